This design comes from an exercise in tuning for small area on the open sky130 flow, not from production work.
RTL that was checked went through simulation tests only; none was proved equivalent to the original.
The runs stand in the order in which they began. Some may have run side by side, so a run need not build on the results above it, and the first need not be the original design.
Some runs may be left out. An edit can pass the tests and still lose a function that they never use.
No functional check of the RTL was part of runs 1 to 10.

<file path="flow/config.mk">
export PLATFORM = sky130hd
export DESIGN_NAME = MemChecker
export DESIGN_NICKNAME = MemChecker
export VERILOG_FILES = /design/flow/design.v
export SDC_FILE = /design/flow/constraint.sdc
export NUM_CORES = 8
export LEC_CHECK = 0
export CAP_MARGIN = 30
export CORE_MARGIN = 2
export CORE_UTILIZATION = 40
export SLEW_MARGIN = 30
</file>
<file path="flow/constraint.sdc">
create_clock -name core_clock -period 10.0 [get_ports {clock}]
set_input_delay 2.0000 -clock core_clock [delete_from_list [all_inputs] [get_ports {clock}]]
set_output_delay 2.0000 -clock core_clock [all_outputs]
set_load 0.01 [all_outputs]
</file>
<file path="flow/design.v">
module MemCheckerAxiSlave(
  input         clock,
  input         reset,
  output        io_ctrl_AW_ready,
  input         io_ctrl_AW_valid,
  input  [7:0]  io_ctrl_AW_bits_addr,
  output        io_ctrl_W_ready,
  input         io_ctrl_W_valid,
  input  [31:0] io_ctrl_W_bits_wdata,
  input         io_ctrl_B_ready,
  output        io_ctrl_B_valid,
  output        io_ctrl_AR_ready,
  input         io_ctrl_AR_valid,
  input  [7:0]  io_ctrl_AR_bits_addr,
  input         io_ctrl_R_ready,
  output        io_ctrl_R_valid,
  output [31:0] io_ctrl_R_bits_rdata,
  output        io_ctrl_dir,
  output [2:0]  io_ctrl_mode,
  output [63:0] io_read_addr,
  output [31:0] io_read_len,
  output        io_read_start,
  input  [31:0] io_rd_stats_resp_cntr,
  input         io_rd_stats_done,
  input  [31:0] io_rd_stats_duration,
  output [63:0] io_write_addr,
  output [31:0] io_write_len,
  output        io_write_start,
  input  [31:0] io_wr_stats_resp_cntr,
  input         io_wr_stats_done,
  input  [31:0] io_wr_stats_duration,
  input  [31:0] io_check_tot,
  input  [31:0] io_check_ok
);
  reg  reg_ctrl_dir;  
  reg [2:0] reg_ctrl_mode;  
  reg [31:0] reg_read_status;  
  reg  reg_read_start;  
  reg [63:0] reg_read_addr;  
  reg [31:0] reg_read_len;  
  reg [31:0] reg_read_resp_cntr;  
  reg [31:0] reg_read_duration;  
  reg [31:0] reg_write_status;  
  reg  reg_write_start;  
  reg [63:0] reg_write_addr;  
  reg [31:0] reg_write_len;  
  reg [31:0] reg_write_resp_cntr;  
  reg [31:0] reg_write_duration;  
  reg [31:0] reg_check_tot;  
  reg [31:0] reg_check_ok;  
  reg  wr_en;  
  reg [5:0] wr_addr;  
  wire  _T_20 = 6'h4 == wr_addr;  
  wire  _T_23 = 6'h8 == wr_addr;  
  reg [31:0] wr_data;  
  wire [31:0] _GEN_79 = _T_23 ? wr_data : 32'h0;  
  wire [31:0] _GEN_89 = _T_20 ? 32'h0 : _GEN_79;  
  wire [31:0] reg_read_status_clear = wr_en ? _GEN_89 : 32'h0;  
  wire [31:0] _T = ~reg_read_status_clear;  
  wire [31:0] _T_1 = reg_read_status & _T;  
  wire [31:0] _T_2 = {31'h0,io_rd_stats_done};  
  wire [31:0] _T_3 = _T_1 | _T_2;  
  wire  _T_24 = 6'h9 == wr_addr;  
  wire  _T_26 = 6'ha == wr_addr;  
  wire  _T_28 = 6'hb == wr_addr;  
  wire  _T_30 = 6'hc == wr_addr;  
  wire  _T_31 = 6'h18 == wr_addr;  
  wire [31:0] _GEN_51 = _T_31 ? wr_data : 32'h0;  
  wire [31:0] _GEN_56 = _T_30 ? 32'h0 : _GEN_51;  
  wire [31:0] _GEN_62 = _T_28 ? 32'h0 : _GEN_56;  
  wire [31:0] _GEN_68 = _T_26 ? 32'h0 : _GEN_62;  
  wire [31:0] _GEN_75 = _T_24 ? 32'h0 : _GEN_68;  
  wire [31:0] _GEN_83 = _T_23 ? 32'h0 : _GEN_75;  
  wire [31:0] _GEN_93 = _T_20 ? 32'h0 : _GEN_83;  
  wire [31:0] reg_write_status_clear = wr_en ? _GEN_93 : 32'h0;  
  wire [31:0] _T_4 = ~reg_write_status_clear;  
  wire [31:0] _T_5 = reg_write_status & _T_4;  
  wire [31:0] _T_6 = {31'h0,io_wr_stats_done};  
  wire [31:0] _T_7 = _T_5 | _T_6;  
  reg [1:0] state_wr;  
  wire  _T_8 = 2'h0 == state_wr;  
  wire  _T_9 = io_ctrl_AW_valid & io_ctrl_W_valid;  
  wire [31:0] _GEN_0 = io_ctrl_W_valid ? io_ctrl_W_bits_wdata : wr_data;  
  wire [1:0] _GEN_2 = io_ctrl_W_valid ? 2'h2 : state_wr;  
  wire [5:0] _GEN_3 = io_ctrl_AW_valid ? io_ctrl_AW_bits_addr[7:2] : wr_addr;  
  wire  _T_12 = 2'h1 == state_wr;  
  wire  _T_13 = 2'h2 == state_wr;  
  wire [1:0] _GEN_16 = io_ctrl_AW_valid ? 2'h3 : state_wr;  
  wire  _T_15 = 2'h3 == state_wr;  
  wire [1:0] _GEN_17 = io_ctrl_B_ready ? 2'h0 : state_wr;  
  wire [1:0] _GEN_18 = _T_15 ? _GEN_17 : state_wr;  
  wire  _GEN_19 = _T_13 & io_ctrl_AW_valid;  
  wire  _GEN_36 = _T_12 ? 1'h0 : _T_15;  
  wire  _GEN_38 = _T_13 ? 1'h0 : _T_12;  
  wire  _GEN_39 = _T_13 ? 1'h0 : _GEN_36;  
  wire [31:0] hi = reg_read_addr[63:32];  
  wire [63:0] _T_27 = {hi,wr_data};  
  wire [31:0] lo = reg_read_addr[31:0];  
  wire [63:0] _T_29 = {wr_data,lo};  
  wire  _T_32 = 6'h19 == wr_addr;  
  wire  _T_34 = 6'h1a == wr_addr;  
  wire [31:0] hi_1 = reg_write_addr[63:32];  
  wire [63:0] _T_35 = {hi_1,wr_data};  
  wire  _T_36 = 6'h1b == wr_addr;  
  wire [31:0] lo_1 = reg_write_addr[31:0];  
  wire [63:0] _T_37 = {wr_data,lo_1};  
  wire  _T_38 = 6'h1c == wr_addr;  
  wire [31:0] _GEN_43 = _T_38 ? wr_data : reg_write_len;  
  wire [63:0] _GEN_44 = _T_36 ? _T_37 : reg_write_addr;  
  wire [31:0] _GEN_45 = _T_36 ? reg_write_len : _GEN_43;  
  wire [63:0] _GEN_46 = _T_34 ? _T_35 : _GEN_44;  
  wire [31:0] _GEN_47 = _T_34 ? reg_write_len : _GEN_45;  
  wire  _GEN_48 = _T_32 & wr_data[0];  
  wire [63:0] _GEN_49 = _T_32 ? reg_write_addr : _GEN_46;  
  wire [31:0] _GEN_50 = _T_32 ? reg_write_len : _GEN_47;  
  wire  _GEN_52 = _T_31 ? 1'h0 : _GEN_48;  
  wire [63:0] _GEN_53 = _T_31 ? reg_write_addr : _GEN_49;  
  wire [31:0] _GEN_54 = _T_31 ? reg_write_len : _GEN_50;  
  wire [31:0] _GEN_55 = _T_30 ? wr_data : reg_read_len;  
  wire  _GEN_57 = _T_30 ? 1'h0 : _GEN_52;  
  wire [63:0] _GEN_58 = _T_30 ? reg_write_addr : _GEN_53;  
  wire [31:0] _GEN_59 = _T_30 ? reg_write_len : _GEN_54;  
  wire [63:0] _GEN_60 = _T_28 ? _T_29 : reg_read_addr;  
  wire [31:0] _GEN_61 = _T_28 ? reg_read_len : _GEN_55;  
  wire  _GEN_63 = _T_28 ? 1'h0 : _GEN_57;  
  wire [63:0] _GEN_64 = _T_28 ? reg_write_addr : _GEN_58;  
  wire [31:0] _GEN_65 = _T_28 ? reg_write_len : _GEN_59;  
  wire [63:0] _GEN_66 = _T_26 ? _T_27 : _GEN_60;  
  wire [31:0] _GEN_67 = _T_26 ? reg_read_len : _GEN_61;  
  wire  _GEN_69 = _T_26 ? 1'h0 : _GEN_63;  
  wire [63:0] _GEN_70 = _T_26 ? reg_write_addr : _GEN_64;  
  wire [31:0] _GEN_71 = _T_26 ? reg_write_len : _GEN_65;  
  wire  _GEN_72 = _T_24 & wr_data[0];  
  wire [63:0] _GEN_73 = _T_24 ? reg_read_addr : _GEN_66;  
  wire [31:0] _GEN_74 = _T_24 ? reg_read_len : _GEN_67;  
  wire  _GEN_76 = _T_24 ? 1'h0 : _GEN_69;  
  wire [63:0] _GEN_77 = _T_24 ? reg_write_addr : _GEN_70;  
  wire [31:0] _GEN_78 = _T_24 ? reg_write_len : _GEN_71;  
  wire  _GEN_80 = _T_23 ? 1'h0 : _GEN_72;  
  wire  _GEN_84 = _T_23 ? 1'h0 : _GEN_76;  
  wire  _GEN_90 = _T_20 ? 1'h0 : _GEN_80;  
  wire  _GEN_94 = _T_20 ? 1'h0 : _GEN_84;  
  wire  _GEN_100 = wr_en & _GEN_90;  
  wire  _GEN_104 = wr_en & _GEN_94;  
  reg [1:0] state_rd;  
  reg  rd_en;  
  reg [5:0] rd_addr;  
  reg [33:0] rd_data;  
  wire  _T_39 = 2'h0 == state_rd;  
  wire  _T_41 = 2'h1 == state_rd;  
  wire  _T_42 = 2'h2 == state_rd;  
  wire [1:0] _GEN_110 = io_ctrl_R_ready ? 2'h0 : state_rd;  
  wire [33:0] _GEN_118 = _T_42 ? rd_data : 34'h0;  
  wire  _GEN_120 = _T_41 ? 1'h0 : _T_42;  
  wire [33:0] _GEN_121 = _T_41 ? 34'h0 : _GEN_118;  
  wire [33:0] _GEN_124 = _T_39 ? 34'h0 : _GEN_121;  
  wire  _T_46 = 6'h0 == rd_addr;  
  wire  _T_47 = 6'h1 == rd_addr;  
  wire  _T_48 = 6'h2 == rd_addr;  
  wire  _T_50 = 6'h4 == rd_addr;  
  wire [10:0] _T_51 = {reg_ctrl_mode,7'h0,reg_ctrl_dir};  
  wire  _T_52 = 6'h8 == rd_addr;  
  wire  _T_53 = 6'h9 == rd_addr;  
  wire  _T_54 = 6'ha == rd_addr;  
  wire  _T_56 = 6'hb == rd_addr;  
  wire  _T_58 = 6'hc == rd_addr;  
  wire  _T_59 = 6'hd == rd_addr;  
  wire  _T_60 = 6'he == rd_addr;  
  wire  _T_61 = 6'h18 == rd_addr;  
  wire  _T_62 = 6'h19 == rd_addr;  
  wire  _T_63 = 6'h1a == rd_addr;  
  wire  _T_65 = 6'h1b == rd_addr;  
  wire  _T_67 = 6'h1c == rd_addr;  
  wire  _T_68 = 6'h1d == rd_addr;  
  wire  _T_69 = 6'h1e == rd_addr;  
  wire  _T_70 = 6'h28 == rd_addr;  
  wire  _T_71 = 6'h29 == rd_addr;  
  wire [33:0] _GEN_125 = _T_71 ? {{2'd0}, reg_check_ok} : rd_data;  
  wire [33:0] _GEN_126 = _T_70 ? {{2'd0}, reg_check_tot} : _GEN_125;  
  wire [33:0] _GEN_127 = _T_69 ? {{2'd0}, reg_write_duration} : _GEN_126;  
  wire [33:0] _GEN_128 = _T_68 ? {{2'd0}, reg_write_resp_cntr} : _GEN_127;  
  wire [33:0] _GEN_129 = _T_67 ? {{2'd0}, reg_write_len} : _GEN_128;  
  wire [33:0] _GEN_130 = _T_65 ? {{2'd0}, hi_1} : _GEN_129;  
  wire [33:0] _GEN_131 = _T_63 ? {{2'd0}, lo_1} : _GEN_130;  
  wire [33:0] _GEN_132 = _T_62 ? 34'h0 : _GEN_131;  
  wire [33:0] _GEN_133 = _T_61 ? {{2'd0}, reg_write_status} : _GEN_132;  
  wire [33:0] _GEN_134 = _T_60 ? {{2'd0}, reg_read_duration} : _GEN_133;  
  wire [33:0] _GEN_135 = _T_59 ? {{2'd0}, reg_read_resp_cntr} : _GEN_134;  
  wire [33:0] _GEN_136 = _T_58 ? {{2'd0}, reg_read_len} : _GEN_135;  
  wire [33:0] _GEN_137 = _T_56 ? {{2'd0}, hi} : _GEN_136;  
  wire [33:0] _GEN_138 = _T_54 ? {{2'd0}, lo} : _GEN_137;  
  wire [33:0] _GEN_139 = _T_53 ? 34'h0 : _GEN_138;  
  wire [33:0] _GEN_140 = _T_52 ? {{2'd0}, reg_read_status} : _GEN_139;  
  wire [33:0] _GEN_141 = _T_50 ? {{23'd0}, _T_51} : _GEN_140;  
  assign io_ctrl_AW_ready = _T_8 | _T_13;  
  assign io_ctrl_W_ready = _T_8 | _GEN_38;  
  assign io_ctrl_B_valid = _T_8 ? 1'h0 : _GEN_39;  
  assign io_ctrl_AR_ready = 2'h0 == state_rd;  
  assign io_ctrl_R_valid = _T_39 ? 1'h0 : _GEN_120;  
  assign io_ctrl_R_bits_rdata = _GEN_124[31:0];
  assign io_ctrl_dir = reg_ctrl_dir;  
  assign io_ctrl_mode = reg_ctrl_mode;  
  assign io_read_addr = reg_read_addr;  
  assign io_read_len = reg_read_len;  
  assign io_read_start = reg_read_start;  
  assign io_write_addr = reg_write_addr;  
  assign io_write_len = reg_write_len;  
  assign io_write_start = reg_write_start;  
  always @(posedge clock) begin
    if (reset) begin  
      reg_ctrl_dir <= 1'h0;  
    end else if (wr_en) begin  
      if (_T_20) begin  
        reg_ctrl_dir <= wr_data[0];  
      end
    end
    if (reset) begin  
      reg_ctrl_mode <= 3'h0;  
    end else if (wr_en) begin  
      if (_T_20) begin  
        reg_ctrl_mode <= wr_data[10:8];  
      end
    end
    if (reset) begin  
      reg_read_status <= 32'h0;  
    end else begin
      reg_read_status <= _T_3;  
    end
    if (reset) begin  
      reg_read_start <= 1'h0;  
    end else begin
      reg_read_start <= _GEN_100;
    end
    if (reset) begin  
      reg_read_addr <= 64'h0;  
    end else if (wr_en) begin  
      if (!(_T_20)) begin  
        if (!(_T_23)) begin  
          reg_read_addr <= _GEN_73;
        end
      end
    end
    if (reset) begin  
      reg_read_len <= 32'h0;  
    end else if (wr_en) begin  
      if (!(_T_20)) begin  
        if (!(_T_23)) begin  
          reg_read_len <= _GEN_74;
        end
      end
    end
    reg_read_resp_cntr <= io_rd_stats_resp_cntr;  
    reg_read_duration <= io_rd_stats_duration;  
    if (reset) begin  
      reg_write_status <= 32'h0;  
    end else begin
      reg_write_status <= _T_7;  
    end
    if (reset) begin  
      reg_write_start <= 1'h0;  
    end else begin
      reg_write_start <= _GEN_104;
    end
    if (reset) begin  
      reg_write_addr <= 64'h0;  
    end else if (wr_en) begin  
      if (!(_T_20)) begin  
        if (!(_T_23)) begin  
          reg_write_addr <= _GEN_77;
        end
      end
    end
    if (reset) begin  
      reg_write_len <= 32'h0;  
    end else if (wr_en) begin  
      if (!(_T_20)) begin  
        if (!(_T_23)) begin  
          reg_write_len <= _GEN_78;
        end
      end
    end
    reg_write_resp_cntr <= io_wr_stats_resp_cntr;  
    reg_write_duration <= io_wr_stats_duration;  
    reg_check_tot <= io_check_tot;  
    reg_check_ok <= io_check_ok;  
    if (_T_8) begin  
      wr_en <= _T_9;
    end else if (_T_12) begin  
      wr_en <= io_ctrl_W_valid;
    end else begin
      wr_en <= _GEN_19;
    end
    if (_T_8) begin  
      if (io_ctrl_AW_valid & io_ctrl_W_valid) begin  
        wr_addr <= io_ctrl_AW_bits_addr[7:2];  
      end else begin
        wr_addr <= _GEN_3;
      end
    end else if (!(_T_12)) begin  
      if (_T_13) begin  
        wr_addr <= _GEN_3;
      end
    end
    if (_T_8) begin  
      if (io_ctrl_AW_valid & io_ctrl_W_valid) begin  
        wr_data <= io_ctrl_W_bits_wdata;  
      end else if (!(io_ctrl_AW_valid)) begin  
        wr_data <= _GEN_0;
      end
    end else if (_T_12) begin  
      wr_data <= _GEN_0;
    end
    if (reset) begin  
      state_wr <= 2'h0;  
    end else if (_T_8) begin  
      if (io_ctrl_AW_valid & io_ctrl_W_valid) begin  
        state_wr <= 2'h3;  
      end else if (io_ctrl_AW_valid) begin  
        state_wr <= 2'h1;  
      end else begin
        state_wr <= _GEN_2;
      end
    end else if (_T_12) begin  
      if (io_ctrl_W_valid) begin  
        state_wr <= 2'h3;  
      end
    end else if (_T_13) begin  
      state_wr <= _GEN_16;
    end else begin
      state_wr <= _GEN_18;
    end
    if (reset) begin  
      state_rd <= 2'h0;  
    end else if (_T_39) begin  
      if (io_ctrl_AR_valid) begin  
        state_rd <= 2'h1;  
      end
    end else if (_T_41) begin  
      state_rd <= 2'h2;  
    end else if (_T_42) begin  
      state_rd <= _GEN_110;
    end
    rd_en <= _T_39 & io_ctrl_AR_valid;  
    if (_T_39) begin  
      if (io_ctrl_AR_valid) begin  
        rd_addr <= io_ctrl_AR_bits_addr[7:2];  
      end
    end
    if (rd_en) begin  
      if (_T_46) begin  
        rd_data <= 34'h3e3c8ec8;  
      end else if (_T_47) begin  
        rd_data <= 34'h10003;  
      end else if (_T_48) begin  
        rd_data <= 34'h4040;  
      end else begin
        rd_data <= _GEN_141;
      end
    end
  end
endmodule
module AvalonMMWriter(
  input          clock,
  input          reset,
  output [31:0]  io_address,
  input  [1:0]   io_response,
  output         io_write,
  output [511:0] io_writedata,
  input          io_waitrequest,
  input          io_writeresponsevalid,
  output [7:0]   io_burstcount,
  input  [31:0]  io_ctrl_addr,
  input  [31:0]  io_ctrl_len_bytes,
  input          io_ctrl_start,
  output         io_data_init,
  output         io_data_inc,
  input  [511:0] io_data_data,
  output [31:0]  io_stats_resp_cntr,
  output         io_stats_done,
  output [31:0]  io_stats_duration
);
  reg [31:0] cur_addr;  
  reg [31:0] rem_tot_len_bytes;  
  reg [7:0] rem_cyc_len_words;  
  reg [1:0] state;  
  wire  _T = 2'h0 == state;  
  wire [31:0] _T_2 = io_ctrl_len_bytes - 32'h40;  
  wire [31:0] _T_4 = io_ctrl_len_bytes / 32'h40;  
  wire [31:0] _T_6 = _T_4 - 32'h1;  
  wire [31:0] _GEN_0 = io_ctrl_len_bytes > 32'h1000 ? 32'h3f : _T_6;  
  wire [31:0] _GEN_3 = io_ctrl_start ? _GEN_0 : {{24'd0}, rem_cyc_len_words};  
  wire  _T_7 = 2'h1 == state;  
  wire  _T_8 = ~io_waitrequest;  
  wire [7:0] _T_10 = rem_cyc_len_words - 8'h1;  
  wire [31:0] _T_12 = rem_tot_len_bytes - 32'h40;  
  wire  _T_13 = rem_cyc_len_words == 8'h0;  
  wire [1:0] _GEN_5 = rem_cyc_len_words == 8'h0 ? 2'h0 : 2'h2;  
  wire [7:0] _GEN_6 = ~io_waitrequest ? _T_10 : rem_cyc_len_words;  
  wire [31:0] _GEN_7 = ~io_waitrequest ? _T_12 : rem_tot_len_bytes;  
  wire  _T_14 = 2'h2 == state;  
  wire [31:0] _T_23 = cur_addr + 32'h1000;  
  wire [31:0] _T_25 = rem_tot_len_bytes / 32'h40;  
  wire [31:0] _T_27 = _T_25 - 32'h1;  
  wire [31:0] _GEN_9 = rem_tot_len_bytes >= 32'h1000 ? 32'h3f : _T_27;  
  wire [1:0] _GEN_10 = rem_tot_len_bytes == 32'h0 ? 2'h0 : 2'h1;  
  wire [31:0] _GEN_11 = rem_tot_len_bytes == 32'h0 ? cur_addr : _T_23;  
  wire [31:0] _GEN_12 = rem_tot_len_bytes == 32'h0 ? {{24'd0}, _T_10} : _GEN_9;  
  wire [1:0] _GEN_13 = _T_13 ? _GEN_10 : state;  
  wire [31:0] _GEN_14 = _T_13 ? _GEN_11 : cur_addr;  
  wire [31:0] _GEN_15 = _T_13 ? _GEN_12 : {{24'd0}, _T_10};  
  wire [31:0] _GEN_16 = _T_8 ? _GEN_15 : {{24'd0}, rem_cyc_len_words};  
  wire [1:0] _GEN_18 = _T_8 ? _GEN_13 : state;  
  wire [31:0] _GEN_20 = _T_14 ? _GEN_16 : {{24'd0}, rem_cyc_len_words};  
  wire [31:0] _GEN_24 = _T_7 ? {{24'd0}, _GEN_6} : _GEN_20;  
  wire [31:0] _GEN_30 = _T ? _GEN_3 : _GEN_24;  
  wire  _T_29 = state == 2'h1;  
  wire [7:0] _T_31 = rem_cyc_len_words + 8'h1;  
  wire  _T_33 = state != 2'h0;  
  wire  _T_34 = state == 2'h0;  
  wire  _T_35 = state == 2'h0 & io_ctrl_start;  
  reg [31:0] resp_cntr_reg;  
  wire [31:0] _T_45 = resp_cntr_reg + 32'h1;  
  reg [1:0] state_prev;  
  reg [31:0] wr_duration;  
  reg  wr_duration_en;  
  wire  _GEN_37 = io_stats_done ? 1'h0 : wr_duration_en;  
  wire  _GEN_38 = _T_35 | _GEN_37;  
  wire [31:0] _T_52 = wr_duration + 32'h1;  
  assign io_address = _T_29 ? cur_addr : 32'h0;  
  assign io_write = state != 2'h0;  
  assign io_writedata = io_data_data;  
  assign io_burstcount = state == 2'h1 ? _T_31 : 8'h0;  
  assign io_data_init = state == 2'h0 & io_ctrl_start;  
  assign io_data_inc = _T_33 & _T_8;  
  assign io_stats_resp_cntr = resp_cntr_reg;  
  assign io_stats_done = state_prev != 2'h0 & _T_34;  
  assign io_stats_duration = wr_duration;  
  always @(posedge clock) begin
    if (_T) begin  
      if (io_ctrl_start) begin  
        cur_addr <= io_ctrl_addr;  
      end
    end else if (!(_T_7)) begin  
      if (_T_14) begin  
        if (_T_8) begin  
          cur_addr <= _GEN_14;
        end
      end
    end
    if (_T) begin  
      if (io_ctrl_start) begin  
        rem_tot_len_bytes <= _T_2;  
      end
    end else if (_T_7) begin  
      rem_tot_len_bytes <= _GEN_7;
    end else if (_T_14) begin  
      rem_tot_len_bytes <= _GEN_7;
    end
    rem_cyc_len_words <= _GEN_30[7:0];
    if (reset) begin  
      state <= 2'h0;  
    end else if (_T) begin  
      if (io_ctrl_start) begin  
        state <= 2'h1;  
      end
    end else if (_T_7) begin  
      if (~io_waitrequest) begin  
        state <= _GEN_5;
      end
    end else if (_T_14) begin  
      state <= _GEN_18;
    end
    if (reset | _T_35) begin  
      resp_cntr_reg <= 32'h0;  
    end else if (_T_33) begin  
      if (io_writeresponsevalid & io_response == 2'h0) begin  
        resp_cntr_reg <= _T_45;  
      end
    end
    state_prev <= state;  
    if (reset) begin  
      wr_duration <= 32'h0;  
    end else if (wr_duration_en) begin  
      wr_duration <= _T_52;  
    end else if (_T_35) begin  
      wr_duration <= 32'h0;  
    end
    if (reset) begin  
      wr_duration_en <= 1'h0;  
    end else begin
      wr_duration_en <= _GEN_38;
    end
  end
endmodule
module AvalonMMReader(
  input          clock,
  input          reset,
  output [31:0]  io_address,
  output         io_read,
  input  [511:0] io_readdata,
  input  [1:0]   io_response,
  input          io_waitrequest,
  input          io_readdatavalid,
  output [7:0]   io_burstcount,
  input  [31:0]  io_ctrl_addr,
  input  [31:0]  io_ctrl_len_bytes,
  input          io_ctrl_start,
  output         io_data_init,
  output         io_data_inc,
  output [511:0] io_data_data,
  output [31:0]  io_stats_resp_cntr,
  output         io_stats_done,
  output [31:0]  io_stats_duration
);
  reg [31:0] cur_addr;  
  reg [31:0] rem_tot_len_bytes;  
  reg [7:0] rem_cyc_len_words;  
  reg [1:0] state;  
  wire  _T = 2'h0 == state;  
  wire [31:0] _T_2 = io_ctrl_len_bytes - 32'h40;  
  wire [31:0] _T_4 = io_ctrl_len_bytes / 32'h40;  
  wire [31:0] _T_6 = _T_4 - 32'h1;  
  wire [31:0] _GEN_0 = io_ctrl_len_bytes > 32'h1000 ? 32'h3f : _T_6;  
  wire [31:0] _GEN_3 = io_ctrl_start ? _GEN_0 : {{24'd0}, rem_cyc_len_words};  
  wire  _T_7 = 2'h1 == state;  
  wire  _T_9 = rem_cyc_len_words == 8'h0;  
  wire [1:0] _GEN_5 = rem_cyc_len_words == 8'h0 ? 2'h0 : 2'h2;  
  wire  _T_10 = 2'h2 == state;  
  wire [7:0] _T_12 = rem_cyc_len_words - 8'h1;  
  wire [31:0] _T_14 = rem_tot_len_bytes - 32'h40;  
  wire [31:0] _T_18 = cur_addr + 32'h1000;  
  wire [31:0] _T_20 = rem_tot_len_bytes / 32'h40;  
  wire [31:0] _T_22 = _T_20 - 32'h1;  
  wire [31:0] _GEN_7 = rem_tot_len_bytes >= 32'h1000 ? 32'h3f : _T_22;  
  wire [1:0] _GEN_8 = rem_tot_len_bytes == 32'h0 ? 2'h0 : 2'h1;  
  wire [31:0] _GEN_9 = rem_tot_len_bytes == 32'h0 ? cur_addr : _T_18;  
  wire [31:0] _GEN_10 = rem_tot_len_bytes == 32'h0 ? {{24'd0}, _T_12} : _GEN_7;  
  wire [1:0] _GEN_11 = _T_9 ? _GEN_8 : state;  
  wire [31:0] _GEN_12 = _T_9 ? _GEN_9 : cur_addr;  
  wire [31:0] _GEN_13 = _T_9 ? _GEN_10 : {{24'd0}, _T_12};  
  wire [31:0] _GEN_14 = io_readdatavalid ? _GEN_13 : {{24'd0}, rem_cyc_len_words};  
  wire [1:0] _GEN_16 = io_readdatavalid ? _GEN_11 : state;  
  wire [31:0] _GEN_18 = _T_10 ? _GEN_14 : {{24'd0}, rem_cyc_len_words};  
  wire [31:0] _GEN_23 = _T_7 ? {{24'd0}, rem_cyc_len_words} : _GEN_18;  
  wire [31:0] _GEN_28 = _T ? _GEN_3 : _GEN_23;  
  wire  _T_23 = state == 2'h1;  
  wire [7:0] _T_25 = rem_cyc_len_words + 8'h1;  
  wire  _T_28 = state == 2'h0;  
  wire  _T_29 = state == 2'h0 & io_ctrl_start;  
  wire  _T_30 = state != 2'h0;  
  reg [31:0] resp_cntr_reg;  
  wire [31:0] _T_38 = resp_cntr_reg + 32'h1;  
  reg [1:0] state_prev;  
  reg [31:0] rd_duration;  
  reg  rd_duration_en;  
  wire  _GEN_35 = io_stats_done ? 1'h0 : rd_duration_en;  
  wire  _GEN_36 = _T_29 | _GEN_35;  
  wire [31:0] _T_45 = rd_duration + 32'h1;  
  assign io_address = _T_23 ? cur_addr : 32'h0;  
  assign io_read = state == 2'h1;  
  assign io_burstcount = state == 2'h1 ? _T_25 : 8'h0;  
  assign io_data_init = state == 2'h0 & io_ctrl_start;  
  assign io_data_inc = state != 2'h0 & io_readdatavalid;  
  assign io_data_data = io_readdata;  
  assign io_stats_resp_cntr = resp_cntr_reg;  
  assign io_stats_done = state_prev != 2'h0 & _T_28;  
  assign io_stats_duration = rd_duration;  
  always @(posedge clock) begin
    if (_T) begin  
      if (io_ctrl_start) begin  
        cur_addr <= io_ctrl_addr;  
      end
    end else if (!(_T_7)) begin  
      if (_T_10) begin  
        if (io_readdatavalid) begin  
          cur_addr <= _GEN_12;
        end
      end
    end
    if (_T) begin  
      if (io_ctrl_start) begin  
        rem_tot_len_bytes <= _T_2;  
      end
    end else if (!(_T_7)) begin  
      if (_T_10) begin  
        if (io_readdatavalid) begin  
          rem_tot_len_bytes <= _T_14;  
        end
      end
    end
    rem_cyc_len_words <= _GEN_28[7:0];
    if (reset) begin  
      state <= 2'h0;  
    end else if (_T) begin  
      if (io_ctrl_start) begin  
        state <= 2'h1;  
      end
    end else if (_T_7) begin  
      if (~io_waitrequest) begin  
        state <= _GEN_5;
      end
    end else if (_T_10) begin  
      state <= _GEN_16;
    end
    if (reset | _T_29) begin  
      resp_cntr_reg <= 32'h0;  
    end else if (_T_30) begin  
      if (io_readdatavalid & io_response == 2'h0) begin  
        resp_cntr_reg <= _T_38;  
      end
    end
    state_prev <= state;  
    if (reset) begin  
      rd_duration <= 32'h0;  
    end else if (rd_duration_en) begin  
      rd_duration <= _T_45;  
    end else if (_T_29) begin  
      rd_duration <= 32'h0;  
    end
    if (reset) begin  
      rd_duration_en <= 1'h0;  
    end else begin
      rd_duration_en <= _GEN_36;
    end
  end
endmodule
module PatternGen(
  input          clock,
  input          reset,
  input          io_data_init,
  input          io_data_inc,
  output [511:0] io_out_walk1,
  output [511:0] io_out_walk0,
  output [511:0] io_out_alt,
  output [511:0] io_out_8bit_cntr,
  output [511:0] io_out_32bit_cntr,
  output [511:0] io_out_128bit_cntr
);
  reg [511:0] data_reg_walk1;  
  reg [511:0] data_reg_walk0;  
  reg [511:0] data_reg_alt;  
  reg [7:0] data_reg_8bit_cntr_vec_0;  
  reg [7:0] data_reg_8bit_cntr_vec_1;  
  reg [7:0] data_reg_8bit_cntr_vec_2;  
  reg [7:0] data_reg_8bit_cntr_vec_3;  
  reg [7:0] data_reg_8bit_cntr_vec_4;  
  reg [7:0] data_reg_8bit_cntr_vec_5;  
  reg [7:0] data_reg_8bit_cntr_vec_6;  
  reg [7:0] data_reg_8bit_cntr_vec_7;  
  reg [7:0] data_reg_8bit_cntr_vec_8;  
  reg [7:0] data_reg_8bit_cntr_vec_9;  
  reg [7:0] data_reg_8bit_cntr_vec_10;  
  reg [7:0] data_reg_8bit_cntr_vec_11;  
  reg [7:0] data_reg_8bit_cntr_vec_12;  
  reg [7:0] data_reg_8bit_cntr_vec_13;  
  reg [7:0] data_reg_8bit_cntr_vec_14;  
  reg [7:0] data_reg_8bit_cntr_vec_15;  
  reg [7:0] data_reg_8bit_cntr_vec_16;  
  reg [7:0] data_reg_8bit_cntr_vec_17;  
  reg [7:0] data_reg_8bit_cntr_vec_18;  
  reg [7:0] data_reg_8bit_cntr_vec_19;  
  reg [7:0] data_reg_8bit_cntr_vec_20;  
  reg [7:0] data_reg_8bit_cntr_vec_21;  
  reg [7:0] data_reg_8bit_cntr_vec_22;  
  reg [7:0] data_reg_8bit_cntr_vec_23;  
  reg [7:0] data_reg_8bit_cntr_vec_24;  
  reg [7:0] data_reg_8bit_cntr_vec_25;  
  reg [7:0] data_reg_8bit_cntr_vec_26;  
  reg [7:0] data_reg_8bit_cntr_vec_27;  
  reg [7:0] data_reg_8bit_cntr_vec_28;  
  reg [7:0] data_reg_8bit_cntr_vec_29;  
  reg [7:0] data_reg_8bit_cntr_vec_30;  
  reg [7:0] data_reg_8bit_cntr_vec_31;  
  reg [7:0] data_reg_8bit_cntr_vec_32;  
  reg [7:0] data_reg_8bit_cntr_vec_33;  
  reg [7:0] data_reg_8bit_cntr_vec_34;  
  reg [7:0] data_reg_8bit_cntr_vec_35;  
  reg [7:0] data_reg_8bit_cntr_vec_36;  
  reg [7:0] data_reg_8bit_cntr_vec_37;  
  reg [7:0] data_reg_8bit_cntr_vec_38;  
  reg [7:0] data_reg_8bit_cntr_vec_39;  
  reg [7:0] data_reg_8bit_cntr_vec_40;  
  reg [7:0] data_reg_8bit_cntr_vec_41;  
  reg [7:0] data_reg_8bit_cntr_vec_42;  
  reg [7:0] data_reg_8bit_cntr_vec_43;  
  reg [7:0] data_reg_8bit_cntr_vec_44;  
  reg [7:0] data_reg_8bit_cntr_vec_45;  
  reg [7:0] data_reg_8bit_cntr_vec_46;  
  reg [7:0] data_reg_8bit_cntr_vec_47;  
  reg [7:0] data_reg_8bit_cntr_vec_48;  
  reg [7:0] data_reg_8bit_cntr_vec_49;  
  reg [7:0] data_reg_8bit_cntr_vec_50;  
  reg [7:0] data_reg_8bit_cntr_vec_51;  
  reg [7:0] data_reg_8bit_cntr_vec_52;  
  reg [7:0] data_reg_8bit_cntr_vec_53;  
  reg [7:0] data_reg_8bit_cntr_vec_54;  
  reg [7:0] data_reg_8bit_cntr_vec_55;  
  reg [7:0] data_reg_8bit_cntr_vec_56;  
  reg [7:0] data_reg_8bit_cntr_vec_57;  
  reg [7:0] data_reg_8bit_cntr_vec_58;  
  reg [7:0] data_reg_8bit_cntr_vec_59;  
  reg [7:0] data_reg_8bit_cntr_vec_60;  
  reg [7:0] data_reg_8bit_cntr_vec_61;  
  reg [7:0] data_reg_8bit_cntr_vec_62;  
  reg [7:0] data_reg_8bit_cntr_vec_63;  
  reg [31:0] data_reg_32bit_cntr_vec_0;  
  reg [31:0] data_reg_32bit_cntr_vec_1;  
  reg [31:0] data_reg_32bit_cntr_vec_2;  
  reg [31:0] data_reg_32bit_cntr_vec_3;  
  reg [31:0] data_reg_32bit_cntr_vec_4;  
  reg [31:0] data_reg_32bit_cntr_vec_5;  
  reg [31:0] data_reg_32bit_cntr_vec_6;  
  reg [31:0] data_reg_32bit_cntr_vec_7;  
  reg [31:0] data_reg_32bit_cntr_vec_8;  
  reg [31:0] data_reg_32bit_cntr_vec_9;  
  reg [31:0] data_reg_32bit_cntr_vec_10;  
  reg [31:0] data_reg_32bit_cntr_vec_11;  
  reg [31:0] data_reg_32bit_cntr_vec_12;  
  reg [31:0] data_reg_32bit_cntr_vec_13;  
  reg [31:0] data_reg_32bit_cntr_vec_14;  
  reg [31:0] data_reg_32bit_cntr_vec_15;  
  reg [127:0] data_reg_128bit_cntr_vec_0;  
  reg [127:0] data_reg_128bit_cntr_vec_1;  
  reg [127:0] data_reg_128bit_cntr_vec_2;  
  reg [127:0] data_reg_128bit_cntr_vec_3;  
  wire [510:0] hi = data_reg_walk1[510:0];  
  wire  lo = data_reg_walk1[511];  
  wire [511:0] _T_3 = {hi,lo};  
  wire [510:0] hi_1 = data_reg_walk0[510:0];  
  wire  lo_1 = data_reg_walk0[511];  
  wire [511:0] _T_4 = {hi_1,lo_1};  
  wire [511:0] _T_6 = data_reg_alt ^ 512'hffffffffffffffffffffffffffffffffffffffffffffffffffffffffffffffffffffffffffffffffffffffffffffffffffffffffffffffffffffffffffffffff
    ;  
  wire [7:0] _T_8 = data_reg_8bit_cntr_vec_0 + 8'h40;  
  wire [7:0] _T_10 = data_reg_8bit_cntr_vec_1 + 8'h40;  
  wire [7:0] _T_12 = data_reg_8bit_cntr_vec_2 + 8'h40;  
  wire [7:0] _T_14 = data_reg_8bit_cntr_vec_3 + 8'h40;  
  wire [7:0] _T_16 = data_reg_8bit_cntr_vec_4 + 8'h40;  
  wire [7:0] _T_18 = data_reg_8bit_cntr_vec_5 + 8'h40;  
  wire [7:0] _T_20 = data_reg_8bit_cntr_vec_6 + 8'h40;  
  wire [7:0] _T_22 = data_reg_8bit_cntr_vec_7 + 8'h40;  
  wire [7:0] _T_24 = data_reg_8bit_cntr_vec_8 + 8'h40;  
  wire [7:0] _T_26 = data_reg_8bit_cntr_vec_9 + 8'h40;  
  wire [7:0] _T_28 = data_reg_8bit_cntr_vec_10 + 8'h40;  
  wire [7:0] _T_30 = data_reg_8bit_cntr_vec_11 + 8'h40;  
  wire [7:0] _T_32 = data_reg_8bit_cntr_vec_12 + 8'h40;  
  wire [7:0] _T_34 = data_reg_8bit_cntr_vec_13 + 8'h40;  
  wire [7:0] _T_36 = data_reg_8bit_cntr_vec_14 + 8'h40;  
  wire [7:0] _T_38 = data_reg_8bit_cntr_vec_15 + 8'h40;  
  wire [7:0] _T_40 = data_reg_8bit_cntr_vec_16 + 8'h40;  
  wire [7:0] _T_42 = data_reg_8bit_cntr_vec_17 + 8'h40;  
  wire [7:0] _T_44 = data_reg_8bit_cntr_vec_18 + 8'h40;  
  wire [7:0] _T_46 = data_reg_8bit_cntr_vec_19 + 8'h40;  
  wire [7:0] _T_48 = data_reg_8bit_cntr_vec_20 + 8'h40;  
  wire [7:0] _T_50 = data_reg_8bit_cntr_vec_21 + 8'h40;  
  wire [7:0] _T_52 = data_reg_8bit_cntr_vec_22 + 8'h40;  
  wire [7:0] _T_54 = data_reg_8bit_cntr_vec_23 + 8'h40;  
  wire [7:0] _T_56 = data_reg_8bit_cntr_vec_24 + 8'h40;  
  wire [7:0] _T_58 = data_reg_8bit_cntr_vec_25 + 8'h40;  
  wire [7:0] _T_60 = data_reg_8bit_cntr_vec_26 + 8'h40;  
  wire [7:0] _T_62 = data_reg_8bit_cntr_vec_27 + 8'h40;  
  wire [7:0] _T_64 = data_reg_8bit_cntr_vec_28 + 8'h40;  
  wire [7:0] _T_66 = data_reg_8bit_cntr_vec_29 + 8'h40;  
  wire [7:0] _T_68 = data_reg_8bit_cntr_vec_30 + 8'h40;  
  wire [7:0] _T_70 = data_reg_8bit_cntr_vec_31 + 8'h40;  
  wire [7:0] _T_72 = data_reg_8bit_cntr_vec_32 + 8'h40;  
  wire [7:0] _T_74 = data_reg_8bit_cntr_vec_33 + 8'h40;  
  wire [7:0] _T_76 = data_reg_8bit_cntr_vec_34 + 8'h40;  
  wire [7:0] _T_78 = data_reg_8bit_cntr_vec_35 + 8'h40;  
  wire [7:0] _T_80 = data_reg_8bit_cntr_vec_36 + 8'h40;  
  wire [7:0] _T_82 = data_reg_8bit_cntr_vec_37 + 8'h40;  
  wire [7:0] _T_84 = data_reg_8bit_cntr_vec_38 + 8'h40;  
  wire [7:0] _T_86 = data_reg_8bit_cntr_vec_39 + 8'h40;  
  wire [7:0] _T_88 = data_reg_8bit_cntr_vec_40 + 8'h40;  
  wire [7:0] _T_90 = data_reg_8bit_cntr_vec_41 + 8'h40;  
  wire [7:0] _T_92 = data_reg_8bit_cntr_vec_42 + 8'h40;  
  wire [7:0] _T_94 = data_reg_8bit_cntr_vec_43 + 8'h40;  
  wire [7:0] _T_96 = data_reg_8bit_cntr_vec_44 + 8'h40;  
  wire [7:0] _T_98 = data_reg_8bit_cntr_vec_45 + 8'h40;  
  wire [7:0] _T_100 = data_reg_8bit_cntr_vec_46 + 8'h40;  
  wire [7:0] _T_102 = data_reg_8bit_cntr_vec_47 + 8'h40;  
  wire [7:0] _T_104 = data_reg_8bit_cntr_vec_48 + 8'h40;  
  wire [7:0] _T_106 = data_reg_8bit_cntr_vec_49 + 8'h40;  
  wire [7:0] _T_108 = data_reg_8bit_cntr_vec_50 + 8'h40;  
  wire [7:0] _T_110 = data_reg_8bit_cntr_vec_51 + 8'h40;  
  wire [7:0] _T_112 = data_reg_8bit_cntr_vec_52 + 8'h40;  
  wire [7:0] _T_114 = data_reg_8bit_cntr_vec_53 + 8'h40;  
  wire [7:0] _T_116 = data_reg_8bit_cntr_vec_54 + 8'h40;  
  wire [7:0] _T_118 = data_reg_8bit_cntr_vec_55 + 8'h40;  
  wire [7:0] _T_120 = data_reg_8bit_cntr_vec_56 + 8'h40;  
  wire [7:0] _T_122 = data_reg_8bit_cntr_vec_57 + 8'h40;  
  wire [7:0] _T_124 = data_reg_8bit_cntr_vec_58 + 8'h40;  
  wire [7:0] _T_126 = data_reg_8bit_cntr_vec_59 + 8'h40;  
  wire [7:0] _T_128 = data_reg_8bit_cntr_vec_60 + 8'h40;  
  wire [7:0] _T_130 = data_reg_8bit_cntr_vec_61 + 8'h40;  
  wire [7:0] _T_132 = data_reg_8bit_cntr_vec_62 + 8'h40;  
  wire [7:0] _T_134 = data_reg_8bit_cntr_vec_63 + 8'h40;  
  wire [31:0] _T_136 = data_reg_32bit_cntr_vec_0 + 32'h10;  
  wire [31:0] _T_138 = data_reg_32bit_cntr_vec_1 + 32'h10;  
  wire [31:0] _T_140 = data_reg_32bit_cntr_vec_2 + 32'h10;  
  wire [31:0] _T_142 = data_reg_32bit_cntr_vec_3 + 32'h10;  
  wire [31:0] _T_144 = data_reg_32bit_cntr_vec_4 + 32'h10;  
  wire [31:0] _T_146 = data_reg_32bit_cntr_vec_5 + 32'h10;  
  wire [31:0] _T_148 = data_reg_32bit_cntr_vec_6 + 32'h10;  
  wire [31:0] _T_150 = data_reg_32bit_cntr_vec_7 + 32'h10;  
  wire [31:0] _T_152 = data_reg_32bit_cntr_vec_8 + 32'h10;  
  wire [31:0] _T_154 = data_reg_32bit_cntr_vec_9 + 32'h10;  
  wire [31:0] _T_156 = data_reg_32bit_cntr_vec_10 + 32'h10;  
  wire [31:0] _T_158 = data_reg_32bit_cntr_vec_11 + 32'h10;  
  wire [31:0] _T_160 = data_reg_32bit_cntr_vec_12 + 32'h10;  
  wire [31:0] _T_162 = data_reg_32bit_cntr_vec_13 + 32'h10;  
  wire [31:0] _T_164 = data_reg_32bit_cntr_vec_14 + 32'h10;  
  wire [31:0] _T_166 = data_reg_32bit_cntr_vec_15 + 32'h10;  
  wire [127:0] _T_168 = data_reg_128bit_cntr_vec_0 + 128'h4;  
  wire [127:0] _T_170 = data_reg_128bit_cntr_vec_1 + 128'h4;  
  wire [127:0] _T_172 = data_reg_128bit_cntr_vec_2 + 128'h4;  
  wire [127:0] _T_174 = data_reg_128bit_cntr_vec_3 + 128'h4;  
  wire [63:0] lo_lo_lo = {data_reg_8bit_cntr_vec_7,data_reg_8bit_cntr_vec_6,data_reg_8bit_cntr_vec_5,
    data_reg_8bit_cntr_vec_4,data_reg_8bit_cntr_vec_3,data_reg_8bit_cntr_vec_2,data_reg_8bit_cntr_vec_1,
    data_reg_8bit_cntr_vec_0};  
  wire [127:0] lo_lo = {data_reg_8bit_cntr_vec_15,data_reg_8bit_cntr_vec_14,data_reg_8bit_cntr_vec_13,
    data_reg_8bit_cntr_vec_12,data_reg_8bit_cntr_vec_11,data_reg_8bit_cntr_vec_10,data_reg_8bit_cntr_vec_9,
    data_reg_8bit_cntr_vec_8,lo_lo_lo};  
  wire [63:0] lo_hi_lo = {data_reg_8bit_cntr_vec_23,data_reg_8bit_cntr_vec_22,data_reg_8bit_cntr_vec_21,
    data_reg_8bit_cntr_vec_20,data_reg_8bit_cntr_vec_19,data_reg_8bit_cntr_vec_18,data_reg_8bit_cntr_vec_17,
    data_reg_8bit_cntr_vec_16};  
  wire [255:0] lo_2 = {data_reg_8bit_cntr_vec_31,data_reg_8bit_cntr_vec_30,data_reg_8bit_cntr_vec_29,
    data_reg_8bit_cntr_vec_28,data_reg_8bit_cntr_vec_27,data_reg_8bit_cntr_vec_26,data_reg_8bit_cntr_vec_25,
    data_reg_8bit_cntr_vec_24,lo_hi_lo,lo_lo};  
  wire [63:0] hi_lo_lo = {data_reg_8bit_cntr_vec_39,data_reg_8bit_cntr_vec_38,data_reg_8bit_cntr_vec_37,
    data_reg_8bit_cntr_vec_36,data_reg_8bit_cntr_vec_35,data_reg_8bit_cntr_vec_34,data_reg_8bit_cntr_vec_33,
    data_reg_8bit_cntr_vec_32};  
  wire [127:0] hi_lo = {data_reg_8bit_cntr_vec_47,data_reg_8bit_cntr_vec_46,data_reg_8bit_cntr_vec_45,
    data_reg_8bit_cntr_vec_44,data_reg_8bit_cntr_vec_43,data_reg_8bit_cntr_vec_42,data_reg_8bit_cntr_vec_41,
    data_reg_8bit_cntr_vec_40,hi_lo_lo};  
  wire [63:0] hi_hi_lo = {data_reg_8bit_cntr_vec_55,data_reg_8bit_cntr_vec_54,data_reg_8bit_cntr_vec_53,
    data_reg_8bit_cntr_vec_52,data_reg_8bit_cntr_vec_51,data_reg_8bit_cntr_vec_50,data_reg_8bit_cntr_vec_49,
    data_reg_8bit_cntr_vec_48};  
  wire [255:0] hi_2 = {data_reg_8bit_cntr_vec_63,data_reg_8bit_cntr_vec_62,data_reg_8bit_cntr_vec_61,
    data_reg_8bit_cntr_vec_60,data_reg_8bit_cntr_vec_59,data_reg_8bit_cntr_vec_58,data_reg_8bit_cntr_vec_57,
    data_reg_8bit_cntr_vec_56,hi_hi_lo,hi_lo};  
  wire [255:0] lo_3 = {data_reg_32bit_cntr_vec_7,data_reg_32bit_cntr_vec_6,data_reg_32bit_cntr_vec_5,
    data_reg_32bit_cntr_vec_4,data_reg_32bit_cntr_vec_3,data_reg_32bit_cntr_vec_2,data_reg_32bit_cntr_vec_1,
    data_reg_32bit_cntr_vec_0};  
  wire [255:0] hi_3 = {data_reg_32bit_cntr_vec_15,data_reg_32bit_cntr_vec_14,data_reg_32bit_cntr_vec_13,
    data_reg_32bit_cntr_vec_12,data_reg_32bit_cntr_vec_11,data_reg_32bit_cntr_vec_10,data_reg_32bit_cntr_vec_9,
    data_reg_32bit_cntr_vec_8};  
  wire [255:0] lo_4 = {data_reg_128bit_cntr_vec_1,data_reg_128bit_cntr_vec_0};  
  wire [255:0] hi_4 = {data_reg_128bit_cntr_vec_3,data_reg_128bit_cntr_vec_2};  
  assign io_out_walk1 = data_reg_walk1;  
  assign io_out_walk0 = data_reg_walk0;  
  assign io_out_alt = data_reg_alt;  
  assign io_out_8bit_cntr = {hi_2,lo_2};  
  assign io_out_32bit_cntr = {hi_3,lo_3};  
  assign io_out_128bit_cntr = {hi_4,lo_4};  
  always @(posedge clock) begin
    if (io_data_init) begin  
      data_reg_walk1 <= 512'h1;  
    end else if (io_data_inc) begin  
      data_reg_walk1 <= _T_3;  
    end
    if (io_data_init) begin  
      data_reg_walk0 <= 512'hfffffffffffffffffffffffffffffffffffffffffffffffffffffffffffffffffffffffffffffffffffffffffffffffffffffffffffffffffffffffffffffffe
        ;  
    end else if (io_data_inc) begin  
      data_reg_walk0 <= _T_4;  
    end
    if (io_data_init) begin  
      data_reg_alt <= 512'hffffffffffffffffffffffffffffffffffffffffffffffffffffffffffffffffffffffffffffffffffffffffffffffffffffffffffffffffffffffffffffffff
        ;  
    end else if (io_data_inc) begin  
      data_reg_alt <= _T_6;  
    end
    if (reset) begin  
      data_reg_8bit_cntr_vec_0 <= 8'h0;  
    end else if (io_data_init) begin  
      data_reg_8bit_cntr_vec_0 <= 8'h0;  
    end else if (io_data_inc) begin  
      data_reg_8bit_cntr_vec_0 <= _T_8;  
    end
    if (reset) begin  
      data_reg_8bit_cntr_vec_1 <= 8'h1;  
    end else if (io_data_init) begin  
      data_reg_8bit_cntr_vec_1 <= 8'h1;  
    end else if (io_data_inc) begin  
      data_reg_8bit_cntr_vec_1 <= _T_10;  
    end
    if (reset) begin  
      data_reg_8bit_cntr_vec_2 <= 8'h2;  
    end else if (io_data_init) begin  
      data_reg_8bit_cntr_vec_2 <= 8'h2;  
    end else if (io_data_inc) begin  
      data_reg_8bit_cntr_vec_2 <= _T_12;  
    end
    if (reset) begin  
      data_reg_8bit_cntr_vec_3 <= 8'h3;  
    end else if (io_data_init) begin  
      data_reg_8bit_cntr_vec_3 <= 8'h3;  
    end else if (io_data_inc) begin  
      data_reg_8bit_cntr_vec_3 <= _T_14;  
    end
    if (reset) begin  
      data_reg_8bit_cntr_vec_4 <= 8'h4;  
    end else if (io_data_init) begin  
      data_reg_8bit_cntr_vec_4 <= 8'h4;  
    end else if (io_data_inc) begin  
      data_reg_8bit_cntr_vec_4 <= _T_16;  
    end
    if (reset) begin  
      data_reg_8bit_cntr_vec_5 <= 8'h5;  
    end else if (io_data_init) begin  
      data_reg_8bit_cntr_vec_5 <= 8'h5;  
    end else if (io_data_inc) begin  
      data_reg_8bit_cntr_vec_5 <= _T_18;  
    end
    if (reset) begin  
      data_reg_8bit_cntr_vec_6 <= 8'h6;  
    end else if (io_data_init) begin  
      data_reg_8bit_cntr_vec_6 <= 8'h6;  
    end else if (io_data_inc) begin  
      data_reg_8bit_cntr_vec_6 <= _T_20;  
    end
    if (reset) begin  
      data_reg_8bit_cntr_vec_7 <= 8'h7;  
    end else if (io_data_init) begin  
      data_reg_8bit_cntr_vec_7 <= 8'h7;  
    end else if (io_data_inc) begin  
      data_reg_8bit_cntr_vec_7 <= _T_22;  
    end
    if (reset) begin  
      data_reg_8bit_cntr_vec_8 <= 8'h8;  
    end else if (io_data_init) begin  
      data_reg_8bit_cntr_vec_8 <= 8'h8;  
    end else if (io_data_inc) begin  
      data_reg_8bit_cntr_vec_8 <= _T_24;  
    end
    if (reset) begin  
      data_reg_8bit_cntr_vec_9 <= 8'h9;  
    end else if (io_data_init) begin  
      data_reg_8bit_cntr_vec_9 <= 8'h9;  
    end else if (io_data_inc) begin  
      data_reg_8bit_cntr_vec_9 <= _T_26;  
    end
    if (reset) begin  
      data_reg_8bit_cntr_vec_10 <= 8'ha;  
    end else if (io_data_init) begin  
      data_reg_8bit_cntr_vec_10 <= 8'ha;  
    end else if (io_data_inc) begin  
      data_reg_8bit_cntr_vec_10 <= _T_28;  
    end
    if (reset) begin  
      data_reg_8bit_cntr_vec_11 <= 8'hb;  
    end else if (io_data_init) begin  
      data_reg_8bit_cntr_vec_11 <= 8'hb;  
    end else if (io_data_inc) begin  
      data_reg_8bit_cntr_vec_11 <= _T_30;  
    end
    if (reset) begin  
      data_reg_8bit_cntr_vec_12 <= 8'hc;  
    end else if (io_data_init) begin  
      data_reg_8bit_cntr_vec_12 <= 8'hc;  
    end else if (io_data_inc) begin  
      data_reg_8bit_cntr_vec_12 <= _T_32;  
    end
    if (reset) begin  
      data_reg_8bit_cntr_vec_13 <= 8'hd;  
    end else if (io_data_init) begin  
      data_reg_8bit_cntr_vec_13 <= 8'hd;  
    end else if (io_data_inc) begin  
      data_reg_8bit_cntr_vec_13 <= _T_34;  
    end
    if (reset) begin  
      data_reg_8bit_cntr_vec_14 <= 8'he;  
    end else if (io_data_init) begin  
      data_reg_8bit_cntr_vec_14 <= 8'he;  
    end else if (io_data_inc) begin  
      data_reg_8bit_cntr_vec_14 <= _T_36;  
    end
    if (reset) begin  
      data_reg_8bit_cntr_vec_15 <= 8'hf;  
    end else if (io_data_init) begin  
      data_reg_8bit_cntr_vec_15 <= 8'hf;  
    end else if (io_data_inc) begin  
      data_reg_8bit_cntr_vec_15 <= _T_38;  
    end
    if (reset) begin  
      data_reg_8bit_cntr_vec_16 <= 8'h10;  
    end else if (io_data_init) begin  
      data_reg_8bit_cntr_vec_16 <= 8'h10;  
    end else if (io_data_inc) begin  
      data_reg_8bit_cntr_vec_16 <= _T_40;  
    end
    if (reset) begin  
      data_reg_8bit_cntr_vec_17 <= 8'h11;  
    end else if (io_data_init) begin  
      data_reg_8bit_cntr_vec_17 <= 8'h11;  
    end else if (io_data_inc) begin  
      data_reg_8bit_cntr_vec_17 <= _T_42;  
    end
    if (reset) begin  
      data_reg_8bit_cntr_vec_18 <= 8'h12;  
    end else if (io_data_init) begin  
      data_reg_8bit_cntr_vec_18 <= 8'h12;  
    end else if (io_data_inc) begin  
      data_reg_8bit_cntr_vec_18 <= _T_44;  
    end
    if (reset) begin  
      data_reg_8bit_cntr_vec_19 <= 8'h13;  
    end else if (io_data_init) begin  
      data_reg_8bit_cntr_vec_19 <= 8'h13;  
    end else if (io_data_inc) begin  
      data_reg_8bit_cntr_vec_19 <= _T_46;  
    end
    if (reset) begin  
      data_reg_8bit_cntr_vec_20 <= 8'h14;  
    end else if (io_data_init) begin  
      data_reg_8bit_cntr_vec_20 <= 8'h14;  
    end else if (io_data_inc) begin  
      data_reg_8bit_cntr_vec_20 <= _T_48;  
    end
    if (reset) begin  
      data_reg_8bit_cntr_vec_21 <= 8'h15;  
    end else if (io_data_init) begin  
      data_reg_8bit_cntr_vec_21 <= 8'h15;  
    end else if (io_data_inc) begin  
      data_reg_8bit_cntr_vec_21 <= _T_50;  
    end
    if (reset) begin  
      data_reg_8bit_cntr_vec_22 <= 8'h16;  
    end else if (io_data_init) begin  
      data_reg_8bit_cntr_vec_22 <= 8'h16;  
    end else if (io_data_inc) begin  
      data_reg_8bit_cntr_vec_22 <= _T_52;  
    end
    if (reset) begin  
      data_reg_8bit_cntr_vec_23 <= 8'h17;  
    end else if (io_data_init) begin  
      data_reg_8bit_cntr_vec_23 <= 8'h17;  
    end else if (io_data_inc) begin  
      data_reg_8bit_cntr_vec_23 <= _T_54;  
    end
    if (reset) begin  
      data_reg_8bit_cntr_vec_24 <= 8'h18;  
    end else if (io_data_init) begin  
      data_reg_8bit_cntr_vec_24 <= 8'h18;  
    end else if (io_data_inc) begin  
      data_reg_8bit_cntr_vec_24 <= _T_56;  
    end
    if (reset) begin  
      data_reg_8bit_cntr_vec_25 <= 8'h19;  
    end else if (io_data_init) begin  
      data_reg_8bit_cntr_vec_25 <= 8'h19;  
    end else if (io_data_inc) begin  
      data_reg_8bit_cntr_vec_25 <= _T_58;  
    end
    if (reset) begin  
      data_reg_8bit_cntr_vec_26 <= 8'h1a;  
    end else if (io_data_init) begin  
      data_reg_8bit_cntr_vec_26 <= 8'h1a;  
    end else if (io_data_inc) begin  
      data_reg_8bit_cntr_vec_26 <= _T_60;  
    end
    if (reset) begin  
      data_reg_8bit_cntr_vec_27 <= 8'h1b;  
    end else if (io_data_init) begin  
      data_reg_8bit_cntr_vec_27 <= 8'h1b;  
    end else if (io_data_inc) begin  
      data_reg_8bit_cntr_vec_27 <= _T_62;  
    end
    if (reset) begin  
      data_reg_8bit_cntr_vec_28 <= 8'h1c;  
    end else if (io_data_init) begin  
      data_reg_8bit_cntr_vec_28 <= 8'h1c;  
    end else if (io_data_inc) begin  
      data_reg_8bit_cntr_vec_28 <= _T_64;  
    end
    if (reset) begin  
      data_reg_8bit_cntr_vec_29 <= 8'h1d;  
    end else if (io_data_init) begin  
      data_reg_8bit_cntr_vec_29 <= 8'h1d;  
    end else if (io_data_inc) begin  
      data_reg_8bit_cntr_vec_29 <= _T_66;  
    end
    if (reset) begin  
      data_reg_8bit_cntr_vec_30 <= 8'h1e;  
    end else if (io_data_init) begin  
      data_reg_8bit_cntr_vec_30 <= 8'h1e;  
    end else if (io_data_inc) begin  
      data_reg_8bit_cntr_vec_30 <= _T_68;  
    end
    if (reset) begin  
      data_reg_8bit_cntr_vec_31 <= 8'h1f;  
    end else if (io_data_init) begin  
      data_reg_8bit_cntr_vec_31 <= 8'h1f;  
    end else if (io_data_inc) begin  
      data_reg_8bit_cntr_vec_31 <= _T_70;  
    end
    if (reset) begin  
      data_reg_8bit_cntr_vec_32 <= 8'h20;  
    end else if (io_data_init) begin  
      data_reg_8bit_cntr_vec_32 <= 8'h20;  
    end else if (io_data_inc) begin  
      data_reg_8bit_cntr_vec_32 <= _T_72;  
    end
    if (reset) begin  
      data_reg_8bit_cntr_vec_33 <= 8'h21;  
    end else if (io_data_init) begin  
      data_reg_8bit_cntr_vec_33 <= 8'h21;  
    end else if (io_data_inc) begin  
      data_reg_8bit_cntr_vec_33 <= _T_74;  
    end
    if (reset) begin  
      data_reg_8bit_cntr_vec_34 <= 8'h22;  
    end else if (io_data_init) begin  
      data_reg_8bit_cntr_vec_34 <= 8'h22;  
    end else if (io_data_inc) begin  
      data_reg_8bit_cntr_vec_34 <= _T_76;  
    end
    if (reset) begin  
      data_reg_8bit_cntr_vec_35 <= 8'h23;  
    end else if (io_data_init) begin  
      data_reg_8bit_cntr_vec_35 <= 8'h23;  
    end else if (io_data_inc) begin  
      data_reg_8bit_cntr_vec_35 <= _T_78;  
    end
    if (reset) begin  
      data_reg_8bit_cntr_vec_36 <= 8'h24;  
    end else if (io_data_init) begin  
      data_reg_8bit_cntr_vec_36 <= 8'h24;  
    end else if (io_data_inc) begin  
      data_reg_8bit_cntr_vec_36 <= _T_80;  
    end
    if (reset) begin  
      data_reg_8bit_cntr_vec_37 <= 8'h25;  
    end else if (io_data_init) begin  
      data_reg_8bit_cntr_vec_37 <= 8'h25;  
    end else if (io_data_inc) begin  
      data_reg_8bit_cntr_vec_37 <= _T_82;  
    end
    if (reset) begin  
      data_reg_8bit_cntr_vec_38 <= 8'h26;  
    end else if (io_data_init) begin  
      data_reg_8bit_cntr_vec_38 <= 8'h26;  
    end else if (io_data_inc) begin  
      data_reg_8bit_cntr_vec_38 <= _T_84;  
    end
    if (reset) begin  
      data_reg_8bit_cntr_vec_39 <= 8'h27;  
    end else if (io_data_init) begin  
      data_reg_8bit_cntr_vec_39 <= 8'h27;  
    end else if (io_data_inc) begin  
      data_reg_8bit_cntr_vec_39 <= _T_86;  
    end
    if (reset) begin  
      data_reg_8bit_cntr_vec_40 <= 8'h28;  
    end else if (io_data_init) begin  
      data_reg_8bit_cntr_vec_40 <= 8'h28;  
    end else if (io_data_inc) begin  
      data_reg_8bit_cntr_vec_40 <= _T_88;  
    end
    if (reset) begin  
      data_reg_8bit_cntr_vec_41 <= 8'h29;  
    end else if (io_data_init) begin  
      data_reg_8bit_cntr_vec_41 <= 8'h29;  
    end else if (io_data_inc) begin  
      data_reg_8bit_cntr_vec_41 <= _T_90;  
    end
    if (reset) begin  
      data_reg_8bit_cntr_vec_42 <= 8'h2a;  
    end else if (io_data_init) begin  
      data_reg_8bit_cntr_vec_42 <= 8'h2a;  
    end else if (io_data_inc) begin  
      data_reg_8bit_cntr_vec_42 <= _T_92;  
    end
    if (reset) begin  
      data_reg_8bit_cntr_vec_43 <= 8'h2b;  
    end else if (io_data_init) begin  
      data_reg_8bit_cntr_vec_43 <= 8'h2b;  
    end else if (io_data_inc) begin  
      data_reg_8bit_cntr_vec_43 <= _T_94;  
    end
    if (reset) begin  
      data_reg_8bit_cntr_vec_44 <= 8'h2c;  
    end else if (io_data_init) begin  
      data_reg_8bit_cntr_vec_44 <= 8'h2c;  
    end else if (io_data_inc) begin  
      data_reg_8bit_cntr_vec_44 <= _T_96;  
    end
    if (reset) begin  
      data_reg_8bit_cntr_vec_45 <= 8'h2d;  
    end else if (io_data_init) begin  
      data_reg_8bit_cntr_vec_45 <= 8'h2d;  
    end else if (io_data_inc) begin  
      data_reg_8bit_cntr_vec_45 <= _T_98;  
    end
    if (reset) begin  
      data_reg_8bit_cntr_vec_46 <= 8'h2e;  
    end else if (io_data_init) begin  
      data_reg_8bit_cntr_vec_46 <= 8'h2e;  
    end else if (io_data_inc) begin  
      data_reg_8bit_cntr_vec_46 <= _T_100;  
    end
    if (reset) begin  
      data_reg_8bit_cntr_vec_47 <= 8'h2f;  
    end else if (io_data_init) begin  
      data_reg_8bit_cntr_vec_47 <= 8'h2f;  
    end else if (io_data_inc) begin  
      data_reg_8bit_cntr_vec_47 <= _T_102;  
    end
    if (reset) begin  
      data_reg_8bit_cntr_vec_48 <= 8'h30;  
    end else if (io_data_init) begin  
      data_reg_8bit_cntr_vec_48 <= 8'h30;  
    end else if (io_data_inc) begin  
      data_reg_8bit_cntr_vec_48 <= _T_104;  
    end
    if (reset) begin  
      data_reg_8bit_cntr_vec_49 <= 8'h31;  
    end else if (io_data_init) begin  
      data_reg_8bit_cntr_vec_49 <= 8'h31;  
    end else if (io_data_inc) begin  
      data_reg_8bit_cntr_vec_49 <= _T_106;  
    end
    if (reset) begin  
      data_reg_8bit_cntr_vec_50 <= 8'h32;  
    end else if (io_data_init) begin  
      data_reg_8bit_cntr_vec_50 <= 8'h32;  
    end else if (io_data_inc) begin  
      data_reg_8bit_cntr_vec_50 <= _T_108;  
    end
    if (reset) begin  
      data_reg_8bit_cntr_vec_51 <= 8'h33;  
    end else if (io_data_init) begin  
      data_reg_8bit_cntr_vec_51 <= 8'h33;  
    end else if (io_data_inc) begin  
      data_reg_8bit_cntr_vec_51 <= _T_110;  
    end
    if (reset) begin  
      data_reg_8bit_cntr_vec_52 <= 8'h34;  
    end else if (io_data_init) begin  
      data_reg_8bit_cntr_vec_52 <= 8'h34;  
    end else if (io_data_inc) begin  
      data_reg_8bit_cntr_vec_52 <= _T_112;  
    end
    if (reset) begin  
      data_reg_8bit_cntr_vec_53 <= 8'h35;  
    end else if (io_data_init) begin  
      data_reg_8bit_cntr_vec_53 <= 8'h35;  
    end else if (io_data_inc) begin  
      data_reg_8bit_cntr_vec_53 <= _T_114;  
    end
    if (reset) begin  
      data_reg_8bit_cntr_vec_54 <= 8'h36;  
    end else if (io_data_init) begin  
      data_reg_8bit_cntr_vec_54 <= 8'h36;  
    end else if (io_data_inc) begin  
      data_reg_8bit_cntr_vec_54 <= _T_116;  
    end
    if (reset) begin  
      data_reg_8bit_cntr_vec_55 <= 8'h37;  
    end else if (io_data_init) begin  
      data_reg_8bit_cntr_vec_55 <= 8'h37;  
    end else if (io_data_inc) begin  
      data_reg_8bit_cntr_vec_55 <= _T_118;  
    end
    if (reset) begin  
      data_reg_8bit_cntr_vec_56 <= 8'h38;  
    end else if (io_data_init) begin  
      data_reg_8bit_cntr_vec_56 <= 8'h38;  
    end else if (io_data_inc) begin  
      data_reg_8bit_cntr_vec_56 <= _T_120;  
    end
    if (reset) begin  
      data_reg_8bit_cntr_vec_57 <= 8'h39;  
    end else if (io_data_init) begin  
      data_reg_8bit_cntr_vec_57 <= 8'h39;  
    end else if (io_data_inc) begin  
      data_reg_8bit_cntr_vec_57 <= _T_122;  
    end
    if (reset) begin  
      data_reg_8bit_cntr_vec_58 <= 8'h3a;  
    end else if (io_data_init) begin  
      data_reg_8bit_cntr_vec_58 <= 8'h3a;  
    end else if (io_data_inc) begin  
      data_reg_8bit_cntr_vec_58 <= _T_124;  
    end
    if (reset) begin  
      data_reg_8bit_cntr_vec_59 <= 8'h3b;  
    end else if (io_data_init) begin  
      data_reg_8bit_cntr_vec_59 <= 8'h3b;  
    end else if (io_data_inc) begin  
      data_reg_8bit_cntr_vec_59 <= _T_126;  
    end
    if (reset) begin  
      data_reg_8bit_cntr_vec_60 <= 8'h3c;  
    end else if (io_data_init) begin  
      data_reg_8bit_cntr_vec_60 <= 8'h3c;  
    end else if (io_data_inc) begin  
      data_reg_8bit_cntr_vec_60 <= _T_128;  
    end
    if (reset) begin  
      data_reg_8bit_cntr_vec_61 <= 8'h3d;  
    end else if (io_data_init) begin  
      data_reg_8bit_cntr_vec_61 <= 8'h3d;  
    end else if (io_data_inc) begin  
      data_reg_8bit_cntr_vec_61 <= _T_130;  
    end
    if (reset) begin  
      data_reg_8bit_cntr_vec_62 <= 8'h3e;  
    end else if (io_data_init) begin  
      data_reg_8bit_cntr_vec_62 <= 8'h3e;  
    end else if (io_data_inc) begin  
      data_reg_8bit_cntr_vec_62 <= _T_132;  
    end
    if (reset) begin  
      data_reg_8bit_cntr_vec_63 <= 8'h3f;  
    end else if (io_data_init) begin  
      data_reg_8bit_cntr_vec_63 <= 8'h3f;  
    end else if (io_data_inc) begin  
      data_reg_8bit_cntr_vec_63 <= _T_134;  
    end
    if (reset) begin  
      data_reg_32bit_cntr_vec_0 <= 32'h0;  
    end else if (io_data_init) begin  
      data_reg_32bit_cntr_vec_0 <= 32'h0;  
    end else if (io_data_inc) begin  
      data_reg_32bit_cntr_vec_0 <= _T_136;  
    end
    if (reset) begin  
      data_reg_32bit_cntr_vec_1 <= 32'h1;  
    end else if (io_data_init) begin  
      data_reg_32bit_cntr_vec_1 <= 32'h1;  
    end else if (io_data_inc) begin  
      data_reg_32bit_cntr_vec_1 <= _T_138;  
    end
    if (reset) begin  
      data_reg_32bit_cntr_vec_2 <= 32'h2;  
    end else if (io_data_init) begin  
      data_reg_32bit_cntr_vec_2 <= 32'h2;  
    end else if (io_data_inc) begin  
      data_reg_32bit_cntr_vec_2 <= _T_140;  
    end
    if (reset) begin  
      data_reg_32bit_cntr_vec_3 <= 32'h3;  
    end else if (io_data_init) begin  
      data_reg_32bit_cntr_vec_3 <= 32'h3;  
    end else if (io_data_inc) begin  
      data_reg_32bit_cntr_vec_3 <= _T_142;  
    end
    if (reset) begin  
      data_reg_32bit_cntr_vec_4 <= 32'h4;  
    end else if (io_data_init) begin  
      data_reg_32bit_cntr_vec_4 <= 32'h4;  
    end else if (io_data_inc) begin  
      data_reg_32bit_cntr_vec_4 <= _T_144;  
    end
    if (reset) begin  
      data_reg_32bit_cntr_vec_5 <= 32'h5;  
    end else if (io_data_init) begin  
      data_reg_32bit_cntr_vec_5 <= 32'h5;  
    end else if (io_data_inc) begin  
      data_reg_32bit_cntr_vec_5 <= _T_146;  
    end
    if (reset) begin  
      data_reg_32bit_cntr_vec_6 <= 32'h6;  
    end else if (io_data_init) begin  
      data_reg_32bit_cntr_vec_6 <= 32'h6;  
    end else if (io_data_inc) begin  
      data_reg_32bit_cntr_vec_6 <= _T_148;  
    end
    if (reset) begin  
      data_reg_32bit_cntr_vec_7 <= 32'h7;  
    end else if (io_data_init) begin  
      data_reg_32bit_cntr_vec_7 <= 32'h7;  
    end else if (io_data_inc) begin  
      data_reg_32bit_cntr_vec_7 <= _T_150;  
    end
    if (reset) begin  
      data_reg_32bit_cntr_vec_8 <= 32'h8;  
    end else if (io_data_init) begin  
      data_reg_32bit_cntr_vec_8 <= 32'h8;  
    end else if (io_data_inc) begin  
      data_reg_32bit_cntr_vec_8 <= _T_152;  
    end
    if (reset) begin  
      data_reg_32bit_cntr_vec_9 <= 32'h9;  
    end else if (io_data_init) begin  
      data_reg_32bit_cntr_vec_9 <= 32'h9;  
    end else if (io_data_inc) begin  
      data_reg_32bit_cntr_vec_9 <= _T_154;  
    end
    if (reset) begin  
      data_reg_32bit_cntr_vec_10 <= 32'ha;  
    end else if (io_data_init) begin  
      data_reg_32bit_cntr_vec_10 <= 32'ha;  
    end else if (io_data_inc) begin  
      data_reg_32bit_cntr_vec_10 <= _T_156;  
    end
    if (reset) begin  
      data_reg_32bit_cntr_vec_11 <= 32'hb;  
    end else if (io_data_init) begin  
      data_reg_32bit_cntr_vec_11 <= 32'hb;  
    end else if (io_data_inc) begin  
      data_reg_32bit_cntr_vec_11 <= _T_158;  
    end
    if (reset) begin  
      data_reg_32bit_cntr_vec_12 <= 32'hc;  
    end else if (io_data_init) begin  
      data_reg_32bit_cntr_vec_12 <= 32'hc;  
    end else if (io_data_inc) begin  
      data_reg_32bit_cntr_vec_12 <= _T_160;  
    end
    if (reset) begin  
      data_reg_32bit_cntr_vec_13 <= 32'hd;  
    end else if (io_data_init) begin  
      data_reg_32bit_cntr_vec_13 <= 32'hd;  
    end else if (io_data_inc) begin  
      data_reg_32bit_cntr_vec_13 <= _T_162;  
    end
    if (reset) begin  
      data_reg_32bit_cntr_vec_14 <= 32'he;  
    end else if (io_data_init) begin  
      data_reg_32bit_cntr_vec_14 <= 32'he;  
    end else if (io_data_inc) begin  
      data_reg_32bit_cntr_vec_14 <= _T_164;  
    end
    if (reset) begin  
      data_reg_32bit_cntr_vec_15 <= 32'hf;  
    end else if (io_data_init) begin  
      data_reg_32bit_cntr_vec_15 <= 32'hf;  
    end else if (io_data_inc) begin  
      data_reg_32bit_cntr_vec_15 <= _T_166;  
    end
    if (reset) begin  
      data_reg_128bit_cntr_vec_0 <= 128'h0;  
    end else if (io_data_init) begin  
      data_reg_128bit_cntr_vec_0 <= 128'h0;  
    end else if (io_data_inc) begin  
      data_reg_128bit_cntr_vec_0 <= _T_168;  
    end
    if (reset) begin  
      data_reg_128bit_cntr_vec_1 <= 128'h1;  
    end else if (io_data_init) begin  
      data_reg_128bit_cntr_vec_1 <= 128'h1;  
    end else if (io_data_inc) begin  
      data_reg_128bit_cntr_vec_1 <= _T_170;  
    end
    if (reset) begin  
      data_reg_128bit_cntr_vec_2 <= 128'h2;  
    end else if (io_data_init) begin  
      data_reg_128bit_cntr_vec_2 <= 128'h2;  
    end else if (io_data_inc) begin  
      data_reg_128bit_cntr_vec_2 <= _T_172;  
    end
    if (reset) begin  
      data_reg_128bit_cntr_vec_3 <= 128'h3;  
    end else if (io_data_init) begin  
      data_reg_128bit_cntr_vec_3 <= 128'h3;  
    end else if (io_data_inc) begin  
      data_reg_128bit_cntr_vec_3 <= _T_174;  
    end
  end
endmodule
module DataDriver(
  input          clock,
  input          reset,
  input  [3:0]   io_ctrl_mode,
  input          io_data_init,
  input          io_data_inc,
  output [511:0] io_data_data
);
  wire  mod_pattern_gen_clock;  
  wire  mod_pattern_gen_reset;  
  wire  mod_pattern_gen_io_data_init;  
  wire  mod_pattern_gen_io_data_inc;  
  wire [511:0] mod_pattern_gen_io_out_walk1;  
  wire [511:0] mod_pattern_gen_io_out_walk0;  
  wire [511:0] mod_pattern_gen_io_out_alt;  
  wire [511:0] mod_pattern_gen_io_out_8bit_cntr;  
  wire [511:0] mod_pattern_gen_io_out_32bit_cntr;  
  wire [511:0] mod_pattern_gen_io_out_128bit_cntr;  
  reg [3:0] mode_reg;  
  wire  _T = 4'h0 == mode_reg;  
  wire  _T_1 = 4'h1 == mode_reg;  
  wire  _T_3 = 4'h2 == mode_reg;  
  wire  _T_4 = 4'h3 == mode_reg;  
  wire  _T_5 = 4'h4 == mode_reg;  
  wire  _T_6 = 4'h5 == mode_reg;  
  wire  _T_7 = 4'h6 == mode_reg;  
  wire  _T_8 = 4'h7 == mode_reg;  
  wire [511:0] _GEN_0 = _T_8 ? mod_pattern_gen_io_out_128bit_cntr : 512'h0;  
  wire [511:0] _GEN_1 = _T_7 ? mod_pattern_gen_io_out_32bit_cntr : _GEN_0;  
  wire [511:0] _GEN_2 = _T_6 ? mod_pattern_gen_io_out_8bit_cntr : _GEN_1;  
  wire [511:0] _GEN_3 = _T_5 ? mod_pattern_gen_io_out_alt : _GEN_2;  
  wire [511:0] _GEN_4 = _T_4 ? mod_pattern_gen_io_out_walk0 : _GEN_3;  
  wire [511:0] _GEN_5 = _T_3 ? mod_pattern_gen_io_out_walk1 : _GEN_4;  
  wire [511:0] _GEN_6 = _T_1 ? 512'hffffffffffffffffffffffffffffffffffffffffffffffffffffffffffffffffffffffffffffffffffffffffffffffffffffffffffffffffffffffffffffffff
     : _GEN_5;  
  PatternGen mod_pattern_gen (  
    .clock(mod_pattern_gen_clock),
    .reset(mod_pattern_gen_reset),
    .io_data_init(mod_pattern_gen_io_data_init),
    .io_data_inc(mod_pattern_gen_io_data_inc),
    .io_out_walk1(mod_pattern_gen_io_out_walk1),
    .io_out_walk0(mod_pattern_gen_io_out_walk0),
    .io_out_alt(mod_pattern_gen_io_out_alt),
    .io_out_8bit_cntr(mod_pattern_gen_io_out_8bit_cntr),
    .io_out_32bit_cntr(mod_pattern_gen_io_out_32bit_cntr),
    .io_out_128bit_cntr(mod_pattern_gen_io_out_128bit_cntr)
  );
  assign io_data_data = _T ? 512'h0 : _GEN_6;  
  assign mod_pattern_gen_clock = clock;
  assign mod_pattern_gen_reset = reset;
  assign mod_pattern_gen_io_data_init = io_data_init;  
  assign mod_pattern_gen_io_data_inc = io_data_inc;  
  always @(posedge clock) begin
    mode_reg <= io_ctrl_mode;  
  end
endmodule
module DataChecker(
  input          clock,
  input          reset,
  input  [3:0]   io_ctrl_mode,
  input          io_data_init,
  input          io_data_inc,
  input  [511:0] io_data_data,
  output [31:0]  io_check_tot,
  output [31:0]  io_check_ok
);
  wire  mod_pattern_gen_clock;  
  wire  mod_pattern_gen_reset;  
  wire  mod_pattern_gen_io_data_init;  
  wire  mod_pattern_gen_io_data_inc;  
  wire [511:0] mod_pattern_gen_io_out_walk1;  
  wire [511:0] mod_pattern_gen_io_out_walk0;  
  wire [511:0] mod_pattern_gen_io_out_alt;  
  wire [511:0] mod_pattern_gen_io_out_8bit_cntr;  
  wire [511:0] mod_pattern_gen_io_out_32bit_cntr;  
  wire [511:0] mod_pattern_gen_io_out_128bit_cntr;  
  reg [3:0] mode_reg;  
  wire  _T = 4'h0 == mode_reg;  
  wire  _T_1 = 4'h1 == mode_reg;  
  wire  _T_3 = 4'h2 == mode_reg;  
  wire  _T_4 = 4'h3 == mode_reg;  
  wire  _T_5 = 4'h4 == mode_reg;  
  wire  _T_6 = 4'h5 == mode_reg;  
  wire  _T_7 = 4'h6 == mode_reg;  
  wire  _T_8 = 4'h7 == mode_reg;  
  wire [511:0] _GEN_0 = _T_8 ? mod_pattern_gen_io_out_128bit_cntr : 512'h0;  
  wire [511:0] _GEN_1 = _T_7 ? mod_pattern_gen_io_out_32bit_cntr : _GEN_0;  
  wire [511:0] _GEN_2 = _T_6 ? mod_pattern_gen_io_out_8bit_cntr : _GEN_1;  
  wire [511:0] _GEN_3 = _T_5 ? mod_pattern_gen_io_out_alt : _GEN_2;  
  wire [511:0] _GEN_4 = _T_4 ? mod_pattern_gen_io_out_walk0 : _GEN_3;  
  wire [511:0] _GEN_5 = _T_3 ? mod_pattern_gen_io_out_walk1 : _GEN_4;  
  wire [511:0] _GEN_6 = _T_1 ? 512'hffffffffffffffffffffffffffffffffffffffffffffffffffffffffffffffffffffffffffffffffffffffffffffffffffffffffffffffffffffffffffffffff
     : _GEN_5;  
  wire [511:0] data_to_cmp = _T ? 512'h0 : _GEN_6;  
  reg [31:0] check_tot_reg;  
  reg [31:0] check_ok_reg;  
  reg  REG;  
  reg  REG_1;  
  wire [31:0] _T_10 = check_tot_reg + 32'h1;  
  reg  REG_2;  
  wire [31:0] _T_13 = check_ok_reg + 32'h1;  
  PatternGen mod_pattern_gen (  
    .clock(mod_pattern_gen_clock),
    .reset(mod_pattern_gen_reset),
    .io_data_init(mod_pattern_gen_io_data_init),
    .io_data_inc(mod_pattern_gen_io_data_inc),
    .io_out_walk1(mod_pattern_gen_io_out_walk1),
    .io_out_walk0(mod_pattern_gen_io_out_walk0),
    .io_out_alt(mod_pattern_gen_io_out_alt),
    .io_out_8bit_cntr(mod_pattern_gen_io_out_8bit_cntr),
    .io_out_32bit_cntr(mod_pattern_gen_io_out_32bit_cntr),
    .io_out_128bit_cntr(mod_pattern_gen_io_out_128bit_cntr)
  );
  assign io_check_tot = check_tot_reg;  
  assign io_check_ok = check_ok_reg;  
  assign mod_pattern_gen_clock = clock;
  assign mod_pattern_gen_reset = reset;
  assign mod_pattern_gen_io_data_init = io_data_init;  
  assign mod_pattern_gen_io_data_inc = io_data_inc;  
  always @(posedge clock) begin
    mode_reg <= io_ctrl_mode;  
    if (reset | REG) begin  
      check_tot_reg <= 32'h0;  
    end else if (REG_1) begin  
      check_tot_reg <= _T_10;  
    end
    if (reset | REG) begin  
      check_ok_reg <= 32'h0;  
    end else if (REG_1) begin  
      if (REG_2) begin  
        check_ok_reg <= _T_13;  
      end
    end
    REG <= io_data_init;  
    REG_1 <= io_data_inc;  
    REG_2 <= data_to_cmp == io_data_data;  
  end
endmodule
module MemChecker(
  input          clock,
  input          reset,
  output [31:0]  io_mem_address,
  output [63:0]  io_mem_byteenable,
  output         io_mem_read,
  input  [511:0] io_mem_readdata,
  input  [1:0]   io_mem_response,
  output         io_mem_write,
  output [511:0] io_mem_writedata,
  input          io_mem_waitrequest,
  input          io_mem_readdatavalid,
  input          io_mem_writeresponsevalid,
  output [7:0]   io_mem_burstcount,
  output         io_ctrl_AW_ready,
  input          io_ctrl_AW_valid,
  input  [7:0]   io_ctrl_AW_bits_addr,
  input  [2:0]   io_ctrl_AW_bits_prot,
  output         io_ctrl_W_ready,
  input          io_ctrl_W_valid,
  input  [31:0]  io_ctrl_W_bits_wdata,
  input  [3:0]   io_ctrl_W_bits_wstrb,
  input          io_ctrl_B_ready,
  output         io_ctrl_B_valid,
  output [1:0]   io_ctrl_B_bits,
  output         io_ctrl_AR_ready,
  input          io_ctrl_AR_valid,
  input  [7:0]   io_ctrl_AR_bits_addr,
  input  [2:0]   io_ctrl_AR_bits_prot,
  input          io_ctrl_R_ready,
  output         io_ctrl_R_valid,
  output [31:0]  io_ctrl_R_bits_rdata,
  output [1:0]   io_ctrl_R_bits_rresp
);
  wire  mod_axi_slave_clock;  
  wire  mod_axi_slave_reset;  
  wire  mod_axi_slave_io_ctrl_AW_ready;  
  wire  mod_axi_slave_io_ctrl_AW_valid;  
  wire [7:0] mod_axi_slave_io_ctrl_AW_bits_addr;  
  wire  mod_axi_slave_io_ctrl_W_ready;  
  wire  mod_axi_slave_io_ctrl_W_valid;  
  wire [31:0] mod_axi_slave_io_ctrl_W_bits_wdata;  
  wire  mod_axi_slave_io_ctrl_B_ready;  
  wire  mod_axi_slave_io_ctrl_B_valid;  
  wire  mod_axi_slave_io_ctrl_AR_ready;  
  wire  mod_axi_slave_io_ctrl_AR_valid;  
  wire [7:0] mod_axi_slave_io_ctrl_AR_bits_addr;  
  wire  mod_axi_slave_io_ctrl_R_ready;  
  wire  mod_axi_slave_io_ctrl_R_valid;  
  wire [31:0] mod_axi_slave_io_ctrl_R_bits_rdata;  
  wire  mod_axi_slave_io_ctrl_dir;  
  wire [2:0] mod_axi_slave_io_ctrl_mode;  
  wire [63:0] mod_axi_slave_io_read_addr;  
  wire [31:0] mod_axi_slave_io_read_len;  
  wire  mod_axi_slave_io_read_start;  
  wire [31:0] mod_axi_slave_io_rd_stats_resp_cntr;  
  wire  mod_axi_slave_io_rd_stats_done;  
  wire [31:0] mod_axi_slave_io_rd_stats_duration;  
  wire [63:0] mod_axi_slave_io_write_addr;  
  wire [31:0] mod_axi_slave_io_write_len;  
  wire  mod_axi_slave_io_write_start;  
  wire [31:0] mod_axi_slave_io_wr_stats_resp_cntr;  
  wire  mod_axi_slave_io_wr_stats_done;  
  wire [31:0] mod_axi_slave_io_wr_stats_duration;  
  wire [31:0] mod_axi_slave_io_check_tot;  
  wire [31:0] mod_axi_slave_io_check_ok;  
  wire  mod_avalon_wr_clock;  
  wire  mod_avalon_wr_reset;  
  wire [31:0] mod_avalon_wr_io_address;  
  wire [1:0] mod_avalon_wr_io_response;  
  wire  mod_avalon_wr_io_write;  
  wire [511:0] mod_avalon_wr_io_writedata;  
  wire  mod_avalon_wr_io_waitrequest;  
  wire  mod_avalon_wr_io_writeresponsevalid;  
  wire [7:0] mod_avalon_wr_io_burstcount;  
  wire [31:0] mod_avalon_wr_io_ctrl_addr;  
  wire [31:0] mod_avalon_wr_io_ctrl_len_bytes;  
  wire  mod_avalon_wr_io_ctrl_start;  
  wire  mod_avalon_wr_io_data_init;  
  wire  mod_avalon_wr_io_data_inc;  
  wire [511:0] mod_avalon_wr_io_data_data;  
  wire [31:0] mod_avalon_wr_io_stats_resp_cntr;  
  wire  mod_avalon_wr_io_stats_done;  
  wire [31:0] mod_avalon_wr_io_stats_duration;  
  wire  mod_avalon_rd_clock;  
  wire  mod_avalon_rd_reset;  
  wire [31:0] mod_avalon_rd_io_address;  
  wire  mod_avalon_rd_io_read;  
  wire [511:0] mod_avalon_rd_io_readdata;  
  wire [1:0] mod_avalon_rd_io_response;  
  wire  mod_avalon_rd_io_waitrequest;  
  wire  mod_avalon_rd_io_readdatavalid;  
  wire [7:0] mod_avalon_rd_io_burstcount;  
  wire [31:0] mod_avalon_rd_io_ctrl_addr;  
  wire [31:0] mod_avalon_rd_io_ctrl_len_bytes;  
  wire  mod_avalon_rd_io_ctrl_start;  
  wire  mod_avalon_rd_io_data_init;  
  wire  mod_avalon_rd_io_data_inc;  
  wire [511:0] mod_avalon_rd_io_data_data;  
  wire [31:0] mod_avalon_rd_io_stats_resp_cntr;  
  wire  mod_avalon_rd_io_stats_done;  
  wire [31:0] mod_avalon_rd_io_stats_duration;  
  wire  mod_data_drv_clock;  
  wire  mod_data_drv_reset;  
  wire [3:0] mod_data_drv_io_ctrl_mode;  
  wire  mod_data_drv_io_data_init;  
  wire  mod_data_drv_io_data_inc;  
  wire [511:0] mod_data_drv_io_data_data;  
  wire  mod_data_chk_clock;  
  wire  mod_data_chk_reset;  
  wire [3:0] mod_data_chk_io_ctrl_mode;  
  wire  mod_data_chk_io_data_init;  
  wire  mod_data_chk_io_data_inc;  
  wire [511:0] mod_data_chk_io_data_data;  
  wire [31:0] mod_data_chk_io_check_tot;  
  wire [31:0] mod_data_chk_io_check_ok;  
  MemCheckerAxiSlave mod_axi_slave (  
    .clock(mod_axi_slave_clock),
    .reset(mod_axi_slave_reset),
    .io_ctrl_AW_ready(mod_axi_slave_io_ctrl_AW_ready),
    .io_ctrl_AW_valid(mod_axi_slave_io_ctrl_AW_valid),
    .io_ctrl_AW_bits_addr(mod_axi_slave_io_ctrl_AW_bits_addr),
    .io_ctrl_W_ready(mod_axi_slave_io_ctrl_W_ready),
    .io_ctrl_W_valid(mod_axi_slave_io_ctrl_W_valid),
    .io_ctrl_W_bits_wdata(mod_axi_slave_io_ctrl_W_bits_wdata),
    .io_ctrl_B_ready(mod_axi_slave_io_ctrl_B_ready),
    .io_ctrl_B_valid(mod_axi_slave_io_ctrl_B_valid),
    .io_ctrl_AR_ready(mod_axi_slave_io_ctrl_AR_ready),
    .io_ctrl_AR_valid(mod_axi_slave_io_ctrl_AR_valid),
    .io_ctrl_AR_bits_addr(mod_axi_slave_io_ctrl_AR_bits_addr),
    .io_ctrl_R_ready(mod_axi_slave_io_ctrl_R_ready),
    .io_ctrl_R_valid(mod_axi_slave_io_ctrl_R_valid),
    .io_ctrl_R_bits_rdata(mod_axi_slave_io_ctrl_R_bits_rdata),
    .io_ctrl_dir(mod_axi_slave_io_ctrl_dir),
    .io_ctrl_mode(mod_axi_slave_io_ctrl_mode),
    .io_read_addr(mod_axi_slave_io_read_addr),
    .io_read_len(mod_axi_slave_io_read_len),
    .io_read_start(mod_axi_slave_io_read_start),
    .io_rd_stats_resp_cntr(mod_axi_slave_io_rd_stats_resp_cntr),
    .io_rd_stats_done(mod_axi_slave_io_rd_stats_done),
    .io_rd_stats_duration(mod_axi_slave_io_rd_stats_duration),
    .io_write_addr(mod_axi_slave_io_write_addr),
    .io_write_len(mod_axi_slave_io_write_len),
    .io_write_start(mod_axi_slave_io_write_start),
    .io_wr_stats_resp_cntr(mod_axi_slave_io_wr_stats_resp_cntr),
    .io_wr_stats_done(mod_axi_slave_io_wr_stats_done),
    .io_wr_stats_duration(mod_axi_slave_io_wr_stats_duration),
    .io_check_tot(mod_axi_slave_io_check_tot),
    .io_check_ok(mod_axi_slave_io_check_ok)
  );
  AvalonMMWriter mod_avalon_wr (  
    .clock(mod_avalon_wr_clock),
    .reset(mod_avalon_wr_reset),
    .io_address(mod_avalon_wr_io_address),
    .io_response(mod_avalon_wr_io_response),
    .io_write(mod_avalon_wr_io_write),
    .io_writedata(mod_avalon_wr_io_writedata),
    .io_waitrequest(mod_avalon_wr_io_waitrequest),
    .io_writeresponsevalid(mod_avalon_wr_io_writeresponsevalid),
    .io_burstcount(mod_avalon_wr_io_burstcount),
    .io_ctrl_addr(mod_avalon_wr_io_ctrl_addr),
    .io_ctrl_len_bytes(mod_avalon_wr_io_ctrl_len_bytes),
    .io_ctrl_start(mod_avalon_wr_io_ctrl_start),
    .io_data_init(mod_avalon_wr_io_data_init),
    .io_data_inc(mod_avalon_wr_io_data_inc),
    .io_data_data(mod_avalon_wr_io_data_data),
    .io_stats_resp_cntr(mod_avalon_wr_io_stats_resp_cntr),
    .io_stats_done(mod_avalon_wr_io_stats_done),
    .io_stats_duration(mod_avalon_wr_io_stats_duration)
  );
  AvalonMMReader mod_avalon_rd (  
    .clock(mod_avalon_rd_clock),
    .reset(mod_avalon_rd_reset),
    .io_address(mod_avalon_rd_io_address),
    .io_read(mod_avalon_rd_io_read),
    .io_readdata(mod_avalon_rd_io_readdata),
    .io_response(mod_avalon_rd_io_response),
    .io_waitrequest(mod_avalon_rd_io_waitrequest),
    .io_readdatavalid(mod_avalon_rd_io_readdatavalid),
    .io_burstcount(mod_avalon_rd_io_burstcount),
    .io_ctrl_addr(mod_avalon_rd_io_ctrl_addr),
    .io_ctrl_len_bytes(mod_avalon_rd_io_ctrl_len_bytes),
    .io_ctrl_start(mod_avalon_rd_io_ctrl_start),
    .io_data_init(mod_avalon_rd_io_data_init),
    .io_data_inc(mod_avalon_rd_io_data_inc),
    .io_data_data(mod_avalon_rd_io_data_data),
    .io_stats_resp_cntr(mod_avalon_rd_io_stats_resp_cntr),
    .io_stats_done(mod_avalon_rd_io_stats_done),
    .io_stats_duration(mod_avalon_rd_io_stats_duration)
  );
  DataDriver mod_data_drv (  
    .clock(mod_data_drv_clock),
    .reset(mod_data_drv_reset),
    .io_ctrl_mode(mod_data_drv_io_ctrl_mode),
    .io_data_init(mod_data_drv_io_data_init),
    .io_data_inc(mod_data_drv_io_data_inc),
    .io_data_data(mod_data_drv_io_data_data)
  );
  DataChecker mod_data_chk (  
    .clock(mod_data_chk_clock),
    .reset(mod_data_chk_reset),
    .io_ctrl_mode(mod_data_chk_io_ctrl_mode),
    .io_data_init(mod_data_chk_io_data_init),
    .io_data_inc(mod_data_chk_io_data_inc),
    .io_data_data(mod_data_chk_io_data_data),
    .io_check_tot(mod_data_chk_io_check_tot),
    .io_check_ok(mod_data_chk_io_check_ok)
  );
  assign io_mem_address = mod_axi_slave_io_ctrl_dir ? mod_avalon_wr_io_address : mod_avalon_rd_io_address;  
  assign io_mem_byteenable = 64'hffffffffffffffff;  
  assign io_mem_read = mod_avalon_rd_io_read;  
  assign io_mem_write = mod_avalon_wr_io_write;  
  assign io_mem_writedata = mod_avalon_wr_io_writedata;  
  assign io_mem_burstcount = mod_axi_slave_io_ctrl_dir ? mod_avalon_wr_io_burstcount : mod_avalon_rd_io_burstcount;  
  assign io_ctrl_AW_ready = mod_axi_slave_io_ctrl_AW_ready;  
  assign io_ctrl_W_ready = mod_axi_slave_io_ctrl_W_ready;  
  assign io_ctrl_B_valid = mod_axi_slave_io_ctrl_B_valid;  
  assign io_ctrl_B_bits = 2'h0;  
  assign io_ctrl_AR_ready = mod_axi_slave_io_ctrl_AR_ready;  
  assign io_ctrl_R_valid = mod_axi_slave_io_ctrl_R_valid;  
  assign io_ctrl_R_bits_rdata = mod_axi_slave_io_ctrl_R_bits_rdata;  
  assign io_ctrl_R_bits_rresp = 2'h0;  
  assign mod_axi_slave_clock = clock;
  assign mod_axi_slave_reset = reset;
  assign mod_axi_slave_io_ctrl_AW_valid = io_ctrl_AW_valid;  
  assign mod_axi_slave_io_ctrl_AW_bits_addr = io_ctrl_AW_bits_addr;  
  assign mod_axi_slave_io_ctrl_W_valid = io_ctrl_W_valid;  
  assign mod_axi_slave_io_ctrl_W_bits_wdata = io_ctrl_W_bits_wdata;  
  assign mod_axi_slave_io_ctrl_B_ready = io_ctrl_B_ready;  
  assign mod_axi_slave_io_ctrl_AR_valid = io_ctrl_AR_valid;  
  assign mod_axi_slave_io_ctrl_AR_bits_addr = io_ctrl_AR_bits_addr;  
  assign mod_axi_slave_io_ctrl_R_ready = io_ctrl_R_ready;  
  assign mod_axi_slave_io_rd_stats_resp_cntr = mod_avalon_rd_io_stats_resp_cntr;  
  assign mod_axi_slave_io_rd_stats_done = mod_avalon_rd_io_stats_done;  
  assign mod_axi_slave_io_rd_stats_duration = mod_avalon_rd_io_stats_duration;  
  assign mod_axi_slave_io_wr_stats_resp_cntr = mod_avalon_wr_io_stats_resp_cntr;  
  assign mod_axi_slave_io_wr_stats_done = mod_avalon_wr_io_stats_done;  
  assign mod_axi_slave_io_wr_stats_duration = mod_avalon_wr_io_stats_duration;  
  assign mod_axi_slave_io_check_tot = mod_data_chk_io_check_tot;  
  assign mod_axi_slave_io_check_ok = mod_data_chk_io_check_ok;  
  assign mod_avalon_wr_clock = clock;
  assign mod_avalon_wr_reset = reset;
  assign mod_avalon_wr_io_response = io_mem_response;  
  assign mod_avalon_wr_io_waitrequest = io_mem_waitrequest;  
  assign mod_avalon_wr_io_writeresponsevalid = io_mem_writeresponsevalid;  
  assign mod_avalon_wr_io_ctrl_addr = mod_axi_slave_io_write_addr[31:0];  
  assign mod_avalon_wr_io_ctrl_len_bytes = mod_axi_slave_io_write_len;  
  assign mod_avalon_wr_io_ctrl_start = mod_axi_slave_io_write_start;  
  assign mod_avalon_wr_io_data_data = mod_data_drv_io_data_data;  
  assign mod_avalon_rd_clock = clock;
  assign mod_avalon_rd_reset = reset;
  assign mod_avalon_rd_io_readdata = io_mem_readdata;  
  assign mod_avalon_rd_io_response = io_mem_response;  
  assign mod_avalon_rd_io_waitrequest = io_mem_waitrequest;  
  assign mod_avalon_rd_io_readdatavalid = io_mem_readdatavalid;  
  assign mod_avalon_rd_io_ctrl_addr = mod_axi_slave_io_read_addr[31:0];  
  assign mod_avalon_rd_io_ctrl_len_bytes = mod_axi_slave_io_read_len;  
  assign mod_avalon_rd_io_ctrl_start = mod_axi_slave_io_read_start;  
  assign mod_data_drv_clock = clock;
  assign mod_data_drv_reset = reset;
  assign mod_data_drv_io_ctrl_mode = {{1'd0}, mod_axi_slave_io_ctrl_mode};  
  assign mod_data_drv_io_data_init = mod_avalon_wr_io_data_init;  
  assign mod_data_drv_io_data_inc = mod_avalon_wr_io_data_inc;  
  assign mod_data_chk_clock = clock;
  assign mod_data_chk_reset = reset;
  assign mod_data_chk_io_ctrl_mode = {{1'd0}, mod_axi_slave_io_ctrl_mode};  
  assign mod_data_chk_io_data_init = mod_avalon_rd_io_data_init;  
  assign mod_data_chk_io_data_inc = mod_avalon_rd_io_data_inc;  
  assign mod_data_chk_io_data_data = mod_avalon_rd_io_data_data;  
endmodule
</file>
<file path="flow/run.sh">
#!/bin/bash
# synth_recipe.tcl (not shown) runs the flow's synth.tcl, then flattens the netlist and writes it again
# the make line also repeats each setting of config.mk as NAME=value (left out here)
make -C /OpenROAD-flow-scripts/flow DESIGN_CONFIG=/design/flow/config.mk WORK_HOME=/design/flow/orfs CLKGATE_MAP_FILE= SYNTH_SCRIPT=/design/flow/synth_recipe.tcl finish
</file>
==> qor.csv, run 1 <==
stage;metric;value;unit
detailed_routing;avgRoutedWirePerCell;28.9;um
cts;h-tree-depth;6;
cts;cts_buffers;673;
critical_path;path_buf_inv;4;
detailed_routing;avgViaCountPerCell;6.00;
detailed_routing;drt_iter0_markers;29100;
cts;cts_buffer_depth;4;
floorplanning;num_rows;302;
critical_path;crit_family;buffers and inverters;
worst_hold_path;holdPathStages;0;
critical_path;path_max_fanout;42;
critical_path;endpoint_kind;primary output;
floorplanning;fp.dieArea;687000;um2
critical_path;reg2reg_from;mod_data_chk.mode_reg[0]$_DFF_P_;
global_routing;grtUsageTotal;32.3;%
final_layout;syn_to_final_growth;15.9;%
floorplanning;io_pins;1241;
synth;yosysTopAreaCell;dfxtp_1;
floorplanning;initial_core_util;40.2;%
sta;fin_crit_sh;75.9;%
critical_path;r2r_cells;14;
synth;synth_edf_count;220;
critical_path;cp.depth;8;
final_layout;fin_nets;31600;
critical_path;cp-start-kind;register;
placed_design;gp_congestion;1.07;
final_layout;layout-drive-gt1-share;8.37;%
critical_path;worst-r2r-setup-slack;3560;ps
sta;worstMarginPinSlew;1340;ps
critical_path;cp_slowest_stage_delay;770;ps
critical_path;critPathKind;register to primary output;
sta;grt_setup_unrepaired;false;
synth;yosysSeqAreaShare;45.8;%
synth;synth_cell_type_count;91;
cts;clock-sinks;6120;
detailed_routing;dr.pass1.iters;9;
synth;synth_cells;30900;
sta;setup_violations;0;
critical_path;cpMostUsedCell;buf_4;
detailed_routing;ant_nets;0;
global_routing;overflow;0;
placed_design;dp_hpwl;840000;um
critical_path;crit_chain;buf_4, and2_4, buf_4, buf_4, o21ai_0, o21a_1, o22ai_1, clkdlybuf4s50_1;
global_routing;grt_pass1_wl;1640000;um
sta;fmax;132;MHz
final_layout;n_fill_cell;64700;
global_routing;antenna_found_initial;134;
global_routing;grt_pass1_vias;220000;
synth;synth.area.top_cells;dfxtp_1 (43%), a21oi_1 (6.1%), nor2_1 (5.8%);
run_status;status;timing/DRC/antenna clean;
cts;ctsResizeCount;0;
synth;synthFlopType;dfxtp_1;
sta;final_hold_viol_count;0;
cts;root_buffer;clkbuf_16;
worst_hold_path;hp-class;register to register;
cts;post-cts-setup-buffers;0;
critical_path;arrival;5590;ps
critical_path;cp_data_required_time;8000;ps
global_routing;grt_max_degree;200;
critical_path;crit_slowest_cell;buf_4;
worst_hold_path;min_to;mod_axi_slave.reg_read_duration[15]$_DFF_P_;
sta;drv_slew;0;
floorplanning;die_width;829;um
run;maxCapViolations;0;
detailed_routing;vias;243000;
synth;ys.warnings.count;6;
sta;tns;0;ps
synth;synth.most_common_cell;dfxtp_1;
placed_design;port_buffers;1158;
critical_path;reg2reg_to;mod_data_chk.REG_2$_DFF_P_;
detailed_routing;drt-total-wl;1170000;um
synth;async_flop_share;0;%
floorplanning;design.core.area;677000;um2
synth;synth_area;272000;um2
synth;synthTopCellsByCount;dfxtp_1 (5900), nor2_1 (4196), a21oi_1 (3315);
sta;slew_headroom;10.6;%
sta;worst_clock_skew;84.6;ps
worst_hold_path;worstHoldStart;mod_avalon_rd.rd_duration[15]$_SDFFE_PP0P_;
detailed_routing;drcViolationCount;0;
cts;holdBufCountCts;0;
synth;syn_avg_cell_area;8.82;um2
cts;cts_tree;done;
cts;clk_latency;1160;ps
synth;synth_top_cell_area_share;43.4;%
floorplanning;die_h;829;um
sta;fin_crit;7590;ps
synth;yosys_register_bits;6120;
cts;clk_pin_slew;60;ps
==> placed cells by master (no fill, tap or decap), drive strengths merged, types with 196 or more instances in the layout <==
cell type and count:
dfxtp 5900, nor2 4196, a21oi 3315, nand2 2608, xor2 1544, clkdlybuf4s50 1157, xnor2 989, clkbuf 985
o22a 971, o21ai 875, nand3 857, a22o 849, nand4 555, buf 525, mux2 476, mux2i 429
and3 416, o31ai 399, inv 397, nor3 345, or3 326, o22ai 323, o221ai 242, edfxtp 220
a22oi 205, mux4 198, nor4 196
==> worst register-to-register path, cell delays in order (launching register included) <==
cell	delay, ps
dfxtp_4	720
buf_4	670
buf_4	410
and2_4	650
buf_12	350
buf_4	630
a22oi_1	230
o221a_2	370
xnor2_1	270
a2111oi_0	520
buf_4	240
nand4_1	350
nor4_1	440
nand4_1	300
nor4_2	280
==> through the flow <==
step	area, um2	cells	hold WS (ps)	utilization, %	worst slack (ps)
after floorplan	272000	30900	326	-	4480
after detailed placement	292000	39300	352	43.1	2810
after global routing	315000	40500	367	46.5	2300
final	315000	40600	346	46.6	2410
after global placement	291000	39200	335	43.0	2820
after CTS	315000	40500	361	46.5	2210
==> cells by family (layout without fill, tap and decap cells) <==
kind of cell	after synthesis	count (layout)	share of synthesized area, %
AND/OR/NAND/NOR	10300	10300	17.2
AO/OA/AOI/OAI	8050	8050	19.5
flip-flops	6120	6120	45.8
buffers and inverters	2678	3281	3.87
XOR/XNOR	2533	2533	8.15
multiplexers	1103	1103	5.19
adder cells (fa/ha/maj)	68	68	0.313
other	2	144	0.00276
==> worst max path at each step <==
stage / endpoint / startpoint
2_1_floorplan: mod_avalon_wr.rem_tot_len_bytes[10]$_DFFE_PP_ / io_mem_waitrequest
3_3_place_gp: register / io_mem_waitrequest
3_5_place_dp: register / io_mem_waitrequest
4_1_cts: io_mem_writedata[36] / mod_data_chk.mode_reg[2]$_DFF_P_
5_1_grt: io_mem_writedata[466] / mod_data_chk.mode_reg[2]$_DFF_P_
6_report: io_mem_writedata[474] / mod_data_chk.mode_reg[0]$_DFF_P_
==> routing by layer <==
| layer | track usage (%) | part of all wire (%) | vias to the layer above |
|---|---|---|---|
| met1 | 44.2 | 42 | 120000 |
| met3 | 7.21 | 9.7 | 2198 |
| met5 | 0 | 0.021 | - |
| met2 | 46.7 | 42 | 11400 |
| li1 | - | - | 110000 |
| met4 | 18.2 | 6.7 | 36 |
==> area by class of cell <==
type,instances,area (um2),share of cell area [%]
Antenna cell,76,190,0.0603
Clock buffer,984,19700,6.24
Clock inverter,242,3260,1.03
Inverter,372,1430,0.452
Multi-Input combinational cell,22100,138000,43.8
Sequential cell,6120,125000,39.6
Tap cell,8968,11200,3.56
Timing Repair Buffer,1683,16600,5.28
Power of run 1 is not shown: the default activity estimate is doubtful for this run.
==> run 2, diff against run 1 <==
==> flow/design.v (replaced) <==
module MemCheckerInc #(parameter W = 32) (
  input  [W-1:0] a,
  input          ci,
  output [W-1:0] s
);
  wire [W:0] c;
  assign c[0] = ci;
  genvar i;
  generate
    for (i = 0; i < W; i = i + 1) begin : g
      assign s[i] = a[i] ^ c[i];
      assign c[i+1] = c[i] & a[i];
    end
  endgenerate
endmodule
module MemCheckerDec #(parameter W = 26) (
  input  [W-1:0] a,
  output [W-1:0] s
);
  wire [W:0] b;
  assign b[0] = 1'b1;
  genvar i;
  generate
    for (i = 0; i < W; i = i + 1) begin : g
      assign s[i] = a[i] ^ b[i];
      assign b[i+1] = b[i] & ~a[i];
    end
  endgenerate
endmodule
module MemCheckerWrPat #(parameter W = 26) (
  input  [2:0]   mode,
  input  [W-1:0] n,
  output [511:0] pat
);
  wire m1 = mode == 3'd1;
  wire m2 = mode == 3'd2;
  wire m3 = mode == 3'd3;
  wire m4 = mode == 3'd4;
  wire m5 = mode == 3'd5;
  wire m6 = mode == 3'd6;
  wire m7 = mode == 3'd7;
  wire walk = m2 | m3;
  wire G = m1 | m3 | (m4 & ~n[0]);
  wire [7:0] phi;
  wire [15:0] plo;
  wire [3:0] dl;
  genvar i, c, l;
  generate
    for (i = 0; i < 8; i = i + 1) begin : g_phi
      assign phi[i] = ~walk | (n[6:4] == i);
    end
    for (i = 0; i < 16; i = i + 1) begin : g_plo
      assign plo[i] = ~walk | (n[3:0] == i);
    end
    for (i = 0; i < 4; i = i + 1) begin : g_dl
      assign dl[i] = n[8:7] == i;
    end
  endgenerate
  wire [3:0] bU  = ({4{m2}} & ~dl) | ({4{m3}} & dl);
  wire [3:0] bA5 = bU | ({4{m5}} & 4'b0101);
  wire [3:0] bB5 = bU | ({4{m5}} & 4'b0011);
  wire [3:0] bA6 = bU | ({4{m6}} & 4'b0101);
  wire [3:0] bB6 = bU | ({4{m6}} & 4'b0011);
  wire [3:0] bA7 = bU | ({4{m7}} & 4'b0101);
  wire [3:0] bB7 = bU | ({4{m7}} & 4'b0011);
  generate
    for (c = 0; c < 128; c = c + 1) begin : g_col
      localparam integer B5 = c % 8;
      localparam integer B6 = c % 32;
      wire v5, v6, v7;
      if (B5 < 4) begin : g5c
        assign v5 = ((c >> (3 + B5)) & 1) ? m5 : 1'b0;
      end else if (B5 < 6) begin : g5m
        assign v5 = m5;
      end else begin : g5n
        assign v5 = m5 & n[B5 - 6];
      end
      if (B6 < 2) begin : g6c
        assign v6 = ((c >> (5 + B6)) & 1) ? m6 : 1'b0;
      end else if (B6 < 4) begin : g6m
        assign v6 = m6;
      end else if (B6 - 4 < W) begin : g6n
        assign v6 = m6 & n[B6 - 4];
      end else begin : g6z
        assign v6 = 1'b0;
      end
      if (c < 2) begin : g7m
        assign v7 = m7;
      end else if (c - 2 < W) begin : g7n
        assign v7 = m7 & n[c - 2];
      end else begin : g7z
        assign v7 = 1'b0;
      end
      wire a = phi[c / 16] & plo[c % 16];
      wire g = ~((m2 & a) | G | v5 | v6 | v7);
      wire [3:0] b = (B5 == 4) ? bA5 : (B5 == 5) ? bB5 : (B6 == 2) ? bA6 : (B6 == 3) ? bB6 :
                     (c == 0) ? bA7 : (c == 1) ? bB7 : bU;
      for (l = 0; l < 4; l = l + 1) begin : g_lane
        assign pat[128 * l + c] = ~((a & b[l]) | g);
      end
    end
  endgenerate
endmodule
module MemCheckerRdChk #(parameter W = 32) (
  input  [2:0]   mode,
  input  [W-1:0] n,
  input  [511:0] rd,
  output         match
);
  wire [127:0] A1, A0, MA, MB;    
  wire [3:0] R1, R0;              
  genvar c, i, l;
  generate
    for (c = 0; c < 128; c = c + 1) begin : g_col
      assign A1[c] = rd[c] & rd[128 + c] & rd[256 + c] & rd[384 + c];
      assign A0[c] = ~(rd[c] | rd[128 + c] | rd[256 + c] | rd[384 + c]);
      assign MA[c] = ~rd[c] & rd[128 + c] & ~rd[256 + c] & rd[384 + c];
      assign MB[c] = ~rd[c] & ~rd[128 + c] & rd[256 + c] & rd[384 + c];
    end
    for (l = 0; l < 4; l = l + 1) begin : g_row
      assign R1[l] = &rd[128 * l +: 128];
      assign R0[l] = ~|rd[128 * l +: 128];
    end
  endgenerate
  wire [7:0] T1, T0;
  wire [15:0] S1, S0;
  generate
    for (i = 0; i < 8; i = i + 1) begin : g_blk
      assign T1[i] = &A1[16 * i +: 16];
      assign T0[i] = &A0[16 * i +: 16];
    end
    for (i = 0; i < 16; i = i + 1) begin : g_str
      assign S1[i] = A1[i] & A1[16 + i] & A1[32 + i] & A1[48 + i] & A1[64 + i] & A1[80 + i] & A1[96 + i] & A1[112 + i];
      assign S0[i] = A0[i] & A0[16 + i] & A0[32 + i] & A0[48 + i] & A0[64 + i] & A0[80 + i] & A0[96 + i] & A0[112 + i];
    end
  endgenerate
  wire [7:0] dhi;
  wire [15:0] dlo;
  wire [3:0] dl;
  generate
    for (i = 0; i < 8; i = i + 1) begin : g_dhi
      assign dhi[i] = n[6:4] == i;
    end
    for (i = 0; i < 16; i = i + 1) begin : g_dlo
      assign dlo[i] = n[3:0] == i;
    end
    for (i = 0; i < 4; i = i + 1) begin : g_dl
      assign dl[i] = n[8:7] == i;
    end
  endgenerate
  wire match0 = &T0;
  wire match1 = &T1;
  wire match2 = (&(T0 | dhi)) & (&(S0 | dlo)) & (&(R0 ^ dl));
  wire match3 = (&(T1 | dhi)) & (&(S1 | dlo)) & (&(R1 ^ dl));
  wire match4 = n[0] ? match0 : match1;
  wire [127:0] leaf5;
  wire [1:0] grp5;
  generate
    for (c = 0; c < 128; c = c + 1) begin : g_l5
      localparam integer B5 = c % 8;
      if (B5 < 4) begin : gc
        assign leaf5[c] = ((c >> (3 + B5)) & 1) ? A1[c] : A0[c];
      end else if (B5 == 4) begin : ga
        assign leaf5[c] = MA[c];
      end else if (B5 == 5) begin : gb
        assign leaf5[c] = MB[c];
      end else begin : gn
        assign leaf5[c] = 1'b1;
      end
    end
    for (i = 0; i < 2; i = i + 1) begin : g_g5
      wire all1 = A1[6 + i] & A1[14 + i] & A1[22 + i] & A1[30 + i] & A1[38 + i] & A1[46 + i] & A1[54 + i] & A1[62 + i] &
                  A1[70 + i] & A1[78 + i] & A1[86 + i] & A1[94 + i] & A1[102 + i] & A1[110 + i] & A1[118 + i] & A1[126 + i];
      wire all0 = A0[6 + i] & A0[14 + i] & A0[22 + i] & A0[30 + i] & A0[38 + i] & A0[46 + i] & A0[54 + i] & A0[62 + i] &
                  A0[70 + i] & A0[78 + i] & A0[86 + i] & A0[94 + i] & A0[102 + i] & A0[110 + i] & A0[118 + i] & A0[126 + i];
      assign grp5[i] = n[i] ? all1 : all0;
    end
  endgenerate
  wire match5 = (&leaf5) & (&grp5);
  wire [31:0] grp6;
  generate
    for (i = 0; i < 32; i = i + 1) begin : g_g6
      wire all1 = A1[i] & A1[32 + i] & A1[64 + i] & A1[96 + i];
      wire all0 = A0[i] & A0[32 + i] & A0[64 + i] & A0[96 + i];
      if (i == 0) begin : g0
        assign grp6[i] = A0[0] & A1[32] & A0[64] & A1[96];
      end else if (i == 1) begin : g1
        assign grp6[i] = A0[1] & A0[33] & A1[65] & A1[97];
      end else if (i == 2) begin : g2
        assign grp6[i] = MA[2] & MA[34] & MA[66] & MA[98];
      end else if (i == 3) begin : g3
        assign grp6[i] = MB[3] & MB[35] & MB[67] & MB[99];
      end else if (i - 4 < W) begin : gn
        assign grp6[i] = n[i - 4] ? all1 : all0;
      end else begin : gz
        assign grp6[i] = all0;
      end
    end
  endgenerate
  wire match6 = &grp6;
  wire [127:0] leaf7;
  generate
    for (c = 0; c < 128; c = c + 1) begin : g_l7
      if (c == 0) begin : ga
        assign leaf7[c] = MA[0];
      end else if (c == 1) begin : gb
        assign leaf7[c] = MB[1];
      end else if (c - 2 < W) begin : gn
        assign leaf7[c] = n[c - 2] ? A1[c] : A0[c];
      end else begin : gz
        assign leaf7[c] = A0[c];
      end
    end
  endgenerate
  wire match7 = &leaf7;
  reg m;
  always @(*) begin
    case (mode)
      3'd0: m = match0;
      3'd1: m = match1;
      3'd2: m = match2;
      3'd3: m = match3;
      3'd4: m = match4;
      3'd5: m = match5;
      3'd6: m = match6;
      default: m = match7;
    endcase
  end
  assign match = m;
endmodule
module MemChecker(
  input          clock,
  input          reset,
  output [31:0]  io_mem_address,
  output [63:0]  io_mem_byteenable,
  output         io_mem_read,
  input  [511:0] io_mem_readdata,
  input  [1:0]   io_mem_response,
  output         io_mem_write,
  output [511:0] io_mem_writedata,
  input          io_mem_waitrequest,
  input          io_mem_readdatavalid,
  input          io_mem_writeresponsevalid,
  output [7:0]   io_mem_burstcount,
  output         io_ctrl_AW_ready,
  input          io_ctrl_AW_valid,
  input  [7:0]   io_ctrl_AW_bits_addr,
  input  [2:0]   io_ctrl_AW_bits_prot,
  output         io_ctrl_W_ready,
  input          io_ctrl_W_valid,
  input  [31:0]  io_ctrl_W_bits_wdata,
  input  [3:0]   io_ctrl_W_bits_wstrb,
  input          io_ctrl_B_ready,
  output         io_ctrl_B_valid,
  output [1:0]   io_ctrl_B_bits,
  output         io_ctrl_AR_ready,
  input          io_ctrl_AR_valid,
  input  [7:0]   io_ctrl_AR_bits_addr,
  input  [2:0]   io_ctrl_AR_bits_prot,
  input          io_ctrl_R_ready,
  output         io_ctrl_R_valid,
  output [31:0]  io_ctrl_R_bits_rdata,
  output [1:0]   io_ctrl_R_bits_rresp
);
  reg         reset_d;     
  always @(posedge clock) reset_d <= reset;
  reg  [1:0]  state_wr;    
  reg         wr_en;
  reg  [5:0]  wr_addr;
  reg  [31:0] wr_data;
  reg  [1:0]  state_rd;    
  reg  [5:0]  rd_addr;
  reg  [31:0] rd_data;
  wire wr_s0 = state_wr == 2'd0;
  wire wr_s1 = state_wr == 2'd1;
  wire wr_s2 = state_wr == 2'd2;
  wire wr_s3 = state_wr == 2'd3;
  wire aw_rdy = wr_s0 | wr_s2;
  wire w_rdy  = wr_s0 | wr_s1;
  always @(posedge clock) begin
    if (reset) begin
      state_wr <= 2'd0;
    end else begin
      case (state_wr)
        2'd0: state_wr <= io_ctrl_AW_valid ? (io_ctrl_W_valid ? 2'd3 : 2'd1) : (io_ctrl_W_valid ? 2'd2 : 2'd0);
        2'd1: if (io_ctrl_W_valid) state_wr <= 2'd3;
        2'd2: if (io_ctrl_AW_valid) state_wr <= 2'd3;
        default: if (io_ctrl_B_ready) state_wr <= 2'd0;
      endcase
    end
    wr_en <= (wr_s0 & io_ctrl_AW_valid & io_ctrl_W_valid) | (wr_s1 & io_ctrl_W_valid) | (wr_s2 & io_ctrl_AW_valid);
    if (aw_rdy) wr_addr <= io_ctrl_AW_bits_addr[7:2];
    if (w_rdy) wr_data <= io_ctrl_W_bits_wdata;
    if (reset) begin
      state_rd <= 2'd0;
    end else begin
      case (state_rd)
        2'd0: if (io_ctrl_AR_valid) state_rd <= 2'd1;
        2'd1: state_rd <= 2'd2;
        default: if (io_ctrl_R_ready) state_rd <= 2'd0;
      endcase
    end
    if (state_rd == 2'd0) rd_addr <= io_ctrl_AR_bits_addr[7:2];
  end
  assign io_ctrl_AW_ready = aw_rdy;
  assign io_ctrl_W_ready = w_rdy;
  assign io_ctrl_B_valid = wr_s3;
  assign io_ctrl_B_bits = 2'd0;
  assign io_ctrl_AR_ready = state_rd == 2'd0;
  assign io_ctrl_R_valid = state_rd == 2'd2;
  assign io_ctrl_R_bits_rdata = rd_data;
  assign io_ctrl_R_bits_rresp = 2'd0;
  reg        ctrl_dir;
  reg  [2:0] ctrl_mode;
  reg        rd_status, wr_status;
  reg        rd_start, wr_start;
  reg [63:0] rd_base, wr_base;
  reg [31:0] rd_len, wr_len;
  wire we_ctrl   = wr_en & (wr_addr == 6'h04);
  wire we_rstat  = wr_en & (wr_addr == 6'h08);
  wire we_rctrl  = wr_en & (wr_addr == 6'h09);
  wire we_radlo  = wr_en & (wr_addr == 6'h0a);
  wire we_radhi  = wr_en & (wr_addr == 6'h0b);
  wire we_rlen   = wr_en & (wr_addr == 6'h0c);
  wire we_wstat  = wr_en & (wr_addr == 6'h18);
  wire we_wctrl  = wr_en & (wr_addr == 6'h19);
  wire we_wadlo  = wr_en & (wr_addr == 6'h1a);
  wire we_wadhi  = wr_en & (wr_addr == 6'h1b);
  wire we_wlen   = wr_en & (wr_addr == 6'h1c);
  wire r_done, w_done;
  always @(posedge clock) begin
    if (reset) begin
      ctrl_dir <= 1'b0;
      ctrl_mode <= 3'd0;
      rd_status <= 1'b0;
      wr_status <= 1'b0;
      rd_start <= 1'b0;
      wr_start <= 1'b0;
      rd_base <= 64'd0;
      wr_base <= 64'd0;
      rd_len <= 32'd0;
      wr_len <= 32'd0;
    end else begin
      if (we_ctrl) begin
        ctrl_dir <= wr_data[0];
        ctrl_mode <= wr_data[10:8];
      end
      rd_status <= (rd_status & ~(we_rstat & wr_data[0])) | r_done;
      wr_status <= (wr_status & ~(we_wstat & wr_data[0])) | w_done;
      rd_start <= we_rctrl & wr_data[0];
      wr_start <= we_wctrl & wr_data[0];
      if (we_radlo) rd_base[31:0] <= wr_data;
      if (we_radhi) rd_base[63:32] <= wr_data;
      if (we_rlen) rd_len <= wr_data;
      if (we_wadlo) wr_base[31:0] <= wr_data;
      if (we_wadhi) wr_base[63:32] <= wr_data;
      if (we_wlen) wr_len <= wr_data;
    end
  end
  reg  [1:0]  w_state;     
  reg  [31:0] w_addr;
  reg  [25:0] w_rem;       
  reg  [25:0] w_n;         
  reg         w_prev, w_en, w_en_d, w_init_d, w_incr_d;
  reg  [31:0] w_sresp, w_sdur;
  wire w_busy = w_state != 2'd0;
  wire w_init = (w_state == 2'd0) & wr_start;
  wire w_acc  = w_busy & ~io_mem_waitrequest;
  wire w_last = w_rem == 26'd0;
  wire w_eob  = w_last | (&w_n[5:0]);
  wire [25:0] w_rem_dec = (w_init ? wr_len[31:6] : w_rem) - 26'd1;
  assign w_done = w_prev & ~w_busy;
  always @(posedge clock) begin
    if (reset) begin
      w_state <= 2'd0;
    end else begin
      case (w_state)
        2'd0: if (wr_start) w_state <= 2'd1;
        2'd1: if (~io_mem_waitrequest) w_state <= w_last ? 2'd0 : 2'd2;
        default: if (~io_mem_waitrequest & w_eob) w_state <= w_last ? 2'd0 : 2'd1;
      endcase
    end
    if (w_init) w_addr <= wr_base[31:0];
    else if ((w_state == 2'd2) & ~io_mem_waitrequest & w_eob & ~w_last) w_addr[31:12] <= w_addr[31:12] + 20'd1;
    if (w_init | w_acc) w_rem <= w_rem_dec;
    if (w_init) w_n <= 26'd0;
    else if (w_acc) w_n <= w_n + 26'd1;
    w_prev <= w_busy;
    if (reset) w_en <= 1'b0;
    else w_en <= w_init | (~w_done & w_en);
    w_en_d <= w_en;
    w_init_d <= w_init;
    w_incr_d <= w_busy & io_mem_writeresponsevalid & (io_mem_response == 2'd0);
    if (reset_d | w_init_d) w_sresp <= 32'd0;
    else if (w_incr_d) w_sresp <= w_sresp + 32'd1;
    if (reset_d) w_sdur <= 32'd0;
    else if (w_en_d) w_sdur <= w_sdur + 32'd1;
    else if (w_init_d) w_sdur <= 32'd0;
  end
  wire w_ge63 = (|w_rem[25:6]) | (&w_rem[5:0]);
  wire [7:0] w_bc = w_ge63 ? 8'd64 : {2'd0, w_rem[5:0]} + 8'd1;
  reg  [1:0]  r_state;
  reg  [31:0] r_addr;
  reg  [25:0] r_rem;
  reg  [5:0]  r_cyc;
  reg         r_prev, r_en, r_en_d, r_incr_d;
  reg  [31:0] r_sresp, r_sdur;
  reg  [2:0]  mode_q;
  reg         c_init_d1, c_init_d2, c_inc_d1, c_inc_d2, c_ok, c_ok_d;
  reg  [31:0] s_tot, s_ok;
  wire r_busy = r_state != 2'd0;
  wire r_init = (r_state == 2'd0) & rd_start;
  wire r_inc  = r_busy & io_mem_readdatavalid;
  wire r_beat = (r_state == 2'd2) & io_mem_readdatavalid;
  wire r_eob  = r_cyc == 6'd0;
  wire [25:0] r_rem_dec = (r_init ? rd_len[31:6] : r_rem) - 26'd1;
  wire [5:0]  r_cyc_new = r_rem_dec[5:0] | {6{|r_rem_dec[25:6]}};
  assign r_done = r_prev & ~r_busy;
  always @(posedge clock) begin
    if (reset) begin
      r_state <= 2'd0;
    end else begin
      case (r_state)
        2'd0: if (rd_start) r_state <= 2'd1;
        2'd1: if (~io_mem_waitrequest) r_state <= r_eob ? 2'd0 : 2'd2;
        default: if (r_beat & r_eob) r_state <= (r_rem == 26'd0) ? 2'd0 : 2'd1;
      endcase
    end
    if (r_init) r_addr <= rd_base[31:0];
    else if (r_beat & r_eob) r_addr[31:12] <= r_addr[31:12] + 20'd1;
    if (r_init | r_beat) r_rem <= r_rem_dec;
    if (r_init | (r_beat & r_eob)) r_cyc <= r_cyc_new;
    else if (r_beat) r_cyc <= r_cyc - 6'd1;
    r_prev <= r_busy;
    if (reset) r_en <= 1'b0;
    else r_en <= r_init | (~r_done & r_en);
    r_en_d <= r_en;
    r_incr_d <= r_inc & (io_mem_response == 2'd0);
    if (reset_d | c_init_d1) r_sresp <= 32'd0;
    else if (r_incr_d) r_sresp <= r_sresp + 32'd1;
    if (reset_d) r_sdur <= 32'd0;
    else if (r_en_d) r_sdur <= r_sdur + 32'd1;
    else if (c_init_d1) r_sdur <= 32'd0;
  end
  wire [31:0] tot_now = (reset_d | c_init_d2) ? 32'd0 : s_tot + {31'd0, c_inc_d2};
  wire [31:0] n_r = c_init_d1 ? 32'd0 : tot_now + {31'd0, c_inc_d1};
  wire r_match;
  MemCheckerRdChk #(.W(32)) u_rchk (.mode(mode_q), .n(n_r), .rd(io_mem_readdata), .match(r_match));
  always @(posedge clock) begin
    mode_q <= ctrl_mode;
    c_init_d1 <= r_init;
    c_init_d2 <= c_init_d1;
    c_inc_d1 <= r_inc;
    c_inc_d2 <= c_inc_d1;
    c_ok <= r_inc & r_match;
    c_ok_d <= c_ok;
    s_tot <= tot_now;
    if (reset_d | c_init_d2) s_ok <= 32'd0;
    else if (c_ok_d) s_ok <= s_ok + 32'd1;
  end
  MemCheckerWrPat #(.W(26)) u_wpat (.mode(mode_q), .n(w_n), .pat(io_mem_writedata));
  wire w_cmd = w_state == 2'd1;
  wire r_cmd = r_state == 2'd1;
  assign io_mem_address = ctrl_dir ? (w_cmd ? w_addr : 32'd0) : (r_cmd ? r_addr : 32'd0);
  assign io_mem_burstcount = ctrl_dir ? (w_cmd ? w_bc : 8'd0) : (r_cmd ? {2'd0, r_cyc} + 8'd1 : 8'd0);
  assign io_mem_byteenable = 64'hffffffffffffffff;
  assign io_mem_read = r_cmd;
  assign io_mem_write = w_busy;
  always @(posedge clock) begin
    if (state_rd == 2'd1) begin
      case (rd_addr)
        6'h00: rd_data <= 32'h3e3c8ec8;
        6'h01: rd_data <= 32'h00010003;
        6'h02: rd_data <= 32'h00004040;
        6'h04: rd_data <= {21'd0, ctrl_mode, 7'd0, ctrl_dir};
        6'h08: rd_data <= {31'd0, rd_status};
        6'h0a: rd_data <= rd_base[31:0];
        6'h0b: rd_data <= rd_base[63:32];
        6'h0c: rd_data <= rd_len;
        6'h0d: rd_data <= r_sresp;
        6'h0e: rd_data <= r_sdur;
        6'h18: rd_data <= {31'd0, wr_status};
        6'h1a: rd_data <= wr_base[31:0];
        6'h1b: rd_data <= wr_base[63:32];
        6'h1c: rd_data <= wr_len;
        6'h1d: rd_data <= w_sresp;
        6'h1e: rd_data <= w_sdur;
        6'h28: rd_data <= s_tot;
        6'h29: rd_data <= s_ok;
        default: rd_data <= 32'd0;
      endcase
    end
  end
endmodule
--- a/flow/config.mk
+++ b/flow/config.mk
@@ -6,4 +6,5 @@
 export NUM_CORES = 8
 export LEC_CHECK = 0
+export ABC_AREA = 0
 export CAP_MARGIN = 30
 export CORE_MARGIN = 2
==> run 2 against run 1 <==
The flow now stops in I/O pin placement; synthesized cell count is 81% lower; synthesized area is 84% lower.
==> qor.csv, run 2 <==
stage;metric;value;unit;change
synth;synth.area.top_cells;dfxtp_1 (20%), edfxtp_1 (13%), a21oi_1 (8.0%);;was dfxtp_1 (43%), a21oi_1 (6.1%), nor2_1 (5.8%)
run_status;status;stopped before the end;;was timing/DRC/antenna clean
synth;synth_edf_count;198;;was 220
synth;synth_cell_type_count;98;;was 91
synth;synth_area;44500;um2;was 272000 um2
synth;synth_top_cell_area_share;20.1;%;was 43.4%
floorplanning;initial_core_util;40.3;%;was 40.2%
synth;async_flop_share;0;%;unchanged
run_status;haltStage;I/O pin placement;;
synth;yosysTopAreaCell;dfxtp_1;;unchanged
floorplanning;die_width;338;um;was 829 um
synth;yosys_register_bits;644;;was 6120
synth;syn_avg_cell_area;7.62;um2;was 8.82 um2
synth;synth_cells;5841;;was 30900
synth;yosysSeqAreaShare;33.4;%;was 45.8%
synth;synth.most_common_cell;nand2_1;;was dfxtp_1
floorplanning;num_rows;122;;was 302
synth;ys.warnings.count;2;;was 6
floorplanning;die_h;338;um;was 829 um
synth;synthFlopType;dfxtp_1;;unchanged
run_status;stop_error;[ERROR PPL-0024] Number of IO pins (1241) exceeds maximum number of available positions (1218). Increase the die perimeter from 1350.42um to 1687.76um.;;
synth;synthTopCellsByCount;nand2_1 (770), a21oi_1 (715), nor2_1 (451);;was dfxtp_1 (5900), nor2_1 (4196), a21oi_1 (3315)
## run 2: cells by family after synthesis
family                     count (synthesis)  synth area share, %
AOI/OAI and AO/OA                       1526                 21.0
xor gates and xnor gates                 217                 4.27
adders and majority gates                 26                0.731
buffers and inverters                    514                 5.00
DFF                                      644                 33.4
muxes                                    157                 3.61
other                                      2               0.0169
and+or+nand+nor                         2755                 32.0
==> run 3, diff against run 2 <==
--- a/flow/config.mk
+++ b/flow/config.mk
@@ -7,6 +7,7 @@
 export LEC_CHECK = 0
 export ABC_AREA = 0
-export CAP_MARGIN = 30
+export CAP_MARGIN = 15
 export CORE_MARGIN = 2
-export CORE_UTILIZATION = 40
-export SLEW_MARGIN = 30
+export CORE_UTILIZATION = 65
+export PLACE_DENSITY = 0.75
+export SLEW_MARGIN = 15
==> run 3 against run 2 <==
The run again fails in I/O pin placement; synthesized area did not move; synthesized cell count did not move.
==> qor.csv, run 3 <==
stage;metric;value;unit;change
synth;syn_avg_cell_area;7.62;um2;unchanged
synth;synth-xor-area-share;4.27;%;unchanged
synth;synth.most_common_cell;nand2_1;;unchanged
floorplanning;die_width;266;um;was 338 um
floorplanning;die_h;266;um;was 338 um
synth;synth_cell_type_count;98;;unchanged
synth;synth-compound-area-share;21.0;%;unchanged
run_status;haltStage;I/O pin placement;;unchanged
synth;async_flop_share;0;%;unchanged
run_status;status;stopped before the end;;unchanged
floorplanning;num_rows;95;;was 122
synth;synth_area;44500;um2;unchanged
synth;yosysSeqAreaShare;33.4;%;unchanged
synth;yosysTopAreaCell;dfxtp_1;;unchanged
synth;synthFlopType;dfxtp_1;;unchanged
synth;synth_edf_count;198;;unchanged
synth;synth.area.top_cells;dfxtp_1 (20%), edfxtp_1 (13%), a21oi_1 (8.0%);;unchanged
synth;synth_top_family_by_area;simple AND/OR/NAND/NOR gates;;unchanged
synth;synth_top_cell_area_share;20.1;%;unchanged
synth;synthTopCellsByCount;nand2_1 (770), a21oi_1 (715), nor2_1 (451);;unchanged
synth;synth-simple-area-share;32.0;%;unchanged
synth;synthMuxAreaShare;3.61;%;unchanged
synth;synth_cells;5841;;unchanged
synth;yosys_register_bits;644;;unchanged
floorplanning;initial_core_util;65.9;%;was 40.3%
synth;synthAdderAreaFrac;0.731;%;unchanged
run_status;stop_error;[ERROR PPL-0024] Number of IO pins (1241) exceeds maximum number of available positions (958). Increase the die perimeter from 1062.80um to 1687.76um.;;was [ERROR PPL-0024] Number of IO pins (1241) exceeds maximum number of available positions (1218). Increase the die perimeter from 1350.42um to 1687.76um.
synth;ys.warnings.count;2;;unchanged
==> run 3: cell counts after synthesis <==
No cell type changed its count.
==> run 3: cell families after synthesis <==
logic type / after synthesis
AND/OR/NAND/NOR: 2755
other: 2
multiplexers: 157
XOR/XNOR: 217
adder cells (fa/ha/maj): 26
buffers and inverters: 514
flip-flops: 644
AO/OA/AOI/OAI: 1526
==> run 4, diff against run 3 <==
--- a/flow/config.mk
+++ b/flow/config.mk
@@ -7,7 +7,6 @@
 export LEC_CHECK = 0
 export ABC_AREA = 0
-export CAP_MARGIN = 15
-export CORE_MARGIN = 2
-export CORE_UTILIZATION = 65
-export PLACE_DENSITY = 0.75
-export SLEW_MARGIN = 15
+export CAP_MARGIN = 30
+export CORE_AREA = 3 3 422 422
+export DIE_AREA = 0 0 425 425
+export SLEW_MARGIN = 30
==> run 4 against run 3 <==
Now clean on timing, DRC and antenna; synthesized cell count stayed put; synthesized area stayed put.
==> qor.csv, run 4 <==
stage;metric;value;unit;change
critical_path;crit_slowest_cell;a31oi_1;;
cts;ctsResizeCount;0;;
floorplanning;design.core.area;174000;um2;
detailed_routing;avgRoutedWirePerCell;43.5;um;
detailed_routing;avgViaCountPerCell;6.32;;
final_layout;syn_to_final_growth;41.4;%;
detailed_routing;drt-total-wl;408000;um;
global_routing;antenna_found_initial;78;;
detailed_routing;ant_nets;0;;
synth;yosys_register_bits;644;;unchanged
placed_design;port_buffers;1157;;
critical_path;cp-start-kind;register;;
synth;yosysTopAreaCell;dfxtp_1;;unchanged
placed_design;placed_area;60200;um2;
critical_path;cp_data_required_time;8000;ps;
cts;cts_tree;done;;
sta;whs;360;ps;
final_layout;final_common_cell;clkdlybuf4s50_1;;
detailed_routing;drt_iter0_markers;8073;;
global_routing;overflow;0;;
synth;synthTopCellsByCount;nand2_1 (770), a21oi_1 (715), nor2_1 (451);;unchanged
global_routing;grt_max_degree;128;;
cts;clock-sinks;644;;
synth;yosysSeqAreaShare;33.4;%;unchanged
cts;post-cts-setup-buffers;0;;
cts;cts_buffers;75;;
final_layout;largest_registers;rd_base x64, wr_base x64;;
synth;synth_top_cell_area_share;20.1;%;unchanged
placed_design;dp_hpwl;341000;um;
run_status;status;timing/DRC/antenna clean;;was stopped before the end
final_layout;final_cell_area;63000;um2;
cts;clk_latency;660;ps;
sta;fin_crit;7340;ps;
floorplanning;num_rows;153;;was 95
final_layout;fin_cells;9374;;
placed_design;gp_congestion;1.07;;
cts;root_buffer;clkbuf_16;;
final_layout;layout-drive-gt1-share;9.12;%;
final_layout;n_fill_cell;18200;;
floorplanning;initial_core_util;25.6;%;was 65.9%
final_layout;fin_nets;7543;;
critical_path;path_max_fanout;28;;
run;maxCapViolations;0;;
floorplanning;die_width;425;um;was 266 um
synth;synthFlopType;dfxtp_1;;unchanged
synth;ys.warnings.count;2;;unchanged
sta;fin_crit_sh;73.4;%;
final_layout;layout_common_cells;clkdlybuf4s50_1 (1156), nand2_1 (764), a21oi_1 (692);;
critical_path;critPathKind;register to primary output;;
sta;worst_clock_skew;41.4;ps;
floorplanning;fp.dieArea;181000;um2;
synth;synth.area.top_cells;dfxtp_1 (20%), edfxtp_1 (13%), a21oi_1 (8.0%);;unchanged
critical_path;arrival;5340;ps;
sta;setup_violations;0;;
critical_path;cp_slowest_stage_delay;850;ps;
synth;async_flop_share;0;%;unchanged
floorplanning;io_pins;1241;;
global_routing;grtUsageTotal;42.9;%;
synth;synth_area;44500;um2;unchanged
detailed_routing;vias;59300;;
cts;cts_buffer_depth;3;;
detailed_routing;drcViolationCount;0;;
detailed_routing;dr.pass1.iters;6;;
synth;synth.most_common_cell;nand2_1;;unchanged
critical_path;endpoint_kind;primary output;;
cts;clk_pin_slew;60;ps;
floorplanning;die_h;425;um;was 266 um
synth;synth_cells;5841;;unchanged
sta;slew_headroom;20.7;%;
sta;tns;0;ps;
sta;drv_slew;0;;
critical_path;crit_chain;buf_4, nor3b_2, a21o_1, buf_4, nand2b_1, a21o_1, a31oi_1, a31oi_1, clkdlybuf4s50_1;;
cts;h-tree-depth;3;;
critical_path;path_buf_inv;3;;
global_routing;grt_pass1_wl;523000;um;
cts;holdBufCountCts;0;;
synth;syn_avg_cell_area;7.62;um2;unchanged
synth;synth_cell_type_count;98;;unchanged
synth;synth_edf_count;198;;unchanged
sta;worstMarginPinSlew;1180;ps;
sta;fmax;136;MHz;
critical_path;crit_family;compound AO/OA/AOI/OAI gates;;
sta;final_hold_viol_count;0;;
placed_design;dp_cells;9180;;
worst_hold_path;hp-class;register to register;;
global_routing;grt_pass1_vias;54200;;
sta;grt_setup_unrepaired;false;;
## run 4: worst reg2reg max path, stage by stage, from the launching register on
cell and delay (ps):
dfxtp_1 530, ha_1 360, ha_1 510, nand3_1 300, nor4_2 530, xnor2_1 220
a211o_1 420, nor4_2 640, nand4_1 160, a21oi_1 540, mux2_2 400, a2111oi_0 750
nand4_1 170, a21oi_1 180
## run 4: logic make-up (layout without fill, tap and decap cells)
kind of cell | after synthesis | after routing | synth area share [%]
adder cells (fa/ha/maj) | 26 | 26 | 0.731
AO/OA/AOI/OAI | 1526 | 1526 | 21.0
multiplexers | 157 | 157 | 3.61
AND/OR/NAND/NOR | 2755 | 2755 | 32.0
flip-flops | 644 | 644 | 33.4
other | 2 | 124 | 0.0169
XOR/XNOR | 217 | 217 | 4.27
buffers and inverters | 514 | 1600 | 5.00
## run 4: layout make-up
cell class,count,area (um2),area share (%)
Clock buffer,97,2080,3.30
Antenna cell,55,138,0.219
Clock inverter,39,398,0.632
Sequential cell,644,14900,23.6
Timing Repair Buffer,1390,13500,21.4
Multi-Input combinational cell,4750,28800,45.8
Inverter,74,280,0.445
Tap cell,2325,2910,4.62
## run 4: routing by layer
metal | up-vias | global-route usage [%] | routed length (um)
met2 | 4286 | 65.6 | 176000
met3 | 1130 | 11.5 | 38300
li1 | 24500 | - | -
met5 | - | 0 | 254
met4 | 40 | 40.0 | 46800
met1 | 29300 | 48.5 | 146000
## run 4: through the flow
step,setup slack (ps),util (%)
finish,2660,36.1
global route,2610,36.1
CTS,2930,36.0
detailed placement,3020,34.5
global placement,3040,34.3
floorplan,4410,-
## run 4: path summary, 6_finish.rpt
kind / slack [ps] / start / cells past startpoint / endpoint
setup / recovery: 2660 / mode_q[2]$_DFF_P_ / 9 / io_mem_writedata[177]
hold / removal: 360 / c_inc_d1$_DFF_P_ / 0 / c_inc_d2$_DFF_P_
setup reg to reg: 4240 / s_tot[0]$_DFF_P_ / 13 / c_ok$_DFF_P_
hold reg to reg: 360 / c_inc_d1$_DFF_P_ / 0 / c_inc_d2$_DFF_P_
Power of run 4 is not shown: the default activity estimate is doubtful for this run.
==> run 5, diff against run 4 <==
--- a/flow/config.mk
+++ b/flow/config.mk
@@ -8,5 +8,5 @@
 export ABC_AREA = 0
 export CAP_MARGIN = 30
-export CORE_AREA = 3 3 422 422
-export DIE_AREA = 0 0 425 425
+export CORE_AREA = 3 3 647 197
+export DIE_AREA = 0 0 650 200
 export SLEW_MARGIN = 30
==> run 5 against run 4 <==
Hold slack improved by 3.5 ps; sequential share of layout area rose by 1.1 points; design area fell by 4.6%; still clean on timing, DRC and antenna; synthesized area did not move; critical path depth fell by 2; synthesized cell count did not move; highest routed layer unchanged; global-route usage rose by 7.5 points.
==> qor.csv, run 5 <==
stage;metric;value;unit;change
global_routing;grt_pass1_vias;53900;;was 54200
sta;fin_crit;7690;ps;was 7340 ps
synth;synthTopCellsByCount;nand2_1 (770), a21oi_1 (715), nor2_1 (451);;unchanged
floorplanning;num_rows;70;;was 153
floorplanning;design.core.area;123000;um2;was 174000 um2
synth;syn_avg_cell_area;7.62;um2;unchanged
synth;synth_edf_count;198;;unchanged
critical_path;endpoint_kind;primary output;;unchanged
floorplanning;die_width;650;um;was 425 um
detailed_routing;drt-total-wl;350000;um;was 408000 um
floorplanning;die_h;200;um;was 425 um
sta;grt_setup_unrepaired;false;;unchanged
final_layout;layout-drive-gt1-share;6.24;%;was 9.12%
final_layout;largest_registers;rd_base x64, wr_base x64;;unchanged
detailed_routing;avgViaCountPerCell;7.19;;was 6.32
synth;async_flop_share;0;%;unchanged
floorplanning;fp.dieArea;130000;um2;was 181000 um2
cts;post-cts-setup-buffers;0;;unchanged
sta;final_hold_viol_count;0;;unchanged
sta;drv_slew;0;;unchanged
synth;ys.warnings.count;2;;unchanged
cts;clk_latency;680;ps;was 660 ps
critical_path;cp_data_required_time;8000;ps;about the same
detailed_routing;dr.pass1.iters;13;;was 6
final_layout;final_common_cell;clkdlybuf4s50_1;;unchanged
synth;synth.most_common_cell;nand2_1;;unchanged
placed_design;dp_slack;3150;ps;was 3020 ps
global_routing;grt_max_degree;102;;was 128
detailed_routing;drt_iter0_markers;13500;;was 8073
sta;tns;0;ps;unchanged
floorplanning;io_pins;1241;;unchanged
global_routing;overflow;0;;unchanged
synth;synthFlopType;dfxtp_1;;unchanged
detailed_routing;vias;61400;;was 59300
critical_path;cp-start-kind;register;;unchanged
critical_path;path_max_fanout;35;;was 28
run;maxCapViolations;0;;unchanged
sta;fmax;130;MHz;was 136 MHz
final_layout;n_fill_cell;11400;;was 18200
sta;setup_ws;2310;ps;was 2660 ps
synth;yosys_register_bits;644;;unchanged
sta;setup_violations;0;;unchanged
cts;clock-sinks;644;;unchanged
global_routing;grt_pass1_wl;456000;um;was 523000 um
final_layout;syn_to_final_growth;35.0;%;was 41.4%
cts;cts_buffer_depth;3;;unchanged
worst_hold_path;hp-class;register to register;;unchanged
critical_path;critPathKind;register to primary output;;unchanged
detailed_routing;avgRoutedWirePerCell;41.0;um;was 43.5 um
synth;synth_area;44500;um2;unchanged
cts;ctsResizeCount;0;;unchanged
final_layout;layout_common_cells;clkdlybuf4s50_1 (1156), nand2_1 (767), a21oi_1 (711);;was clkdlybuf4s50_1 (1156), nand2_1 (764), a21oi_1 (692)
detailed_routing;drcViolationCount;0;;unchanged
floorplanning;initial_core_util;36.3;%;was 25.6%
global_routing;antenna_found_initial;50;;was 78
synth;synth.area.top_cells;dfxtp_1 (20%), edfxtp_1 (13%), a21oi_1 (8.0%);;unchanged
critical_path;arrival;5690;ps;was 5340 ps
global_routing;grtUsageTotal;50.5;%;was 42.9%
synth;synth_top_cell_area_share;20.1;%;unchanged
cts;clk_pin_slew;70;ps;was 60 ps
placed_design;port_buffers;1157;;unchanged
run_status;status;timing/DRC/antenna clean;;unchanged
sta;worst_clock_skew;70.7;ps;was 41.4 ps
synth;synth_cells;5841;;unchanged
final_layout;fin_nets;7414;;was 7543
cts;cts_tree;done;;unchanged
synth;yosysTopAreaCell;dfxtp_1;;unchanged
cts;root_buffer;clkbuf_16;;unchanged
sta;worstMarginPinSlew;1250;ps;was 1180 ps
sta;slew_headroom;16.4;%;was 20.7%
cts;holdBufCountCts;0;;unchanged
placed_design;dp_hpwl;291000;um;was 341000 um
cts;h-tree-depth;2;;was 3
cts;cts_buffers;50;;was 75
placed_design;gp_congestion;1.17;;was 1.07
synth;yosysSeqAreaShare;33.4;%;unchanged
synth;synth_cell_type_count;98;;unchanged
sta;fin_crit_sh;76.9;%;was 73.4%
detailed_routing;ant_nets;0;;unchanged
sta;whs;364;ps;was 360 ps
==> run 5: cell type report <==
| cell class | count | area [um2] | share of cell area, % |
|---|---|---|---|
| Inverter | 74 | 280 | 0.467 |
| Multi-Input combinational cell | 4750 | 28300 | 47.1 |
| Clock inverter | 35 | 462 | 0.768 |
| Tap cell | 1656 | 2070 | 3.45 |
| Antenna cell | 24 | 60.1 | 0.100 |
| Sequential cell | 644 | 14900 | 24.8 |
| Timing Repair Buffer | 1286 | 12700 | 21.1 |
| Clock buffer | 59 | 1340 | 2.22 |
==> run 5: critical path, cell delays in order, from the launching register on <==
cell and delay [ps]:
dfxtp_2 570, nor3b_2 590, a21o_1 850, nand2b_1 840, a21o_1 400, a221oi_1 170
a21oi_1 860, clkdlybuf4s50_1 710
==> run 5: metrics by stage <==
| stage | cells | utilization, % | instance area, um2 |
|---|---|---|---|
| after CTS | 8499 | 48.8 | 59800 |
| after detailed placement | 8405 | 47.4 | 58000 |
| after global routing | 8505 | 49.0 | 60000 |
| final | 8528 | 49.0 | 60100 |
| after global placement | 8401 | 47.1 | 57700 |
| after floorplan | 5908 | - | 44800 |
==> run 5: cells by family (layout without fill, tap and decap cells) <==
logic type | count (synthesis) | in the layout | share of synthesized area [%]
AOI/OAI and AO/OA | 1526 | 1526 | 21.0
xor gates and xnor gates | 217 | 217 | 4.27
adders and majority gates | 26 | 26 | 0.731
buffers and inverters | 514 | 1454 | 5.00
DFF | 644 | 644 | 33.4
muxes | 157 | 157 | 3.61
other | 2 | 93 | 0.0169
and+or+nand+nor | 2755 | 2755 | 32.0
==> run 5: worst paths after layout <==
kind	slack (ps)	to	startpoint	depth (start not counted)
min reg2reg	360	c_inc_d2$_DFF_P_	c_inc_d1$_DFF_P_	0
min	360	c_inc_d2$_DFF_P_	c_inc_d1$_DFF_P_	0
max reg2reg	4050	r_cyc[5]$_DFFE_PP_	r_state[1]$_SDFFE_PP0P_	15
max	2310	io_mem_writedata[396]	mode_q[0]$_DFF_P_	7
==> run 5: per-layer routing <==
layer | global-route usage (%) | routed length (um)
met1 | 66.1 | 136000
met2 | 65.8 | 129000
met3 | 27.4 | 61900
met4 | 25.5 | 22900
met5 | 0.555 | 606
Power of run 5 is not shown: the default activity estimate is doubtful for this run.
==> run 6, diff against run 5 <==
--- a/flow/design.v
+++ b/flow/design.v
@@ -329,31 +329,26 @@
   wire we_wlen   = wr_en & (wr_addr == 6'h1c);
   wire r_done, w_done;
+  wire [31:0] wd = wr_data & {32{~reset}};
   always @(posedge clock) begin
+    if (we_ctrl | reset) begin
+      ctrl_dir <= wd[0];
+      ctrl_mode <= wd[10:8];
+    end
+    if (we_radlo | reset) rd_base[31:0] <= wd;
+    if (we_radhi | reset) rd_base[63:32] <= wd;
+    if (we_rlen | reset) rd_len <= wd;
+    if (we_wadlo | reset) wr_base[31:0] <= wd;
+    if (we_wadhi | reset) wr_base[63:32] <= wd;
+    if (we_wlen | reset) wr_len <= wd;
     if (reset) begin
-      ctrl_dir <= 1'b0;
-      ctrl_mode <= 3'd0;
       rd_status <= 1'b0;
       wr_status <= 1'b0;
       rd_start <= 1'b0;
       wr_start <= 1'b0;
-      rd_base <= 64'd0;
-      wr_base <= 64'd0;
-      rd_len <= 32'd0;
-      wr_len <= 32'd0;
     end else begin
-      if (we_ctrl) begin
-        ctrl_dir <= wr_data[0];
-        ctrl_mode <= wr_data[10:8];
-      end
       rd_status <= (rd_status & ~(we_rstat & wr_data[0])) | r_done;
       wr_status <= (wr_status & ~(we_wstat & wr_data[0])) | w_done;
       rd_start <= we_rctrl & wr_data[0];
       wr_start <= we_wctrl & wr_data[0];
-      if (we_radlo) rd_base[31:0] <= wr_data;
-      if (we_radhi) rd_base[63:32] <= wr_data;
-      if (we_rlen) rd_len <= wr_data;
-      if (we_wadlo) wr_base[31:0] <= wr_data;
-      if (we_wadhi) wr_base[63:32] <= wr_data;
-      if (we_wlen) wr_len <= wr_data;
     end
   end
@@ -369,5 +364,13 @@
   wire w_last = w_rem == 26'd0;
   wire w_eob  = w_last | (&w_n[5:0]);
-  wire [25:0] w_rem_dec = (w_init ? wr_len[31:6] : w_rem) - 26'd1;
+  wire [25:0] w_rem_dec;
+  MemCheckerDec #(.W(26)) u_wdec (.a(w_init ? wr_len[31:6] : w_rem), .s(w_rem_dec));
+  wire [19:0] w_page_inc;
+  MemCheckerInc #(.W(20)) u_wpage (.a(w_addr[31:12]), .ci(1'b1), .s(w_page_inc));
+  wire [25:0] w_n_inc;
+  MemCheckerInc #(.W(26)) u_wn (.a(w_n), .ci(w_acc), .s(w_n_inc));
+  wire [31:0] w_sresp_inc, w_sdur_inc;
+  MemCheckerInc #(.W(32)) u_wresp (.a(w_sresp), .ci(w_incr_d), .s(w_sresp_inc));
+  MemCheckerInc #(.W(32)) u_wdur (.a(w_sdur), .ci(w_en_d), .s(w_sdur_inc));
   assign w_done = w_prev & ~w_busy;
   always @(posedge clock) begin
@@ -382,8 +385,7 @@
     end
     if (w_init) w_addr <= wr_base[31:0];
-    else if ((w_state == 2'd2) & ~io_mem_waitrequest & w_eob & ~w_last) w_addr[31:12] <= w_addr[31:12] + 20'd1;
+    else if ((w_state == 2'd2) & ~io_mem_waitrequest & w_eob & ~w_last) w_addr[31:12] <= w_page_inc;
     if (w_init | w_acc) w_rem <= w_rem_dec;
-    if (w_init) w_n <= 26'd0;
-    else if (w_acc) w_n <= w_n + 26'd1;
+    w_n <= w_init ? 26'd0 : w_n_inc;
     w_prev <= w_busy;
     if (reset) w_en <= 1'b0;
@@ -393,11 +395,12 @@
     w_incr_d <= w_busy & io_mem_writeresponsevalid & (io_mem_response == 2'd0);
     if (reset_d | w_init_d) w_sresp <= 32'd0;
-    else if (w_incr_d) w_sresp <= w_sresp + 32'd1;
-    if (reset_d) w_sdur <= 32'd0;
-    else if (w_en_d) w_sdur <= w_sdur + 32'd1;
-    else if (w_init_d) w_sdur <= 32'd0;
+    else w_sresp <= w_sresp_inc;
+    if (reset_d | (~w_en_d & w_init_d)) w_sdur <= 32'd0;
+    else w_sdur <= w_sdur_inc;
   end
   wire w_ge63 = (|w_rem[25:6]) | (&w_rem[5:0]);
-  wire [7:0] w_bc = w_ge63 ? 8'd64 : {2'd0, w_rem[5:0]} + 8'd1;
+  wire [6:0] w_rem_p1;
+  MemCheckerInc #(.W(7)) u_wbc (.a({1'b0, w_rem[5:0]}), .ci(1'b1), .s(w_rem_p1));
+  wire [7:0] w_bc = w_ge63 ? 8'd64 : {1'b0, w_rem_p1};
   reg  [1:0]  r_state;
   reg  [31:0] r_addr;
@@ -414,5 +417,15 @@
   wire r_beat = (r_state == 2'd2) & io_mem_readdatavalid;
   wire r_eob  = r_cyc == 6'd0;
-  wire [25:0] r_rem_dec = (r_init ? rd_len[31:6] : r_rem) - 26'd1;
+  wire [25:0] r_rem_dec;
+  MemCheckerDec #(.W(26)) u_rdec (.a(r_init ? rd_len[31:6] : r_rem), .s(r_rem_dec));
+  wire [19:0] r_page_inc;
+  MemCheckerInc #(.W(20)) u_rpage (.a(r_addr[31:12]), .ci(1'b1), .s(r_page_inc));
+  wire [5:0] r_cyc_dec;
+  MemCheckerDec #(.W(6)) u_rcyc (.a(r_cyc), .s(r_cyc_dec));
+  wire [6:0] r_cyc_p1;
+  MemCheckerInc #(.W(7)) u_rbc (.a({1'b0, r_cyc}), .ci(1'b1), .s(r_cyc_p1));
+  wire [31:0] r_sresp_inc, r_sdur_inc;
+  MemCheckerInc #(.W(32)) u_rresp (.a(r_sresp), .ci(r_incr_d), .s(r_sresp_inc));
+  MemCheckerInc #(.W(32)) u_rdur (.a(r_sdur), .ci(r_en_d), .s(r_sdur_inc));
   wire [5:0]  r_cyc_new = r_rem_dec[5:0] | {6{|r_rem_dec[25:6]}};
   assign r_done = r_prev & ~r_busy;
@@ -428,8 +441,8 @@
     end
     if (r_init) r_addr <= rd_base[31:0];
-    else if (r_beat & r_eob) r_addr[31:12] <= r_addr[31:12] + 20'd1;
+    else if (r_beat & r_eob) r_addr[31:12] <= r_page_inc;
     if (r_init | r_beat) r_rem <= r_rem_dec;
     if (r_init | (r_beat & r_eob)) r_cyc <= r_cyc_new;
-    else if (r_beat) r_cyc <= r_cyc - 6'd1;
+    else if (r_beat) r_cyc <= r_cyc_dec;
     r_prev <= r_busy;
     if (reset) r_en <= 1'b0;
@@ -438,11 +451,14 @@
     r_incr_d <= r_inc & (io_mem_response == 2'd0);
     if (reset_d | c_init_d1) r_sresp <= 32'd0;
-    else if (r_incr_d) r_sresp <= r_sresp + 32'd1;
-    if (reset_d) r_sdur <= 32'd0;
-    else if (r_en_d) r_sdur <= r_sdur + 32'd1;
-    else if (c_init_d1) r_sdur <= 32'd0;
+    else r_sresp <= r_sresp_inc;
+    if (reset_d | (~r_en_d & c_init_d1)) r_sdur <= 32'd0;
+    else r_sdur <= r_sdur_inc;
   end
-  wire [31:0] tot_now = (reset_d | c_init_d2) ? 32'd0 : s_tot + {31'd0, c_inc_d2};
-  wire [31:0] n_r = c_init_d1 ? 32'd0 : tot_now + {31'd0, c_inc_d1};
+  wire [31:0] s_tot_inc, s_ok_inc, n_r_inc;
+  MemCheckerInc #(.W(32)) u_tot (.a(s_tot), .ci(c_inc_d2), .s(s_tot_inc));
+  MemCheckerInc #(.W(32)) u_ok (.a(s_ok), .ci(c_ok_d), .s(s_ok_inc));
+  wire [31:0] tot_now = (reset_d | c_init_d2) ? 32'd0 : s_tot_inc;
+  MemCheckerInc #(.W(32)) u_nr (.a(tot_now), .ci(c_inc_d1), .s(n_r_inc));
+  wire [31:0] n_r = c_init_d1 ? 32'd0 : n_r_inc;
   wire r_match;
   MemCheckerRdChk #(.W(32)) u_rchk (.mode(mode_q), .n(n_r), .rd(io_mem_readdata), .match(r_match));
@@ -457,5 +473,5 @@
     s_tot <= tot_now;
     if (reset_d | c_init_d2) s_ok <= 32'd0;
-    else if (c_ok_d) s_ok <= s_ok + 32'd1;
+    else s_ok <= s_ok_inc;
   end
   MemCheckerWrPat #(.W(26)) u_wpat (.mode(mode_q), .n(w_n), .pat(io_mem_writedata));
@@ -463,5 +479,5 @@
   wire r_cmd = r_state == 2'd1;
   assign io_mem_address = ctrl_dir ? (w_cmd ? w_addr : 32'd0) : (r_cmd ? r_addr : 32'd0);
-  assign io_mem_burstcount = ctrl_dir ? (w_cmd ? w_bc : 8'd0) : (r_cmd ? {2'd0, r_cyc} + 8'd1 : 8'd0);
+  assign io_mem_burstcount = ctrl_dir ? (w_cmd ? w_bc : 8'd0) : (r_cmd ? {1'b0, r_cyc_p1} : 8'd0);
   assign io_mem_byteenable = 64'hffffffffffffffff;
   assign io_mem_read = r_cmd;
==> flow/flow/run.sh (new file) <==
#!/bin/bash
# Layout flow: the standard flow (standard.sh), with two changes to how the layout is built:
#  - the port buffers that buffer_ports inserts use the smallest buffer cell (buf_1) instead of
#    the cell buffer_ports picks by itself (clkdlybuf4s50_1);
#  - clock tree synthesis runs without dummy loads.
# Each tool's output goes to standard.log in the work folder; ORFS's own logs stay under orfs/logs.
set -euo pipefail
export BUFFER_PORTS_ARGS="-buffer_cell sky130_fd_sc_hd__buf_1"
export CTS_ARGS="-sink_clustering_enable -repair_clock_nets -dont_use_dummy_load"
bash standard.sh > standard.log 2>&1
==> flow/standard.sh (new file) <==
#!/bin/bash
# synth_recipe.tcl (not shown) runs the flow's synth.tcl, then flattens the netlist and writes it again
# the make line also repeats each setting of config.mk as NAME=value (left out here)
make -C /OpenROAD-flow-scripts/flow DESIGN_CONFIG=/design/flow/config.mk WORK_HOME=/design/flow/orfs CLKGATE_MAP_FILE= SYNTH_SCRIPT=/design/flow/synth_recipe.tcl "${@:-finish}"
removed: flow/run.sh
==> run 6 against run 5 <==
Still clean; first-iteration DRC count fell by 11%; critical path depth grew 30; routed wire length is 6.0% higher; hold slack worse by 41 ps; fmax shrank 13%; setup slack lost 1200 ps; global-route usage rose by 3.1 points; non-clock buffer count up 70; clock skew up 19 ps.
==> qor.csv, run 6 <==
stage;metric;value;unit;change
run_status;status;timing/DRC/antenna clean;;unchanged
synth;yosysSeqAreaShare;41.0;%;was 33.4%
critical_path;arrival;9350;ps;was 5690 ps
critical_path;cp_data_required_time;10500;ps;was 8000 ps
synth;yosysTopAreaCell;edfxtp_1;;was dfxtp_1
global_routing;grt_pass1_vias;45900;;was 53900
worst_hold_path;worstHoldStart;c_inc_d1$_DFF_P_;;unchanged
synth;synthFlopType;edfxtp_1;;was dfxtp_1
cts;holdBufCountCts;0;;unchanged
detailed_routing;drt_iter0_markers;12000;;was 13500
critical_path;cp-start-kind;register;;unchanged
sta;drv_slew;0;;unchanged
detailed_routing;drcViolationCount;0;;unchanged
final_layout;final_common_cell;buf_1;;was clkdlybuf4s50_1
final_layout;layout-drive-gt1-share;7.70;%;was 6.24%
critical_path;crit_family;adder cells;;was compound AO/OA/AOI/OAI gates
detailed_routing;drt-total-wl;371000;um;was 350000 um
sta;grt_setup_unrepaired;false;;unchanged
cts;h-tree-depth;2;;unchanged
detailed_routing;vias;53100;;was 61400
floorplanning;die_h;200;um;unchanged
detailed_routing;avgRoutedWirePerCell;51.7;um;was 41.0 um
sta;fin_crit;8850;ps;was 7690 ps
final_layout;layout_common_cells;buf_1 (1147), a31oi_1 (542), edfxtp_1 (394);;was clkdlybuf4s50_1 (1156), nand2_1 (767), a21oi_1 (711)
synth;synthTopCellsByCount;a31oi_1 (561), edfxtp_1 (394), nor4_1 (377);;was nand2_1 (770), a21oi_1 (715), nor2_1 (451)
synth;syn_avg_cell_area;9.46;um2;was 7.62 um2
cts;cts_tree;done;;unchanged
synth;async_flop_share;0;%;unchanged
final_layout;largest_registers;rd_base x64, wr_base x64;;unchanged
final_layout;syn_to_final_growth;22.4;%;was 35.0%
cts;ctsResizeCount;0;;unchanged
cts;post-cts-setup-buffers;0;;unchanged
synth;synth.area.top_cells;edfxtp_1 (29%), dfxtp_1 (12%), ha_1 (11%);;was dfxtp_1 (20%), edfxtp_1 (13%), a21oi_1 (8.0%)
sta;tns;0;ps;unchanged
cts;clk_pin_slew;70;ps;about the same
cts;clock-sinks;644;;unchanged
sta;fmax;113;MHz;was 130 MHz
critical_path;cp_slowest_stage_delay;740;ps;was 860 ps
critical_path;cpMostUsedCell;ha_1;;was a21o_1
synth;synth_cells;4339;;was 5841
sta;setup_violations;0;;unchanged
synth;yosys_register_bits;644;;unchanged
cts;clk_latency;660;ps;was 680 ps
global_routing;grt_max_degree;104;;was 102
global_routing;grt_pass1_wl;458000;um;was 456000 um
global_routing;antenna_found_initial;74;;was 50
critical_path;critPathKind;register to register;;was register to primary output
sta;worstMarginPinSlew;1370;ps;was 1250 ps
placed_design;dp_cells;7035;;was 8405
synth;synth_area;41100;um2;was 44500 um2
final_layout;fin_cells;7162;;was 8528
floorplanning;num_rows;70;;unchanged
cts;cts_buffers;51;;was 50
synth;synth_cell_type_count;70;;was 98
placed_design;port_buffers;1157;;unchanged
detailed_routing;ant_nets;0;;unchanged
run;maxCapViolations;0;;unchanged
synth;synth_top_cell_area_share;28.8;%;was 20.1%
global_routing;grtUsageTotal;53.6;%;was 50.5%
cts;cts_buffer_depth;3;;unchanged
critical_path;path_max_fanout;26;;was 35
floorplanning;io_pins;1241;;unchanged
final_layout;fin_util;41.0;%;was 49.0%
sta;whs;322;ps;was 364 ps
detailed_routing;avgViaCountPerCell;7.42;;was 7.19
critical_path;path_buf_inv;1;;unchanged
final_layout;fin_nets;6361;;was 7414
critical_path;endpoint_kind;register;;was primary output
synth;ys.warnings.count;2;;unchanged
critical_path;reg2reg_from;reset_d$_DFF_P_;;was r_state[1]$_SDFFE_PP0P_
floorplanning;design.core.area;123000;um2;unchanged
floorplanning;die_width;650;um;unchanged
cts;root_buffer;clkbuf_16;;unchanged
floorplanning;fp.dieArea;130000;um2;unchanged
worst_hold_path;hp-class;register to register;;unchanged
sta;final_hold_viol_count;0;;unchanged
placed_design;dp_hpwl;307000;um;was 291000 um
floorplanning;initial_core_util;33.5;%;was 36.3%
sta;slew_headroom;8.18;%;was 16.4%
sta;worst_clock_skew;90.1;ps;was 70.7 ps
global_routing;overflow;0;;unchanged
sta;fin_crit_sh;88.5;%;was 76.9%
placed_design;gp_congestion;1.15;;was 1.17
detailed_routing;dr.pass1.iters;13;;unchanged
critical_path;critPathLaunch;reset_d$_DFF_P_;;was mode_q[0]$_DFF_P_
critical_path;crit_slowest_cell;a2111oi_0;;was a21oi_1
synth;synth.most_common_cell;a31oi_1;;was nand2_1
synth;synth_edf_count;394;;was 198
==> run 6: changes by cell type after synthesis, moves of 125 or more <==
cell and change:
nand3_1 -125, edfxtp_1 +196, dfxtp_1 -196, and2_1 +198, a21oi_1 -600, nor2_1 -313
a31oi_1 +332, ha_1 +319, nand2_1 -493
==> run 6: logic make-up after synthesis <==
kind of cell	Yosys count	share of synthesized area, %
simple gates	1663	22.9
compound gates	1097	17.9
flops	644	41.0
buf+inv	477	4.99
fa+ha+maj	345	10.5
mux	94	2.30
xor+xnor	17	0.363
other cells	2	0.0183
==> run 6: routing by layer <==
metal  up-vias  share of wire (%)  global-route usage, %
met5         -               0.57                   10.4
met4        61                6.5                   25.7
met3      1316                 20                   37.8
met2      5874                 35                   66.6
met1     26300                 38                   67.2
li1      19600                  -                      -
==> run 6: final cells by class <==
cell class | count | area (um2)
Antenna cell | 74 | 185
Clock buffer | 51 | 1280
Fill cell | 12200 | 72300
Inverter | 96 | 360
Multi-Input combinational cell | 3285 | 23500
Sequential cell | 644 | 16800
Tap cell | 1656 | 2070
Timing Repair Buffer | 1356 | 5980
==> run 6: stage by stage <==
| step | setup WS (ps) | instance area, um2 |
|---|---|---|
| final | 1150 | 50200 |
| after global routing | 1040 | 50100 |
| after CTS | 1560 | 49800 |
| after detailed placement | 1670 | 48600 |
| after global placement | 1950 | 48200 |
| after floorplan | 2550 | 41300 |
==> run 6: path summary, 6_finish.rpt <==
check                endpoint  slack, ps  depth (start not counted)
min reg2reg  c_inc_d2$_DFF_P_        320                          0
max reg2reg      c_ok$_DFF_P_       1150                         37
max              c_ok$_DFF_P_       1150                         37
min          c_inc_d2$_DFF_P_        320                          0
==> run 6: worst reg2reg max path: cells and delay by family, from the launching register on <==
kind / cells / cell delay [ps]
flops: 1 / 730
simple gates: 6 / 1320
compound gates: 2 / 940
buf+inv: 1 / 270
fa+ha+maj: 28 / 5460
Power of run 6 is not shown: the default activity estimate is doubtful for this run.
==> run 7, diff against run 6 <==
--- a/flow/design.v
+++ b/flow/design.v
@@ -355,5 +355,5 @@
   reg  [1:0]  w_state;     
   reg  [31:0] w_addr;
-  reg  [25:0] w_rem;       
+  reg  [25:0] w_len;       
   reg  [25:0] w_n;         
   reg         w_prev, w_en, w_en_d, w_init_d, w_incr_d;
@@ -362,11 +362,10 @@
   wire w_init = (w_state == 2'd0) & wr_start;
   wire w_acc  = w_busy & ~io_mem_waitrequest;
-  wire w_last = w_rem == 26'd0;
+  wire [25:0] w_n_inc;
+  wire w_eqhi = w_n_inc[25:6] == w_len[25:6];
+  wire w_last = w_eqhi & (w_n_inc[5:0] == w_len[5:0]);
   wire w_eob  = w_last | (&w_n[5:0]);
-  wire [25:0] w_rem_dec;
-  MemCheckerDec #(.W(26)) u_wdec (.a(w_init ? wr_len[31:6] : w_rem), .s(w_rem_dec));
   wire [19:0] w_page_inc;
   MemCheckerInc #(.W(20)) u_wpage (.a(w_addr[31:12]), .ci(1'b1), .s(w_page_inc));
-  wire [25:0] w_n_inc;
   MemCheckerInc #(.W(26)) u_wn (.a(w_n), .ci(w_acc), .s(w_n_inc));
   wire [31:0] w_sresp_inc, w_sdur_inc;
@@ -386,5 +385,5 @@
     if (w_init) w_addr <= wr_base[31:0];
     else if ((w_state == 2'd2) & ~io_mem_waitrequest & w_eob & ~w_last) w_addr[31:12] <= w_page_inc;
-    if (w_init | w_acc) w_rem <= w_rem_dec;
+    if (w_init) w_len <= wr_len[31:6];
     w_n <= w_init ? 26'd0 : w_n_inc;
     w_prev <= w_busy;
@@ -399,8 +398,5 @@
     else w_sdur <= w_sdur_inc;
   end
-  wire w_ge63 = (|w_rem[25:6]) | (&w_rem[5:0]);
-  wire [6:0] w_rem_p1;
-  MemCheckerInc #(.W(7)) u_wbc (.a({1'b0, w_rem[5:0]}), .ci(1'b1), .s(w_rem_p1));
-  wire [7:0] w_bc = w_ge63 ? 8'd64 : {1'b0, w_rem_p1};
+  wire [7:0] w_bc = w_eqhi ? {2'd0, w_len[5:0]} : 8'd64;
   reg  [1:0]  r_state;
   reg  [31:0] r_addr;
==> flow/flow/run.sh (replaced) <==
#!/bin/bash
# Layout flow: the standard flow (standard.sh) with these changes to how the layout is built:
#  - synthesis is standard.sh's own, except that ABC maps the logic with an area-oriented
#    script (flow/abc_area_nf.script) instead of ORFS's abc_speed.script; the flip-flops,
#    their names and cell types come out as in the standard synthesis;
#  - the port buffers that buffer_ports inserts use the smallest buffer cell (buf_1);
#  - clock tree synthesis runs without dummy loads.
# Output: synth.log (synthesis), standard.log (the rest of the flow); ORFS's logs under orfs/logs.
set -euo pipefail
work=$(pwd)
rm -rf "$work/orfs_scripts"
cp -r "$FLOW_HOME/scripts" "$work/orfs_scripts"
cp "$work/flow/abc_area_nf.script" "$work/orfs_scripts/abc_speed.script"
SCRIPTS_DIR="$work/orfs_scripts" bash standard.sh synth > synth.log 2>&1
export BUFFER_PORTS_ARGS="-buffer_cell sky130_fd_sc_hd__buf_1"
export CTS_ARGS="-sink_clustering_enable -repair_clock_nets -dont_use_dummy_load"
bash standard.sh > standard.log 2>&1
==> flow/flow/abc_area_nf.script (new file) <==
&get -n
&st
&dch
&nf -a
&put
--- a/flow/config.mk
+++ b/flow/config.mk
@@ -8,5 +8,5 @@
 export ABC_AREA = 0
 export CAP_MARGIN = 30
-export CORE_AREA = 3 3 647 197
-export DIE_AREA = 0 0 650 200
+export CORE_AREA = 3 3 422 422
+export DIE_AREA = 0 0 425 425
 export SLEW_MARGIN = 30
==> run 7 against run 6 <==
Still clean; die area rose by 39%; count of clock-buffer cells in the layout increased by 16; non-clock buffer count is 23 lower; synthesized area down 5.8%; fmax fell by 9.4%; flip-flop and latch count unchanged; design area up 0.41%; sequential share of layout area decreased by 0.14 points; critical path depth shrank 3; routed wire length is 14% lower; via count fell by 13%; largest cell class unchanged.
==> qor.csv, run 7 <==
stage;metric;value;unit;change
cts;cts_buffer_depth;3;;unchanged
detailed_routing;vias;46300;;was 53100
sta;worst_clock_skew;68.8;ps;was 90.1 ps
sta;fin_crit;9770;ps;was 8850 ps
sta;worstMarginPinSlew;1170;ps;was 1370 ps
detailed_routing;dr.pass1.iters;10;;was 13
detailed_routing;ant_nets;0;;unchanged
cts;post-cts-setup-buffers;0;;unchanged
floorplanning;num_rows;153;;was 70
run_status;status;timing/DRC/antenna clean;;unchanged
synth;synth.area.top_cells;edfxtp_1 (31%), dfxtp_1 (13%), ha_1 (10%);;was edfxtp_1 (29%), dfxtp_1 (12%), ha_1 (11%)
cts;cts_tree;done;;unchanged
critical_path;critPathKind;primary input to primary output;;was register to register
sta;tns;0;ps;unchanged
synth;synth.most_common_cell;a31oi_1;;unchanged
floorplanning;die_width;425;um;was 650 um
critical_path;crit_slowest_cell;nor3_4;;was a2111oi_0
global_routing;grtUsageTotal;33.4;%;was 53.6%
placed_design;dp_hpwl;267000;um;was 307000 um
final_layout;final_common_cell;buf_1;;unchanged
synth;synthTopCellsByCount;a31oi_1 (548), nand4_1 (416), nor4_1 (411);;was a31oi_1 (561), edfxtp_1 (394), nor4_1 (377)
critical_path;path_buf_inv;3;;was 1
synth;yosysTopAreaCell;edfxtp_1;;unchanged
final_layout;layout-drive-gt1-share;8.68;%;was 7.70%
synth;synth_area;38700;um2;was 41100 um2
cts;clock-sinks;644;;unchanged
final_layout;n_fill_cell;18700;;was 12200
synth;synth_cells;3870;;was 4339
final_layout;largest_registers;rd_base x64, wr_base x64;;unchanged
critical_path;endpoint_kind;primary output;;was register
cts;clk_pin_slew;60;ps;was 70 ps
sta;whs;331;ps;was 322 ps
final_layout;fin_util;29.0;%;was 41.0%
sta;setup_violations;0;;unchanged
synth;synth_edf_count;394;;unchanged
final_layout;syn_to_final_growth;30.5;%;was 22.4%
sta;final_hold_viol_count;0;;unchanged
detailed_routing;avgViaCountPerCell;6.05;;was 7.42
sta;drv_slew;0;;unchanged
floorplanning;io_pins;1241;;unchanged
critical_path;cp-start-kind;primary input;;was register
detailed_routing;avgRoutedWirePerCell;41.7;um;was 51.7 um
synth;synth_top_cell_area_share;30.6;%;was 28.8%
critical_path;worst-r2r-setup-slack;1750;ps;was 1150 ps
synth;yosys_register_bits;644;;unchanged
critical_path;crit_family;adder cells;;unchanged
cts;clk_latency;620;ps;was 660 ps
run;maxCapViolations;0;;unchanged
critical_path;path_max_fanout;8;;was 26
synth;synth_cell_type_count;63;;was 70
floorplanning;fp.dieArea;181000;um2;was 130000 um2
synth;synthFlopType;edfxtp_1;;unchanged
synth;async_flop_share;0;%;unchanged
synth;ys.warnings.count;2;;unchanged
global_routing;grt_pass1_vias;43200;;was 45900
critical_path;arrival;7770;ps;was 9350 ps
sta;fin_crit_sh;97.7;%;was 88.5%
detailed_routing;drcViolationCount;0;;unchanged
synth;syn_avg_cell_area;9.99;um2;was 9.46 um2
critical_path;cp_slowest_stage_delay;230;ps;was 740 ps
cts;h-tree-depth;3;;was 2
placed_design;port_buffers;1157;;unchanged
floorplanning;design.core.area;174000;um2;was 123000 um2
cts;root_buffer;clkbuf_16;;unchanged
critical_path;cp_data_required_time;8000;ps;was 10500 ps
floorplanning;initial_core_util;22.2;%;was 33.5%
sta;fmax;102;MHz;was 113 MHz
synth;yosysSeqAreaShare;43.5;%;was 41.0%
placed_design;gp_congestion;1.04;;was 1.15
floorplanning;die_h;425;um;was 200 um
detailed_routing;drt-total-wl;319000;um;was 371000 um
sta;slew_headroom;21.1;%;was 8.18%
global_routing;grt_max_degree;104;;unchanged
final_layout;layout_common_cells;buf_1 (1149), a31oi_1 (495), nand4_1 (416);;was buf_1 (1147), a31oi_1 (542), edfxtp_1 (394)
global_routing;overflow;0;;unchanged
sta;grt_setup_unrepaired;false;;unchanged
global_routing;antenna_found_initial;71;;was 74
cts;cts_buffers;67;;was 51
global_routing;grt_pass1_wl;408000;um;was 458000 um
worst_hold_path;hp-class;register to register;;unchanged
final_layout;fin_nets;6167;;was 6361
detailed_routing;drt_iter0_markers;6348;;was 12000
run 7: stage by stage:
step / setup slack, ps / cell area (um2) / instances
finish: 235 / 50400 / 7644
global route: 4.24 / 50400 / 7625
CTS: 4.39 / 50000 / 7589
detailed placement: -774 / 48200 / 7522
global placement: -831 / 47800 / 7518
floorplan: 70.2 / 38900 / 3937
run 7: kinds of logic after synthesis:
kind of cell / Yosys count / share of synthesized area, %
simple gates: 1703 / 24.9
flops: 644 / 43.5
fa+ha+maj: 315 / 10.2
mux: 28 / 0.728
buf+inv: 116 / 1.80
xor+xnor: 42 / 0.951
compound gates: 1020 / 17.8
other cells: 2 / 0.0194
run 7: timing repair:
item / CTS / global route
gates cloned: 0 / 0
gates resized for setup: 36 / 12
hold buffers: 0 / 0
endpoints found under the setup margin: 7 / 7
pin swaps: 7 / 4
run 7: path summary, 6_finish.rpt:
path                     endpoint                from  cells past startpoint
min                r_en_d$_DFF_P_     r_en$_SDFF_PP0_                      0
min reg2reg        r_en_d$_DFF_P_     r_en$_SDFF_PP0_                      0
max reg2reg          c_ok$_DFF_P_     reset_d$_DFF_P_                     39
max          io_mem_burstcount[4]  io_mem_waitrequest                     34
run 7: cell type report:
cell class                      count  area (um2)  area share (%)
Antenna cell                       51         128           0.253
Inverter                           47         178           0.352
Multi-Input combinational cell   3177       22900            45.4
Clock buffer                       67        1680            3.32
Timing Repair Buffer             1333        5790            11.5
Sequential cell                   644       16800            33.4
Tap cell                         2325        2910            5.77
run 7: metal layers:
metal | vias to the layer above | routed length, um | track usage (%)
met3 | 679 | 26600 | 6.71
met5 | - | 112 | 0
met4 | 18 | 26800 | 23.0
li1 | 19100 | - | -
met1 | 23200 | 120000 | 39.9
met2 | 3283 | 145000 | 53.8
Power of run 7 is not shown: the default activity estimate is doubtful for this run.
==> run 8, diff against run 7 <==
--- a/flow/design.v
+++ b/flow/design.v
@@ -14,4 +14,25 @@
   endgenerate
 endmodule
+module MemCheckerIncF #(parameter W = 32) (
+  input  [W-1:0] a,
+  input          ci,
+  output [W-1:0] s
+);
+  localparam integer NB = W / 4;
+  wire [NB:0] cb;
+  assign cb[0] = ci;
+  genvar b, i;
+  generate
+    for (b = 0; b < NB; b = b + 1) begin : g_blk
+      assign cb[b+1] = cb[b] & (&a[4 * b +: 4]);
+      wire [4:0] c;
+      assign c[0] = cb[b];
+      for (i = 0; i < 4; i = i + 1) begin : g_bit
+        assign s[4 * b + i] = a[4 * b + i] ^ c[i];
+        assign c[i+1] = c[i] & a[4 * b + i];
+      end
+    end
+  endgenerate
+endmodule
 module MemCheckerDec #(parameter W = 26) (
   input  [W-1:0] a,
@@ -452,8 +473,8 @@
   end
   wire [31:0] s_tot_inc, s_ok_inc, n_r_inc;
-  MemCheckerInc #(.W(32)) u_tot (.a(s_tot), .ci(c_inc_d2), .s(s_tot_inc));
+  MemCheckerIncF #(.W(32)) u_tot (.a(s_tot), .ci(c_inc_d2), .s(s_tot_inc));
   MemCheckerInc #(.W(32)) u_ok (.a(s_ok), .ci(c_ok_d), .s(s_ok_inc));
   wire [31:0] tot_now = (reset_d | c_init_d2) ? 32'd0 : s_tot_inc;
-  MemCheckerInc #(.W(32)) u_nr (.a(tot_now), .ci(c_inc_d1), .s(n_r_inc));
+  MemCheckerIncF #(.W(32)) u_nr (.a(tot_now), .ci(c_inc_d1), .s(n_r_inc));
   wire [31:0] n_r = c_init_d1 ? 32'd0 : n_r_inc;
   wire r_match;
--- a/flow/flow/run.sh
+++ b/flow/flow/run.sh
@@ -14,4 +14,4 @@
 SCRIPTS_DIR="$work/orfs_scripts" bash standard.sh synth > synth.log 2>&1
 export BUFFER_PORTS_ARGS="-buffer_cell sky130_fd_sc_hd__buf_1"
-export CTS_ARGS="-sink_clustering_enable -repair_clock_nets -dont_use_dummy_load"
+export CTS_ARGS="-sink_clustering_enable -repair_clock_nets -dont_use_dummy_load -buf_list {sky130_fd_sc_hd__clkbuf_4 sky130_fd_sc_hd__clkbuf_8}"
 bash standard.sh > standard.log 2>&1
==> run 8 against run 7 <==
Still clean; clock skew rose by 34 ps; first-iteration DRC count up 1.9%; synthesized area is 1.2% higher; critical endpoint is now io_mem_burstcount[5]; largest cell class unchanged; via count rose by 1.3%; synthesized cell count is 1.8% higher; critical path type unchanged.
==> qor.csv, run 8 <==
stage;metric;value;unit;change
synth;synth_cells;3941;;was 3870
final_layout;n_fill_cell;18800;;was 18700
global_routing;grt_pass1_vias;43600;;was 43200
worst_hold_path;hp-class;register to register;;unchanged
sta;slew_headroom;17.9;%;was 21.1%
synth;synthFlopType;edfxtp_1;;unchanged
floorplanning;io_pins;1241;;unchanged
final_layout;final_common_cell;buf_1;;unchanged
critical_path;endpoint_kind;primary output;;unchanged
global_routing;antenna_found_initial;117;;was 71
final_layout;layout_common_cells;buf_1 (1149), a31oi_1 (502), nand4_1 (416);;was buf_1 (1149), a31oi_1 (495), nand4_1 (416)
placed_design;gp_congestion;1.07;;was 1.04
critical_path;cpMostUsedCell;ha_2;;
synth;async_flop_share;0;%;unchanged
cts;cts_buffers;101;;was 67
synth;syn_avg_cell_area;9.93;um2;was 9.99 um2
synth;ys.warnings.count;2;;unchanged
synth;synth.most_common_cell;a31oi_1;;unchanged
run;maxCapViolations;0;;unchanged
synth;synth_cell_type_count;56;;was 63
global_routing;overflow;0;;unchanged
critical_path;path_buf_inv;3;;unchanged
synth;yosysSeqAreaShare;43.0;%;was 43.5%
detailed_routing;avgViaCountPerCell;6.05;;about the same
floorplanning;initial_core_util;22.5;%;was 22.2%
final_layout;layout-drive-gt1-share;8.68;%;about the same
cts;clk_latency;740;ps;was 620 ps
detailed_routing;avgRoutedWirePerCell;42.0;um;was 41.7 um
critical_path;cp_data_required_time;8000;ps;about the same
synth;synth_edf_count;394;;unchanged
floorplanning;die_h;425;um;unchanged
critical_path;critPathKind;primary input to primary output;;unchanged
placed_design;placed_area;48500;um2;was 48200 um2
synth;synth_top_cell_area_share;30.2;%;was 30.6%
global_routing;grt_pass1_wl;418000;um;was 408000 um
sta;worst_clock_skew;102;ps;was 68.8 ps
placed_design;dp_hpwl;270000;um;was 267000 um
synth;synthTopCellsByCount;a31oi_1 (558), nand4_1 (416), nor4_1 (400);;was a31oi_1 (548), nand4_1 (416), nor4_1 (411)
final_layout;syn_to_final_growth;28.7;%;was 30.5%
critical_path;crit_family;adder cells;;unchanged
detailed_routing;ant_nets;0;;unchanged
critical_path;path_max_fanout;8;;unchanged
synth;yosysTopAreaCell;edfxtp_1;;unchanged
cts;h-tree-depth;3;;unchanged
global_routing;grtUsageTotal;34.1;%;was 33.4%
critical_path;cp-start-kind;primary input;;unchanged
detailed_routing;vias;46900;;was 46300
floorplanning;design.core.area;174000;um2;unchanged
critical_path;arrival;7780;ps;was 7770 ps
sta;fmax;102;MHz;about the same
detailed_routing;drt-total-wl;325000;um;was 319000 um
placed_design;port_buffers;1157;;unchanged
critical_path;cp_slowest_stage_delay;240;ps;was 230 ps
sta;final_hold_viol_count;0;;unchanged
detailed_routing;dr.pass1.iters;8;;was 10
cts;clk_pin_slew;60;ps;about the same
detailed_routing;drt_iter0_markers;6469;;was 6348
sta;fin_crit;9780;ps;was 9770 ps
final_layout;final_cell_area;50400;um2;about the same
floorplanning;die_width;425;um;unchanged
cts;cts_tree;done;;unchanged
cts;root_buffer;clkbuf_8;;was clkbuf_16
critical_path;crit_slowest_cell;nor4_1;;was nor3_4
final_layout;largest_registers;rd_base x64, wr_base x64;;unchanged
floorplanning;num_rows;153;;unchanged
cts;clock-sinks;644;;unchanged
run_status;status;timing/DRC/antenna clean;;unchanged
critical_path;worst-r2r-setup-slack;2350;ps;was 1750 ps
sta;drv_slew;0;;unchanged
synth;yosys_register_bits;644;;unchanged
sta;worstMarginPinSlew;1230;ps;was 1170 ps
global_routing;grt_max_degree;82;;was 104
synth;synth.area.top_cells;edfxtp_1 (30%), dfxtp_1 (13%), ha_1 (9.6%);;was edfxtp_1 (31%), dfxtp_1 (13%), ha_1 (10%)
detailed_routing;drcViolationCount;0;;unchanged
cts;cts_buffer_depth;3;;unchanged
floorplanning;fp.dieArea;181000;um2;unchanged
final_layout;fin_nets;6245;;was 6167
sta;setup_violations;0;;unchanged
sta;fin_crit_sh;97.8;%;was 97.7%
synth;synth_area;39100;um2;was 38700 um2
## run 8: cell count changes after synthesis, moves of 10 or more
| cell | delta |
|---|---|
| a21oi_1 | -16 |
| a31oi_1 | +10 |
| and4_1 | +10 |
| ha_1 | -14 |
| mux2i_1 | +16 |
| nand2_1 | -12 |
| nand2b_1 | +20 |
| nor2_1 | +38 |
| nor4_1 | -11 |
| nor4bb_1 | +17 |
## run 8: cell type report
class | count | area (um2) | share of cell area (%)
Antenna cell | 55 | 138 | 0.273
Clock buffer | 101 | 1390 | 2.76
Inverter | 50 | 189 | 0.375
Multi-Input combinational cell | 3245 | 23300 | 46.2
Sequential cell | 644 | 16800 | 33.4
Tap cell | 2325 | 2910 | 5.78
Timing Repair Buffer | 1320 | 5620 | 11.2
## run 8: cell families after synthesis
group / after synthesis / synth area share, %
DFF: 644 / 43.0
muxes: 46 / 1.19
adders and majority gates: 301 / 9.63
xor gates and xnor gates: 53 / 1.19
and+or+nand+nor: 1772 / 25.8
buffers and inverters: 119 / 1.80
AOI/OAI and AO/OA: 1004 / 17.4
other: 2 / 0.0192
## run 8: repair_timing
item | in CTS | in global routing
pin swaps | 5 | 4
gates resized for setup | 42 | 9
endpoints found under the setup margin | 7 | 7
hold buffers | 0 | 0
buffers inserted | 0 | 0
## run 8: routing by layer
metal | part of all wire (%) | vias to the layer above | GRT usage [%]
li1 | - | 19400 | -
met2 | 45 | 3097 | 53.5
met4 | 6.2 | 42 | 18.3
met3 | 10 | 646 | 10.2
met5 | 0.12 | - | 0
met1 | 39 | 23700 | 41.9
## run 8: path summary, 6_finish.rpt
kind | startpoint | end | cells past startpoint
max | io_mem_waitrequest | io_mem_burstcount[5] | 35
min | c_ok$_DFF_P_ | c_ok_d$_DFF_P_ | 0
max reg2reg | r_state[1]$_SDFFE_PP0P_ | r_cyc[0]$_DFFE_PP_ | 33
min reg2reg | c_ok$_DFF_P_ | c_ok_d$_DFF_P_ | 0
## run 8: metrics by stage
step / TNS, ps / hold WS (ps) / instances / worst slack (ps) / utilization [%]
2_1_floorplan: 0 / 310 / 4008 / 32.5 / -
3_3_place_gp: -7020 / 320 / 7584 / -1080 / 27.6
3_5_place_dp: -6640 / 321 / 7585 / -1020 / 27.9
4_1_cts: 0 / 346 / 7685 / 3.19 / 28.7
5_1_grt: -0.491 / 355 / 7723 / -0.491 / 28.9
6_report: 0 / 345 / 7740 / 222 / 28.9
Power of run 8 is not shown: the default activity estimate is doubtful for this run.
==> run 9, diff against run 8 <==
--- a/flow/design.v
+++ b/flow/design.v
@@ -384,6 +384,6 @@
   wire w_acc  = w_busy & ~io_mem_waitrequest;
   wire [25:0] w_n_inc;
-  wire w_eqhi = w_n_inc[25:6] == w_len[25:6];
-  wire w_last = w_eqhi & (w_n_inc[5:0] == w_len[5:0]);
+  wire w_eqhi = w_n[25:6] == w_len[25:6];
+  wire w_last = w_n_inc == w_len;
   wire w_eob  = w_last | (&w_n[5:0]);
   wire [19:0] w_page_inc;
--- a/flow/config.mk
+++ b/flow/config.mk
@@ -7,6 +7,6 @@
 export LEC_CHECK = 0
 export ABC_AREA = 0
-export CAP_MARGIN = 30
+export CAP_MARGIN = 10
 export CORE_AREA = 3 3 422 422
 export DIE_AREA = 0 0 425 425
-export SLEW_MARGIN = 30
+export SLEW_MARGIN = 10
==> run 9 against run 8 <==
Now fails the layout checks on capacitance limit, slew limit; die area unchanged; critical path type is now primary input to register; setup slack better by 1100 ps; hold slack worse by 42 ps; largest cell class unchanged.
==> qor.csv, run 9 <==
stage;metric;value;unit;change
critical_path;critPathLaunch;io_mem_waitrequest;;unchanged
global_routing;antenna_found_initial;86;;was 117
cts;root_buffer;clkbuf_8;;unchanged
synth;yosys_register_bits;644;;unchanged
sta;worst_clock_skew;108;ps;was 102 ps
sta;fin_crit_sh;86.7;%;was 97.8%
final_layout;final_common_cell;buf_1;;unchanged
cts;holdBufCountCts;0;;unchanged
synth;synth_cells;3948;;was 3941
run;maxCapViolations;1;;was 0
floorplanning;fp.dieArea;181000;um2;unchanged
synth;syn_avg_cell_area;9.98;um2;was 9.93 um2
detailed_routing;drt-total-wl;321000;um;was 325000 um
worst_hold_path;hp-class;register to register;;unchanged
critical_path;cp_data_required_time;10380;ps;was 8000 ps
critical_path;critPathCapture;w_addr[30]$_DFFE_PP_;;was io_mem_burstcount[5]
sta;slew_headroom;-2.93;%;was 17.9%
synth;synthTopCellsByCount;a31oi_1 (552), nand4_1 (434), nor4_1 (403);;was a31oi_1 (558), nand4_1 (416), nor4_1 (400)
floorplanning;design.core.area;174000;um2;unchanged
cts;cts_buffer_depth;3;;unchanged
final_layout;layout-drive-gt1-share;7.31;%;was 8.68%
critical_path;worst-r2r-setup-slack;1900;ps;was 2350 ps
synth;synthFlopType;edfxtp_1;;unchanged
placed_design;gp_congestion;1.07;;about the same
synth;synth_edf_count;394;;unchanged
synth;yosysTopAreaCell;edfxtp_1;;unchanged
detailed_routing;vias;48200;;was 46900
floorplanning;io_pins;1241;;unchanged
final_layout;syn_to_final_growth;26.9;%;was 28.7%
sta;worstMarginPinSlew;1540;ps;was 1230 ps
cts;cts_tree;done;;unchanged
synth;async_flop_share;0;%;unchanged
critical_path;critPathKind;primary input to register;;was primary input to primary output
final_layout;multiInputGateArea;22800;um2;was 23300 um2
synth;synth_cell_type_count;58;;was 56
detailed_routing;drt_iter0_markers;7300;;was 6469
synth;synth.most_common_cell;a31oi_1;;unchanged
synth;yosysSeqAreaShare;42.7;%;was 43.0%
global_routing;overflow;0;;unchanged
critical_path;path_max_fanout;15;;was 8
critical_path;crit_slowest_cell;ha_1;;was nor4_1
global_routing;grtUsageTotal;33.5;%;was 34.1%
critical_path;endpoint_kind;register;;was primary output
cts;clock-sinks;644;;unchanged
sta;fmax;115;MHz;was 102 MHz
critical_path;reg2reg_from;w_state[0]$_SDFFE_PP0P_;;was r_state[1]$_SDFFE_PP0P_
sta;tns;0;ps;unchanged
final_layout;fin_nets;6278;;was 6245
placed_design;port_buffers;1157;;unchanged
final_layout;layout_common_cells;buf_1 (1156), a31oi_1 (517), nand4_1 (434);;was buf_1 (1149), a31oi_1 (502), nand4_1 (416)
global_routing;grt_pass1_vias;44400;;was 43600
run_status;violatedChecks;capacitance limit, slew limit;;
global_routing;grt_max_degree;87;;was 82
cts;clk_pin_slew;60;ps;about the same
critical_path;cp_slowest_stage_delay;320;ps;was 240 ps
detailed_routing;avgRoutedWirePerCell;41.4;um;was 42.0 um
cts;post-cts-setup-buffers;0;;unchanged
detailed_routing;ant_nets;0;;unchanged
synth;ys.warnings.count;2;;unchanged
run_status;status;failed layout checks;;was timing/DRC/antenna clean
sta;final_hold_viol_count;0;;unchanged
cts;h-tree-depth;3;;unchanged
floorplanning;die_width;425;um;unchanged
sta;fin_crit;8670;ps;was 9780 ps
floorplanning;initial_core_util;22.6;%;was 22.5%
detailed_routing;avgViaCountPerCell;6.22;;was 6.05
floorplanning;num_rows;153;;unchanged
synth;synth_top_cell_area_share;30.0;%;was 30.2%
final_layout;largest_registers;rd_base x64, wr_base x64;;unchanged
final_layout;seq_area;16800;um2;unchanged
final_layout;n_fill_cell;18900;;was 18800
synth;synth.area.top_cells;edfxtp_1 (30%), dfxtp_1 (13%), ha_1 (9.6%);;unchanged
sta;setup_violations;0;;unchanged
detailed_routing;drcViolationCount;0;;unchanged
sta;grt_setup_unrepaired;false;;
sta;drv_slew;5;;was 0
cts;cts_buffers;103;;was 101
critical_path;cpMostUsedCell;ha_1;;was ha_2
cts;ctsResizeCount;0;;was 42
critical_path;r2r_cells;34;;was 33
critical_path;arrival;9050;ps;was 7780 ps
placed_design;dp_hpwl;266000;um;was 270000 um
critical_path;cp-start-kind;primary input;;unchanged
detailed_routing;dr.pass1.iters;9;;was 8
critical_path;reg2reg_to;w_addr[30]$_DFFE_PP_;;was r_cyc[0]$_DFFE_PP_
cts;clk_latency;740;ps;about the same
synth;synth_area;39400;um2;was 39100 um2
global_routing;grt_pass1_wl;413000;um;was 418000 um
floorplanning;die_h;425;um;unchanged
[run 9: cell type report]
class	count	area share, %
inverter	54	0.405
sequential	644	33.7
timing repair buffer	1344	11.5
tap	2325	5.82
multi-input combinational	3248	45.6
clock buffer	103	2.83
antenna	32	0.160
[run 9: worst max-delay path: cells and delay by family]
| kind | cells | cell delay [ps] |
|---|---|---|
| AOI/OAI and AO/OA | 2 | 390 |
| xor gates and xnor gates | 1 | 150 |
| adders and majority gates | 24 | 5040 |
| buffers and inverters | 2 | 540 |
| and+or+nand+nor | 5 | 950 |
[run 9: worst min path at each step]
stage	from	end	cells past startpoint
6_report	c_inc_d1$_DFF_P_	c_inc_d2$_DFF_P_	0
5_1_grt	c_inc_d1$_DFF_P_	c_inc_d2$_DFF_P_	0
4_1_cts	c_inc_d1$_DFF_P_	c_inc_d2$_DFF_P_	0
3_5_place_dp	c_ok$_DFF_P_	c_ok_d$_DFF_P_	0
3_3_place_gp	c_ok$_DFF_P_	c_ok_d$_DFF_P_	0
2_1_floorplan	c_ok$_DFF_P_	c_ok_d$_DFF_P_	0
[run 9: per-layer routing]
| layer | up-vias | routed length, um | GRT usage [%] |
|---|---|---|---|
| met3 | 740 | 35900 | 10.5 |
| li1 | 19400 | - | - |
| met4 | 18 | 16600 | 14.6 |
| met1 | 24300 | 131000 | 44.0 |
| met2 | 3622 | 137000 | 50.2 |
| met5 | - | 355 | 0.672 |
[run 9: stage by stage]
stage	instances	worst slack [ps]	cell area, um2	hold WS (ps)	util [%]
floorplan	4015	823	39700	310	-
global placement	7615	655	48500	320	27.8
detailed placement	7615	734	48500	319	27.8
CTS	7718	1460	49900	293	28.7
global route	7740	1060	50000	301	28.7
finish	7750	1330	50000	303	28.7
[run 9: cells by family after synthesis]
kind of cell	Yosys count	synth area share, %
AO/OA/AOI/OAI	1026	17.6
XOR/XNOR	75	1.67
adder cells (fa/ha/maj)	301	9.55
buffers and inverters	123	1.83
flip-flops	644	42.7
multiplexers	57	1.51
other	2	0.0191
AND/OR/NAND/NOR	1720	25.1
Power of run 9 is not shown: the default activity estimate is doubtful for this run.
==> run 10, diff against run 9 <==
--- a/flow/config.mk
+++ b/flow/config.mk
@@ -7,6 +7,6 @@
 export LEC_CHECK = 0
 export ABC_AREA = 0
-export CAP_MARGIN = 10
-export CORE_AREA = 3 3 422 422
-export DIE_AREA = 0 0 425 425
-export SLEW_MARGIN = 10
+export CAP_MARGIN = 30
+export CORE_AREA = 3 3 647 197
+export DIE_AREA = 0 0 650 200
+export SLEW_MARGIN = 30
==> run 10 against run 9 <==
Hold slack better by 52 ps; final cell count down 8.0%; first-iteration DRC count up 42%; now clean on timing, DRC and antenna; via count is 4.0% higher; sequential share of layout area rose by 0.14 points; critical endpoint is now w_addr[29]$_DFFE_PP_; die area fell by 28%.
==> qor.csv, run 10 <==
stage;metric;value;unit;change
final_layout;multiInputGateArea;23500;um2;was 22800 um2
final_layout;final_common_cell;buf_1;;unchanged
detailed_routing;vias;50100;;was 48200
floorplanning;num_rows;70;;was 153
synth;yosysSeqAreaShare;42.7;%;unchanged
critical_path;cp_slowest_stage_delay;380;ps;was 320 ps
global_routing;grt_pass1_vias;43300;;was 44400
synth;ys.warnings.count;2;;unchanged
final_layout;seq_area;16800;um2;unchanged
final_layout;largest_registers;rd_base x64, wr_base x64;;unchanged
global_routing;grtUsageTotal;47.0;%;was 33.5%
synth;synth_cells;3948;;unchanged
final_layout;final_cell_area;49800;um2;was 50000 um2
synth;syn_avg_cell_area;9.98;um2;unchanged
sta;tns;0;ps;unchanged
cts;clock-sinks;644;;unchanged
placed_design;port_buffers;1157;;unchanged
global_routing;antenna_found_initial;117;;was 86
cts;root_buffer;clkbuf_8;;unchanged
synth;synth_area;39400;um2;unchanged
cts;cts_tree;done;;unchanged
sta;fin_crit_sh;91.2;%;was 86.7%
worst_hold_path;holdPathStages;0;;unchanged
sta;fin_crit;9120;ps;was 8670 ps
floorplanning;die_h;200;um;was 425 um
critical_path;cpMostUsedCell;ha_1;;unchanged
detailed_routing;ant_nets;0;;unchanged
cts;cts_buffers;90;;was 103
global_routing;grt_max_degree;133;;was 87
sta;fmax;110;MHz;was 115 MHz
detailed_routing;dr.pass1.iters;13;;was 9
sta;slew_headroom;15.3;%;was -2.93%
detailed_routing;drt_iter0_markers;10400;;was 7300
placed_design;gp_congestion;1.20;;was 1.07
detailed_routing;drcViolationCount;0;;unchanged
final_layout;syn_to_final_growth;26.4;%;was 26.9%
global_routing;overflow;0;;unchanged
final_layout;fin_util;40.6;%;was 28.7%
synth;synthTopCellsByCount;a31oi_1 (552), nand4_1 (434), nor4_1 (403);;unchanged
detailed_routing;avgRoutedWirePerCell;45.4;um;was 41.4 um
sta;grt_setup_unrepaired;false;;unchanged
critical_path;critPathKind;primary input to register;;unchanged
floorplanning;initial_core_util;32.2;%;was 22.6%
cts;clk_pin_slew;70;ps;was 60 ps
final_layout;n_fill_cell;12500;;was 18900
sta;drv_slew;0;;was 5
placed_design;dp_hpwl;270000;um;was 266000 um
worst_hold_path;hp-class;register to register;;unchanged
cts;h-tree-depth;3;;unchanged
synth;synthFlopType;edfxtp_1;;unchanged
run_status;status;timing/DRC/antenna clean;;was failed layout checks
cts;ctsResizeCount;0;;unchanged
final_layout;layout-drive-gt1-share;8.14;%;was 7.31%
sta;final_hold_viol_count;0;;unchanged
floorplanning;fp.dieArea;130000;um2;was 181000 um2
detailed_routing;avgViaCountPerCell;7.03;;was 6.22
synth;async_flop_share;0;%;unchanged
synth;synth_top_cell_area_share;30.0;%;unchanged
critical_path;cp_data_required_time;10340;ps;was 10380 ps
floorplanning;io_pins;1241;;unchanged
critical_path;crit_slowest_cell;nand2_1;;was ha_1
synth;yosysTopAreaCell;edfxtp_1;;unchanged
sta;worst_clock_skew;134;ps;was 108 ps
cts;cts_buffer_depth;3;;unchanged
detailed_routing;drt-total-wl;323000;um;was 321000 um
final_layout;fin_nets;6256;;was 6278
final_layout;layout_common_cells;buf_1 (1156), a31oi_1 (510), nand4_1 (434);;was buf_1 (1156), a31oi_1 (517), nand4_1 (434)
critical_path;endpoint_kind;register;;unchanged
critical_path;r2r_cells;34;;unchanged
cts;clk_latency;770;ps;was 740 ps
sta;setup_ws;884;ps;was 1330 ps
synth;synth.most_common_cell;a31oi_1;;unchanged
critical_path;cp-start-kind;primary input;;unchanged
synth;synth.area.top_cells;edfxtp_1 (30%), dfxtp_1 (13%), ha_1 (9.6%);;unchanged
synth;synth_cell_type_count;58;;unchanged
cts;post-cts-setup-buffers;0;;unchanged
floorplanning;design.core.area;123000;um2;was 174000 um2
synth;synth_edf_count;394;;unchanged
global_routing;grt_pass1_wl;409000;um;was 413000 um
cts;holdBufCountCts;0;;unchanged
floorplanning;die_width;650;um;was 425 um
sta;worstMarginPinSlew;1270;ps;was 1540 ps
sta;setup_violations;0;;unchanged
critical_path;path_max_fanout;20;;was 15
placed_design;dp_slack;514;ps;was 734 ps
run;maxCapViolations;0;;was 1
critical_path;arrival;9460;ps;was 9050 ps
placed_design;placed_area;48000;um2;was 48500 um2
synth;yosys_register_bits;644;;unchanged
[run 10: cell count changes in the layout (fill, tap and decap cells not counted), moves of 6 or more]
cell,delta
a31oi_4,+13
a31oi_2,-6
nor4_4,+14
a31oi_1,-7
clkbuf_8,-13
nor4_2,+35
diode_2,+70
nor4_1,-49
buf_4,-14
[run 10: cell type report]
type,count,area share [%]
inverter,54,0.407
sequential,644,33.8
timing repair buffer,1335,11.5
tap,1656,4.16
clock buffer,90,2.49
antenna,102,0.512
multi-input combinational,3248,47.1
[run 10: worst max-delay path, delay by kind of cell]
| kind | cells | cell delay, ps |
|---|---|---|
| adder cells (fa/ha/maj) | 24 | 5170 |
| AND/OR/NAND/NOR | 5 | 1210 |
| AO/OA/AOI/OAI | 2 | 500 |
| buffers and inverters | 2 | 400 |
| XOR/XNOR | 1 | 160 |
[run 10: kinds of logic (layout without fill, tap and decap cells)]
| group | after synthesis | after routing | share of synthesized area (%) |
|---|---|---|---|
| multiplexers | 57 | 57 | 1.51 |
| adder cells (fa/ha/maj) | 301 | 301 | 9.55 |
| AND/OR/NAND/NOR | 1720 | 1720 | 25.1 |
| AO/OA/AOI/OAI | 1026 | 1026 | 17.6 |
| XOR/XNOR | 75 | 75 | 1.67 |
| buffers and inverters | 123 | 1479 | 1.83 |
| flip-flops | 644 | 644 | 42.7 |
| other | 2 | 171 | 0.0191 |
[run 10: worst paths after layout]
path / end / slack [ps] / startpoint
max: w_addr[29]$_DFFE_PP_ / 880 / io_mem_waitrequest
min: r_en_d$_DFF_P_ / 350 / r_en$_SDFF_PP0_
max reg2reg: w_addr[28]$_DFFE_PP_ / 1620 / w_state[0]$_SDFFE_PP0P_
min reg2reg: r_en_d$_DFF_P_ / 350 / r_en$_SDFF_PP0_
[run 10: per-stage QoR]
step / hold WS (ps) / std cells
floorplan: 310 / 4015
global placement: 339 / 6934
detailed placement: 341 / 6935
CTS: 357 / 7025
global route: 360 / 7101
finish: 355 / 7129
[run 10: layer usage]
layer  vias to the layer above  track usage, %  wire length, um
met5                         -            16.5             2610
met4                        82            13.4            10100
met3                       793            34.8            63200
met2                      4539            54.3           110000
met1                     25200            63.6           138000
li1                      19500               -                -
Power of run 10 is not shown: the default activity estimate is doubtful for this run.
==> run 11, diff against run 10 <==
--- a/flow/design.v
+++ b/flow/design.v
@@ -85,4 +85,11 @@
   wire [3:0] bA7 = bU | ({4{m7}} & 4'b0101);
   wire [3:0] bB7 = bU | ({4{m7}} & 4'b0011);
+  wire [7:0] phm2 = phi & {8{m2}};
+  wire [31:0] bUh;
+  generate
+    for (i = 0; i < 32; i = i + 1) begin : g_buh
+      assign bUh[i] = phi[i / 4] & bU[i % 4];
+    end
+  endgenerate
   generate
     for (c = 0; c < 128; c = c + 1) begin : g_col
@@ -113,10 +120,16 @@
         assign v7 = 1'b0;
       end
-      wire a = phi[c / 16] & plo[c % 16];
-      wire g = ~((m2 & a) | G | v5 | v6 | v7);
-      wire [3:0] b = (B5 == 4) ? bA5 : (B5 == 5) ? bB5 : (B6 == 2) ? bA6 : (B6 == 3) ? bB6 :
-                     (c == 0) ? bA7 : (c == 1) ? bB7 : bU;
-      for (l = 0; l < 4; l = l + 1) begin : g_lane
-        assign pat[128 * l + c] = ~((a & b[l]) | g);
+      wire g = ~((phm2[c / 16] & plo[c % 16]) | G | v5 | v6 | v7);
+      if ((B5 == 4) || (B5 == 5) || (B6 == 2) || (B6 == 3) || (c < 2)) begin : g_mix
+        wire a = phi[c / 16] & plo[c % 16];
+        wire [3:0] b = (B5 == 4) ? bA5 : (B5 == 5) ? bB5 : (B6 == 2) ? bA6 : (B6 == 3) ? bB6 :
+                       (c == 0) ? bA7 : bB7;
+        for (l = 0; l < 4; l = l + 1) begin : g_lane
+          assign pat[128 * l + c] = ~((a & b[l]) | g);
+        end
+      end else begin : g_uni
+        for (l = 0; l < 4; l = l + 1) begin : g_lane
+          assign pat[128 * l + c] = ~((plo[c % 16] & bUh[4 * (c / 16) + l]) | g);
+        end
       end
     end
--- a/flow/config.mk
+++ b/flow/config.mk
@@ -8,5 +8,6 @@
 export ABC_AREA = 0
 export CAP_MARGIN = 30
-export CORE_AREA = 3 3 647 197
-export DIE_AREA = 0 0 650 200
+export CORE_AREA = 3 3 422 422
+export DIE_AREA = 0 0 425 425
+export PLACE_DENSITY = 0.75
 export SLEW_MARGIN = 30
==> run 11 against run 10 <==
First-iteration DRC count fell by 33%; core utilization shrank 12 points; synthesized cell count up 0.51%; via count decreased by 5.6%; design area fell by 0.20%; routed wire length down 0.80%; global-route usage is 13 points lower; sequential share of layout area up 0.068 points; clock skew decreased by 40 ps; synthesized area down 1.2%.
==> qor.csv, run 11 <==
stage;metric;value;unit;change
run_status;status;timing/DRC/antenna clean;;unchanged
floorplanning;design.core.area;174000;um2;was 123000 um2
sta;grt_setup_unrepaired;false;;unchanged
floorplanning;num_rows;153;;was 70
final_layout;multiInputGateArea;22500;um2;was 23500 um2
sta;drv_slew;0;;unchanged
synth;synthTopCellsByCount;a21oi_1 (494), edfxtp_1 (394), nand4_1 (378), nor4_1 (378), ha_1 (301);;was a31oi_1 (552), nand4_1 (434), nor4_1 (403)
synth;synthFlopType;edfxtp_1;;unchanged
synth;syn_avg_cell_area;9.82;um2;was 9.98 um2
synth;synth_top_cell_area_share;30.4;%;was 30.0%
critical_path;path_max_fanout;20;;unchanged
critical_path;cp_data_required_time;10320;ps;was 10340 ps
detailed_routing;drt_iter0_markers;6931;;was 10400
final_layout;fin_nets;6290;;was 6256
cts;h-tree-depth;3;;unchanged
placed_design;gp_congestion;1.06;;was 1.20
final_layout;layout-drive-gt1-share;7.72;%;was 8.14%
critical_path;cpMostUsedCell;ha_1;;unchanged
cts;post-cts-setup-buffers;0;;unchanged
sta;slew_headroom;20.5;%;was 15.3%
sta;tns;0;ps;unchanged
critical_path;r2r_cells;31;;was 34
placed_design;dp_hpwl;269000;um;was 270000 um
critical_path;reg2reg_to;r_cyc[0]$_DFFE_PP_;;was w_addr[28]$_DFFE_PP_
detailed_routing;drt-total-wl;321000;um;was 323000 um
critical_path;critPathKind;primary input to register;;unchanged
critical_path;critPathCapture;w_addr[29]$_DFFE_PP_;;unchanged
synth;async_flop_share;0;%;unchanged
cts;cts_buffer_depth;3;;unchanged
cts;ctsResizeCount;0;;unchanged
synth;yosysTopAreaCell;edfxtp_1;;unchanged
detailed_routing;ant_nets;0;;unchanged
final_layout;final_common_cell;buf_1;;unchanged
critical_path;cp.depth;33;;was 34
final_layout;largest_registers;rd_base x64, wr_base x64;;unchanged
detailed_routing;vias;47300;;was 50100
floorplanning;die_width;425;um;was 650 um
critical_path;cp-start-kind;primary input;;unchanged
floorplanning;initial_core_util;22.4;%;was 32.2%
synth;synth.most_common_cell;a21oi_1;;was a31oi_1
global_routing;grt_pass1_vias;44100;;was 43300
critical_path;reg2reg_from;r_state[0]$_SDFFE_PP0P_;;was w_state[0]$_SDFFE_PP0P_
detailed_routing;avgRoutedWirePerCell;41.3;um;was 45.4 um
synth;ys.warnings.count;2;;unchanged
floorplanning;io_pins;1241;;unchanged
cts;clk_pin_slew;60;ps;was 70 ps
sta;fin_crit;8530;ps;was 9120 ps
synth;synth.area.top_cells;edfxtp_1 (30%), dfxtp_1 (13%), ha_1 (9.7%);;was edfxtp_1 (30%), dfxtp_1 (13%), ha_1 (9.6%)
worst_hold_path;hp-class;register to register;;unchanged
sta;setup_violations;0;;unchanged
synth;synth_edf_count;394;;unchanged
critical_path;worst-r2r-setup-slack;2070;ps;was 1620 ps
cts;cts_tree;done;;unchanged
sta;worstMarginPinSlew;1180;ps;was 1270 ps
detailed_routing;dr.pass1.iters;7;;was 13
cts;root_buffer;clkbuf_8;;unchanged
critical_path;path_buf_inv;2;;unchanged
global_routing;overflow;0;;unchanged
detailed_routing;avgViaCountPerCell;6.08;;was 7.03
cts;clk_latency;720;ps;was 770 ps
final_layout;layout_common_cells;buf_1 (1156), a21oi_1 (465), edfxtp_1 (394);;was buf_1 (1156), a31oi_1 (510), nand4_1 (434)
sta;final_hold_viol_count;0;;unchanged
critical_path;arrival;8850;ps;was 9460 ps
critical_path;endpoint_kind;register;;unchanged
detailed_routing;drcViolationCount;0;;unchanged
synth;yosysSeqAreaShare;43.2;%;was 42.7%
cts;cts_buffers;99;;was 90
final_layout;seq_area;16800;um2;unchanged
global_routing;grt_pass1_wl;411000;um;was 409000 um
run;maxCapViolations;0;;unchanged
synth;synth_cell_type_count;61;;was 58
critical_path;crit_family;adder cells;;unchanged
synth;synth_cells;3968;;was 3948
global_routing;antenna_found_initial;77;;was 117
critical_path;crit_slowest_cell;nand4_1;;was nand2_1
critical_path;critPathLaunch;io_mem_waitrequest;;unchanged
sta;fin_crit_sh;85.3;%;was 91.2%
global_routing;grt_max_degree;71;;was 133
floorplanning;fp.dieArea;181000;um2;was 130000 um2
placed_design;port_buffers;1157;;unchanged
global_routing;grtUsageTotal;33.6;%;was 47.0%
synth;yosys_register_bits;644;;unchanged
cts;holdBufCountCts;0;;unchanged
critical_path;cp_slowest_stage_delay;310;ps;was 380 ps
floorplanning;die_h;425;um;was 200 um
synth;synth_area;39000;um2;was 39400 um2
cts;clock-sinks;644;;unchanged
sta;fmax;117;MHz;was 110 MHz
final_layout;syn_to_final_growth;27.6;%;was 26.4%
sta;worst_clock_skew;93.4;ps;was 134 ps
final_layout;n_fill_cell;18700;;was 12500
[run 11: per-layer routing]
metal  vias to the layer above  share of wire [%]  GRT usage [%]
met5                         -              0.049              0
met4                        26                9.7           25.9
met1                     23500                 35           38.3
met3                       881                9.9           8.34
li1                      19100                  -              -
met2                      3712                 45           53.9
[run 11: worst min path at each step]
stage / from / depth (start not counted) / end / slack (ps)
global route: c_ok$_DFF_P_ / 0 / c_ok_d$_DFF_P_ / 340
finish: c_ok$_DFF_P_ / 0 / c_ok_d$_DFF_P_ / 330
CTS: c_ok$_DFF_P_ / 0 / c_ok_d$_DFF_P_ / 340
detailed placement: c_ok$_DFF_P_ / 0 / c_ok_d$_DFF_P_ / 320
floorplan: c_ok$_DFF_P_ / 0 / c_ok_d$_DFF_P_ / 310
global placement: c_ok$_DFF_P_ / 0 / c_ok_d$_DFF_P_ / 320
[run 11: final cells by class]
class                           count  share of cell area (%)
Multi-Input combinational cell   3266                    45.3
Sequential cell                   644                    33.9
Timing Repair Buffer             1340                    11.6
Tap cell                         2325                    5.85
Clock buffer                       99                    2.74
Inverter                           56                   0.423
Antenna cell                       44                   0.222
[run 11: through the flow]
| step | hold WS [ps] | area, um2 | instances | worst slack, ps | util [%] |
|---|---|---|---|---|---|
| 3_3_place_gp | 320 | 47800 | 7622 | 851 | 27.5 |
| 3_5_place_dp | 321 | 48100 | 7628 | 898 | 27.6 |
| 6_report | 331 | 49700 | 7774 | 1470 | 28.5 |
| 2_1_floorplan | 310 | 39200 | 4035 | 1630 | - |
| 5_1_grt | 343 | 49700 | 7759 | 1220 | 28.5 |
| 4_1_cts | 335 | 49500 | 7727 | 1560 | 28.4 |
[run 11: logic make-up (layout without fill, tap and decap cells)]
family / count (synthesis) / count (layout) / share of synthesized area (%)
adders and majority gates: 301 / 301 / 9.67
xor gates and xnor gates: 70 / 70 / 1.57
other: 2 / 113 / 0.0193
and+or+nand+nor: 1757 / 1757 / 25.6
muxes: 66 / 66 / 1.76
AOI/OAI and AO/OA: 1003 / 1003 / 16.2
buffers and inverters: 125 / 1495 / 1.87
DFF: 644 / 644 / 43.2
Power of run 11 is not shown: the default activity estimate is doubtful for this run.
==> run 12, diff against run 11 <==
--- a/flow/config.mk
+++ b/flow/config.mk
@@ -10,4 +10,4 @@
 export CORE_AREA = 3 3 422 422
 export DIE_AREA = 0 0 425 425
-export PLACE_DENSITY = 0.75
+export PLACE_DENSITY = 0.9
 export SLEW_MARGIN = 30
==> run 12 against run 11 <==
Hold slack improved by 23 ps; still clean on timing, DRC and antenna; critical path depth did not move; critical path type unchanged; design area rose by 0.11%.
==> qor.csv, run 12 <==
stage;metric;value;unit;change
run_status;status;timing/DRC/antenna clean;;unchanged
final_layout;seq_area;16800;um2;unchanged
global_routing;grt_pass1_vias;45000;;was 44100
cts;clock-sinks;644;;unchanged
sta;grt_setup_unrepaired;false;;unchanged
detailed_routing;ant_nets;0;;unchanged
floorplanning;num_rows;153;;unchanged
synth;yosysSeqAreaShare;43.2;%;unchanged
synth;synthTopCellsByCount;a21oi_1 (494), edfxtp_1 (394), nand4_1 (378), nor4_1 (378), ha_1 (301);;unchanged
final_layout;multiInputGateArea;22500;um2;about the same
placed_design;gp_congestion;1.09;;was 1.06
critical_path;cp-start-kind;primary input;;unchanged
synth;synth.most_common_cell;a21oi_1;;unchanged
sta;worstMarginPinSlew;1260;ps;was 1180 ps
synth;synth-xor-area-share;1.57;%;unchanged
cts;holdBufCountCts;0;;unchanged
critical_path;path_max_fanout;20;;unchanged
floorplanning;design.core.area;174000;um2;unchanged
synth;synth-compound-area-share;16.2;%;unchanged
final_layout;layout_common_cells;buf_1 (1155), a21oi_1 (461), edfxtp_1 (394);;was buf_1 (1156), a21oi_1 (465), edfxtp_1 (394)
cts;cts_buffers;98;;was 99
cts;ctsResizeCount;0;;unchanged
synth;synthFlopType;edfxtp_1;;unchanged
sta;fin_crit;8530;ps;about the same
synth;synth_edf_count;394;;unchanged
cts;post-cts-setup-buffers;0;;unchanged
sta;fmax;117;MHz;about the same
synth;synth.area.top_cells;edfxtp_1 (30%), dfxtp_1 (13%), ha_1 (9.7%);;unchanged
final_layout;n_fill_cell;18300;;was 18700
synth;synthAdderAreaFrac;9.67;%;unchanged
synth;synth_top_family_by_area;simple AND/OR/NAND/NOR gates;;unchanged
cts;clk_pin_slew;60;ps;about the same
global_routing;grtUsageTotal;33.9;%;was 33.6%
cts;h-tree-depth;3;;unchanged
critical_path;cp_slowest_stage_delay;320;ps;was 310 ps
detailed_routing;avgRoutedWirePerCell;41.7;um;was 41.3 um
synth;synth_area;39000;um2;unchanged
sta;slew_headroom;14.9;%;was 20.5%
critical_path;arrival;8850;ps;about the same
critical_path;path_buf_inv;2;;unchanged
critical_path;crit_slowest_cell;buf_4;;was nand4_1
final_layout;fin_nets;6297;;was 6290
final_layout;final_cell_area;49800;um2;was 49700 um2
critical_path;crit_family;adder cells;;unchanged
global_routing;grt_max_degree;71;;unchanged
critical_path;endpoint_kind;register;;unchanged
critical_path;cp_data_required_time;10320;ps;about the same
detailed_routing;drt-total-wl;325000;um;was 321000 um
placed_design;dp_cells;7632;;was 7628
global_routing;antenna_found_initial;90;;was 77
sta;final_hold_viol_count;0;;unchanged
sta;fin_crit_sh;85.3;%;about the same
synth;async_flop_share;0;%;unchanged
placed_design;dp_slack;879;ps;was 898 ps
cts;cts_buffer_depth;3;;unchanged
global_routing;overflow;0;;unchanged
synth;synth_top_cell_area_share;30.4;%;unchanged
final_layout;largest_registers;rd_base x64, wr_base x64;;unchanged
synth;syn_avg_cell_area;9.82;um2;unchanged
sta;worst_clock_skew;75.8;ps;was 93.4 ps
floorplanning;die_width;425;um;unchanged
floorplanning;io_pins;1241;;unchanged
run;maxCapViolations;0;;unchanged
synth;yosys_register_bits;644;;unchanged
final_layout;final_common_cell;buf_1;;unchanged
synth;synthMuxAreaShare;1.76;%;unchanged
sta;setup_ws;1470;ps;about the same
placed_design;dp_hpwl;267000;um;was 269000 um
global_routing;grt_pass1_wl;416000;um;was 411000 um
detailed_routing;drt_iter0_markers;8535;;was 6931
floorplanning;fp.dieArea;181000;um2;unchanged
synth;ys.warnings.count;2;;unchanged
critical_path;cpMostUsedCell;ha_1;;unchanged
final_layout;layout-drive-gt1-share;7.96;%;was 7.72%
floorplanning;initial_core_util;22.4;%;unchanged
synth;synth_cell_type_count;61;;unchanged
synth;yosysTopAreaCell;edfxtp_1;;unchanged
cts;cts_tree;done;;unchanged
worst_hold_path;hp-class;register to register;;unchanged
final_layout;fin_cells;7789;;was 7774
detailed_routing;dr.pass1.iters;10;;was 7
sta;tns;0;ps;unchanged
sta;drv_slew;0;;unchanged
detailed_routing;vias;48600;;was 47300
sta;setup_violations;0;;unchanged
placed_design;placed_area;48100;um2;about the same
floorplanning;die_h;425;um;unchanged
detailed_routing;drcViolationCount;0;;unchanged
detailed_routing;avgViaCountPerCell;6.24;;was 6.08
cts;clk_latency;720;ps;about the same
placed_design;port_buffers;1157;;unchanged
critical_path;critPathKind;primary input to register;;unchanged
synth;synth_cells;3968;;unchanged
cts;root_buffer;clkbuf_8;;unchanged
final_layout;syn_to_final_growth;27.7;%;was 27.6%
synth;synth-simple-area-share;25.6;%;unchanged
[run 12: cell counts after synthesis]
No cell type changed its count.
[run 12: logic make-up after synthesis]
family,after synthesis
compound gates,1003
flops,644
simple gates,1757
buf+inv,125
other cells,2
fa+ha+maj,301
mux,66
xor+xnor,70
[run 12: final cells by class]
type / instances / area share [%]
Multi-Input combinational cell: 3266 / 45.3
Inverter: 56 / 0.422
Tap cell: 2325 / 5.85
Sequential cell: 644 / 33.8
Antenna cell: 52 / 0.262
Timing Repair Buffer: 1348 / 11.6
Clock buffer: 98 / 2.71
[run 12: path summary, 6_finish.rpt]
kind	start	to	slack, ps	cells after the start
setup / recovery	io_mem_waitrequest	w_addr[16]$_DFFE_PP_	1470	33
hold reg to reg	w_en$_SDFF_PP0_	w_en_d$_DFF_P_	350	0
setup reg to reg	r_state[0]$_SDFFE_PP0P_	r_cyc[5]$_DFFE_PP_	1860	32
hold / removal	w_en$_SDFF_PP0_	w_en_d$_DFF_P_	350	0
[run 12: per-stage QoR]
step | utilization (%) | hold WS (ps)
floorplan | - | 310
finish | 28.6 | 353
detailed placement | 27.6 | 345
global placement | 27.5 | 335
global route | 28.5 | 356
CTS | 28.4 | 356
[run 12: worst register-to-register path, delay by kind of cell (launching register included)]
| kind | cells | cell delay, ps |
|---|---|---|
| AO/OA/AOI/OAI | 1 | 80 |
| flip-flops | 1 | 420 |
| adder cells (fa/ha/maj) | 22 | 4620 |
| buffers and inverters | 1 | 650 |
| AND/OR/NAND/NOR | 7 | 1910 |
| multiplexers | 1 | 200 |
[run 12: routing by layer]
metal  part of all wire (%)  wire length (um)  vias up  track usage [%]
li1                       -                 -    19200                -
met1                     34            111000    23500             37.9
met2                     45            148000     4615             55.0
met3                     11             36200     1260             10.0
met4                    9.1             29600       34             24.4
met5                  0.063               206        -                0
Power of run 12 is not shown: the default activity estimate is doubtful for this run.
==> run 13, diff against run 12 <==
--- a/flow/config.mk
+++ b/flow/config.mk
@@ -7,7 +7,7 @@
 export LEC_CHECK = 0
 export ABC_AREA = 0
-export CAP_MARGIN = 30
+export CAP_MARGIN = 20
 export CORE_AREA = 3 3 422 422
 export DIE_AREA = 0 0 425 425
-export PLACE_DENSITY = 0.9
-export SLEW_MARGIN = 30
+export PLACE_DENSITY = 0.75
+export SLEW_MARGIN = 20
==> run 13 against run 12 <==
Global-route usage decreased by 0.40 points; clock skew increased by 12 ps; via count fell by 2.4%; flip-flop and latch count unchanged; hold slack got worse by 25 ps; routed wire length fell by 1.4%; core utilization down 0.18 points; die area did not move.
==> qor.csv, run 13 <==
stage;metric;value;unit;change
critical_path;cp_data_required_time;10320;ps;about the same
synth;yosys_register_bits;644;;unchanged
critical_path;arrival;8780;ps;was 8850 ps
sta;worst_clock_skew;87.4;ps;was 75.8 ps
detailed_routing;avgViaCountPerCell;6.10;;was 6.24
placed_design;placed_area;47900;um2;was 48100 um2
synth;syn_avg_cell_area;9.82;um2;unchanged
final_layout;final_common_cell;buf_1;;unchanged
detailed_routing;drt-total-wl;320000;um;was 325000 um
final_layout;final_cell_area;49400;um2;was 49800 um2
floorplanning;design.core.area;174000;um2;unchanged
synth;async_flop_share;0;%;unchanged
final_layout;layout_common_cells;buf_1 (1156), a21oi_1 (466), edfxtp_1 (394);;was buf_1 (1155), a21oi_1 (461), edfxtp_1 (394)
sta;slew_headroom;6.21;%;was 14.9%
placed_design;dp_hpwl;269000;um;was 267000 um
worst_hold_path;worstHoldStart;c_ok$_DFF_P_;;was w_en$_SDFF_PP0_
cts;cts_tree;done;;unchanged
critical_path;critPathLaunch;io_mem_waitrequest;;unchanged
critical_path;worst-r2r-setup-slack;2040;ps;was 1860 ps
critical_path;cp_slowest_stage_delay;310;ps;was 320 ps
cts;ctsResizeCount;0;;unchanged
global_routing;antenna_found_initial;85;;was 90
synth;synth.most_common_cell;a21oi_1;;unchanged
floorplanning;fp.dieArea;181000;um2;unchanged
synth;synth_edf_count;394;;unchanged
cts;cts_buffers;100;;was 98
cts;cts_buffer_depth;3;;unchanged
floorplanning;die_h;425;um;unchanged
cts;clk_pin_slew;50;ps;was 60 ps
final_layout;syn_to_final_growth;26.9;%;was 27.7%
critical_path;cpMostUsedCell;ha_1;;unchanged
global_routing;grtUsageTotal;33.5;%;was 33.9%
synth;synth.area.top_cells;edfxtp_1 (30%), dfxtp_1 (13%), ha_1 (9.7%);;unchanged
synth;synth_cells;3968;;unchanged
synth;synth_cell_type_count;61;;unchanged
detailed_routing;ant_nets;0;;unchanged
synth;yosysSeqAreaShare;43.2;%;unchanged
floorplanning;die_width;425;um;unchanged
sta;whs;328;ps;was 353 ps
final_layout;n_fill_cell;18700;;was 18300
sta;tns;0;ps;unchanged
run;maxCapViolations;0;;unchanged
sta;fin_crit;8460;ps;was 8530 ps
sta;final_hold_viol_count;0;;unchanged
floorplanning;initial_core_util;22.4;%;unchanged
placed_design;gp_congestion;1.06;;was 1.09
floorplanning;io_pins;1241;;unchanged
global_routing;grt_pass1_vias;44000;;was 45000
final_layout;largest_registers;rd_base x64, wr_base x64;;unchanged
final_layout;fin_nets;6283;;was 6297
run_status;status;timing/DRC/antenna clean;;unchanged
sta;fmax;118;MHz;was 117 MHz
global_routing;grtUsageMet2;53.7;%;was 55.0%
cts;clk_latency;730;ps;was 720 ps
critical_path;cp-start-kind;primary input;;unchanged
synth;yosysTopAreaCell;edfxtp_1;;unchanged
critical_path;crit_slowest_cell;nand4_1;;was buf_4
global_routing;overflow;0;;unchanged
sta;fin_crit_sh;84.6;%;was 85.3%
detailed_routing;avgRoutedWirePerCell;41.2;um;was 41.7 um
global_routing;grt_pass1_wl;410000;um;was 416000 um
cts;post-cts-setup-buffers;0;;unchanged
detailed_routing;drt_iter0_markers;7065;;was 8535
critical_path;endpoint_kind;register;;unchanged
synth;synth_area;39000;um2;unchanged
critical_path;reg2reg_from;r_state[0]$_SDFFE_PP0P_;;unchanged
cts;root_buffer;clkbuf_8;;unchanged
placed_design;port_buffers;1157;;unchanged
sta;drv_slew;0;;unchanged
cts;holdBufCountCts;0;;unchanged
sta;worstMarginPinSlew;1390;ps;was 1260 ps
final_layout;layout-drive-gt1-share;7.19;%;was 7.96%
global_routing;busiest_layer;met2;;unchanged
detailed_routing;drcViolationCount;0;;unchanged
sta;grt_setup_unrepaired;false;;unchanged
worst_hold_path;hp-class;register to register;;unchanged
critical_path;critPathKind;primary input to register;;unchanged
cts;clock-sinks;644;;unchanged
critical_path;path_max_fanout;20;;unchanged
synth;synth_top_cell_area_share;30.4;%;unchanged
global_routing;use_met1;37.7;%;was 37.9%
floorplanning;num_rows;153;;unchanged
detailed_routing;vias;47400;;was 48600
global_routing;grtUsageMet3;9.43;%;was 10.0%
synth;synthFlopType;edfxtp_1;;unchanged
detailed_routing;dr.pass1.iters;10;;unchanged
synth;ys.warnings.count;2;;unchanged
synth;synthTopCellsByCount;a21oi_1 (494), edfxtp_1 (394), nand4_1 (378), nor4_1 (378), ha_1 (301);;unchanged
global_routing;grt_max_degree;71;;unchanged
cts;h-tree-depth;3;;unchanged
sta;setup_violations;0;;unchanged
run 13: cell counts after synthesis:
Identical to the previous run, type by type.
run 13: worst max-delay path, delay by kind of cell:
family / cells / cell delay (ps)
xor gates and xnor gates: 2 / 370
buffers and inverters: 2 / 540
adders and majority gates: 24 / 4820
AOI/OAI and AO/OA: 2 / 450
and+or+nand+nor: 3 / 610
run 13: cell type report:
type,instances,area [um2],area share (%)
antenna,52,130,0.263
clock buffer,100,1380,2.78
inverter,56,210,0.425
multi-input combinational,3266,22300,45.1
sequential,644,16800,34.1
tap,2325,2910,5.88
timing repair buffer,1332,5670,11.5
run 13: per-stage QoR:
| stage | util [%] | setup slack [ps] | instances |
|---|---|---|---|
| 6_report | 28.4 | 1540 | 7775 |
| 5_1_grt | 28.3 | 1330 | 7751 |
| 4_1_cts | 28.3 | 1630 | 7723 |
| 3_5_place_dp | 27.5 | 958 | 7623 |
| 3_3_place_gp | 27.5 | 851 | 7622 |
| 2_1_floorplan | - | 1630 | 4035 |
run 13: path summary, 6_finish.rpt:
path / end / cells after the start
setup reg to reg: r_cyc[0]$_DFFE_PP_ / 31
hold reg to reg: c_ok_d$_DFF_P_ / 0
hold / removal: c_ok_d$_DFF_P_ / 0
setup / recovery: w_addr[26]$_DFFE_PP_ / 33
run 13: kinds of logic (layout without fill, tap and decap cells):
logic type,Yosys count,after routing,share of synthesized area (%)
other,2,121,0.0193
buffers and inverters,125,1488,1.87
xor gates and xnor gates,70,70,1.57
AOI/OAI and AO/OA,1003,1003,16.2
and+or+nand+nor,1757,1757,25.6
adders and majority gates,301,301,9.67
DFF,644,644,43.2
muxes,66,66,1.76
run 13: layer usage:
layer  vias up  part of all wire [%]
met2      3828                    45
li1      19200                     -
met4        32                   9.6
met1     23500                    35
met3       975                    10
met5         -                 0.064
Power of run 13 is not shown: the default activity estimate is doubtful for this run.
==> run 14, diff against run 13 <==
--- a/flow/design.v
+++ b/flow/design.v
@@ -35,4 +35,19 @@
   endgenerate
 endmodule
+module MemCheckerDecB #(parameter W = 26) (
+  input  [W-1:0] a,
+  input          bi,
+  output [W-1:0] s
+);
+  wire [W:0] b;
+  assign b[0] = bi;
+  genvar i;
+  generate
+    for (i = 0; i < W; i = i + 1) begin : g
+      assign s[i] = a[i] ^ b[i];
+      assign b[i+1] = b[i] & ~a[i];
+    end
+  endgenerate
+endmodule
 module MemCheckerDec #(parameter W = 26) (
   input  [W-1:0] a,
@@ -335,5 +350,5 @@
       endcase
     end
-    if (state_rd == 2'd0) rd_addr <= io_ctrl_AR_bits_addr[7:2];
+    rd_addr <= io_ctrl_AR_bits_addr[7:2];    
   end
   assign io_ctrl_AW_ready = aw_rdy;
@@ -401,4 +416,5 @@
   wire w_eob  = w_last | (&w_n[5:0]);
   wire [19:0] w_page_inc;
+  wire w_next_burst = (w_state == 2'd2) & ~io_mem_waitrequest & w_eob & ~w_last;
   MemCheckerInc #(.W(20)) u_wpage (.a(w_addr[31:12]), .ci(1'b1), .s(w_page_inc));
   MemCheckerInc #(.W(26)) u_wn (.a(w_n), .ci(w_acc), .s(w_n_inc));
@@ -417,6 +433,7 @@
       endcase
     end
-    if (w_init) w_addr <= wr_base[31:0];
-    else if ((w_state == 2'd2) & ~io_mem_waitrequest & w_eob & ~w_last) w_addr[31:12] <= w_page_inc;
+    if (w_init) w_addr[11:0] <= wr_base[11:0];
+    if (w_init) w_addr[31:12] <= wr_base[31:12];
+    else if (w_next_burst) w_addr[31:12] <= w_page_inc;
     if (w_init) w_len <= wr_len[31:6];
     w_n <= w_init ? 26'd0 : w_n_inc;
@@ -448,9 +465,9 @@
   wire r_eob  = r_cyc == 6'd0;
   wire [25:0] r_rem_dec;
-  MemCheckerDec #(.W(26)) u_rdec (.a(r_init ? rd_len[31:6] : r_rem), .s(r_rem_dec));
+  MemCheckerDecB #(.W(26)) u_rdec (.a(r_init ? rd_len[31:6] : r_rem), .bi(r_init | r_beat), .s(r_rem_dec));
   wire [19:0] r_page_inc;
-  MemCheckerInc #(.W(20)) u_rpage (.a(r_addr[31:12]), .ci(1'b1), .s(r_page_inc));
+  MemCheckerInc #(.W(20)) u_rpage (.a(r_addr[31:12]), .ci(r_beat & r_eob), .s(r_page_inc));
   wire [5:0] r_cyc_dec;
-  MemCheckerDec #(.W(6)) u_rcyc (.a(r_cyc), .s(r_cyc_dec));
+  MemCheckerDecB #(.W(6)) u_rcyc (.a(r_cyc), .bi(r_beat), .s(r_cyc_dec));
   wire [6:0] r_cyc_p1;
   MemCheckerInc #(.W(7)) u_rbc (.a({1'b0, r_cyc}), .ci(1'b1), .s(r_cyc_p1));
@@ -470,9 +487,8 @@
       endcase
     end
-    if (r_init) r_addr <= rd_base[31:0];
-    else if (r_beat & r_eob) r_addr[31:12] <= r_page_inc;
-    if (r_init | r_beat) r_rem <= r_rem_dec;
-    if (r_init | (r_beat & r_eob)) r_cyc <= r_cyc_new;
-    else if (r_beat) r_cyc <= r_cyc_dec;
+    if (r_init) r_addr[11:0] <= rd_base[11:0];
+    r_addr[31:12] <= r_init ? rd_base[31:12] : r_page_inc;
+    r_rem <= r_rem_dec;
+    r_cyc <= (r_init | (r_beat & r_eob)) ? r_cyc_new : r_cyc_dec;
     r_prev <= r_busy;
     if (reset) r_en <= 1'b0;
==> flow/flow/abc_area_nf.script (replaced) <==
&get -n
&st
&dch
&nf -a -R 10000 -E 1000
&put
==> run 14 against run 13 <==
Still clean on timing, DRC and antenna; count of clock-buffer cells in the layout is 1 lower; synthesized area is 1.9% lower; fmax shrank 0.81%; via count shrank 3.4%; non-clock buffer count is 18 higher; final cell count grew 0.17%; sequential share of layout area fell by 0.72 points; highest routed layer unchanged.
==> qor.csv, run 14 <==
stage;metric;value;unit;change
run_status;status;timing/DRC/antenna clean;;unchanged
detailed_routing;drt-total-wl;323000;um;was 320000 um
synth;ys.warnings.count;2;;unchanged
detailed_routing;drcViolationCount;0;;unchanged
synth;synth_area;38200;um2;was 39000 um2
sta;tns;0;ps;unchanged
cts;cts_buffer_depth;3;;unchanged
cts;h-tree-depth;3;;unchanged
final_layout;n_fill_cell;18800;;was 18700
cts;clk_latency;720;ps;was 730 ps
floorplanning;num_rows;153;;unchanged
critical_path;path_max_fanout;20;;unchanged
synth;synth.area.top_cells;edfxtp_1 (26%), dfxtp_1 (16%), ha_1 (10%);;was edfxtp_1 (30%), dfxtp_1 (13%), ha_1 (9.7%)
detailed_routing;dr.pass1.iters;9;;was 10
detailed_routing;avgViaCountPerCell;5.89;;was 6.10
sta;grt_setup_unrepaired;false;;unchanged
placed_design;dp_cells;7639;;was 7623
cts;post-cts-setup-buffers;0;;unchanged
global_routing;grt_max_degree;65;;was 71
worst_hold_path;hp-class;register to register;;unchanged
detailed_routing;drt_iter0_markers;5829;;was 7065
global_routing;overflow;0;;unchanged
final_layout;seq_area;16300;um2;was 16800 um2
synth;synth_cells;3975;;was 3968
synth;yosysSeqAreaShare;42.6;%;was 43.2%
synth;async_flop_share;0;%;unchanged
synth;synth_cell_type_count;59;;was 61
floorplanning;die_width;425;um;unchanged
cts;root_buffer;clkbuf_8;;unchanged
floorplanning;fp.dieArea;181000;um2;unchanged
run;maxCapViolations;0;;unchanged
detailed_routing;ant_nets;0;;unchanged
final_layout;layout-drive-gt1-share;7.47;%;was 7.19%
floorplanning;die_h;425;um;unchanged
synth;synthTopCellsByCount;a21oi_1 (650), nand4_1 (422), nor4_1 (386);;was a21oi_1 (494), edfxtp_1 (394), nand4_1 (378), nor4_1 (378), ha_1 (301)
global_routing;grt_pass1_vias;43500;;was 44000
critical_path;critPathKind;primary input to register;;unchanged
sta;final_hold_viol_count;0;;unchanged
critical_path;r2r_cells;34;;was 31
global_routing;antenna_found_initial;70;;was 85
worst_hold_path;holdPathStages;0;;unchanged
sta;fmax;117;MHz;was 118 MHz
detailed_routing;vias;45900;;was 47400
placed_design;port_buffers;1157;;unchanged
final_layout;fin_nets;6311;;was 6283
placed_design;gp_congestion;1.06;;about the same
synth;synth_edf_count;336;;was 394
sta;worstMarginPinSlew;1370;ps;was 1390 ps
placed_design;dp_hpwl;271000;um;was 269000 um
final_layout;largest_registers;rd_base x64, wr_base x64;;unchanged
sta;worst_clock_skew;121;ps;was 87.4 ps
cts;cts_tree;done;;unchanged
global_routing;grtUsageTotal;34.1;%;was 33.5%
global_routing;grt_pass1_wl;415000;um;was 410000 um
placed_design;dp_slack;853;ps;was 958 ps
cts;cts_buffers;99;;was 100
floorplanning;design.core.area;174000;um2;unchanged
synth;synth_top_cell_area_share;26.4;%;was 30.4%
cts;clock-sinks;644;;unchanged
cts;ctsResizeCount;0;;unchanged
sta;slew_headroom;7.58;%;was 6.21%
critical_path;arrival;8880;ps;was 8780 ps
synth;synth.most_common_cell;a21oi_1;;unchanged
synth;syn_avg_cell_area;9.61;um2;was 9.82 um2
synth;synthFlopType;edfxtp_1;;unchanged
detailed_routing;avgRoutedWirePerCell;41.4;um;was 41.2 um
sta;fin_crit;8530;ps;was 8460 ps
final_layout;layout_common_cells;buf_1 (1156), a21oi_1 (620), nand4_1 (422);;was buf_1 (1156), a21oi_1 (466), edfxtp_1 (394)
critical_path;cp_data_required_time;10350;ps;was 10320 ps
critical_path;cp-start-kind;primary input;;unchanged
final_layout;multiInputGateArea;22100;um2;was 22300 um2
critical_path;crit_slowest_cell;buf_1;;was nand4_1
synth;yosys_register_bits;644;;unchanged
final_layout;fin_cells;7788;;was 7775
critical_path;endpoint_kind;register;;unchanged
synth;yosysTopAreaCell;edfxtp_1;;unchanged
cts;clk_pin_slew;60;ps;was 50 ps
final_layout;final_common_cell;buf_1;;unchanged
floorplanning;initial_core_util;21.9;%;was 22.4%
critical_path;cpMostUsedCell;ha_1;;unchanged
sta;setup_violations;0;;unchanged
cts;holdBufCountCts;0;;unchanged
sta;drv_slew;0;;unchanged
final_layout;syn_to_final_growth;27.6;%;was 26.9%
sta;fin_crit_sh;85.3;%;was 84.6%
critical_path;cp_slowest_stage_delay;340;ps;was 310 ps
floorplanning;io_pins;1241;;unchanged
sta;setup_ws;1470;ps;was 1540 ps
run 14: cell type report:
class / count / share of cell area (%)
well taps: 2325 / 5.97
flip-flops and latches: 644 / 33.3
diodes: 41 / 0.210
inverters: 54 / 0.416
repair buffers: 1350 / 11.9
multi-input cells: 3275 / 45.4
clock buffers: 99 / 2.79
run 14: metrics by stage:
step / area (um2) / util (%) / hold slack [ps]
2_1_floorplan: 38500 / - / 310
3_3_place_gp: 47000 / 27.0 / 320
3_5_place_dp: 47100 / 27.0 / 326
4_1_cts: 48500 / 27.8 / 294
5_1_grt: 48700 / 28.0 / 310
6_report: 48800 / 28.0 / 301
run 14: final timing paths:
check	start	to	slack [ps]
worst max-delay path	io_mem_waitrequest	w_addr[23]$_DFFE_PP_	1470
worst min-delay path	c_inc_d1$_DFF_P_	c_inc_d2$_DFF_P_	300
worst min register to register	c_inc_d1$_DFF_P_	c_inc_d2$_DFF_P_	300
worst max register to register	r_state[1]$_SDFFE_PP0P_	r_cyc[0]$_DFF_P_	2250
run 14: cell families (layout without fill, tap and decap cells):
family	after synthesis	count (layout)	synth area share [%]
compound gates	1015	1015	16.3
xor+xnor	81	81	1.86
fa+ha+maj	305	305	9.99
buf+inv	123	1503	1.89
flops	644	644	42.6
mux	61	61	1.66
other cells	2	110	0.0197
simple gates	1744	1744	25.8
run 14: critical path, delay by kind of cell:
family / cells / cell delay (ps)
adder cells (fa/ha/maj): 24 / 4770
AND/OR/NAND/NOR: 4 / 730
buffers and inverters: 2 / 640
XOR/XNOR: 2 / 350
AO/OA/AOI/OAI: 2 / 340
run 14: routing by layer:
metal,share of wire (%),global-route usage [%],vias to the layer above
met5,0.11,0,-
met4,8.0,22.4,54
met3,8.3,8.18,727
met2,46,55.6,3112
met1,37,39.8,23000
li1,-,-,19000
Power of run 14 is not shown: the default activity estimate is doubtful for this run.
==> run 15, diff against run 14 <==
--- a/flow/flow/run.sh
+++ b/flow/flow/run.sh
@@ -14,4 +14,4 @@
 SCRIPTS_DIR="$work/orfs_scripts" bash standard.sh synth > synth.log 2>&1
 export BUFFER_PORTS_ARGS="-buffer_cell sky130_fd_sc_hd__buf_1"
-export CTS_ARGS="-sink_clustering_enable -repair_clock_nets -dont_use_dummy_load -buf_list {sky130_fd_sc_hd__clkbuf_4 sky130_fd_sc_hd__clkbuf_8}"
+export CTS_ARGS="-sink_clustering_enable -repair_clock_nets -dont_use_dummy_load -buf_list {sky130_fd_sc_hd__clkbuf_4 sky130_fd_sc_hd__clkbuf_8} -sink_clustering_size 16 -sink_clustering_max_diameter 60"
 bash standard.sh > standard.log 2>&1
==> run 15 against run 14 <==
Sequential share of layout area rose by 0.50 points; clock skew rose by 9.7 ps; core utilization fell by 0.42 points; global-route usage fell by 0.17 points; fmax rose by 0.27%; first-iteration DRC count rose by 2.9%.
==> qor.csv, run 15 <==
stage;metric;value;unit;change
critical_path;critPathKind;primary input to register;;unchanged
cts;holdBufCountCts;0;;unchanged
global_routing;grt_pass1_vias;42900;;was 43500
synth;synth.area.top_cells;edfxtp_1 (26%), dfxtp_1 (16%), ha_1 (10%);;unchanged
worst_hold_path;holdPathStages;0;;unchanged
critical_path;reg2reg_to;r_cyc[4]$_DFF_P_;;was r_cyc[0]$_DFF_P_
final_layout;fin_nets;6259;;was 6311
global_routing;grtUsageTotal;33.9;%;was 34.1%
cts;cts_buffer_depth;3;;unchanged
synth;synthFlopType;edfxtp_1;;unchanged
cts;cts_buffers;49;;was 99
placed_design;port_buffers;1157;;unchanged
sta;final_hold_viol_count;0;;unchanged
placed_design;dp_cells;7639;;unchanged
global_routing;overflow;0;;unchanged
final_layout;final_common_cell;buf_1;;unchanged
detailed_routing;avgViaCountPerCell;5.89;;about the same
global_routing;antenna_found_initial;67;;was 70
synth;synth_area;38200;um2;unchanged
cts;h-tree-depth;2;;was 3
final_layout;syn_to_final_growth;25.8;%;was 27.6%
cts;clock-sinks;644;;unchanged
sta;whs;336;ps;was 301 ps
critical_path;cpMostUsedCell;ha_1;;unchanged
cts;ctsResizeCount;0;;unchanged
cts;post-cts-setup-buffers;0;;unchanged
detailed_routing;dr.pass1.iters;9;;unchanged
run_status;status;timing/DRC/antenna clean;;unchanged
cts;clk_pin_slew;110;ps;was 60 ps
final_layout;largest_registers;rd_base x64, wr_base x64;;unchanged
floorplanning;fp.dieArea;181000;um2;unchanged
final_layout;fin_util;27.6;%;was 28.0%
floorplanning;io_pins;1241;;unchanged
critical_path;cp_slowest_stage_delay;340;ps;about the same
synth;synth_cells;3975;;unchanged
sta;worstMarginPinSlew;1350;ps;was 1370 ps
synth;yosysSeqAreaShare;42.6;%;unchanged
sta;fin_crit;8510;ps;was 8530 ps
critical_path;arrival;8870;ps;was 8880 ps
sta;setup_violations;0;;unchanged
cts;root_buffer;clkbuf_8;;unchanged
synth;synth_edf_count;336;;unchanged
final_layout;n_fill_cell;18800;;about the same
detailed_routing;drt-total-wl;322000;um;was 323000 um
floorplanning;initial_core_util;21.9;%;unchanged
critical_path;cp-start-kind;primary input;;unchanged
detailed_routing;avgRoutedWirePerCell;41.7;um;was 41.4 um
sta;grt_setup_unrepaired;false;;unchanged
sta;drv_slew;0;;unchanged
placed_design;dp_hpwl;271000;um;unchanged
synth;synthTopCellsByCount;a21oi_1 (650), nand4_1 (422), nor4_1 (386);;unchanged
floorplanning;die_h;425;um;unchanged
detailed_routing;drcViolationCount;0;;unchanged
cts;cts_tree;done;;unchanged
detailed_routing;vias;45600;;was 45900
synth;syn_avg_cell_area;9.61;um2;unchanged
critical_path;r2r_cells;34;;unchanged
critical_path;endpoint_kind;register;;unchanged
synth;synth.most_common_cell;a21oi_1;;unchanged
floorplanning;num_rows;153;;unchanged
sta;worst_clock_skew;130;ps;was 121 ps
worst_hold_path;hp-class;register to register;;unchanged
final_layout;fin_cells;7734;;was 7788
run;maxCapViolations;0;;unchanged
floorplanning;die_width;425;um;unchanged
worst_hold_path;min_to;r_addr[8]$_DFFE_PP_;;was c_inc_d2$_DFF_P_
synth;synth_top_cell_area_share;26.4;%;unchanged
global_routing;grt_pass1_wl;412000;um;was 415000 um
critical_path;reg2reg_from;r_state[1]$_SDFFE_PP0P_;;unchanged
final_layout;layout_common_cells;buf_1 (1156), a21oi_1 (620), nand4_1 (422);;unchanged
worst_hold_path;worstHoldStart;rd_base[8]$_DFFE_PP_;;was c_inc_d1$_DFF_P_
cts;clk_latency;720;ps;about the same
global_routing;grt_max_degree;65;;unchanged
synth;yosys_register_bits;644;;unchanged
synth;yosysTopAreaCell;edfxtp_1;;unchanged
placed_design;gp_congestion;1.06;;unchanged
critical_path;cp_data_required_time;10360;ps;was 10350 ps
detailed_routing;ant_nets;0;;unchanged
final_layout;layout-drive-gt1-share;6.57;%;was 7.47%
sta;fmax;118;MHz;was 117 MHz
synth;async_flop_share;0;%;unchanged
detailed_routing;drt_iter0_markers;5999;;was 5829
synth;ys.warnings.count;2;;unchanged
sta;tns;0;ps;unchanged
critical_path;path_max_fanout;20;;unchanged
critical_path;crit_slowest_cell;buf_1;;unchanged
sta;fin_crit_sh;85.1;%;was 85.3%
critical_path;worst-r2r-setup-slack;2230;ps;was 2250 ps
sta;slew_headroom;10.1;%;was 7.58%
floorplanning;design.core.area;174000;um2;unchanged
synth;synth_cell_type_count;59;;unchanged
-- run 15: cell types whose count changed in the layout (fill, tap and decap cells not counted) --
| cell | previous run | this run |
|---|---|---|
| a21oi_2 | 26 | 27 |
| buf_8 | 1 | 0 |
| clkbuf_4 | 1 | 0 |
| clkbuf_2 | 3 | 2 |
| a21oi_4 | 4 | 3 |
| diode_2 | 41 | 39 |
| clkbuf_8 | 99 | 49 |
| buf_2 | 3 | 4 |
-- run 15: worst max-delay path: cells and delay by family --
kind / cells / cell delay, ps
buffers and inverters: 2 / 630
xor gates and xnor gates: 2 / 350
and+or+nand+nor: 4 / 730
adders and majority gates: 24 / 4770
AOI/OAI and AO/OA: 2 / 340
-- run 15: layer usage --
metal	share of wire [%]	up-vias	wire length, um	track usage [%]
met5	0.11	-	364	0
met4	8.2	54	26600	22.8
met3	8.4	701	26900	7.54
met2	46	3058	148000	55.3
met1	37	22900	121000	39.8
li1	-	18900	-	-
-- run 15: layout make-up --
class                      count  area (um2)  share of cell area [%]
clock buffer                  49         674                    1.40
sequential                   644       16300                    33.8
tap                         2325        2910                    6.06
multi-input combinational   3275       22100                    46.0
inverter                      54         203                   0.422
timing repair buffer        1348        5780                    12.0
antenna                       39        97.6                   0.203
-- run 15: how the worst max path moves through the flow --
stage	start	end	slack [ps]	cells past startpoint
final	io_mem_waitrequest	w_addr[23]$_DFFE_PP_	1490	34
after global routing	io_mem_waitrequest	w_addr[23]$_DFFE_PP_	1150	34
after CTS	io_mem_waitrequest	w_addr[23]$_DFFE_PP_	1550	34
after detailed placement	io_mem_waitrequest	w_addr[14]$_DFFE_PP_	850	34
after global placement	io_mem_waitrequest	w_addr[13]$_DFFE_PP_	750	34
after floorplan	io_mem_waitrequest	w_addr[12]$_DFFE_PP_	1570	32
-- run 15: cells by family after synthesis --
| kind of cell | share of synthesized area (%) |
|---|---|
| AND/OR/NAND/NOR | 25.8 |
| AO/OA/AOI/OAI | 16.3 |
| flip-flops | 42.6 |
| adder cells (fa/ha/maj) | 9.99 |
| buffers and inverters | 1.89 |
| XOR/XNOR | 1.86 |
| multiplexers | 1.66 |
| other | 0.0197 |
-- run 15: metrics by stage --
| stage | setup WS (ps) | instance area [um2] |
|---|---|---|
| after floorplan | 1570 | 38500 |
| after global placement | 748 | 47000 |
| after detailed placement | 853 | 47100 |
| after CTS | 1550 | 47800 |
| after global routing | 1150 | 48000 |
| final | 1490 | 48000 |
Power of run 15 is not shown: the default activity estimate is doubtful for this run.
==> run 16, diff against run 15 <==
--- a/flow/flow/run.sh
+++ b/flow/flow/run.sh
@@ -2,8 +2,9 @@
 # Layout flow: the standard flow (standard.sh) with these changes to how the layout is built:
 #  - synthesis is standard.sh's own, except that ABC maps the logic with an area-oriented
-#    script (flow/abc_area_nf.script) instead of ORFS's abc_speed.script; the flip-flops,
-#    their names and cell types come out as in the standard synthesis;
+#    script (flow/abc_area_nf.script: &dch then &nf -a) instead of ORFS's abc_speed.script;
+#    the flip-flops, their names and cell types come out as in the standard synthesis;
 #  - the port buffers that buffer_ports inserts use the smallest buffer cell (buf_1);
-#  - clock tree synthesis runs without dummy loads.
+#  - clock tree synthesis runs without dummy loads, with clkbuf_4/clkbuf_8 and sink clusters of
+#    up to 16 flip-flops within 60 um.
 # Output: synth.log (synthesis), standard.log (the rest of the flow); ORFS's logs under orfs/logs.
 set -euo pipefail
==> run 16 against run 15 <==
Hold slack is the same; routed wire length unchanged; setup slack unchanged; die area unchanged; highest routed layer unchanged; register-to-register slack about the same; first-iteration DRC count stayed put; core utilization did not move.
==> qor.csv, run 16 <==
stage;metric;value;unit;change
run_status;status;timing/DRC/antenna clean;;unchanged
synth;synth_area;38200;um2;unchanged
run;maxCapViolations;0;;unchanged
critical_path;cp_data_required_time;10360;ps;about the same
cts;cts_tree;done;;unchanged
placed_design;dp_hpwl;271000;um;unchanged
global_routing;grt_pass1_vias;42900;;unchanged
critical_path;cp_slowest_stage_delay;340;ps;about the same
cts;cts_buffers;49;;unchanged
floorplanning;fp.dieArea;181000;um2;unchanged
synth;synth.area.top_cells;edfxtp_1 (26%), dfxtp_1 (16%), ha_1 (10%);;unchanged
synth;synthFlopType;edfxtp_1;;unchanged
cts;clk_latency;720;ps;about the same
cts;cts_buffer_depth;3;;unchanged
synth;syn_avg_cell_area;9.61;um2;unchanged
synth;synth_cell_type_count;59;;unchanged
cts;ctsResizeCount;0;;unchanged
detailed_routing;avgViaCountPerCell;5.89;;unchanged
detailed_routing;dr.pass1.iters;9;;unchanged
global_routing;grt_max_degree;65;;unchanged
critical_path;arrival;8870;ps;about the same
sta;fmax;118;MHz;unchanged
cts;holdBufCountCts;0;;unchanged
sta;fin_crit;8510;ps;unchanged
synth;synth.most_common_cell;a21oi_1;;unchanged
placed_design;port_buffers;1157;;unchanged
final_layout;fin_nets;6259;;unchanged
synth;yosys_register_bits;644;;unchanged
synth;ys.warnings.count;2;;unchanged
floorplanning;num_rows;153;;unchanged
detailed_routing;drcViolationCount;0;;unchanged
critical_path;critPathKind;primary input to register;;unchanged
floorplanning;die_h;425;um;unchanged
sta;setup_violations;0;;unchanged
critical_path;cp-start-kind;primary input;;unchanged
critical_path;crit_slowest_cell;buf_1;;unchanged
detailed_routing;avgRoutedWirePerCell;41.7;um;unchanged
sta;drv_slew;0;;unchanged
critical_path;endpoint_kind;register;;unchanged
final_layout;largest_registers;rd_base x64, wr_base x64;;unchanged
worst_hold_path;hp-class;register to register;;unchanged
sta;slew_headroom;10.1;%;unchanged
sta;worst_clock_skew;130;ps;unchanged
detailed_routing;ant_nets;0;;unchanged
floorplanning;die_width;425;um;unchanged
critical_path;cpMostUsedCell;ha_1;;unchanged
placed_design;gp_congestion;1.06;;unchanged
synth;yosysTopAreaCell;edfxtp_1;;unchanged
final_layout;final_common_cell;buf_1;;unchanged
cts;h-tree-depth;2;;unchanged
synth;synth_edf_count;336;;unchanged
cts;root_buffer;clkbuf_8;;unchanged
final_layout;syn_to_final_growth;25.8;%;unchanged
global_routing;grt_pass1_wl;412000;um;unchanged
final_layout;multiInputGateArea;22100;um2;unchanged
final_layout;layout-drive-gt1-share;6.57;%;unchanged
synth;synthTopCellsByCount;a21oi_1 (650), nand4_1 (422), nor4_1 (386);;unchanged
global_routing;grtUsageTotal;33.9;%;unchanged
final_layout;seq_area;16300;um2;unchanged
sta;grt_setup_unrepaired;false;;unchanged
global_routing;overflow;0;;unchanged
sta;fin_crit_sh;85.1;%;unchanged
cts;clk_pin_slew;110;ps;about the same
sta;final_hold_viol_count;0;;unchanged
critical_path;path_max_fanout;20;;unchanged
synth;async_flop_share;0;%;unchanged
cts;post-cts-setup-buffers;0;;unchanged
global_routing;antenna_found_initial;67;;unchanged
sta;tns;0;ps;unchanged
synth;yosysSeqAreaShare;42.6;%;unchanged
cts;clock-sinks;644;;unchanged
detailed_routing;vias;45600;;unchanged
detailed_routing;drt_iter0_markers;5999;;unchanged
floorplanning;initial_core_util;21.9;%;unchanged
final_layout;n_fill_cell;18800;;unchanged
floorplanning;io_pins;1241;;unchanged
sta;worstMarginPinSlew;1350;ps;unchanged
detailed_routing;drt-total-wl;322000;um;unchanged
synth;synth_top_cell_area_share;26.4;%;unchanged
final_layout;layout_common_cells;buf_1 (1156), a21oi_1 (620), nand4_1 (422);;unchanged
floorplanning;design.core.area;174000;um2;unchanged
synth;synth_cells;3975;;unchanged
-- run 16: cell counts after synthesis --
Identical to the previous run, type by type.
-- run 16: layout make-up --
class / instances / area share, %
antenna: 39 / 0.203
clock buffer: 49 / 1.40
inverter: 54 / 0.422
multi-input combinational: 3275 / 46.0
sequential: 644 / 33.8
tap: 2325 / 6.06
timing repair buffer: 1348 / 12.0
-- run 16: layer usage --
metal,vias up,GRT usage (%),routed length [um]
met2,3058,55.3,148000
met3,701,7.54,26900
met4,54,22.8,26600
met5,-,0,364
met1,22900,39.8,121000
li1,18900,-,-
-- run 16: through the flow --
stage | area [um2] | utilization [%] | instances | hold slack, ps | setup slack [ps]
global placement | 47000 | 27.0 | 7634 | 320 | 748
global route | 48000 | 27.5 | 7715 | 346 | 1150
finish | 48000 | 27.6 | 7734 | 336 | 1490
CTS | 47800 | 27.4 | 7688 | 334 | 1550
floorplan | 38500 | - | 4042 | 310 | 1570
detailed placement | 47100 | 27.0 | 7639 | 326 | 853
-- run 16: kinds of logic (layout without fill, tap and decap cells) --
logic type / count (synthesis) / after routing / share of synthesized area [%]
AND/OR/NAND/NOR: 1744 / 1744 / 25.8
AO/OA/AOI/OAI: 1015 / 1015 / 16.3
flip-flops: 644 / 644 / 42.6
adder cells (fa/ha/maj): 305 / 305 / 9.99
buffers and inverters: 123 / 1451 / 1.89
XOR/XNOR: 81 / 81 / 1.86
multiplexers: 61 / 61 / 1.66
other: 2 / 108 / 0.0197
-- run 16: path summary, 6_finish.rpt --
check | from | end | slack, ps | cells past startpoint
min reg2reg | rd_base[8]$_DFFE_PP_ | r_addr[8]$_DFFE_PP_ | 340 | 0
max | io_mem_waitrequest | w_addr[23]$_DFFE_PP_ | 1490 | 34
min | rd_base[8]$_DFFE_PP_ | r_addr[8]$_DFFE_PP_ | 340 | 0
max reg2reg | r_state[1]$_SDFFE_PP0P_ | r_cyc[4]$_DFF_P_ | 2230 | 34
-- run 16: worst max-delay path, delay by kind of cell --
kind                       cells  cell delay [ps]
xor gates and xnor gates       2              350
and+or+nand+nor                4              730
AOI/OAI and AO/OA              2              340
buffers and inverters          2              630
adders and majority gates     24             4770
Power of run 16 is not shown: the default activity estimate is doubtful for this run.
==> run 17, diff against run 16 <==
--- a/flow/config.mk
+++ b/flow/config.mk
@@ -10,4 +10,5 @@
 export CORE_AREA = 3 3 422 422
 export DIE_AREA = 0 0 425 425
+export GPL_TIMING_DRIVEN = 0
 export PLACE_DENSITY = 0.75
 export SLEW_MARGIN = 20
==> run 17 against run 16 <==
Register-to-register slack worse by 960 ps; hold slack worse by 12 ps; clock skew down 30 ps; flip-flop and latch count unchanged; sequential share of layout area down 1.1 points; routed wire length down 1.6%; largest cell class unchanged; via count up 1.6%.
==> qor.csv, run 17 <==
stage;metric;value;unit;change
run_status;status;timing/DRC/antenna clean;;unchanged
cts;clk_pin_slew;90;ps;was 110 ps
detailed_routing;drcViolationCount;0;;unchanged
synth;syn_avg_cell_area;9.61;um2;unchanged
synth;synth_edf_count;336;;unchanged
critical_path;critPathKind;primary input to register;;unchanged
sta;fin_crit;9280;ps;was 8510 ps
floorplanning;die_width;425;um;unchanged
critical_path;cpMostUsedCell;ha_1;;unchanged
synth;yosys_register_bits;644;;unchanged
synth;async_flop_share;0;%;unchanged
final_layout;fin_nets;6292;;was 6259
synth;yosysSeqAreaShare;42.6;%;unchanged
global_routing;grt_max_degree;55;;was 65
cts;post-cts-setup-buffers;0;;unchanged
detailed_routing;drt-total-wl;317000;um;was 322000 um
synth;synth_area;38200;um2;unchanged
floorplanning;design.core.area;174000;um2;unchanged
critical_path;cp_data_required_time;10320;ps;was 10360 ps
floorplanning;initial_core_util;21.9;%;unchanged
cts;ctsResizeCount;0;;unchanged
final_layout;layout-drive-gt1-share;9.07;%;was 6.57%
critical_path;cp-start-kind;primary input;;unchanged
critical_path;crit_slowest_cell;a21o_1;;was buf_1
placed_design;port_buffers;1157;;unchanged
floorplanning;io_pins;1241;;unchanged
cts;clk_latency;710;ps;was 720 ps
synth;synthTopCellsByCount;a21oi_1 (650), nand4_1 (422), nor4_1 (386);;unchanged
cts;holdBufCountCts;0;;unchanged
critical_path;endpoint_kind;register;;unchanged
cts;cts_tree;done;;unchanged
global_routing;overflow;0;;unchanged
synth;synth.area.top_cells;edfxtp_1 (26%), dfxtp_1 (16%), ha_1 (10%);;unchanged
critical_path;cp_slowest_stage_delay;860;ps;was 340 ps
synth;synth_cell_type_count;59;;unchanged
run;maxCapViolations;0;;unchanged
detailed_routing;dr.pass1.iters;12;;was 9
detailed_routing;avgRoutedWirePerCell;40.8;um;was 41.7 um
cts;cts_buffers;51;;was 49
sta;slew_headroom;10.7;%;was 10.1%
synth;synthFlopType;edfxtp_1;;unchanged
final_layout;layout_common_cells;buf_1 (1156), a21oi_1 (586), nand4_1 (422);;was buf_1 (1156), a21oi_1 (620), nand4_1 (422)
detailed_routing;avgViaCountPerCell;5.95;;was 5.89
detailed_routing;vias;46300;;was 45600
synth;ys.warnings.count;2;;unchanged
sta;fmax;108;MHz;was 118 MHz
final_layout;n_fill_cell;18700;;was 18800
sta;worst_clock_skew;101;ps;was 130 ps
critical_path;r2r_cells;33;;was 34
final_layout;syn_to_final_growth;30.0;%;was 25.8%
placed_design;gp_congestion;1.14;;was 1.06
synth;synth_cells;3975;;unchanged
global_routing;grtUsageTotal;33.5;%;was 33.9%
detailed_routing;ant_nets;0;;unchanged
worst_hold_path;hp-class;register to register;;unchanged
cts;clock-sinks;644;;unchanged
critical_path;reg2reg_from;w_state[0]$_SDFFE_PP0P_;;was r_state[1]$_SDFFE_PP0P_
final_layout;fin_util;28.5;%;was 27.6%
sta;drv_slew;0;;unchanged
synth;synth.most_common_cell;a21oi_1;;unchanged
worst_hold_path;min_to;c_ok_d$_DFF_P_;;was r_addr[8]$_DFFE_PP_
final_layout;final_common_cell;buf_1;;unchanged
global_routing;grt_pass1_wl;409000;um;was 412000 um
floorplanning;fp.dieArea;181000;um2;unchanged
placed_design;dp_hpwl;271000;um;about the same
global_routing;antenna_found_initial;74;;was 67
synth;synth_top_cell_area_share;26.4;%;unchanged
sta;worstMarginPinSlew;1330;ps;was 1350 ps
sta;final_hold_viol_count;0;;unchanged
worst_hold_path;worstHoldStart;c_ok$_DFF_P_;;was rd_base[8]$_DFFE_PP_
critical_path;path_buf_inv;1;;was 2
critical_path;path_max_fanout;20;;unchanged
critical_path;worst-r2r-setup-slack;1270;ps;was 2230 ps
worst_hold_path;holdPathStages;0;;unchanged
cts;h-tree-depth;2;;unchanged
global_routing;grt_pass1_vias;43400;;was 42900
critical_path;crit_family;adder cells;;unchanged
floorplanning;num_rows;153;;unchanged
sta;setup_violations;0;;unchanged
cts;root_buffer;clkbuf_8;;unchanged
floorplanning;die_h;425;um;unchanged
synth;yosysTopAreaCell;edfxtp_1;;unchanged
critical_path;arrival;9600;ps;was 8870 ps
critical_path;reg2reg_to;w_addr[23]$_DFFE_PP_;;was r_cyc[4]$_DFF_P_
sta;fin_crit_sh;92.8;%;was 85.1%
sta;grt_setup_unrepaired;false;;unchanged
critical_path;critPathLaunch;io_mem_waitrequest;;unchanged
final_layout;largest_registers;rd_base x64, wr_base x64;;unchanged
detailed_routing;drt_iter0_markers;6635;;was 5999
cts;cts_buffer_depth;3;;unchanged
-- run 17: cell counts after synthesis --
No cell type changed its count.
-- run 17: worst max path at each step --
stage | end | slack, ps | cells after the start
CTS | w_addr[23]$_DFFE_PP_ | 930 | 33
floorplan | w_addr[12]$_DFFE_PP_ | 1570 | 32
finish | w_addr[23]$_DFFE_PP_ | 720 | 33
global placement | io_mem_writedata[80] | -1960 | 5
global route | w_addr[23]$_DFFE_PP_ | 430 | 33
detailed placement | w_addr[13]$_DFFE_PP_ | 180 | 33
-- run 17: final cells by class --
| cell class | count | area [um2] | area share [%] |
|---|---|---|---|
| inverter | 54 | 204 | 0.411 |
| tap | 2325 | 2910 | 5.86 |
| buffer | 69 | 518 | 1.04 |
| multi-input combinational | 3275 | 22700 | 45.7 |
| clock buffer | 51 | 702 | 1.41 |
| timing repair buffer | 1310 | 6290 | 12.7 |
| antenna | 47 | 118 | 0.237 |
| sequential | 644 | 16300 | 32.7 |
-- run 17: through the flow --
| stage | worst slack (ps) | hold slack [ps] | instance area [um2] | TNS [ps] | std cells |
|---|---|---|---|---|---|
| after floorplan | 1570 | 310 | 38500 | 0 | 4042 |
| after global placement | -1960 | 314 | 45700 | -127290 | 7524 |
| after detailed placement | 175 | 315 | 48600 | 0 | 7668 |
| after CTS | 927 | 327 | 49300 | 0 | 7719 |
| after global routing | 434 | 335 | 49600 | 0 | 7751 |
| final | 725 | 324 | 49700 | 0 | 7775 |
-- run 17: metal layers --
layer | up-vias | share of wire (%) | global-route usage, % | routed length (um)
met2 | 3328 | 45 | 52.8 | 142000
li1 | 19000 | - | - | -
met5 | - | 0.088 | 0 | 278
met1 | 23200 | 36 | 38.6 | 115000
met4 | 44 | 8.7 | 23.9 | 27700
met3 | 790 | 10 | 9.84 | 32700
-- run 17: kinds of logic (layout without fill, tap and decap cells) --
family	count (synthesis)	in the layout	share of synthesized area, %
flops	644	644	42.6
fa+ha+maj	305	305	9.99
buf+inv	123	1484	1.89
compound gates	1015	1015	16.3
other cells	2	116	0.0197
mux	61	61	1.66
xor+xnor	81	81	1.86
simple gates	1744	1744	25.8
Power of run 17 is not shown: the default activity estimate is doubtful for this run.
==> run 18, diff against run 17 <==
--- a/flow/flow/run.sh
+++ b/flow/flow/run.sh
@@ -15,4 +15,4 @@
 SCRIPTS_DIR="$work/orfs_scripts" bash standard.sh synth > synth.log 2>&1
 export BUFFER_PORTS_ARGS="-buffer_cell sky130_fd_sc_hd__buf_1"
-export CTS_ARGS="-sink_clustering_enable -repair_clock_nets -dont_use_dummy_load -buf_list {sky130_fd_sc_hd__clkbuf_4 sky130_fd_sc_hd__clkbuf_8} -sink_clustering_size 16 -sink_clustering_max_diameter 60"
+export CTS_ARGS="-sink_clustering_enable -repair_clock_nets -dont_use_dummy_load -buf_list {sky130_fd_sc_hd__clkbuf_4 sky130_fd_sc_hd__clkbuf_8} -sink_clustering_size 12 -sink_clustering_max_diameter 50"
 bash standard.sh > standard.log 2>&1
--- a/flow/config.mk
+++ b/flow/config.mk
@@ -7,8 +7,7 @@
 export LEC_CHECK = 0
 export ABC_AREA = 0
-export CAP_MARGIN = 20
-export CORE_AREA = 3 3 422 422
-export DIE_AREA = 0 0 425 425
-export GPL_TIMING_DRIVEN = 0
+export CAP_MARGIN = 30
+export CORE_AREA = 3 3 647 197
+export DIE_AREA = 0 0 650 200
 export PLACE_DENSITY = 0.75
 export SLEW_MARGIN = 20
==> run 18 against run 17 <==
Still clean on timing, DRC and antenna; via count is 0.96% higher; global-route usage is 4.3 points higher; non-clock buffer count is 41 lower; synthesized area stayed put; routed wire length is 17% lower; sequential share of layout area is 1.8 points higher; setup slack better by 420 ps; critical path depth is 1 higher; critical path type unchanged; critical endpoint is now w_addr[22]$_DFFE_PP_.
==> qor.csv, run 18 <==
stage;metric;value;unit;change
run_status;status;timing/DRC/antenna clean;;unchanged
global_routing;grt_pass1_vias;39300;;was 43400
sta;drv_slew;0;;unchanged
global_routing;antenna_found_initial;121;;was 74
critical_path;crit_family;adder cells;;unchanged
critical_path;cp-start-kind;primary input;;unchanged
critical_path;path_max_fanout;20;;unchanged
worst_hold_path;hp-class;register to register;;unchanged
detailed_routing;drt_iter0_markers;9968;;was 6635
critical_path;path_buf_inv;2;;was 1
global_routing;overflow;0;;unchanged
sta;worstMarginPinSlew;1260;ps;was 1330 ps
critical_path;cp_data_required_time;10380;ps;was 10320 ps
synth;synth_area;38200;um2;unchanged
cts;clk_latency;740;ps;was 710 ps
final_layout;syn_to_final_growth;23.3;%;was 30.0%
synth;synth_cells;3975;;unchanged
detailed_routing;vias;46700;;was 46300
floorplanning;initial_core_util;31.2;%;was 21.9%
cts;h-tree-depth;2;;unchanged
cts;clock-sinks;644;;unchanged
synth;yosysSeqAreaShare;42.6;%;unchanged
cts;cts_buffers;59;;was 51
synth;synthTopCellsByCount;a21oi_1 (650), nand4_1 (422), nor4_1 (386);;unchanged
placed_design;gp_congestion;1.11;;was 1.14
cts;clk_pin_slew;80;ps;was 90 ps
sta;tns;0;ps;unchanged
synth;synth_edf_count;336;;unchanged
sta;setup_violations;0;;unchanged
sta;grt_setup_unrepaired;false;;unchanged
floorplanning;die_width;650;um;was 425 um
cts;ctsResizeCount;0;;unchanged
run;maxCapViolations;0;;unchanged
detailed_routing;drt-total-wl;263000;um;was 317000 um
final_layout;largest_registers;rd_base x64, wr_base x64;;unchanged
floorplanning;die_h;200;um;was 425 um
critical_path;arrival;9240;ps;was 9600 ps
detailed_routing;drcViolationCount;0;;unchanged
cts;cts_buffer_depth;3;;unchanged
synth;yosys_register_bits;644;;unchanged
global_routing;grt_pass1_wl;339000;um;was 409000 um
placed_design;dp_hpwl;220000;um;was 271000 um
synth;yosysTopAreaCell;edfxtp_1;;unchanged
detailed_routing;ant_nets;0;;unchanged
global_routing;grtUsageTotal;37.7;%;was 33.5%
critical_path;critPathKind;primary input to register;;unchanged
synth;syn_avg_cell_area;9.61;um2;unchanged
final_layout;layout_common_cells;buf_1 (1156), a21oi_1 (648), nand4_1 (422);;was buf_1 (1156), a21oi_1 (586), nand4_1 (422)
placed_design;port_buffers;1157;;unchanged
floorplanning;design.core.area;123000;um2;was 174000 um2
synth;synth.area.top_cells;edfxtp_1 (26%), dfxtp_1 (16%), ha_1 (10%);;unchanged
detailed_routing;dr.pass1.iters;11;;was 12
sta;fin_crit_sh;88.6;%;was 92.8%
floorplanning;fp.dieArea;130000;um2;was 181000 um2
cts;holdBufCountCts;0;;unchanged
synth;async_flop_share;0;%;unchanged
final_layout;layout-drive-gt1-share;5.64;%;was 9.07%
cts;cts_tree;done;;unchanged
cts;root_buffer;clkbuf_8;;unchanged
critical_path;endpoint_kind;register;;unchanged
detailed_routing;avgViaCountPerCell;6.57;;was 5.95
global_routing;grt_max_degree;63;;was 55
synth;synth_top_cell_area_share;26.4;%;unchanged
synth;synth_cell_type_count;59;;unchanged
critical_path;cp_slowest_stage_delay;410;ps;was 860 ps
floorplanning;io_pins;1241;;unchanged
critical_path;cpMostUsedCell;ha_1;;unchanged
sta;fin_crit;8860;ps;was 9280 ps
final_layout;fin_nets;6259;;was 6292
synth;ys.warnings.count;2;;unchanged
cts;post-cts-setup-buffers;0;;unchanged
synth;synthFlopType;edfxtp_1;;unchanged
sta;fmax;113;MHz;was 108 MHz
critical_path;crit_slowest_cell;nand2_1;;was a21o_1
sta;final_hold_viol_count;0;;unchanged
synth;synth.most_common_cell;a21oi_1;;unchanged
final_layout;final_common_cell;buf_1;;unchanged
sta;worst_clock_skew;79.5;ps;was 101 ps
detailed_routing;avgRoutedWirePerCell;37.0;um;was 40.8 um
final_layout;n_fill_cell;12400;;was 18700
floorplanning;num_rows;70;;was 153
sta;slew_headroom;15.1;%;was 10.7%
run 18: cell count changes in the layout (fill, tap and decap cells not counted), sizes merged:
cell / before / now
clkbuf: 51 / 65
buf: 1379 / 1328
clkinv: 54 / 53
clkdlybuf4s18: 0 / 2
diode: 47 / 83
clkdlybuf4s15: 0 / 2
inv: 0 / 1
run 18: cells by family (layout without fill, tap and decap cells):
| family | after synthesis | in the layout | synth area share, % |
|---|---|---|---|
| other | 2 | 152 | 0.0197 |
| XOR/XNOR | 81 | 81 | 1.86 |
| buffers and inverters | 123 | 1451 | 1.89 |
| AO/OA/AOI/OAI | 1015 | 1015 | 16.3 |
| adder cells (fa/ha/maj) | 305 | 305 | 9.99 |
| AND/OR/NAND/NOR | 1744 | 1744 | 25.8 |
| flip-flops | 644 | 644 | 42.6 |
| multiplexers | 61 | 61 | 1.66 |
run 18: routing by layer:
layer / global-route usage [%] / share of wire [%]
met5: 10.2 / 0.76
met4: 9.93 / 3.0
met3: 25.5 / 19
met2: 46.0 / 36
met1: 51.2 / 41
run 18: layout make-up:
class / instances / area (um2) / share of cell area, %
timing repair buffer: 1338 / 5670 / 12.0
inverter: 54 / 203 / 0.430
sequential: 644 / 16300 / 34.5
multi-input combinational: 3275 / 21900 / 46.4
antenna: 83 / 208 / 0.441
tap: 1656 / 2070 / 4.40
clock buffer: 59 / 812 / 1.72
run 18: worst paths after layout:
kind	to	slack (ps)	cells after the start	start
max	w_addr[22]$_DFFE_PP_	1140	34	io_mem_waitrequest
min	c_ok_d$_DFF_P_	330	0	c_ok$_DFF_P_
max reg2reg	w_addr[22]$_DFFE_PP_	2180	34	w_state[0]$_SDFFE_PP0P_
min reg2reg	c_ok_d$_DFF_P_	330	0	c_ok$_DFF_P_
run 18: through the flow:
stage / hold WS, ps / instances / area (um2) / setup slack [ps] / util, %
global route: 353 / 7073 / 47000 / 876 / 38.4
global placement: 311 / 6915 / 45700 / 733 / 37.3
CTS: 335 / 7007 / 46700 / 1360 / 38.1
detailed placement: 316 / 6948 / 45900 / 672 / 37.5
floorplan: 310 / 4042 / 38500 / 1570 / -
finish: 333 / 7109 / 47100 / 1140 / 38.4
Power of run 18 is not shown: the default activity estimate is doubtful for this run.
==> run 19, diff against run 18 <==
--- a/flow/flow/run.sh
+++ b/flow/flow/run.sh
@@ -2,5 +2,5 @@
 # Layout flow: the standard flow (standard.sh) with these changes to how the layout is built:
 #  - synthesis is standard.sh's own, except that ABC maps the logic with an area-oriented
-#    script (flow/abc_area_nf.script: &dch then &nf -a) instead of ORFS's abc_speed.script;
+#    script (flow/abc_area_nf.script: &synch2, &dch, then &nf -a) instead of ORFS's abc_speed.script;
 #    the flip-flops, their names and cell types come out as in the standard synthesis;
 #  - the port buffers that buffer_ports inserts use the smallest buffer cell (buf_1);
@@ -15,4 +15,4 @@
 SCRIPTS_DIR="$work/orfs_scripts" bash standard.sh synth > synth.log 2>&1
 export BUFFER_PORTS_ARGS="-buffer_cell sky130_fd_sc_hd__buf_1"
-export CTS_ARGS="-sink_clustering_enable -repair_clock_nets -dont_use_dummy_load -buf_list {sky130_fd_sc_hd__clkbuf_4 sky130_fd_sc_hd__clkbuf_8} -sink_clustering_size 12 -sink_clustering_max_diameter 50"
+export CTS_ARGS="-sink_clustering_enable -repair_clock_nets -dont_use_dummy_load -buf_list {sky130_fd_sc_hd__clkbuf_4 sky130_fd_sc_hd__clkbuf_8} -sink_clustering_size 16 -sink_clustering_max_diameter 60"
 bash standard.sh > standard.log 2>&1
==> flow/flow/abc_area_nf.script (replaced) <==
&get -n
&st
&synch2
&dch
&nf -a -R 10000 -E 1000
&put
--- a/flow/config.mk
+++ b/flow/config.mk
@@ -7,7 +7,7 @@
 export LEC_CHECK = 0
 export ABC_AREA = 0
-export CAP_MARGIN = 30
-export CORE_AREA = 3 3 647 197
-export DIE_AREA = 0 0 650 200
+export CAP_MARGIN = 20
+export CORE_AREA = 3 3 422 422
+export DIE_AREA = 0 0 425 425
 export PLACE_DENSITY = 0.75
 export SLEW_MARGIN = 20
==> run 19 against run 18 <==
Die area is 39% higher; still clean on timing, DRC and antenna; design area is 1.5% higher; flip-flop and latch count unchanged; synthesized cell count fell by 0.48%; critical endpoint is now w_addr[19]$_DFFE_PP_; synthesized area hardly changed.
==> qor.csv, run 19 <==
stage;metric;value;unit;change
global_routing;antenna_found_initial;59;;was 121
final_layout;fin_cells;7697;;was 7109
floorplanning;num_rows;153;;was 70
synth;async_flop_share;0;%;unchanged
sta;fmax;112;MHz;was 113 MHz
detailed_routing;ant_nets;0;;unchanged
sta;worst_clock_skew;86.9;ps;was 79.5 ps
sta;grt_setup_unrepaired;false;;unchanged
synth;synth.area.top_cells;edfxtp_1 (26%), dfxtp_1 (16%), ha_1 (10%);;unchanged
final_layout;fin_nets;6230;;was 6259
critical_path;arrival;9350;ps;was 9240 ps
cts;post-cts-setup-buffers;0;;unchanged
global_routing;grtUsageMet2;59.2;%;was 46.0%
critical_path;crit_slowest_cell;buf_1;;was nand2_1
synth;synth_top_cell_area_share;26.4;%;about the same
sta;setup_violations;0;;unchanged
run_status;status;timing/DRC/antenna clean;;unchanged
cts;clock-sinks;644;;unchanged
cts;cts_tree;done;;unchanged
placed_design;gp_congestion;1.06;;was 1.11
final_layout;layout_common_cells;buf_1 (1156), a21oi_1 (621), nand4_1 (382);;was buf_1 (1156), a21oi_1 (648), nand4_1 (422)
floorplanning;initial_core_util;21.9;%;was 31.2%
detailed_routing;avgRoutedWirePerCell;46.1;um;was 37.0 um
worst_hold_path;hp-class;register to register;;unchanged
critical_path;cp_data_required_time;10430;ps;was 10380 ps
sta;fin_crit_sh;89.2;%;was 88.6%
cts;root_buffer;clkbuf_8;;unchanged
global_routing;grt_pass1_vias;44100;;was 39300
critical_path;cpMostUsedCell;ha_1;;unchanged
cts;h-tree-depth;2;;unchanged
global_routing;overflow;0;;unchanged
floorplanning;design.core.area;174000;um2;was 123000 um2
cts;clk_latency;690;ps;was 740 ps
synth;synthFlopType;edfxtp_1;;unchanged
cts;clk_pin_slew;100;ps;was 80 ps
sta;fin_crit;8920;ps;was 8860 ps
synth;synth_cell_type_count;61;;was 59
detailed_routing;drcViolationCount;0;;unchanged
sta;tns;0;ps;unchanged
critical_path;cp-start-kind;primary input;;unchanged
final_layout;syn_to_final_growth;25.3;%;was 23.3%
floorplanning;die_h;425;um;was 200 um
sta;worstMarginPinSlew;1350;ps;was 1260 ps
synth;synth_edf_count;336;;unchanged
global_routing;grtUsageMet3;9.24;%;was 25.5%
placed_design;dp_cells;7614;;was 6948
synth;synth_cells;3956;;was 3975
detailed_routing;dr.pass1.iters;7;;was 11
synth;yosysTopAreaCell;edfxtp_1;;unchanged
critical_path;endpoint_kind;register;;unchanged
placed_design;dp_hpwl;297000;um;was 220000 um
synth;yosys_register_bits;644;;unchanged
global_routing;use_met1;44.4;%;was 51.2%
critical_path;reg2reg_from;w_state[1]$_SDFFE_PP0P_;;was w_state[0]$_SDFFE_PP0P_
final_layout;largest_registers;rd_base x64, wr_base x64;;unchanged
synth;yosysSeqAreaShare;42.6;%;about the same
detailed_routing;vias;46600;;was 46700
critical_path;path_max_fanout;20;;unchanged
cts;ctsResizeCount;0;;unchanged
run;maxCapViolations;0;;unchanged
cts;cts_buffer_depth;3;;unchanged
global_routing;grtUsageTotal;37.4;%;was 37.7%
critical_path;cp_slowest_stage_delay;440;ps;was 410 ps
synth;synth.most_common_cell;a21oi_1;;unchanged
global_routing;busiest_layer;met2;;was met1
floorplanning;fp.dieArea;181000;um2;was 130000 um2
sta;drv_slew;0;;unchanged
synth;syn_avg_cell_area;9.65;um2;was 9.61 um2
global_routing;grt_max_degree;61;;was 63
synth;synth_area;38200;um2;about the same
floorplanning;io_pins;1241;;unchanged
final_layout;final_common_cell;buf_1;;unchanged
cts;holdBufCountCts;0;;unchanged
critical_path;critPathKind;primary input to register;;unchanged
detailed_routing;avgViaCountPerCell;6.05;;was 6.57
placed_design;port_buffers;1157;;unchanged
critical_path;critPathLaunch;io_mem_waitrequest;;unchanged
detailed_routing;drt_iter0_markers;6881;;was 9968
detailed_routing;drt-total-wl;355000;um;was 263000 um
worst_hold_path;worstHoldStart;c_ok$_DFF_P_;;unchanged
global_routing;grt_pass1_wl;449000;um;was 339000 um
final_layout;layout-drive-gt1-share;6.35;%;was 5.64%
sta;final_hold_viol_count;0;;unchanged
critical_path;path_buf_inv;2;;unchanged
synth;ys.warnings.count;2;;unchanged
synth;synthTopCellsByCount;a21oi_1 (644), nand4_1 (382), nor4_1 (369);;was a21oi_1 (650), nand4_1 (422), nor4_1 (386)
sta;slew_headroom;8.89;%;was 15.1%
cts;cts_buffers;50;;was 59
critical_path;crit_family;adder cells;;unchanged
floorplanning;die_width;425;um;was 650 um
## run 19: changes by cell type in the layout (fill, tap and decap cells not counted), sizes merged, moves of 30 or more
cell,change
o21ai,-30
nand2,-39
nand4,-40
a222oi,-31
and2,+31
diode,-52
nor3,+31
a22o,+35
## run 19: routing by layer
| metal | up-vias | routed length [um] |
|---|---|---|
| met2 | 3528 | 158000 |
| met4 | 40 | 30700 |
| met3 | 869 | 32500 |
| li1 | 18700 | - |
| met5 | - | 322 |
| met1 | 23400 | 133000 |
## run 19: worst paths after layout
check                         end  slack (ps)  cells after the start
min                c_ok_d$_DFF_P_         350                      0
max          w_addr[19]$_DFFE_PP_        1080                     34
min reg2reg        c_ok_d$_DFF_P_         350                      0
max reg2reg  w_addr[19]$_DFFE_PP_        1910                     34
## run 19: area by class of cell
cell class	instances	area (um2)
timing repair buffer	1337	5710
clock buffer	50	688
antenna	31	77.6
fill	19000	126000
multi-input combinational	3251	22000
inverter	59	223
tap	2325	2910
sequential	644	16300
## run 19: through the flow
step | hold slack [ps] | instance area (um2) | util, % | setup WS, ps
2_1_floorplan | 310 | 38400 | - | 665
3_3_place_gp | 334 | 46900 | 26.9 | 380
3_5_place_dp | 315 | 46900 | 26.9 | 418
4_1_cts | 354 | 47600 | 27.3 | 1120
5_1_grt | 362 | 47800 | 27.4 | 748
6_report | 353 | 47800 | 27.4 | 1080
## run 19: kinds of logic after synthesis
group | after synthesis | synth area share, %
simple gates | 1707 | 25.3
compound gates | 1033 | 16.7
flops | 644 | 42.6
fa+ha+maj | 305 | 10.0
buf+inv | 128 | 1.94
xor+xnor | 76 | 1.74
mux | 61 | 1.68
other cells | 2 | 0.0197
Power of run 19 is not shown: the default activity estimate is doubtful for this run.

==> what the ideal ports hide <==
How much do the figures lean on ideal ports? The routed layouts below were timed once more, with nothing changed but the port constraints.
Step 1 assumes that a clkbuf_16 drives the clock port and a buf_2 every other input.
Step 2, shift: input delay + t, output delay - t, t = (earliest + latest rising clock arrival at the registers) / 2. This alone moves slack from input paths to output paths.
a / b / c = ideal / step 1 / step 2; a / b = the first two.
run	t (ns)	setup slack, ns	cell pins on the clock port's net
run 1	1.266	2.410 / 2.267 / 2.571	1
run 4	0.714	2.660 / 2.587 / 2.773	1
run 5	0.741	2.313 / 2.215 / 2.744	1
run 6	0.671	1.149 / 1.149 / 1.149	1
run 7	0.647	0.235 / 0.177 / 0.177	1
run 8	0.747	0.222 / 0.167 / 0.167	1
run 9	0.727	1.328 / 1.349 / 0.622	1
run 10	0.750	0.884 / 0.880 / 0.130	1
run 11	0.726	1.472 / 1.481 / 0.755	1
run 12	0.737	1.466 / 1.451 / 0.714	1
run 13	0.741	1.538 / 1.547 / 0.806	1
run 14	0.702	1.469 / 1.414 / 0.712	1
run 15	0.691	1.492 / 1.436 / 0.745	1
run 16	0.691	1.492 / 1.436 / 0.745	1
run 17	0.698	0.725 / 0.658 / -0.040	1
run 18	0.757	1.142 / 1.166 / 0.409	1
run 19	0.690	1.082 / 1.106 / 0.417	1
Met with ideal ports but missed after step 2: setup timing in run 17. For run 17, which loses most, drivers alone change the setup slack by -0.067 ns; drivers and shift together by -0.765 ns.
